Background: an optimization exercise with open tools, aiming at small area. Do not read the settings as production practice.
RTL that was checked went through simulation tests only; none was proved equivalent to the original.
The runs stand in the order in which they began. Some may have run side by side, so a run need not build on the results above it, and the first need not be the original design.
The series may have gaps, and a smaller design here may also do less where the tests do not look.
For runs 10 to 12, 15, 17 to 19, 21 and 23, only the layout was checked, not whether the RTL still works.
In runs 5 to 23 the design's own scripts or RTL, not TritonCTS, make the clock network.
The clock port is modelled as an ideal driver, which makes a skipped or thinned clock tree look cheaper than it is; a real chip needs a root buffer or a tree.
Power and IR drop assume default switching activity.

$ cat flow/config.mk
export PLATFORM = sky130hd
export DESIGN_NAME = UAPBCORE
export DESIGN_NICKNAME = UAPBCORE
export VERILOG_FILES = /design/flow/design.v
export SDC_FILE = /design/flow/constraint.sdc
export NUM_CORES = 4
export LEC_CHECK = 0
export CAP_MARGIN = 20
export CORE_MARGIN = 2
export CORE_UTILIZATION = 40
export SLEW_MARGIN = 20
$ cat flow/constraint.sdc
create_clock -name core_clock -period 10.0 [get_ports {PCLK}]
set_input_delay 2.0000 -clock core_clock [delete_from_list [all_inputs] [get_ports {PCLK}]]
set_output_delay 2.0000 -clock core_clock [all_outputs]
set_load 0.01 [all_outputs]
$ cat flow/design.v
`timescale 1ns/1ps
module BGEN(
    input clk,
    input reset_n,
    input enable,
    input [8 - 1:0] FINAL_VALUE,
    output done
    );
    reg [8 - 1:0] Q_reg;
    wire [8 - 1:0] Q_next;
always @(posedge clk, negedge reset_n)
 begin
 if (~reset_n)
   Q_reg <= 'b0;
 else if(enable)
   Q_reg <= Q_next;
 else
   Q_reg <= Q_reg;
end
assign done = Q_reg == FINAL_VALUE;
assign Q_next = done ? 'b0 : Q_reg + 1'b1;
endmodule
`timescale 1ns / 1ps
module uart_rx(
input clk, reset_n,
input rx, s_tick,
output reg rx_done_tick,
output [8-1:0] rx_dout
);
localparam  idle = 0, start = 1,data = 2, stop = 3;
reg [1:0] state_reg, state_next;
reg [3:0] s_reg;
reg [3:0] s_next;                 
reg [8-1:0] n_reg;
reg [8-1:0] n_next;  
reg [8-1:0] b_reg, b_next;          
always @(posedge clk, negedge reset_n)
begin
 if(~reset_n)
 begin
  state_reg <= idle;
  s_reg <= 1'b0;
  n_reg <= 1'b0;
  b_reg <= 1'b0;
  end
else
 begin
  state_reg <= state_next;
  s_reg <= s_next;
  n_reg <= n_next;
  b_reg <= b_next;
  end
end
always @*
 begin
  state_next = state_reg;
  s_next = s_reg;
  n_next = n_reg;
  b_next = b_reg;
  rx_done_tick = 1'b0;
 case(state_reg)
  idle:
    if (~rx)
    begin
     s_next = 1'b0;
     state_next = start;
    end
 start:
  if (s_tick)
   if (s_reg == 7)
   begin
    s_next = 1'b0;
    n_next = 1'b0;
    state_next = data;
   end
   else
   s_next = s_reg + 1'b1;
 data:
  if (s_tick )
  if(s_reg == 15)
   begin
    s_next = 0;
    b_next = {rx, b_reg[8-1:1]};  
  if (n_reg == (8-1))
   state_next = stop;
  else
   n_next = n_reg + 1'b1;
  end
  else
   s_next = s_reg + 1'b1;
stop:
  if (s_tick)
	  if(s_reg == (16-1))
    begin
     rx_done_tick = 1'b1;
     state_next = idle;
    end
    else
     s_next = s_reg + 1'b1;
 default:
   state_next = idle;
 endcase
end
 assign rx_dout = b_reg;
endmodule
`timescale 1ns /1ps
module uart_tx(
  input clk, reset_n,
  input tx_start, s_tick,
  input [8-1:0] tx_din,
  output reg tx_done_tick,
  output tx_load,
  output tx
    );
localparam  idle = 0, start = 1,data = 2, stop = 3;
reg [1:0] state_reg, state_next;
reg [3:0] s_reg, s_next;                 
reg [8-1:0] n_reg, n_next;  
reg [8-1:0] b_reg, b_next;          
reg tx_reg, tx_next;                     
always @(posedge clk, negedge reset_n)
 begin
  if (~reset_n)
  begin
   state_reg <= idle;
   s_reg <= 0;
   n_reg <= 0;
   b_reg <= 0;
   tx_reg <= 1'b1;
  end
  else
  begin
   state_reg <= state_next;
   s_reg <= s_next;
   n_reg <= n_next;
   b_reg <= b_next;
   tx_reg <= tx_next;
 end
end
 always @*
  begin
  state_next = state_reg;
  s_next = s_reg;
  n_next = n_reg;
  b_next = b_reg;
  tx_next = tx_reg;
  tx_done_tick = 1'b0;
case (state_reg)
   idle:
	begin
      tx_next = 1'b1;
 if (tx_start)
    begin
    s_next = 0;
    b_next = tx_din;
    state_next = start;
     end
   end
  start:
    begin
     tx_next = 1'b0;
    if (s_tick)
     if (s_reg == 15)
       begin
       s_next = 0;
       n_next = 0;
       state_next = data;
       end
   else
  s_next = s_reg + 1'b1;
    end
  data: begin
    tx_next = b_reg[0];
     if (s_tick)
       if(s_reg == 15)
       begin
       s_next = 0;
       b_next = {1'b0, b_reg[8 - 1:1]};  
      if (n_reg == (8 - 1))
        state_next = stop;
       else
        n_next = n_reg + 1'b1;
        end
       else
       s_next = s_reg + 1'b1;
		 end
   stop: begin
      tx_next = 1;
     if (s_tick)
     if(s_reg == (16-1))
         begin
          tx_done_tick = 1'b1;
          state_next = idle;
         end
       else
       s_next = s_reg + 1'b1;
      end
    default:
           state_next = idle;
        endcase
    end
    assign tx_load = (state_reg == idle) && tx_start;
    assign tx = tx_reg;
endmodule
`timescale 1ns/1ps
module buffer_r( Clk, dataIn,RD, WR, dataOut, Rst,EMPTY);
input  Clk,RD,WR,Rst;
output  EMPTY;
input [8-1:0]dataIn;
output reg[8-1:0] dataOut;
reg full;
  assign EMPTY = !full;   
always @(posedge Clk, negedge Rst)
begin
 if(!Rst)begin
   full <= 1'b0;
   dataOut <= 'b0;
 end
 else if(WR)begin
   dataOut <= dataIn;      
   full <= 1'b1;
 end
 else if(RD)begin
   full <= 1'b0;           
 end
end
endmodule
`timescale 1ns/1ps
module buffer_t( tClk, tdataIn,tRD, tWR, tdataOut,tRst,tEMPTY,ttxrdy);
 input  tClk,tRD,tWR,tRst;
 output  tEMPTY,ttxrdy;
 input [8-1:0]tdataIn;
 output reg[8-1:0] tdataOut;
reg full;
 assign tEMPTY = !full;  
 assign ttxrdy = !full;  
always @(posedge tClk, negedge tRst)
begin
if(!tRst)begin
  full <= 1'b0;
  tdataOut <= 'b0;
end
else if(tWR && !full)begin
  tdataOut <= tdataIn;        
  full <= 1'b1;
end
else if(tRD)begin
  full <= 1'b0;               
end
end
endmodule
`timescale 1ns/1ps
module uart (
        input clk, reset_n,
	output [8-1:0] r_data,
        input rd_uart,
        output rx_empty,
        input rx,
	input [8-1: 0] w_data,
        input wr_uart,
        output tx_full,
        output t_x,
	input [8-1:0] TIMER_FINAL_VALUE,
		  output wire tick
    );
    BGEN baud_rate_generator (
        .clk(clk),
        .reset_n(reset_n),
        .enable(1'b1),
        .FINAL_VALUE(TIMER_FINAL_VALUE),
        .done(tick)
    );
    wire rx_done_tick;
    wire [8-1:0] rx_dout;
    uart_rx receiver(
        .clk(clk),
        .reset_n(reset_n),
        .rx(rx),
        .s_tick(tick),
        .rx_done_tick(rx_done_tick),
        .rx_dout(rx_dout)
    );
    buffer_r Rx (
        .Clk(clk),
        .Rst(reset_n),
        .dataIn(rx_dout),
        .WR(rx_done_tick),
        .RD(rd_uart),
        .dataOut(r_data),
        .EMPTY(rx_empty)
    );
    wire tx_empty, tx_done_tick, tx_load, tx_rdy;
	wire [8-1:0] txdin;
    uart_tx transmitter(
        .clk(clk),
        .reset_n(reset_n),
        .tx_start(~tx_empty),
        .s_tick(tick),
        .tx_din(txdin),
        .tx_done_tick(tx_done_tick),
        .tx_load(tx_load),
        .tx(t_x)
    );
    buffer_t tx (
        .tClk(clk),
        .tRst(reset_n),
        .tdataIn(w_data),
        .tWR(wr_uart),
        .tRD(tx_load),
        .tdataOut(txdin),
        .ttxrdy(tx_rdy),
        .tEMPTY(tx_empty)
    );
    assign tx_full = ~tx_rdy;
endmodule
`timescale 1ns / 1ps
module apbslave(
input  pclk,
input  presetn,
input  psel,
input  penable,
input  [1:0]P_ADDR,
input  pwrite,
input  [BITWIDTH-1:0]PW_DATA,
input rx,
input  [BITWIDTH-1:0]datain,
output reg[BITWIDTH-1:0]Pr_data,
output P_READY,
output [BITWIDTH-1:0]o_baud_val,
output [BITWIDTH-1:0]data_in,
output  wr_tx,
output  rd_rx,
output  TX_RDY,
output  RX_RDY,
output  RXOUT,
input tf_TXFULL,
input rbuff_RXEMPTY
);
parameter BITWIDTH=8;
reg [BITWIDTH-1:0] baud;
reg rxout;
wire wr = psel & penable & pwrite;
wire rd = psel & penable & ~pwrite;
always @(posedge pclk, negedge presetn)begin
 if(!presetn)begin
   baud <= 8'b00000011;
   rxout <= 1'b1;
 end else begin
   rxout <= rx;                        
   if(wr && P_ADDR == 2'd0)
     baud <= PW_DATA;
 end
end
always @*
 case(P_ADDR)
  2'd0: Pr_data = baud;
  2'd1: Pr_data = {6'b0, RX_RDY, TX_RDY};
  2'd2: Pr_data = 8'b0;
  default: Pr_data = datain;
 endcase
assign wr_tx = wr && P_ADDR == 2'd2;
assign rd_rx = rd && P_ADDR == 2'd3;
assign P_READY = 1'b1;
assign RXOUT = rxout; assign o_baud_val = baud; assign data_in = PW_DATA;
assign TX_RDY = ~tf_TXFULL; assign RX_RDY = ~rbuff_RXEMPTY;
endmodule
`timescale 1ns/1ps
module UAPBCORE(
input PCLK,
input PRESETN,
input PSEL,
input PENABLE,
input [1:0]PADDR,
input PWRITE,
input [8-1:0]PWDATA,
output [8-1:0]PRDATA,
output wire PREADY,
input RX,
output wire TX,
output wire TXRDY,
output wire RXRDY,
output wire[8-1:0]DATAOUT,
output wire s_tick
);
wire [8-1:0]data_intodatain;
wire [8-1:0]o_baud_valuetodatain;
wire rxtorx;
wire RR;  
wire TT;  
wire wr_tx, rd_rx;
uart uart(.clk(PCLK),.reset_n(PRESETN),.r_data(DATAOUT),.rd_uart(rd_rx),.wr_uart(wr_tx),.rx_empty(RR),.w_data(data_intodatain),.t_x(TX),.rx(rxtorx),.TIMER_FINAL_VALUE(o_baud_valuetodatain),.tx_full(TT),.tick(s_tick));
apbslave apbslave(.pclk(PCLK),.presetn(PRESETN),.psel(PSEL),.penable(PENABLE),.P_ADDR(PADDR),.pwrite(PWRITE),.PW_DATA(PWDATA),.rx(RX),.datain(DATAOUT),.Pr_data(PRDATA),.P_READY(PREADY),.o_baud_val(o_baud_valuetodatain),.data_in(data_intodatain),.wr_tx(wr_tx),.rd_rx(rd_rx),.RXOUT(rxtorx),.TX_RDY(TXRDY),.RX_RDY(RXRDY),.tf_TXFULL(TT),.rbuff_RXEMPTY(RR));
endmodule
$ cat flow/run.sh
#!/bin/bash
# synth_recipe.tcl (not shown) runs the flow's synth.tcl, then flattens the netlist and writes it again
# the make line also repeats each setting of config.mk as NAME=value (left out here)
make -C /OpenROAD-flow-scripts/flow DESIGN_CONFIG=/design/flow/config.mk WORK_HOME=/design/flow/orfs CLKGATE_MAP_FILE= SYNTH_SCRIPT=/design/flow/synth_recipe.tcl finish
==> results.py, run 1 <==
metrics = {
    "sta": {
        "tns_ns": 0,
        "fin_crit_sh": 0.5748,
        "slew_headroom": 0.4692,
        "fin_skew_ns": 0.01161,
        "drv_slew": 0,
        "setup-violations-final": 0,
        "worst_pin_slew_ns": 0.7862,
        "hold_viol": 0,
        "rsz0062_at_grt": "false",
        "fmax_mhz": 174.0,
        "finalCriticalPeriod_ns": 5.748,
    },
    "route": {
        "firstDrtPassIters": 5,
        "detail-route-antenna-nets": 0,
        "drc": 0,
        "num_vias": 2944,
        "wl_per_cell_um": 15.71,
        "finalWirelength_mm": 8.423,
        "drt_iter0_markers": 107,
        "vias_per_cell": 5.493,
    },
    "clock_tree": {
        "cts_setup_buffers": 0,
        "cts-buffers-inserted": 9,
        "cts_resized": 0,
        "htree_levels": 3,
        "insertion_delay_ns": 0.35,
        "cts.clk_slew.worst_paths_ns": 0.08,
        "cts.sinks": 80,
        "cts_hold_buf": 0,
        "cts_tree": "yes",
        "cts_buffer_depth": 2,
        "clock-root-buffer": "clkbuf_8",
    },
    "grt": {
        "track_usage": 0.1616,
        "overflow": 0,
        "antenna_found_initial": 0,
        "grt_max_degree": 81,
        "grt_pass1_wl_mm": 14.64,
        "grt_pass1_vias": 2965,
    },
    "worst_setup_path": {
        "crit_path_max_fanout": 8,
        "cp-start-kind": "input port",
        "critPathKind": "in -> out",
        "endpoint_kind": "output port",
        "critPathArrivalTime_ns": 3.75,
        "critical_path_required_ns": 8.00,
    },
    "logic_synthesis": {
        "synth_top_area_cell": "dfrtp_1",
        "synthCells": 360,
        "netlist_area_um2": 4121,
        "synthTopCellsByCount": "dfrtp_1, mux2_2, nand2_1, inv_1, o21ai_0",
        "synthTopCellsByArea": "dfrtp_1, mux2_2, ha_1",
        "synth_warnings": 6,
        "async_flop_share": 1.000,
        "synth_cell_types": 47,
        "avgSynthCellArea_um2": 11.45,
        "synth_nets": 391,
        "synth_edf_count": 0,
        "ys_ff_latch": 80,
        "synth_most_common_cell": "dfrtp_1",
        "synthFlopType": "dfrtp_1",
        "post-synth-top-area-fraction": 0.4614,
        "yosysSeqAreaShare": 0.4869,
    },
    "layout": {
        "nFillCells": 921,
        "n_antenna_cell": 0,
        "fin_nets": 427,
        "drive_gt1_frac": 0.2025,
        "syn_to_final_growth_pct": 17.18,
    },
    "floorplan": {
        "core_um2": 10180,
        "rows": 37,
        "dieArea_um2": 11130,
        "start_util": 0.4047,
        "fp.dieW_um": 105.5,
        "io-pin-count": 37,
        "die_y_um": 105.5,
    },
    "placement": {
        "gp_congestion": 0.7998,
        "dp_hpwl_mm": 5.893,
        "port_buffers": 35,
    },
    "power_and_ir_drop": {
        "p_per_area_nw_per_um2": 257.2,
        "p_total_w": 0.001242,
        "ir_drop_mv": 0.1198,
        "p_leak_nw": 2.131,
    },
    "min_path": {
        "hold_class": "reg -> reg",
    },
    "outcome": {
        "status": "finished clean",
    },
    "run": {
        "cap_violations": 0,
    },
}
## power by group
part / internal, W / total (W) / switching [W] / leakage [nW]
clock network: 0.000141 / 0.000267 / 0.000126 / 0.102
logic: 0.000225 / 0.000500 / 0.000276 / 0.997
registers: 0.000409 / 0.000475 / 0.0000658 / 1.03
total: 0.000775 / 0.00124 / 0.000468 / 2.13
## worst max-delay path, stage by stage
cell and delay [ns]:
clkdlybuf4s50_1 0.54, nor2_1 0.45, a22o_1 0.23, clkdlybuf4s50_1 0.53
## layout make-up
type	count	area, um2	area share
Clock buffer	9	123.9	0.02565
Clock inverter	6	92.59	0.01917
Inverter	19	71.32	0.01477
Multi-Input combinational cell	251	2013	0.4168
Sequential cell	80	2007	0.4155
Tap cell	136	170.2	0.03523
Timing Repair Buffer	35	351.6	0.07280
## worst paths after layout
check | start | to | slack, ns | cells past startpoint
worst max-delay path | PADDR[1] | PRDATA[1] | 4.25 | 4
worst min-delay path | uart.receiver.n_reg[7]$_DFFE_PN0P_ | uart.receiver.n_reg[7]$_DFFE_PN0P_ | 0.49 | 1
worst max register to register | uart.transmitter.state_reg[0]$_DFFE_PN0P_ | uart.transmitter.n_reg[3]$_DFFE_PN0P_ | 7.04 | 7
worst min register to register | uart.receiver.n_reg[7]$_DFFE_PN0P_ | uart.receiver.n_reg[7]$_DFFE_PN0P_ | 0.49 | 1
max in group asynchronous | PRESETN | uart.Rx.dataOut[2]$_DFFE_PN0P_ | 7.83 | 1
min in group asynchronous | PRESETN | uart.transmitter.n_reg[2]$_DFFE_PN0P_ | 1.66 | 1
## placed cells by master (no fill, tap or decap), types with 11 or more instances in the layout
cell type,instances
and3_1,12
a31oi_1,11
xor2_1,11
inv_1,17
dfrtp_1,76
nand2_1,18
nand3_1,14
clkdlybuf4s50_1,34
nor2_1,14
o21ai_0,16
mux2_2,50
a22o_1,11
ha_1,15
## logic make-up after synthesis
family / Yosys count / share of synthesized area
simple gates: 95 / 0.1354
flops: 80 / 0.4869
compound gates: 71 / 0.1251
mux: 54 / 0.1463
buf+inv: 29 / 0.02793
fa+ha+maj: 15 / 0.04554
xor+xnor: 15 / 0.03187
other cells: 1 / 0.0009099
## metrics by stage
| step | utilization | hold WS (ns) | cells | setup slack [ns] | cell area, um2 |
|---|---|---|---|---|---|
| final | 0.4742 | 0.4859 | 536 | 4.252 | 4830 |
| after global routing | 0.4742 | 0.5065 | 536 | 4.126 | 4830 |
| after CTS | 0.4733 | 0.4895 | 536 | 4.286 | 4821 |
| after detailed placement | 0.4521 | 0.4713 | 521 | 4.293 | 4604 |
| after global placement | 0.4512 | 0.4661 | 521 | 4.381 | 4596 |
| after floorplan | - | 0.4457 | 360 | 5.452 | 4121 |
## routing by layer
| metal | GRT usage | vias up | share of wire | wire length (um) |
|---|---|---|---|---|
| li1 | - | 1395 | - | - |
| met1 | 0.2206 | 1488 | 0.49 | 4089 |
| met2 | 0.2590 | 51 | 0.47 | 3991 |
| met3 | 0.03401 | 10 | 0.028 | 235 |
| met4 | 0.04887 | 0 | 0.013 | 107 |
| met5 | 0 | - | 0 | 0 |
==> run 2: changes to the inputs <==
==> flow/design.v (replaced) <==
`timescale 1ns/1ps
module UAPBCORE(
input PCLK,
input PRESETN,
input PSEL,
input PENABLE,
input [1:0] PADDR,
input PWRITE,
input [7:0] PWDATA,
output [7:0] PRDATA,
output PREADY,
input RX,
output TX,
output TXRDY,
output RXRDY,
output [7:0] DATAOUT,
output s_tick
);
wire wr = PSEL & PENABLE & PWRITE;
wire rd = PSEL & PENABLE & ~PWRITE;
reg [7:0] baud, q;
assign s_tick = (q == baud);
always @(posedge PCLK, negedge PRESETN)
  if (!PRESETN) begin
    baud <= 8'd3;
    q <= 8'd0;
  end else begin
    if (wr && PADDR == 2'd0)
      baud <= PWDATA;
    q <= s_tick ? 8'd0 : q + 8'd1;
  end
reg [7:0] thr;           
reg       tfull;
reg [7:0] tsr;           
reg [3:0] tp, ts;
reg       txr;
wire t_idle = ~tp[3] & tp[0] & ~tp[1];
wire t_load = t_idle & tfull;
wire t_en   = s_tick & ~t_idle;
always @(posedge PCLK)
  if (!tfull)
    thr <= PWDATA;
always @(posedge PCLK)
  if (t_idle)
    tsr <= thr;
always @(posedge PCLK)
  if (t_load)
    ts <= 4'd0;
  else if (t_en)
    ts <= ts + 4'd1;
always @(posedge PCLK, negedge PRESETN)
  if (!PRESETN) begin
    tfull <= 1'b0;
    tp <= 4'd1;
    txr <= 1'b1;
  end else begin
    if (wr && PADDR == 2'd2 && !tfull)
      tfull <= 1'b1;
    else if (t_load)
      tfull <= 1'b0;
    if (t_load)
      tp <= 4'd7;
    else if (t_en && ts == 4'd15)
      tp <= tp + 4'd1;
    txr <= tp[3] ? tsr[tp[2:0]] : ~tp[1];
  end
assign TX = txr;
assign TXRDY = ~tfull;
reg       rxs;
reg [3:0] rp, rs;
reg [7:0] rsr;
reg [7:0] rbuf;
reg       rfull;
wire r_idle  = ~rp[3] & rp[0] & ~rp[1];
wire r_start = r_idle & ~rxs;
wire r_en    = s_tick & ~r_idle;
wire r_last  = r_en && rs == 4'd15;
wire r_done  = r_last & ~rp[3] & ~rp[0];
always @(posedge PCLK)
  if (r_start)
    rs <= 4'd8;
  else if (r_en)
    rs <= rs + 4'd1;
always @(posedge PCLK)
  if (r_last & rp[3])
    rsr <= {rxs, rsr[7:1]};
always @(posedge PCLK, negedge PRESETN)
  if (!PRESETN) begin
    rxs <= 1'b1;
    rp <= 4'd1;
    rbuf <= 8'd0;
    rfull <= 1'b0;
  end else begin
    rxs <= RX;
    if (r_start)
      rp <= 4'd7;
    else if (r_last)
      rp <= rp + 4'd1;
    if (r_done) begin
      rbuf <= rsr;
      rfull <= 1'b1;
    end else if (rd && PADDR == 2'd3)
      rfull <= 1'b0;
  end
assign RXRDY = rfull;
assign DATAOUT = rbuf;
assign PREADY = 1'b1;
assign PRDATA = PADDR[1] ? (PADDR[0] ? rbuf : 8'd0)
                         : (PADDR[0] ? {6'd0, RXRDY, TXRDY} : baud);
endmodule
--- a/flow/config.mk
+++ b/flow/config.mk
@@ -6,4 +6,5 @@
 export NUM_CORES = 4
 export LEC_CHECK = 0
+export ABC_AREA = 1
 export CAP_MARGIN = 20
 export CORE_MARGIN = 2
==> run 2 against run 1 <==
Effect of this change: still clean on timing, DRC and antenna; sequential power decreased by 25%; worst hold slack got worse by 0.067 ns; cell count decreased by 15%; largest power group is now sequential cells.
==> results.py, run 2 <==
metrics = {
    "floorplan": {
        "die_y_um": 92.18,
        "io-pin-count": 37,
        "core_um2": 7647,
        "fp.dieW_um": 92.18,
        "dieArea_um2": 8497,
        "start_util": 0.4067,
        "rows": 32,
    },
    "clock_tree": {
        "cts.sinks": 68,
        "cts_resized": 0,
        "cts_buffer_depth": 2,
        "insertion_delay_ns": 0.33,
        "cts-buffers-inserted": 9,
        "htree_levels": 3,
        "cts_setup_buffers": 0,
        "cts.clk_slew.worst_paths_ns": 0.07,
        "cts_hold_buf": 0,
        "clock-root-buffer": "clkbuf_8",
        "cts_tree": "yes",
    },
    "logic_synthesis": {
        "synthTopCellsByCount": "nand2_1, dfrtp_1, inv_1, nand3_1, edfxtp_1",
        "avgSynthCellArea_um2": 9.969,
        "ys_ff_latch": 68,
        "synth_cell_types": 41,
        "synthFlopType": "dfrtp_1",
        "post-synth-top-area-fraction": 0.2414,
        "synth_top_area_cell": "dfrtp_1",
        "netlist_area_um2": 3110,
        "synth_most_common_cell": "nand2_1",
        "synth_edf_count": 24,
        "synthCells": 312,
        "synthTopCellsByArea": "dfrtp_1, edfxtp_1, nand2_1",
        "async_flop_share": 0.5294,
        "synth_warnings": 1,
        "yosysSeqAreaShare": 0.5752,
        "synth_nets": 333,
    },
    "worst_setup_path": {
        "cp_slowest_stage_delay_ns": 0.62,
        "endpoint_kind": "output port",
        "crit_chain": "clkdlybuf4s50_1, nor2_1, nand2_1, nand2_1, clkdlybuf4s50_1",
        "cp_num_buf_inv": 2,
        "critPathTopFamily": "buffers and inverters",
        "cp_slowest_cell": "clkdlybuf4s50_1",
        "critPathArrivalTime_ns": 3.81,
        "critical_path_required_ns": 8.00,
        "cp-start-kind": "input port",
        "critPathKind": "in -> out",
        "crit_path_max_fanout": 13,
    },
    "sta": {
        "fin_skew_ns": 0.008703,
        "finalCriticalPeriod_ns": 5.806,
        "setup_slack_ns": 4.194,
        "slew_headroom": 0.4601,
        "fmax_mhz": 172.2,
        "setup-violations-final": 0,
        "worst_pin_slew_ns": 0.8099,
        "hold_viol": 0,
        "fin_crit_sh": 0.5806,
        "tns_ns": 0,
        "drv_slew": 0,
        "rsz0062_at_grt": "false",
    },
    "min_path": {
        "hold_class": "reg -> reg",
    },
    "layout": {
        "layout_commonest_cell": "nand2_1",
        "syn_to_final_growth_pct": 18.66,
        "nFillCells": 707,
        "drive_gt1_frac": 0.1236,
        "fin_nets": 372,
        "n_antenna_cell": 0,
        "final_cell_mix": "nand2_1, clkdlybuf4s50_1, dfrtp_1, nand3_1, inv_1",
    },
    "placement": {
        "gp_congestion": 0.7668,
        "dp_hpwl_mm": 4.402,
        "pre_cts_ws_ns": 4.195,
        "port_buffers": 35,
    },
    "grt": {
        "antenna_found_initial": 0,
        "grt_pass1_vias": 2174,
        "grt_pass1_wl_mm": 10.37,
        "grt_max_degree": 37,
        "overflow": 0,
        "track_usage": 0.1574,
    },
    "route": {
        "wl_per_cell_um": 13.14,
        "detail-route-antenna-nets": 0,
        "vias_per_cell": 4.773,
        "drc": 0,
        "firstDrtPassIters": 4,
        "drt_iter0_markers": 95,
        "finalWirelength_mm": 6.020,
        "num_vias": 2186,
    },
    "power_and_ir_drop": {
        "ir_drop_mv": 0.1082,
        "pwr-share-comb": 0.199,
        "pwr-share-seq": 0.526,
        "p_leak_nw": 1.653,
        "p_total_w": 0.0006799,
        "p_clk_frac": 0.275,
        "p_per_area_nw_per_um2": 184.2,
        "intPower_w": 0.0004741,
        "power.share.switching": 0.3027,
        "power.switching_w": 0.0002058,
    },
    "run": {
        "cap_violations": 0,
    },
    "outcome": {
        "status": "finished clean",
    },
}
-- run 2: metrics by stage --
step | area [um2] | utilization | std cells | hold slack (ns)
floorplan | 3110 | - | 312 | 0.4003
CTS | 3691 | 0.4827 | 458 | 0.4207
global placement | 3530 | 0.4616 | 442 | 0.4007
finish | 3691 | 0.4827 | 458 | 0.4188
detailed placement | 3530 | 0.4616 | 442 | 0.4045
global route | 3691 | 0.4827 | 458 | 0.4338
-- run 2: final timing paths --
path                                      from  cells after the start                   to  slack (ns)
setup reg to reg           baud[0]$_DFFE_PN1P_                      8     rsr[6]$_DFFE_PP_        7.73
hold / removal                thr[4]$_DFFE_PN_                      0     tsr[4]$_DFFE_PN_        0.42
hold reg to reg               thr[4]$_DFFE_PN_                      0     tsr[4]$_DFFE_PN_        0.42
min in group asynchronous              PRESETN                      1  baud[3]$_DFFE_PN0P_        1.76
setup / recovery                      PADDR[0]                      5            PRDATA[6]        4.19
max in group asynchronous              PRESETN                      1       q[0]$_DFF_PN0_        7.73
-- run 2: cells by family (layout without fill, tap and decap cells) --
| kind of cell | count (synthesis) | count (layout) | share of synthesized area |
|---|---|---|---|
| DFF | 68 | 68 | 0.5752 |
| buffers and inverters | 38 | 82 | 0.05551 |
| other | 1 | 1 | 0.001206 |
| AOI/OAI and AO/OA | 30 | 30 | 0.05350 |
| muxes | 5 | 5 | 0.01810 |
| and+or+nand+nor | 150 | 150 | 0.2341 |
| adders and majority gates | 5 | 5 | 0.02011 |
| xor gates and xnor gates | 15 | 15 | 0.04224 |
-- run 2: area by class of cell --
| class | instances | area, um2 | area share |
|---|---|---|---|
| Clock buffer | 12 | 135.1 | 0.03661 |
| Timing Repair Buffer | 35 | 345.3 | 0.09356 |
| Inverter | 31 | 118.9 | 0.03220 |
| Sequential cell | 68 | 1789 | 0.4847 |
| Tap cell | 102 | 127.6 | 0.03458 |
| Clock inverter | 4 | 26.28 | 0.007119 |
| Multi-Input combinational cell | 206 | 1149 | 0.3112 |
-- run 2: power groups by stage --
stage               sequential (W)  clock, W  combinational (W)
floorplan                 0.000353         0           0.000106
global placement          0.000362         0           0.000134
detailed placement        0.000362         0           0.000137
CTS                       0.000358  0.000195           0.000138
global route              0.000363  0.000207           0.000160
finish                    0.000357  0.000187           0.000135
-- run 2: per-layer routing --
metal  track usage  vias to the layer above  share of wire
li1              -                     1113              -
met2        0.2604                       27           0.48
met5             0                        -              0
met3       0.04437                        7          0.032
met4       0.05597                        0          0.014
met1        0.1977                     1039           0.47
==> run 3: changes to the inputs <==
--- a/flow/config.mk
+++ b/flow/config.mk
@@ -6,5 +6,4 @@
 export NUM_CORES = 4
 export LEC_CHECK = 0
-export ABC_AREA = 1
 export CAP_MARGIN = 20
 export CORE_MARGIN = 2
==> run 3 against run 2 <==
Effect of this change: still clean; area after synthesis is 7.5% lower; worst hold slack hardly changed; total power is 25% higher; combinational power is 35% higher; cell area is 4.1% lower; register-to-register slack better by 0.10 ns; utilization is 3.2 points higher; sequential power is 17% higher; setup slack better by 0.015 ns.
==> results.py, run 3 <==
metrics = {
    "outcome": {
        "status": "finished clean",
    },
    "logic_synthesis": {
        "netlist_area_um2": 2878,
        "synth_edf_count": 24,
        "synth_warnings": 1,
        "synth_nets": 235,
        "yosysSeqAreaShare": 0.6217,
        "synthFlopType": "dfrtp_1",
        "synth_cell_types": 46,
        "synth_most_common_cell": "dfrtp_1",
        "synthTopCellsByCount": "dfrtp_1, edfxtp_1, mux2_2, nor2_1, xnor2_1",
        "post-synth-top-area-fraction": 0.2609,
        "synthTopCellsByArea": "dfrtp_1, edfxtp_1, mux2_2",
        "ys_ff_latch": 68,
        "synthCells": 214,
        "synth_top_area_cell": "dfrtp_1",
        "async_flop_share": 0.5294,
        "avgSynthCellArea_um2": 13.45,
    },
    "clock_tree": {
        "cts.sinks": 68,
        "cts_hold_buf": 0,
        "clock-root-buffer": "clkbuf_8",
        "htree_levels": 3,
        "cts_buffer_depth": 2,
        "cts_setup_buffers": 0,
        "cts.clk_slew.worst_paths_ns": 0.08,
        "cts-buffers-inserted": 9,
        "insertion_delay_ns": 0.34,
        "cts_tree": "yes",
        "cts_resized": 0,
    },
    "layout": {
        "syn_to_final_growth_pct": 22.96,
        "post-route-util": 0.5151,
        "drive_gt1_frac": 0.2077,
        "nFillCells": 604,
        "regArea_um2": 1789,
        "layout_commonest_cell": "clkdlybuf4s50_1",
        "fin_nets": 276,
        "fin_cells": 356,
        "multiInputGateArea_um2": 1035,
        "final_cell_mix": "clkdlybuf4s50_1, dfrtp_1, edfxtp_1, mux2_2, nor2_1",
        "n_antenna_cell": 0,
    },
    "power_and_ir_drop": {
        "p_total_w": 0.0008504,
        "ir_drop_mv": 0.1495,
        "p_per_area_nw_per_um2": 240.3,
        "p_leak_nw": 1.433,
    },
    "worst_setup_path": {
        "cp-start-kind": "input port",
        "critPathArrivalTime_ns": 3.79,
        "reg2reg_to": "rsr[2]$_DFFE_PP_",
        "cp_num_buf_inv": 2,
        "endpoint_kind": "output port",
        "r2r_start": "baud[0]$_DFFE_PN1P_",
        "critical_path_required_ns": 8.00,
        "critPathTopFamily": "buffers and inverters",
        "critPathKind": "in -> out",
        "worstSetupEndpoint": "PRDATA[1]",
        "cp.depth": 4,
        "cp_common_cell": "clkdlybuf4s50_1",
        "reg2reg_slack_ns": 7.83,
        "startpoint": "PADDR[1]",
        "cp_slowest_stage_delay_ns": 0.53,
        "cp_slowest_cell": "clkdlybuf4s50_1",
        "crit_chain": "clkdlybuf4s50_1, nor2_1, a22o_1, clkdlybuf4s50_1",
        "r2r_cells": 4,
        "crit_path_max_fanout": 8,
    },
    "placement": {
        "gp_congestion": 0.7677,
        "dp_hpwl_mm": 3.932,
        "pre_cts_ws_ns": 4.234,
        "dpl.cell_count": 340,
        "port_buffers": 35,
    },
    "route": {
        "drc": 0,
        "drt_iter0_markers": 49,
        "firstDrtPassIters": 4,
        "vias_per_cell": 4.997,
        "finalWirelength_mm": 5.532,
        "detail-route-antenna-nets": 0,
        "wl_per_cell_um": 15.54,
        "num_vias": 1779,
    },
    "sta": {
        "fin_crit_sh": 0.5792,
        "fin_skew_ns": 0.006181,
        "setup-violations-final": 0,
        "setup_slack_ns": 4.208,
        "fmax_mhz": 172.7,
        "worst_pin_slew_ns": 0.8186,
        "slew_headroom": 0.4543,
        "drv_slew": 0,
        "rsz0062_at_grt": "false",
        "hold_viol": 0,
        "tns_ns": 0,
        "finalCriticalPeriod_ns": 5.792,
    },
    "floorplan": {
        "dieArea_um2": 7889,
        "fp.dieW_um": 88.82,
        "die_y_um": 88.82,
        "io-pin-count": 37,
        "start_util": 0.4189,
        "core_um2": 6869,
        "rows": 30,
    },
    "grt": {
        "grt_max_degree": 37,
        "grt_pass1_vias": 1799,
        "overflow": 0,
        "track_usage": 0.1575,
        "grt_pass1_wl_mm": 8.997,
        "antenna_found_initial": 0,
    },
    "run": {
        "cap_violations": 0,
    },
    "min_path": {
        "hold_class": "reg -> reg",
    },
}
run 3: changes by cell type after synthesis, sizes merged, moves of 3 or more:
cell and delta:
o21ai -5, xnor2 +6, a22o +10, and2 +3, nor2 -6, nand4 -3
inv -24, nand2 -74, nand3 -21, mux2 +14, a21oi -10
run 3: stage by stage:
step	hold WS, ns	area [um2]
final	0.4184	3538
after global routing	0.4279	3538
after CTS	0.4203	3538
after detailed placement	0.4045	3316
after global placement	0.4002	3316
after floorplan	0.4003	2878
run 3: worst min-delay path by stage:
stage                     startpoint  depth (start not counted)          endpoint
detailed placement  thr[5]$_DFFE_PN_                          0  tsr[5]$_DFFE_PN_
global placement    thr[3]$_DFFE_PN_                          0  tsr[3]$_DFFE_PN_
CTS                 thr[5]$_DFFE_PN_                          0  tsr[5]$_DFFE_PN_
floorplan           thr[0]$_DFFE_PN_                          0  tsr[0]$_DFFE_PN_
finish              thr[5]$_DFFE_PN_                          0  tsr[5]$_DFFE_PN_
global route        thr[5]$_DFFE_PN_                          0  tsr[5]$_DFFE_PN_
run 3: cell families (layout without fill, tap and decap cells):
logic type | after synthesis | count (layout) | synth area share
XOR/XNOR | 19 | 19 | 0.05783
buffers and inverters | 12 | 58 | 0.01869
adder cells (fa/ha/maj) | 5 | 5 | 0.02174
AO/OA/AOI/OAI | 29 | 29 | 0.07435
multiplexers | 22 | 22 | 0.09348
AND/OR/NAND/NOR | 58 | 58 | 0.1109
other | 1 | 1 | 0.001303
flip-flops | 68 | 68 | 0.6217
run 3: final cells by class:
type                       count  share of cell area
sequential                    68              0.5057
multi-input combinational    134              0.2924
timing repair buffer          35             0.09760
clock buffer                   9             0.03501
tap                           96             0.03395
clock inverter                 7             0.02793
inverter                       7            0.007426
run 3: layer usage:
metal | global-route usage | vias up | routed length (um)
met5 | 0 | - | 0
met4 | 0.07851 | 0 | 76
met3 | 0.04291 | 10 | 225
met2 | 0.2327 | 40 | 2526
met1 | 0.2138 | 866 | 2703
li1 | - | 863 | -
run 3: where the power goes:
group          internal (W)  switching [W]
logic              0.000101      0.0000812
registers          0.000358      0.0000595
clock network      0.000142       0.000109
==> run 4: changes to the inputs <==
==> flow/flow/run.sh (new file) <==
#!/bin/bash
# Standard ORFS layout with smaller port buffers and a lighter clock tree.
set -euo pipefail
export BUFFER_PORTS_ARGS="-buffer_cell sky130_fd_sc_hd__buf_1"
export CTS_ARGS="-sink_clustering_enable -repair_clock_nets -dont_use_dummy_load -buf_list sky130_fd_sc_hd__clkbuf_8 -sink_clustering_size 40"
bash standard.sh > flow_standard.log 2>&1
==> flow/standard.sh (new file) <==
#!/bin/bash
# synth_recipe.tcl (not shown) runs the flow's synth.tcl, then flattens the netlist and writes it again
# the make line also repeats each setting of config.mk as NAME=value (left out here)
make -C /OpenROAD-flow-scripts/flow DESIGN_CONFIG=/design/flow/config.mk WORK_HOME=/design/flow/orfs CLKGATE_MAP_FILE= SYNTH_SCRIPT=/design/flow/synth_recipe.tcl "${@:-finish}"
removed: flow/run.sh
==> run 4 against run 3 <==
Effect of this change: area after synthesis stayed put; first-iteration DRC count up 43%; critical path type unchanged; global-route usage decreased by 0.32 points.
==> results.py, run 4 <==
metrics = {
    "outcome": {
        "status": "finished clean",
    },
    "route": {
        "finalWirelength_mm": 5.294,
        "num_vias": 1789,
        "detail-route-antenna-nets": 0,
        "drt_iter0_markers": 70,
        "wl_per_cell_um": 15.17,
        "drc": 0,
        "vias_per_cell": 5.126,
        "firstDrtPassIters": 4,
    },
    "worst_setup_path": {
        "reg2reg_to": "rsr[6]$_DFFE_PP_",
        "critPathArrivalTime_ns": 3.01,
        "crit_path_max_fanout": 8,
        "cp-start-kind": "input port",
        "critPathKind": "in -> out",
        "reg2reg_slack_ns": 7.83,
        "r2r_cells": 4,
        "endpoint_kind": "output port",
        "critical_path_required_ns": 8.00,
        "r2r_start": "baud[0]$_DFFE_PN1P_",
    },
    "sta": {
        "setup-violations-final": 0,
        "worst_pin_slew_ns": 0.9396,
        "finalCriticalPeriod_ns": 5.010,
        "drv_slew": 0,
        "fin_crit_sh": 0.5010,
        "rsz0062_at_grt": "false",
        "fmax_mhz": 199.6,
        "hold_viol": 0,
        "fin_skew_ns": 0.02338,
        "slew_headroom": 0.3736,
        "tns_ns": 0,
    },
    "logic_synthesis": {
        "async_flop_share": 0.5294,
        "synth_nets": 235,
        "post-synth-top-area-fraction": 0.2609,
        "yosys.area_share.adder": 0.02174,
        "synthTopCellsByArea": "dfrtp_1, edfxtp_1, mux2_2",
        "synth_xor_area_frac": 0.05783,
        "synthFlopType": "dfrtp_1",
        "synthTopCellsByCount": "dfrtp_1, edfxtp_1, mux2_2, nor2_1, xnor2_1",
        "synth_top_area_cell": "dfrtp_1",
        "synth_top_family_by_area": "simple AND/OR/NAND/NOR gates",
        "synth_most_common_cell": "dfrtp_1",
        "synth_edf_count": 24,
        "synthMuxAreaShare": 0.09348,
        "yosysSeqAreaShare": 0.6217,
        "avgSynthCellArea_um2": 13.45,
        "synthCells": 214,
        "synth_cell_types": 46,
        "synth_compound_area_frac": 0.07435,
        "synth-simple-area-share": 0.1109,
        "synth_warnings": 1,
        "netlist_area_um2": 2878,
        "ys_ff_latch": 68,
    },
    "layout": {
        "drive_gt1_frac": 0.1897,
        "post-route-util": 0.4698,
        "fin_nets": 276,
        "layout_commonest_cell": "buf_1",
        "syn_to_final_growth_pct": 12.13,
        "n_antenna_cell": 0,
        "final_cell_mix": "buf_1, dfrtp_1, edfxtp_1, mux2_2, nor2_1",
        "nFillCells": 615,
    },
    "clock_tree": {
        "htree_levels": 3,
        "cts_setup_buffers": 0,
        "cts_tree": "yes",
        "cts-buffers-inserted": 9,
        "cts.sinks": 68,
        "cts.clk_slew.worst_paths_ns": 0.08,
        "clock-root-buffer": "clkbuf_8",
        "cts_buffer_depth": 2,
        "insertion_delay_ns": 0.34,
        "cts_resized": 0,
        "cts_hold_buf": 0,
    },
    "grt": {
        "grt_pass1_vias": 1766,
        "track_usage": 0.1543,
        "grt_pass1_wl_mm": 8.873,
        "grt_max_degree": 37,
        "overflow": 0,
        "antenna_found_initial": 0,
    },
    "power_and_ir_drop": {
        "p_per_area_nw_per_um2": 230.1,
        "p_leak_nw": 1.301,
        "ir_drop_mv": 0.1134,
    },
    "placement": {
        "gp_congestion": 0.7568,
        "dp_hpwl_mm": 3.781,
        "port_buffers": 35,
    },
    "floorplan": {
        "fp.dieW_um": 88.82,
        "die_y_um": 88.82,
        "start_util": 0.4189,
        "dieArea_um2": 7889,
        "rows": 30,
        "io-pin-count": 37,
        "core_um2": 6869,
    },
    "min_path": {
        "hold_depth": 0,
        "hold_class": "reg -> reg",
        "min-delay-start": "thr[5]$_DFFE_PN_",
        "worst_hold_path.endpoint": "tsr[5]$_DFFE_PN_",
    },
    "run": {
        "cap_violations": 0,
    },
}
-- run 4: cell counts after synthesis --
No cell type changed its count.
-- run 4: layout make-up --
type	count	area, um2	share of cell area
clock buffers	9	123.9	0.03839
well taps	96	120.1	0.03722
repair buffers	35	132.6	0.04110
multi-input cells	134	1035	0.3207
inverters	7	26.28	0.008143
flip-flops and latches	68	1789	0.5545
-- run 4: worst max-delay path by stage --
| stage | from | end | slack [ns] | cells past startpoint |
|---|---|---|---|---|
| after floorplan | PADDR[1] | PRDATA[2] | 5.45 | 3 |
| after global placement | PADDR[1] | PRDATA[0] | 5.02 | 4 |
| final | PADDR[1] | PRDATA[0] | 4.99 | 4 |
| after CTS | PADDR[1] | PRDATA[1] | 5.01 | 4 |
| after detailed placement | PADDR[1] | PRDATA[1] | 5.01 | 4 |
| after global routing | PADDR[1] | PRDATA[0] | 4.91 | 4 |
-- run 4: metrics by stage --
step           std cells  hold WS [ns]  setup slack (ns)  cell area (um2)  total power [W]
3_3_place_gp         340        0.4028             5.024             3103        0.0005792
3_5_place_dp         340        0.4045             5.010             3103        0.0005849
4_1_cts              349        0.4052             5.010             3227        0.0007533
6_report             349        0.4049             4.990             3227        0.0007426
5_1_grt              349        0.4192             4.911             3227        0.0007924
2_1_floorplan        214        0.4003             5.452             2878        0.0005315
-- run 4: kinds of logic after synthesis --
kind of cell,Yosys count
other,1
XOR/XNOR,19
adder cells (fa/ha/maj),5
flip-flops,68
multiplexers,22
AND/OR/NAND/NOR,58
AO/OA/AOI/OAI,29
buffers and inverters,12
-- run 4: where the power goes --
part	internal (W)	switching, W	leakage, nW
clock network	0.0000800	0.0000845	0.0647
logic	0.0000792	0.0000810	0.498
registers	0.000359	0.0000590	0.738
-- run 4: per-layer routing --
metal	wire length (um)	vias up	global-route usage	part of all wire
met5	0	-	0	0
met4	85	0	0.07163	0.016
met3	308	7	0.04478	0.058
met2	2515	51	0.2395	0.48
met1	2384	871	0.1996	0.45
li1	-	860	-	-
-- run 4: worst max-delay path: stages --
cell    delay (ns)
buf_1         0.15
nor2_1        0.47
a22o_2        0.25
buf_1         0.14
==> run 5: changes to the inputs <==
==> flow/flow/run.sh (replaced) <==
#!/bin/bash
# The standard ORFS layout with buf_1 port buffers and a small clock tree of
# our own (flow/myclk.tcl, run after CTS): a grid of CLK_NX x CLK_NY clock
# buffers, each driving the flip-flops nearest to it.
set -euo pipefail
here=$(pwd)
export BUFFER_PORTS_ARGS="-buffer_cell sky130_fd_sc_hd__buf_1"
export CTS_ARGS="-sink_clustering_enable -repair_clock_nets -dont_use_dummy_load"
export POST_CTS_TCL=$here/flow/myclk.tcl
export CLK_NX=${CLK_NX:-2} CLK_NY=${CLK_NY:-2}
export CLK_BUF=${CLK_BUF:-sky130_fd_sc_hd__clkbuf_8}
export CLK_ROOT=${CLK_ROOT:-sky130_fd_sc_hd__clkbuf_4}
bash standard.sh > flow_standard.log 2>&1
==> flow/flow/myclk.tcl (new file) <==
# Replace the clock tree with CLK_NBUF buffers of type CLK_BUF, each driving
# a group of flip-flops split by x position; the clock port drives the buffers.
proc my_clock_tree {} {
  set bufm $::env(CLK_BUF)
  set block [ord::get_db_block]
  set db [ord::get_db]
  set clk [$block findNet PCLK]
  # collect every flip-flop clock pin reached from PCLK through buffers
  set sinks {}
  set bufs {}
  set todo [list $clk]
  while {[llength $todo]} {
    set n [lindex $todo 0]; set todo [lrange $todo 1 end]
    foreach it [$n getITerms] {
      if {![$it isInputSignal] && [$it getIoType] ne "INPUT"} continue
      set inst [$it getInst]
      set m [$inst getMaster]
      if {[$m isSequential]} { lappend sinks $it; continue }
      lappend bufs $inst
      foreach o [$inst getITerms] {
        if {[$o getIoType] eq "OUTPUT" && [$o getNet] ne "NULL"} { lappend todo [$o getNet] }
      }
    }
  }
  foreach inst $bufs {
    set nets {}
    foreach o [$inst getITerms] { if {[$o getIoType] eq "OUTPUT" && [$o getNet] ne "NULL"} {lappend nets [$o getNet]} }
    odb::dbInst_destroy $inst
    foreach n $nets { if {$n ne $clk} { odb::dbNet_destroy $n } }
  }
  # cut the sinks into a CLK_NX x CLK_NY grid of groups of equal size:
  # columns by x, then each column into rows by y
  set nx $::env(CLK_NX)
  set ny $::env(CLK_NY)
  set l {}
  foreach it $sinks {
    set b [[$it getInst] getBBox]
    lappend l [list [$b xMin] [$b yMin] $it]
  }
  set l [lsort -integer -index 0 $l]
  set n [llength $l]
  set groups {}
  for {set c 0} {$c < $nx} {incr c} {
    set col [lrange $l [expr {$c * $n / $nx}] [expr {($c + 1) * $n / $nx - 1}]]
    set col [lsort -integer -index 1 $col]
    set m [llength $col]
    for {set r 0} {$r < $ny} {incr r} {
      lappend groups [lrange $col [expr {$r * $m / $ny}] [expr {($r + 1) * $m / $ny - 1}]]
    }
  }
  set master [$db findMaster $bufm]
  set src $clk
  if {[llength $groups] > 4} {
    set rm [$db findMaster $::env(CLK_ROOT)]
    set root [odb::dbInst_create $block $rm "clkbuf_my_root"]
    set src [odb::dbNet_create $block "clknet_root"]
    $src setSigType CLOCK
    [$root findITerm A] connect $clk
    [$root findITerm X] connect $src
    set rx 0; set ry 0
    foreach e $l { incr rx [lindex $e 0]; incr ry [lindex $e 1] }
    $root setLocation [expr {$rx / $n}] [expr {$ry / $n}]
    $root setPlacementStatus PLACED
  }
  set g 0
  foreach grp $groups {
    set net [odb::dbNet_create $block "clknet_$g"]
    $net setSigType CLOCK
    set inst [odb::dbInst_create $block $master "clkbuf_my_$g"]
    set sx 0; set sy 0
    foreach e $grp {
      set it [lindex $e 2]
      $it disconnect
      $it connect $net
      incr sx [lindex $e 0]; incr sy [lindex $e 1]
    }
    set k [llength $grp]
    $inst setLocation [expr {$sx / $k}] [expr {$sy / $k}]
    $inst setPlacementStatus PLACED
    [$inst findITerm A] connect $src
    [$inst findITerm X] connect $net
    incr g
  }
  set nbuf [llength $groups]
  puts "my_clock_tree: $n sinks, removed [llength $bufs] buffers, $nbuf x $bufm"
}
my_clock_tree
detailed_placement
check_placement -verbose
--- a/flow/config.mk
+++ b/flow/config.mk
@@ -8,4 +8,4 @@
 export CAP_MARGIN = 20
 export CORE_MARGIN = 2
-export CORE_UTILIZATION = 40
+export CORE_UTILIZATION = 70
 export SLEW_MARGIN = 20
==> run 5 against run 4 <==
Effect of this change: still clean; setup slack got worse by 0.011 ns; maximum frequency fell by 0.21%; utilization rose by 31 points; sequential power barely moved; total power fell by 7.2%; first-iteration DRC count rose by 120%; sequential share of layout area rose by 2.3 points; cell count fell by 15%; critical endpoint is now PRDATA[4]; largest power group unchanged; highest routed layer unchanged.
==> results.py, run 5 <==
metrics = {
    "worst_setup_path": {
        "cp-start-kind": "input port",
        "crit_chain": "buf_1, nor2_1, a22o_1, buf_1",
        "cp_slowest_cell": "nor2_1",
        "cp.depth": 4,
        "cp_num_buf_inv": 2,
        "startpoint": "PADDR[1]",
        "critPathKind": "in -> out",
        "reg2reg_slack_ns": 7.76,
        "cp_slowest_stage_delay_ns": 0.47,
        "critPathTopFamily": "simple AND/OR/NAND/NOR gates",
        "critPathArrivalTime_ns": 3.02,
        "r2r_start": "baud[1]$_DFFE_PN1P_",
        "r2r_cells": 4,
        "cp_common_cell": "buf_1",
        "crit_path_max_fanout": 8,
        "worstSetupEndpoint": "PRDATA[4]",
        "endpoint_kind": "output port",
        "critical_path_required_ns": 8.00,
        "reg2reg_to": "rsr[1]$_DFFE_PP_",
    },
    "layout": {
        "drive_gt1_frac": 0.1734,
        "final_cell_mix": "buf_1, dfrtp_1, edfxtp_1, mux2_2, nor2_1",
        "regArea_um2": 1789,
        "nFillCells": 254,
        "n_antenna_cell": 0,
        "multiInputGateArea_um2": 1035,
        "syn_to_final_growth_pct": 7.739,
        "layout_commonest_cell": "buf_1",
        "fin_area_um2": 3100,
        "fin_nets": 271,
        "fin_cells": 298,
    },
    "power_and_ir_drop": {
        "p_clk_frac": 0.147,
        "p_leak_nw": 1.265,
        "power.switching_w": 0.0002143,
        "pwr-share-comb": 0.247,
        "intPower_w": 0.0004750,
        "pwr-share-seq": 0.606,
        "p_per_area_nw_per_um2": 222.3,
        "ir_drop_mv": 0.1542,
        "power.share.switching": 0.3109,
    },
    "grt": {
        "track_usage": 0.2694,
        "grt_max_degree": 37,
        "antenna_found_initial": 0,
        "overflow": 0,
        "grt_pass1_vias": 1814,
        "grt_pass1_wl_mm": 8.783,
    },
    "logic_synthesis": {
        "synthTopCellsByArea": "dfrtp_1, edfxtp_1, mux2_2",
        "synth_nets": 235,
        "avgSynthCellArea_um2": 13.45,
        "synthFlopType": "dfrtp_1",
        "post-synth-top-area-fraction": 0.2609,
        "synth_cell_types": 46,
        "synthCells": 214,
        "netlist_area_um2": 2878,
        "synth_top_area_cell": "dfrtp_1",
        "ys_ff_latch": 68,
        "async_flop_share": 0.5294,
        "synth_most_common_cell": "dfrtp_1",
        "synth_edf_count": 24,
        "synth_warnings": 1,
        "yosysSeqAreaShare": 0.6217,
        "synthTopCellsByCount": "dfrtp_1, edfxtp_1, mux2_2, nor2_1, xnor2_1",
    },
    "run": {
        "cap_violations": 0,
    },
    "floorplan": {
        "start_util": 0.7246,
        "fp.dieW_um": 68.12,
        "die_y_um": 68.12,
        "io-pin-count": 37,
        "dieArea_um2": 4640,
        "core_um2": 3971,
        "rows": 23,
    },
    "sta": {
        "finalCriticalPeriod_ns": 5.021,
        "tns_ns": 0,
        "rsz0062_at_grt": "false",
        "hold_viol": 0,
        "fmax_mhz": 199.2,
        "setup_slack_ns": 4.979,
        "worst_pin_slew_ns": 0.8704,
        "slew_headroom": 0.4197,
        "whs_ns": 0.4289,
        "fin_skew_ns": 0.008402,
        "drv_slew": 0,
        "fin_crit_sh": 0.5021,
        "setup-violations-final": 0,
    },
    "outcome": {
        "status": "finished clean",
    },
    "route": {
        "firstDrtPassIters": 4,
        "finalWirelength_mm": 5.597,
        "drt_iter0_markers": 153,
        "wl_per_cell_um": 18.78,
        "detail-route-antenna-nets": 0,
        "num_vias": 1777,
        "drc": 0,
        "vias_per_cell": 5.963,
    },
    "placement": {
        "gp_congestion": 0.8250,
        "place_area_um2": 3045,
        "dp_hpwl_mm": 4.095,
        "pre_cts_ws_ns": 5.006,
        "port_buffers": 35,
        "dpl.cell_count": 294,
    },
    "clock_tree": {
        "cts.sinks": 68,
        "cts.clk_slew.worst_paths_ns": 0.09,
        "insertion_delay_ns": 0.16,
    },
    "min_path": {
        "hold_class": "reg -> reg",
    },
}
run 5: cell counts after synthesis:
No cell type changed its count.
run 5: cell type report:
type / count / share of cell area
Buffer: 4 / 0.01776
Sequential cell: 68 / 0.5771
Timing Repair Buffer: 35 / 0.04278
Inverter: 7 / 0.008475
Multi-Input combinational cell: 134 / 0.3337
Tap cell: 50 / 0.02018
run 5: routing by layer:
layer	vias up	global-route usage	wire, um
met5	-	0	0
met4	0	0.07500	74
met3	8	0.05592	231
met2	48	0.4818	3077
met1	881	0.3311	2214
li1	840	-	-
run 5: metrics by stage:
stage               utilization  total power (W)
global route             0.7807        0.0007294
global placement         0.7669        0.0005693
detailed placement       0.7669        0.0005897
finish                   0.7807        0.0006893
floorplan                     -        0.0005315
run 5: worst min-delay path by stage:
| stage | startpoint | endpoint | depth (start not counted) |
|---|---|---|---|
| floorplan | thr[0]$_DFFE_PN_ | tsr[0]$_DFFE_PN_ | 0 |
| global placement | thr[5]$_DFFE_PN_ | tsr[5]$_DFFE_PN_ | 0 |
| detailed placement | thr[0]$_DFFE_PN_ | tsr[0]$_DFFE_PN_ | 0 |
| global route | thr[0]$_DFFE_PN_ | tsr[0]$_DFFE_PN_ | 0 |
| finish | thr[6]$_DFFE_PN_ | tsr[6]$_DFFE_PN_ | 0 |
run 5: power groups by stage:
stage | logic (W) | registers (W) | clock network, W
5_1_grt | 0.000192 | 0.000426 | 0.000111
2_1_floorplan | 0.000123 | 0.000409 | 0
6_report | 0.000170 | 0.000418 | 0.000101
3_5_place_dp | 0.000167 | 0.000422 | 0
3_3_place_gp | 0.000153 | 0.000416 | 0
run 5: kinds of logic (layout without fill, tap and decap cells):
| family | after synthesis | after routing | synth area share |
|---|---|---|---|
| simple gates | 58 | 58 | 0.1109 |
| flops | 68 | 68 | 0.6217 |
| compound gates | 29 | 29 | 0.07435 |
| fa+ha+maj | 5 | 5 | 0.02174 |
| mux | 22 | 22 | 0.09348 |
| other cells | 1 | 1 | 0.001303 |
| buf+inv | 12 | 46 | 0.01869 |
| xor+xnor | 19 | 19 | 0.05783 |
==> run 6: changes to the inputs <==
--- a/flow/design.v
+++ b/flow/design.v
@@ -33,5 +33,8 @@
 reg       tfull;
 reg [7:0] tsr;           
-reg [3:0] tp, ts;
+reg [3:0] ts;
+reg [2:0] tpr;         
+reg       tp2;
+wire [3:0] tp = {tpr[2], tp2, tpr[1:0]};
 reg       txr;
 wire t_idle = ~tp[3] & tp[0] & ~tp[1];
@@ -46,4 +49,9 @@
 always @(posedge PCLK)
   if (t_load)
+    tp2 <= 1'b1;
+  else if (t_en && ts == 4'd15)
+    tp2 <= tp[2] ^ (tp[1] & tp[0]);
+always @(posedge PCLK)
+  if (t_load)
     ts <= 4'd0;
   else if (t_en)
@@ -52,5 +60,5 @@
   if (!PRESETN) begin
     tfull <= 1'b0;
-    tp <= 4'd1;
+    tpr <= 3'b001;
     txr <= 1'b1;
   end else begin
@@ -60,7 +68,7 @@
       tfull <= 1'b0;
     if (t_load)
-      tp <= 4'd7;
+      tpr <= 3'b011;
     else if (t_en && ts == 4'd15)
-      tp <= tp + 4'd1;
+      tpr <= {tp[3] ^ (&tp[2:0]), tp[1] ^ tp[0], ~tp[0]};
     txr <= tp[3] ? tsr[tp[2:0]] : ~tp[1];
   end
@@ -68,5 +76,8 @@
 assign TXRDY = ~tfull;
 reg       rxs;
-reg [3:0] rp, rs;
+reg [3:0] rs;
+reg [2:0] rpr;         
+reg       rp2;
+wire [3:0] rp = {rpr[2], rp2, rpr[1:0]};
 reg [7:0] rsr;
 reg [7:0] rbuf;
@@ -83,4 +94,9 @@
     rs <= rs + 4'd1;
 always @(posedge PCLK)
+  if (r_start)
+    rp2 <= 1'b1;
+  else if (r_last)
+    rp2 <= rp[2] ^ (rp[1] & rp[0]);
+always @(posedge PCLK)
   if (r_last & rp[3])
     rsr <= {rxs, rsr[7:1]};
@@ -88,5 +104,5 @@
   if (!PRESETN) begin
     rxs <= 1'b1;
-    rp <= 4'd1;
+    rpr <= 3'b001;
     rbuf <= 8'd0;
     rfull <= 1'b0;
@@ -94,7 +110,7 @@
     rxs <= RX;
     if (r_start)
-      rp <= 4'd7;
+      rpr <= 3'b011;
     else if (r_last)
-      rp <= rp + 4'd1;
+      rpr <= {rp[3] ^ (&rp[2:0]), rp[1] ^ rp[0], ~rp[0]};
     if (r_done) begin
       rbuf <= rsr;
--- a/flow/flow/run.sh
+++ b/flow/flow/run.sh
@@ -8,4 +8,5 @@
 export CTS_ARGS="-sink_clustering_enable -repair_clock_nets -dont_use_dummy_load"
 export POST_CTS_TCL=$here/flow/myclk.tcl
+export POST_SYNTH_TCL=$here/flow/downsize.tcl
 export CLK_NX=${CLK_NX:-2} CLK_NY=${CLK_NY:-2}
 export CLK_BUF=${CLK_BUF:-sky130_fd_sc_hd__clkbuf_8}
==> flow/flow/downsize.tcl (new file) <==
# Give every cell the smallest-area variant of its own function (same cell
# name up to the drive-strength suffix); later repair steps size up again
# where timing, slew or capacitance need it.
proc downsize_all {} {
  set db [ord::get_db]
  set block [ord::get_db_block]
  array set best {}
  foreach lib [$db getLibs] {
    foreach m [$lib getMasters] {
      if {![regexp {^(sky130_fd_sc_hd__.+)_(\d+)$} [$m getName] -> base drv]} continue
      set a [expr {[$m getWidth] * [$m getHeight]}]
      if {![info exists best($base)]} {
        set best($base) [list $a $drv $m]
        continue
      }
      lassign $best($base) ba bd
      if {$a < $ba || ($a == $ba && $drv < $bd)} {
        set best($base) [list $a $drv $m]
      }
    }
  }
  set n 0
  foreach inst [$block getInsts] {
    set m [$inst getMaster]
    if {![regexp {^(sky130_fd_sc_hd__.+)_(\d+)$} [$m getName] -> base drv]} continue
    if {![info exists best($base)]} continue
    set b [lindex $best($base) 2]
    if {$b ne $m} {
      $inst swapMaster $b
      incr n
    }
  }
  puts "downsize_all: $n cells changed"
}
downsize_all
==> run 6 against run 5 <==
Effect of this change: clock power hardly changed; worst hold slack got worse by 0.0026 ns; setup slack lost 0.00076 ns; largest cell class unchanged.
==> results.py, run 6 <==
metrics = {
    "grt": {
        "antenna_found_initial": 0,
        "grt_pass1_wl_mm": 8.362,
        "grt_pass1_vias": 1745,
        "grt_max_degree": 35,
        "overflow": 0,
        "track_usage": 0.2563,
    },
    "power_and_ir_drop": {
        "p_total_w": 0.0006148,
        "p_clk_frac": 0.165,
        "pwr-share-seq": 0.636,
        "p_leak_nw": 1.246,
        "power.share.switching": 0.2888,
        "p_per_area_nw_per_um2": 199.9,
        "intPower_w": 0.0004373,
        "power.switching_w": 0.0001775,
        "ir_drop_mv": 0.1669,
        "pwr-share-comb": 0.198,
    },
    "layout": {
        "post-route-util": 0.7801,
        "layout_commonest_cell": "buf_1",
        "fin_nets": 272,
        "n_antenna_cell": 0,
        "drive_gt1_frac": 0.03239,
        "final_cell_mix": "buf_1, dfrtp_1, edfxtp_1, mux2_1, nor2_1",
        "syn_to_final_growth_pct": 8.139,
    },
    "logic_synthesis": {
        "synthTopCellsByArea": "edfxtp_1, dfrtp_1, mux2_2",
        "synth_cell_types": 40,
        "synth_edf_count": 24,
        "netlist_area_um2": 2844,
        "yosysSeqAreaShare": 0.6210,
        "synth_top_area_cell": "edfxtp_1",
        "avgSynthCellArea_um2": 13.29,
        "yosysChipArea_um2": 2865,
        "synthMuxAreaShare": 0.09782,
        "synthFlopType": "dfrtp_1",
        "synthCells": 214,
        "synth_most_common_cell": "dfrtp_1",
        "synth_compound_area_frac": 0.07336,
        "synthTopCellsByCount": "dfrtp_1, edfxtp_1, mux2_2, nor2_1, xor2_1",
        "synth_xor_area_frac": 0.05502,
        "synth_top_family_by_area": "simple AND/OR/NAND/NOR gates",
        "yosys.area_share.adder": 0.03057,
        "async_flop_share": 0.5000,
        "synth_nets": 237,
        "post-synth-top-area-fraction": 0.2515,
        "synth-simple-area-share": 0.1017,
        "ys_ff_latch": 68,
        "synth_warnings": 1,
    },
    "placement": {
        "pre_cts_ws_ns": 5.002,
        "dp_hpwl_mm": 4.007,
        "gp_congestion": 0.8035,
        "port_buffers": 35,
    },
    "outcome": {
        "status": "finished clean",
    },
    "sta": {
        "setup_slack_ns": 4.978,
        "rsz0062_at_grt": "false",
        "fin_crit_sh": 0.5022,
        "slew_headroom": 0.4211,
        "finalCriticalPeriod_ns": 5.022,
        "setup-violations-final": 0,
        "drv_slew": 0,
        "fmax_mhz": 199.1,
        "tns_ns": 0,
        "worst_pin_slew_ns": 0.8684,
        "hold_viol": 0,
        "fin_skew_ns": 0.004970,
    },
    "floorplan": {
        "rows": 23,
        "die_y_um": 67.74,
        "core_um2": 3943,
        "io-pin-count": 37,
        "dieArea_um2": 4589,
        "fp.dieW_um": 67.74,
        "start_util": 0.7214,
    },
    "worst_setup_path": {
        "cp_common_cell": "buf_1",
        "cp_slowest_stage_delay_ns": 0.49,
        "reg2reg_slack_ns": 7.43,
        "cp_slowest_cell": "nor2_1",
        "r2r_start": "baud[1]$_DFFE_PN1P_",
        "r2r_cells": 5,
        "cp_num_buf_inv": 2,
        "critPathTopFamily": "simple AND/OR/NAND/NOR gates",
        "crit_path_max_fanout": 8,
        "worstSetupEndpoint": "PRDATA[0]",
        "crit_chain": "buf_1, nor2_1, a22o_1, buf_1",
        "critPathArrivalTime_ns": 3.02,
        "endpoint_kind": "output port",
        "cp.depth": 4,
        "reg2reg_to": "rsr[3]$_DFFE_PP_",
        "startpoint": "PADDR[0]",
        "critPathKind": "in -> out",
        "critical_path_required_ns": 8.00,
        "cp-start-kind": "input port",
    },
    "route": {
        "vias_per_cell": 5.912,
        "drt_iter0_markers": 120,
        "wl_per_cell_um": 17.72,
        "drc": 0,
        "detail-route-antenna-nets": 0,
        "num_vias": 1756,
        "finalWirelength_mm": 5.262,
        "firstDrtPassIters": 4,
    },
    "min_path": {
        "hold_class": "reg -> reg",
        "hold_depth": 0,
    },
    "clock_tree": {
        "cts.sinks": 68,
        "insertion_delay_ns": 0.16,
        "cts.clk_slew.worst_paths_ns": 0.10,
    },
    "run": {
        "cap_violations": 0,
    },
}
run 6: cell types whose count changed after synthesis, sizes merged, moves of 3 or more:
cell / change
xnor2: -8
nand4: -3
nand3: +5
xor2: +7
nor4: +3
run 6: metal layers:
metal | routed length [um] | share of wire | GRT usage
met1 | 2258 | 0.43 | 0.3364
met2 | 2727 | 0.52 | 0.4240
met3 | 193 | 0.037 | 0.06000
met4 | 82 | 0.016 | 0.08163
met5 | 0 | 0 | 0
run 6: per-stage QoR:
stage	instance area (um2)	hold WS, ns	cells
after global placement	3020	0.4025	293
final	3075	0.4262	297
after global routing	3075	0.4329	297
after floorplan	2844	0.4003	214
after detailed placement	3020	0.4054	293
run 6: worst min-delay path by stage:
stage | from | to | slack (ns)
floorplan | thr[0]$_DFFE_PN_ | tsr[0]$_DFFE_PN_ | 0.40
global placement | thr[6]$_DFFE_PN_ | tsr[6]$_DFFE_PN_ | 0.40
detailed placement | thr[4]$_DFFE_PN_ | tsr[4]$_DFFE_PN_ | 0.41
global route | thr[5]$_DFFE_PN_ | tsr[5]$_DFFE_PN_ | 0.43
finish | thr[6]$_DFFE_PN_ | tsr[6]$_DFFE_PN_ | 0.43
run 6: layout make-up:
class	instances	area, um2
well taps	50	62.56
flip-flops and latches	68	1779
repair buffers	36	140.1
plain buffers	4	55.05
fillers	236	867.1
multi-input cells	133	1016
inverters	6	22.52
run 6: cell families after synthesis:
kind of cell / after synthesis
DFF: 68
and+or+nand+nor: 56
AOI/OAI and AO/OA: 28
muxes: 23
xor gates and xnor gates: 18
buffers and inverters: 13
adders and majority gates: 7
other: 1
run 6: power groups by stage:
stage	Sequential (W)	Combinational (W)	Clock [W]
after floorplan	0.000382	0.0000933	0
after global placement	0.000392	0.000113	0
after detailed placement	0.000396	0.000122	0
after global routing	0.000397	0.000141	0.000114
final	0.000391	0.000122	0.000102
==> run 7: changes to the inputs <==
==> flow/flow/run.sh (replaced) <==
#!/bin/bash
# The standard ORFS layout with:
#  - the standard synthesis, then its combinational logic re-mapped for area
#    (flow/resynth.sh; flip-flops untouched);
#  - every cell first at its smallest drive (flow/downsize.tcl, after synthesis);
#  - buf_1 port buffers;
#  - a small clock tree of our own (flow/myclk.tcl, run after CTS): a grid of
#    CLK_NX x CLK_NY clock buffers, each driving the flip-flops nearest to it.
set -euo pipefail
here=$(pwd)
export BUFFER_PORTS_ARGS="-buffer_cell sky130_fd_sc_hd__buf_1"
export CTS_ARGS="-sink_clustering_enable -repair_clock_nets -dont_use_dummy_load"
export POST_CTS_TCL=$here/flow/myclk.tcl
export POST_SYNTH_TCL=$here/flow/downsize.tcl
export CLK_NX=${CLK_NX:-2} CLK_NY=${CLK_NY:-2}
export CLK_BUF=${CLK_BUF:-sky130_fd_sc_hd__clkbuf_8}
export CLK_ROOT=${CLK_ROOT:-sky130_fd_sc_hd__clkbuf_4}
results=$here/orfs/results/$FLOW_PLATFORM/UAPBCORE/base
bash standard.sh synth > flow_synth.log 2>&1
bash flow/resynth.sh $results/1_2_yosys.v
bash standard.sh > flow_standard.log 2>&1
==> flow/flow/resynth.sh (new file) <==
#!/bin/bash
# Re-map the combinational logic of the standard synthesis netlist for area.
# The flip-flops are kept as they are (same instances, names and cells): the
# liberty models of every sequential cell are black boxes, the combinational
# cells are flattened into gates and mapped again by ABC with amap.
set -euo pipefail
net=$1
lib=$FLOW_HOME/platforms/sky130hd/lib/sky130_fd_sc_hd__tt_025C_1v80.lib
here=$(pwd)
dontuse=""
for c in $(grep -A40 "DONT_USE_CELLS" $FLOW_HOME/platforms/sky130hd/config.mk | grep -o "sky130_fd_sc_hd__[a-z0-9_]*"); do
  dontuse="$dontuse -dont_use $c"
done
cp "$net" "$here/resynth_in.v"
cat > "$here/resynth.abc" <<'ABC'
strash
dch -f
amap -m
ABC
cat > "$here/resynth.ys" <<YS
read_liberty -ignore_miss_func $lib
blackbox sky130_fd_sc_hd__df* sky130_fd_sc_hd__edf* sky130_fd_sc_hd__sdf* sky130_fd_sc_hd__dl* sky130_fd_sc_hd__sedf*
read_verilog $here/resynth_in.v
hierarchy -check -top $FLOW_TOP
flatten
opt_clean -purge
stat -liberty $lib
abc -liberty $lib $dontuse -script $here/resynth.abc
opt_clean -purge
hilomap -singleton -hicell sky130_fd_sc_hd__conb_1 HI -locell sky130_fd_sc_hd__conb_1 LO
splitnets
opt_clean -purge
insbuf -buf sky130_fd_sc_hd__buf_4 A X
stat -liberty $lib
select $FLOW_TOP
write_verilog -selected -noattr -nohex -nodec $net
YS
yosys=${YOSYS_EXE:-$(command -v yosys || echo $FLOW_HOME/../tools/install/yosys/bin/yosys)}
ok=1
"$yosys" -s "$here/resynth.ys" > "$here/resynth.log" 2>&1 || ok=0
# the new netlist must read back cleanly and match the standard one,
# register for register; otherwise keep the standard netlist
if [[ $ok == 1 ]]; then
  "$yosys" -p "read_liberty -lib $lib; read_verilog $net; hierarchy -check -top $FLOW_TOP; check -assert" \
    > "$here/resynth_check.log" 2>&1 || ok=0
fi
if [[ $ok == 1 ]]; then
  "$yosys" -p "read_liberty -ignore_miss_func $lib; read_verilog $here/resynth_in.v; rename $FLOW_TOP gold; read_verilog $net; rename $FLOW_TOP gate; flatten; rename -hide w:_*; async2sync; equiv_make gold gate equiv; hierarchy -top equiv; equiv_simple; equiv_induct; equiv_status -assert" \
    > "$here/resynth_equiv.log" 2>&1 || ok=0
fi
if [[ $ok == 1 ]]; then
  grep "Chip area" "$here/resynth.log"
else
  echo "resynth failed; keeping the standard netlist"
  cp "$here/resynth_in.v" "$net"
fi
==> run 7 against run 6 <==
Effect of this change: setup slack lost 0.019 ns; clock skew grew 0.0015 ns; clock power about the same; combinational power shrank 41%; sequential cell count unchanged; utilization rose by 1.6 points; total power is 18% lower; via count up 13%; cell count is 14% higher; synthesized cell count is 21% higher; critical path type unchanged; largest power group unchanged.
==> results.py, run 7 <==
metrics = {
    "worst_setup_path": {
        "critPathArrivalTime_ns": 3.04,
        "reg2reg_slack_ns": 6.43,
        "endpoint_kind": "output port",
        "reg2reg_to": "rbuf[1]$_DFFE_PN0P_",
        "r2r_start": "baud[1]$_DFFE_PN1P_",
        "cp-start-kind": "input port",
        "critPathKind": "in -> out",
        "crit_path_max_fanout": 7,
        "critical_path_required_ns": 8.00,
        "r2r_cells": 12,
    },
    "clock_tree": {
        "cts.clk_slew.worst_paths_ns": 0.09,
        "cts.sinks": 68,
        "insertion_delay_ns": 0.16,
    },
    "min_path": {
        "worst_hold_path.endpoint": "tsr[7]$_DFFE_PN_",
        "hold_depth": 0,
        "min-delay-start": "thr[7]$_DFFE_PN_",
        "hold_class": "reg -> reg",
    },
    "placement": {
        "port_buffers": 35,
        "gp_congestion": 0.8693,
        "dp_hpwl_mm": 3.866,
    },
    "sta": {
        "hold_viol": 0,
        "slew_headroom": 0.4353,
        "fin_crit_sh": 0.5041,
        "finalCriticalPeriod_ns": 5.041,
        "whs_ns": 0.4270,
        "fmax_mhz": 198.4,
        "tns_ns": 0,
        "fin_skew_ns": 0.006482,
        "drv_slew": 0,
        "rsz0062_at_grt": "false",
        "worst_pin_slew_ns": 0.8471,
        "setup-violations-final": 0,
    },
    "floorplan": {
        "start_util": 0.7354,
        "rows": 22,
        "dieArea_um2": 4389,
        "core_um2": 3689,
        "die_y_um": 66.25,
        "io-pin-count": 37,
        "fp.dieW_um": 66.25,
    },
    "route": {
        "drt_iter0_markers": 218,
        "drc": 0,
        "wl_per_cell_um": 15.40,
        "detail-route-antenna-nets": 0,
        "vias_per_cell": 5.858,
        "num_vias": 1980,
        "firstDrtPassIters": 4,
        "finalWirelength_mm": 5.205,
    },
    "logic_synthesis": {
        "avgSynthCellArea_um2": 10.51,
        "synth_warnings": 1,
        "netlist_area_um2": 2713,
        "synthCells": 258,
        "synth_nets": 274,
    },
    "grt": {
        "grt_pass1_wl_mm": 8.542,
        "overflow": 0,
        "antenna_found_initial": 0,
        "grt_max_degree": 35,
        "track_usage": 0.2655,
        "grt_pass1_vias": 1884,
    },
    "power_and_ir_drop": {
        "ir_drop_mv": 0.1265,
        "p_leak_nw": 1.060,
        "p_per_area_nw_per_um2": 171.9,
    },
    "layout": {
        "n_antenna_cell": 0,
        "final_cell_mix": "nor2_1, clkinv_1, buf_1, dfrtp_1, edfxtp_1",
        "drive_gt1_frac": 0.02069,
        "syn_to_final_growth_pct": 8.303,
        "layout_commonest_cell": "nor2_1",
        "fin_nets": 308,
    },
    "run": {
        "cap_violations": 0,
    },
    "outcome": {
        "status": "finished clean",
    },
}
==> run 7: changes by cell type in the layout (fill, tap and decap cells not counted), moves of 6 or more <==
cell,change
clkinv_1,+36
nor2_1,+22
mux2_1,-19
a21oi_1,+18
o22ai_1,+13
xor2_1,-13
a22o_1,-11
nand3_1,-8
o21ai_0,+8
ha_1,-7
nand2_1,+7
nor3_1,+6
==> run 7: per-stage QoR <==
step	power [W]	worst slack [ns]	util	cell area, um2	std cells
floorplan	0.0003857	5.409	-	2713	258
global placement	0.0004047	5.104	0.7815	2883	334
finish	0.0005051	4.959	0.7965	2938	338
detailed placement	0.0004092	4.982	0.7815	2883	334
global route	0.0005324	4.850	0.7965	2938	338
==> run 7: power by group <==
| part | leakage [nW] | switching [W] | internal [W] | total (W) |
|---|---|---|---|---|
| clock network | 0.0288 | 0.0000645 | 0.0000371 | 0.000102 |
| registers | 0.703 | 0.0000188 | 0.000313 | 0.000332 |
| logic | 0.328 | 0.0000434 | 0.0000280 | 0.0000714 |
| total | 1.06 | 0.000127 | 0.000378 | 0.000505 |
==> run 7: worst max-delay path by stage <==
| stage | start | to | slack (ns) | depth (start not counted) |
|---|---|---|---|---|
| finish | PADDR[1] | PRDATA[3] | 4.96 | 5 |
| global route | PADDR[1] | PRDATA[1] | 4.85 | 5 |
| detailed placement | PADDR[1] | PRDATA[3] | 4.98 | 5 |
| global placement | PADDR[1] | PRDATA[1] | 5.10 | 5 |
| floorplan | PADDR[1] | PRDATA[1] | 5.41 | 3 |
==> run 7: layout make-up <==
class                   count  area [um2]
inverters                  37       138.9
well taps                  48       60.06
repair buffers             36       140.1
multi-input cells         145       764.5
flip-flops and latches     68        1779
plain buffers               4       55.05
fillers                   226       750.7
==> run 7: worst max-delay path, stage by stage <==
cell and delay, ns:
buf_1 0.14, nor2_1 0.22, clkinv_1 0.26, o22ai_1 0.25
buf_1 0.18
==> run 7: layer usage <==
metal | vias to the layer above | wire [um] | track usage | part of all wire
met5 | - | 0 | 0 | 0
met1 | 926 | 2152 | 0.3425 | 0.41
met3 | 6 | 360 | 0.05622 | 0.069
met4 | 0 | 74 | 0.07908 | 0.014
li1 | 973 | - | - | -
met2 | 75 | 2617 | 0.4538 | 0.50
==> run 8: changes to the inputs <==
--- a/flow/flow/run.sh
+++ b/flow/flow/run.sh
@@ -18,4 +18,4 @@
 results=$here/orfs/results/$FLOW_PLATFORM/UAPBCORE/base
 bash standard.sh synth > flow_synth.log 2>&1
-bash flow/resynth.sh $results/1_2_yosys.v
+bash flow/resynth.sh $results/1_2_yosys.v > resynth.log 2>&1
 bash standard.sh > flow_standard.log 2>&1
==> flow/flow/resynth.sh (replaced) <==
#!/bin/bash
# Re-map the combinational logic of the standard synthesis netlist for area.
# The flip-flops are kept as they are (same instances, names and cells): the
# liberty models of every sequential cell are black boxes, the combinational
# cells are flattened into gates and mapped again by ABC with a few area
# scripts. The smallest result that reads back cleanly and is proven
# equivalent to the standard netlist (register for register) replaces it;
# if none is, the standard netlist stays.
set -euo pipefail
net=$1
lib=$FLOW_HOME/platforms/sky130hd/lib/sky130_fd_sc_hd__tt_025C_1v80.lib
here=$(pwd)
rs=$here/resynth
mkdir -p "$rs"
yosys=${YOSYS_EXE:-$(command -v yosys || echo $FLOW_HOME/../tools/install/yosys/bin/yosys)}
dontuse=""
for c in $(grep -A40 "DONT_USE_CELLS" $FLOW_HOME/platforms/sky130hd/config.mk | grep -o "sky130_fd_sc_hd__[a-z0-9_]*"); do
  dontuse="$dontuse -dont_use $c"
done
cp "$net" "$rs/std.v"

scripts=(
  "strash; dch -f; amap -m"
  "strash; dch -f; amap"
  "strash; dch -f; amap -m; strash; dch -f; amap -m"
  "strash; dc2; dch -f; amap -m"
  "strash; ifraig; scorr; dc2; dch -f; amap"
  "strash; balance; rewrite; refactor; balance; rewrite; rewrite -z; balance; refactor -z; rewrite -z; balance; dch -f; amap"
  "strash; dch -f; map -a"
)
i=0
for s in "${scripts[@]}"; do
  echo "$s" | tr ';' '\n' > "$rs/s$i.abc"
  cat > "$rs/s$i.ys" <<YS
read_liberty -ignore_miss_func $lib
blackbox sky130_fd_sc_hd__df* sky130_fd_sc_hd__edf* sky130_fd_sc_hd__sdf* sky130_fd_sc_hd__dl* sky130_fd_sc_hd__sedf*
read_verilog $rs/std.v
hierarchy -check -top $FLOW_TOP
flatten
rename -hide w:*.*
opt_clean -purge
abc -liberty $lib $dontuse -script $rs/s$i.abc
opt_clean -purge
hilomap -singleton -hicell sky130_fd_sc_hd__conb_1 HI -locell sky130_fd_sc_hd__conb_1 LO
splitnets
opt_clean -purge
insbuf -buf sky130_fd_sc_hd__buf_4 A X
select $FLOW_TOP
tee -o $rs/s$i.area stat -liberty $lib
write_verilog -selected -noattr -nohex -nodec $rs/n$i.v
YS
  ( "$yosys" -s "$rs/s$i.ys" > "$rs/s$i.log" 2>&1 || rm -f "$rs/n$i.v" ) &
  i=$((i + 1))
done
wait
cands=""
for j in $(seq 0 $((i - 1))); do
  [[ -f $rs/n$j.v ]] || continue
  a=$(grep "Chip area" "$rs/s$j.area" | awk '{print $NF}')
  echo "script $j: area $a"
  cands="$cands$a $j"$'\n'
done
chosen=""
for j in $(echo -n "$cands" | sort -n | awk '{print $2}'); do
  c=$rs/n$j.v
  "$yosys" -p "read_liberty -lib $lib; read_verilog $c; hierarchy -check -top $FLOW_TOP; check -assert" \
    > "$rs/check$j.log" 2>&1 || continue
  "$yosys" -p "read_liberty -ignore_miss_func $lib; read_verilog $rs/std.v; rename $FLOW_TOP gold; read_verilog $c; rename $FLOW_TOP gate; flatten; rename -hide w:_*; async2sync; equiv_make gold gate equiv; hierarchy -top equiv; equiv_simple; equiv_induct; equiv_status -assert" \
    > "$rs/equiv$j.log" 2>&1 || continue
  chosen=$j
  break
done
if [[ -n $chosen ]]; then
  echo "using script $chosen"
  cp "$rs/n$chosen.v" "$net"
else
  echo "no re-mapped netlist passed; keeping the standard netlist"
fi
--- a/flow/config.mk
+++ b/flow/config.mk
@@ -6,6 +6,6 @@
 export NUM_CORES = 4
 export LEC_CHECK = 0
-export CAP_MARGIN = 20
+export CAP_MARGIN = 0
 export CORE_MARGIN = 2
-export CORE_UTILIZATION = 70
-export SLEW_MARGIN = 20
+export CORE_UTILIZATION = 40
+export SLEW_MARGIN = 0
==> run 8 against run 7 <==
Effect of this change: first-iteration DRC count shrank 67%; utilization shrank 33 points; clock skew grew 0.0039 ns; highest routed layer unchanged; synthesized cell count shrank 2.7%; cell count grew 9.2%; still clean on timing, DRC and antenna.
==> results.py, run 8 <==
metrics = {
    "grt": {
        "overflow": 0,
        "track_usage": 0.1473,
        "grt_pass1_vias": 1787,
        "grt_pass1_wl_mm": 8.500,
        "grt_max_degree": 35,
        "antenna_found_initial": 0,
    },
    "logic_synthesis": {
        "synth_nets": 267,
        "netlist_area_um2": 2666,
        "avgSynthCellArea_um2": 10.62,
        "synthCells": 251,
        "synth_warnings": 1,
    },
    "floorplan": {
        "start_util": 0.4175,
        "core_um2": 6386,
        "io-pin-count": 37,
        "rows": 29,
        "dieArea_um2": 7335,
        "fp.dieW_um": 85.65,
        "die_y_um": 85.65,
    },
    "sta": {
        "slew_headroom": 0.4075,
        "setup-violations-final": 0,
        "tns_ns": 0,
        "fin_crit_sh": 0.4998,
        "whs_ns": 0.4260,
        "hold_viol": 0,
        "finalCriticalPeriod_ns": 4.998,
        "fmax_mhz": 200.1,
        "drv_slew": 0,
        "fin_skew_ns": 0.01036,
        "worst_pin_slew_ns": 0.8887,
        "rsz0062_at_grt": "false",
    },
    "power_and_ir_drop": {
        "pwr-share-seq": 0.665,
        "p_clk_frac": 0.212,
        "pwr-share-comb": 0.123,
        "p_leak_nw": 1.101,
        "power.share.switching": 0.2451,
        "power.switching_w": 0.0001209,
        "p_per_area_nw_per_um2": 166.0,
        "intPower_w": 0.0003723,
        "ir_drop_mv": 0.09775,
        "p_total_w": 0.0004932,
    },
    "clock_tree": {
        "cts.clk_slew.worst_paths_ns": 0.10,
        "cts.sinks": 68,
        "insertion_delay_ns": 0.16,
    },
    "placement": {
        "gp_congestion": 0.8089,
        "place_area_um2": 2917,
        "dp_hpwl_mm": 3.764,
        "dpl.cell_count": 365,
        "port_buffers": 35,
    },
    "worst_setup_path": {
        "critPathKind": "in -> out",
        "cp.depth": 5,
        "reg2reg_to": "tpr[2]$_DFFE_PN0P_",
        "cp-start-kind": "input port",
        "critPathArrivalTime_ns": 3.00,
        "r2r_cells": 13,
        "endpoint_kind": "output port",
        "reg2reg_slack_ns": 6.86,
        "worstSetupEndpoint": "PRDATA[1]",
        "startpoint": "PADDR[1]",
        "crit_chain": "buf_1, nor2_1, clkinv_1, o22ai_1, buf_1",
        "cp_slowest_stage_delay_ns": 0.25,
        "cp_common_cell": "buf_1",
        "cp_slowest_cell": "clkinv_1",
        "critical_path_required_ns": 8.00,
        "crit_path_max_fanout": 7,
        "r2r_start": "baud[0]$_DFFE_PN1P_",
        "critPathTopFamily": "buffers and inverters",
        "cp_num_buf_inv": 3,
    },
    "route": {
        "firstDrtPassIters": 4,
        "drt_iter0_markers": 72,
        "drc": 0,
        "vias_per_cell": 5.019,
        "routed.top_layer": "met4",
        "detail-route-antenna-nets": 0,
        "wl_per_cell_um": 13.52,
        "wl_met1_mm": 2.340,
        "num_vias": 1852,
        "finalWirelength_mm": 4.988,
        "route.met2.wl_mm": 2.429,
        "wl_met3_um": 148,
    },
    "layout": {
        "fin_cells": 369,
        "fin_nets": 310,
        "layout_commonest_cell": "nor2_1",
        "syn_to_final_growth_pct": 11.45,
        "drive_gt1_frac": 0.02740,
        "final_cell_mix": "nor2_1, clkinv_1, buf_1, dfrtp_1, edfxtp_1",
        "nFillCells": 624,
        "n_antenna_cell": 0,
        "fin_area_um2": 2972,
    },
    "min_path": {
        "hold_class": "reg -> reg",
    },
    "outcome": {
        "status": "finished clean",
    },
    "run": {
        "cap_violations": 0,
    },
}
[run 8: worst min-delay path by stage]
stage / start / end / cells after the start
5_1_grt: thr[5]$_DFFE_PN_ / tsr[5]$_DFFE_PN_ / 0
2_1_floorplan: thr[0]$_DFFE_PN_ / tsr[0]$_DFFE_PN_ / 0
3_3_place_gp: thr[2]$_DFFE_PN_ / tsr[2]$_DFFE_PN_ / 0
6_report: thr[5]$_DFFE_PN_ / tsr[5]$_DFFE_PN_ / 0
3_5_place_dp: thr[0]$_DFFE_PN_ / tsr[0]$_DFFE_PN_ / 0
[run 8: worst reg2reg max path, cell delays in order (launching register included)]
cell,delay (ns)
dfstp_1,0.61
o22ai_1,0.12
a2111oi_0,0.35
nand2_1,0.12
a2111oi_2,0.22
buf_4,0.24
clkinv_1,0.13
nor2_1,0.22
and3_1,0.24
and2_0,0.20
nand2_1,0.13
nor3_1,0.31
nor2_1,0.07
a21oi_1,0.12
[run 8: power by group through the flow]
stage                logic, W  clock network (W)  registers [W]
finish              0.0000607           0.000104       0.000328
floorplan           0.0000417                  0       0.000330
global placement    0.0000602                  0       0.000333
global route        0.0000712           0.000117       0.000332
detailed placement  0.0000619                  0       0.000334
[run 8: cell type report]
type	count	area (um2)	share of cell area
flip-flops and latches	68	1779	0.5987
inverters	41	153.9	0.05179
repair buffers	37	147.6	0.04968
plain buffers	4	55.05	0.01853
multi-input cells	142	739.5	0.2488
well taps	77	96.34	0.03242
[run 8: per-stage QoR]
stage | setup WS, ns | utilization
6_report | 5.002 | 0.4653
5_1_grt | 4.841 | 0.4653
3_5_place_dp | 5.027 | 0.4567
3_3_place_gp | 5.063 | 0.4567
2_1_floorplan | 5.305 | -
[run 8: per-layer routing]
| metal | vias to the layer above | global-route usage |
|---|---|---|
| li1 | 960 | - |
| met2 | 19 | 0.2514 |
| met4 | 0 | 0.04762 |
| met3 | 6 | 0.02695 |
| met5 | - | 0 |
| met1 | 867 | 0.1906 |
==> run 9: changes to the inputs <==
--- a/flow/config.mk
+++ b/flow/config.mk
@@ -8,4 +8,5 @@
 export CAP_MARGIN = 0
 export CORE_MARGIN = 2
-export CORE_UTILIZATION = 40
+export CORE_UTILIZATION = 70
+export GPL_TIMING_DRIVEN = 0
 export SLEW_MARGIN = 0
==> run 9 against run 8 <==
Effect of this change: still clean; critical path depth up 1; sequential share of layout area up 0.79 points; clock skew up 0.0022 ns; die area down 41%; utilization up 34 points; worst hold slack worse by 0.012 ns; synthesized cell count unchanged; register-to-register slack worse by 0.60 ns; sequential cell count unchanged; critical path type unchanged; critical endpoint is now PRDATA[2]; largest cell class unchanged.
==> results.py, run 9 <==
metrics = {
    "sta": {
        "rsz0062_at_grt": "false",
        "fin_skew_ns": 0.01256,
        "setup-violations-final": 0,
        "hold_viol": 0,
        "tns_ns": 0,
        "slew_headroom": 0.3983,
        "setup_slack_ns": 4.889,
        "finalCriticalPeriod_ns": 5.111,
        "drv_slew": 0,
        "fmax_mhz": 195.6,
        "worst_pin_slew_ns": 0.8976,
        "whs_ns": 0.4137,
        "fin_crit_sh": 0.5111,
    },
    "layout": {
        "drive_gt1_frac": 0.02749,
        "layout_commonest_cell": "nor2_1",
        "multiInputGateArea_um2": 744.5,
        "n_antenna_cell": 0,
        "nFillCells": 231,
        "regArea_um2": 1779,
        "final_cell_mix": "nor2_1, clkinv_1, buf_1, dfrtp_1, edfxtp_1",
        "post-route-util": 0.8011,
        "fin_nets": 309,
        "syn_to_final_growth_pct": 9.995,
    },
    "floorplan": {
        "io-pin-count": 37,
        "core_um2": 3661,
        "start_util": 0.7283,
        "rows": 22,
        "die_y_um": 65.72,
        "dieArea_um2": 4318,
        "fp.dieW_um": 65.72,
    },
    "power_and_ir_drop": {
        "intPower_w": 0.0003723,
        "power.switching_w": 0.0001215,
        "p_clk_frac": 0.202,
        "p_leak_nw": 1.097,
        "p_per_area_nw_per_um2": 168.4,
        "p_total_w": 0.0004938,
        "pwr-share-seq": 0.668,
        "power.share.switching": 0.2461,
        "pwr-share-comb": 0.130,
        "ir_drop_mv": 0.1480,
    },
    "route": {
        "wl_per_cell_um": 16.24,
        "drt_iter0_markers": 178,
        "firstDrtPassIters": 5,
        "vias_per_cell": 5.894,
        "num_vias": 1998,
        "finalWirelength_mm": 5.504,
        "detail-route-antenna-nets": 0,
        "drc": 0,
    },
    "logic_synthesis": {
        "synthCells": 251,
        "netlist_area_um2": 2666,
        "synth_warnings": 1,
        "avgSynthCellArea_um2": 10.62,
        "synth_nets": 267,
    },
    "grt": {
        "grt_max_degree": 35,
        "grt_pass1_vias": 1894,
        "overflow": 0,
        "track_usage": 0.2758,
        "antenna_found_initial": 0,
        "grt_pass1_wl_mm": 8.721,
    },
    "placement": {
        "gp_congestion": 0.8187,
        "dp_hpwl_mm": 4.075,
        "port_buffers": 35,
        "pre_cts_ws_ns": 4.949,
    },
    "outcome": {
        "status": "finished clean",
    },
    "min_path": {
        "hold_depth": 0,
        "min-delay-start": "thr[0]$_DFFE_PN_",
        "hold_class": "reg -> reg",
        "worst_hold_path.endpoint": "tsr[0]$_DFFE_PN_",
    },
    "worst_setup_path": {
        "critical_path_required_ns": 8.00,
        "startpoint": "PADDR[1]",
        "critPathArrivalTime_ns": 3.11,
        "cp_slowest_stage_delay_ns": 0.25,
        "critPathTopFamily": "buffers and inverters",
        "cp_slowest_cell": "clkinv_1",
        "critPathKind": "in -> out",
        "r2r_start": "baud[1]$_DFFE_PN1P_",
        "cp-start-kind": "input port",
        "crit_path_max_fanout": 7,
        "reg2reg_slack_ns": 6.26,
        "reg2reg_to": "rbuf[0]$_DFFE_PN0P_",
        "cp_num_buf_inv": 4,
        "r2r_cells": 10,
        "endpoint_kind": "output port",
        "crit_chain": "buf_1, clkinv_1, nor2_1, clkinv_1, o22ai_1, buf_1",
    },
    "clock_tree": {
        "cts.clk_slew.worst_paths_ns": 0.10,
        "insertion_delay_ns": 0.16,
        "cts.sinks": 68,
    },
    "run": {
        "cap_violations": 0,
    },
}
-- run 9: final cells by class --
| cell class | instances | area share |
|---|---|---|
| flip-flops and latches | 68 | 0.6067 |
| multi-input cells | 142 | 0.2538 |
| inverters | 41 | 0.05247 |
| repair buffers | 36 | 0.04778 |
| well taps | 48 | 0.02048 |
| plain buffers | 4 | 0.01877 |
-- run 9: routing by layer --
layer / wire, um / vias to the layer above / GRT usage
met1: 2187 / 960 / 0.3354
met4: 78 / 0 / 0.09375
met5: 0 / - / 0
met2: 2976 / 71 / 0.4836
met3: 261 / 10 / 0.06336
li1: - / 957 / -
-- run 9: worst max-delay path by stage --
stage	end	slack, ns	cells after the start
final	PRDATA[2]	4.89	6
after global routing	PRDATA[5]	4.82	6
after detailed placement	PRDATA[5]	4.95	6
after global placement	rbuf[1]$_DFFE_PN0P_	3.98	9
after floorplan	s_tick	5.31	4
-- run 9: power by group through the flow --
stage | clock network [W] | registers [W] | logic (W)
2_1_floorplan | 0 | 0.000330 | 0.0000417
5_1_grt | 0.000110 | 0.000333 | 0.0000717
3_3_place_gp | 0 | 0.000333 | 0.0000571
3_5_place_dp | 0 | 0.000335 | 0.0000635
6_report | 0.0000997 | 0.000330 | 0.0000641
-- run 9: through the flow --
| step | std cells | cell area (um2) |
|---|---|---|
| detailed placement | 335 | 2873 |
| finish | 339 | 2933 |
| floorplan | 251 | 2666 |
| global placement | 334 | 2858 |
| global route | 339 | 2933 |
-- run 9: worst reg2reg max path, cell delays in order, from the launching register on --
cell	delay, ns
dfstp_1	0.55
o22ai_1	0.10
a2111oi_0	0.39
nand2_1	0.12
a2111oi_2	0.54
buf_4	0.27
clkinv_1	0.10
or2_0	0.28
nor3_2	0.74
clkinv_1	0.28
a22o_1	0.27
==> run 10: changes to the inputs <==
--- a/flow/design.v
+++ b/flow/design.v
@@ -63,8 +63,8 @@
     txr <= 1'b1;
   end else begin
-    if (wr && PADDR == 2'd2 && !tfull)
+    if (t_load)
+      tfull <= 1'b0;
+    else if (wr && PADDR == 2'd2)
       tfull <= 1'b1;
-    else if (t_load)
-      tfull <= 1'b0;
     if (t_load)
       tpr <= 3'b011;
==> run 10 against run 9 <==
Effect of this change: register-to-register slack worse by 0.17 ns; largest power group unchanged; utilization is 0.24 points lower; worst hold slack better by 0.012 ns; largest cell class unchanged; global-route usage is 0.43 points lower; critical endpoint is now PRDATA[5]; sequential share of layout area is 0.18 points higher.
==> results.py, run 10 <==
metrics = {
    "layout": {
        "fin_cells": 338,
        "layout_commonest_cell": "nor2_1",
        "n_antenna_cell": 0,
        "final_cell_mix": "nor2_1, clkinv_1, buf_1, dfrtp_1, edfxtp_1",
        "syn_to_final_growth_pct": 9.925,
        "drive_gt1_frac": 0.02759,
        "fin_nets": 308,
    },
    "worst_setup_path": {
        "crit_chain": "buf_1, clkinv_1, nor2_1, clkinv_1, o22ai_1, buf_1",
        "critPathArrivalTime_ns": 3.03,
        "reg2reg_to": "rbuf[1]$_DFFE_PN0P_",
        "r2r_cells": 10,
        "critPathTopFamily": "buffers and inverters",
        "cp_slowest_stage_delay_ns": 0.21,
        "cp_slowest_cell": "clkinv_1",
        "cp-start-kind": "input port",
        "reg2reg_slack_ns": 6.09,
        "r2r_start": "baud[0]$_DFFE_PN1P_",
        "critPathKind": "in -> out",
        "endpoint_kind": "output port",
        "crit_path_max_fanout": 7,
        "cp_num_buf_inv": 4,
        "critical_path_required_ns": 8.00,
    },
    "power_and_ir_drop": {
        "power.share.switching": 0.2470,
        "p_per_area_nw_per_um2": 169.1,
        "power.switching_w": 0.0001221,
        "p_clk_frac": 0.204,
        "ir_drop_mv": 0.1659,
        "pwr-share-seq": 0.667,
        "p_leak_nw": 1.092,
        "pwr-share-comb": 0.129,
        "intPower_w": 0.0003723,
    },
    "route": {
        "firstDrtPassIters": 4,
        "num_vias": 2015,
        "finalWirelength_mm": 5.348,
        "drc": 0,
        "detail-route-antenna-nets": 0,
        "vias_per_cell": 5.962,
        "drt_iter0_markers": 135,
        "wl_per_cell_um": 15.82,
    },
    "clock_tree": {
        "insertion_delay_ns": 0.16,
        "cts.clk_slew.worst_paths_ns": 0.10,
        "cts.sinks": 68,
    },
    "grt": {
        "track_usage": 0.2715,
        "grt_max_degree": 35,
        "antenna_found_initial": 0,
        "grt_pass1_vias": 1883,
        "grt_pass1_wl_mm": 8.597,
        "overflow": 0,
    },
    "sta": {
        "slew_headroom": 0.4022,
        "fin_skew_ns": 0.004284,
        "finalCriticalPeriod_ns": 5.025,
        "hold_viol": 0,
        "setup-violations-final": 0,
        "whs_ns": 0.4255,
        "rsz0062_at_grt": "false",
        "fmax_mhz": 199.0,
        "fin_crit_sh": 0.5025,
        "drv_slew": 0,
        "worst_pin_slew_ns": 0.8918,
        "setup_slack_ns": 4.975,
        "tns_ns": 0,
    },
    "floorplan": {
        "die_y_um": 65.65,
        "fp.dieW_um": 65.65,
        "io-pin-count": 37,
        "start_util": 0.7266,
        "core_um2": 3661,
        "dieArea_um2": 4309,
        "rows": 22,
    },
    "min_path": {
        "hold_depth": 0,
        "hold_class": "reg -> reg",
        "min-delay-start": "thr[3]$_DFFE_PN_",
        "worst_hold_path.endpoint": "tsr[3]$_DFFE_PN_",
    },
    "placement": {
        "gp_congestion": 0.7834,
        "port_buffers": 35,
        "dpl.cell_count": 334,
        "pre_cts_ws_ns": 5.026,
        "dp_hpwl_mm": 3.894,
    },
    "logic_synthesis": {
        "synthCells": 250,
        "avgSynthCellArea_um2": 10.64,
        "synth_nets": 266,
        "netlist_area_um2": 2660,
        "synth_warnings": 1,
    },
    "run": {
        "cap_violations": 0,
    },
    "outcome": {
        "status": "finished clean",
    },
}
run 10: how the worst max path moves through the flow:
stage,startpoint,to,slack [ns],cells past startpoint
after global placement,baud[0]$_DFFE_PN1P_,rbuf[0]$_DFFE_PN0P_,4.03,9
after detailed placement,PADDR[1],PRDATA[4],5.03,6
final,PADDR[1],PRDATA[5],4.97,6
after global routing,PADDR[0],PRDATA[5],4.89,6
after floorplan,baud[1]$_DFFE_PN1P_,s_tick,5.31,4
run 10: metrics by stage:
step / total power [W] / cell area [um2] / util
2_1_floorplan: 0.0003715 / 2660 / -
3_3_place_gp: 0.0003896 / 2851 / 0.7789
3_5_place_dp: 0.0003960 / 2864 / 0.7823
5_1_grt: 0.0005169 / 2924 / 0.7987
6_report: 0.0004944 / 2924 / 0.7987
run 10: final cells by class:
type	instances	area [um2]
Timing Repair Buffer	36	137.6
Tap cell	48	60.06
Fill cell	231	737.0
Sequential cell	68	1779
Buffer	4	55.05
Inverter	41	153.9
Multi-Input combinational cell	141	738.2
run 10: power by group through the flow:
| stage | logic (W) | registers, W | clock network [W] |
|---|---|---|---|
| 2_1_floorplan | 0.0000417 | 0.000330 | 0 |
| 3_3_place_gp | 0.0000572 | 0.000332 | 0 |
| 3_5_place_dp | 0.0000616 | 0.000334 | 0 |
| 5_1_grt | 0.0000720 | 0.000333 | 0.000112 |
| 6_report | 0.0000639 | 0.000330 | 0.000101 |
run 10: layer usage:
layer | wire [um] | GRT usage | up-vias
met4 | 183 | 0.1198 | 0
met2 | 2745 | 0.4482 | 65
met1 | 2170 | 0.3483 | 975
li1 | - | - | 956
met3 | 248 | 0.05651 | 19
met5 | 0 | 0 | -
==> run 11: changes to the inputs <==
--- a/flow/design.v
+++ b/flow/design.v
@@ -55,5 +55,5 @@
   if (t_load)
     ts <= 4'd0;
-  else if (t_en)
+  else if (s_tick)
     ts <= ts + 4'd1;
 always @(posedge PCLK, negedge PRESETN)
@@ -91,5 +91,5 @@
   if (r_start)
     rs <= 4'd8;
-  else if (r_en)
+  else if (s_tick)
     rs <= rs + 4'd1;
 always @(posedge PCLK)
@@ -99,5 +99,5 @@
     rp2 <= rp[2] ^ (rp[1] & rp[0]);
 always @(posedge PCLK)
-  if (r_last & rp[3])
+  if (s_tick && rs == 4'd15)
     rsr <= {rxs, rsr[7:1]};
 always @(posedge PCLK, negedge PRESETN)
==> run 11 against run 10 <==
Effect of this change: still clean; clock power barely moved; sequential share of layout area is 1.2 points higher; area after synthesis decreased by 1.6%; setup slack got worse by 0.054 ns; critical path type unchanged.
==> results.py, run 11 <==
metrics = {
    "worst_setup_path": {
        "critical_path_required_ns": 8.00,
        "cp_slowest_cell": "clkinv_1",
        "crit_path_max_fanout": 7,
        "cp-start-kind": "input port",
        "critPathKind": "in -> out",
        "crit_chain": "buf_1, clkinv_1, nor2_1, clkinv_1, o22ai_1, buf_1",
        "critPathArrivalTime_ns": 3.08,
        "endpoint_kind": "output port",
        "cp_slowest_stage_delay_ns": 0.23,
    },
    "grt": {
        "grt_pass1_wl_mm": 7.866,
        "antenna_found_initial": 0,
        "grt_pass1_vias": 1791,
        "overflow": 0,
        "grt-busiest-layer": "met2",
        "met3_usage": 0.05993,
        "grt_max_degree": 35,
        "gr-usage-met1": 0.3190,
        "use_met2": 0.4265,
        "track_usage": 0.2527,
    },
    "sta": {
        "worst_pin_slew_ns": 1.260,
        "hold_viol": 0,
        "fin_crit_sh": 0.5080,
        "fmax_mhz": 196.9,
        "tns_ns": 0,
        "fin_skew_ns": 0.005034,
        "slew_headroom": 0.1532,
        "setup-violations-final": 0,
        "rsz0062_at_grt": "false",
        "finalCriticalPeriod_ns": 5.080,
        "whs_ns": 0.4288,
        "drv_slew": 0,
    },
    "route": {
        "finalWirelength_mm": 5.010,
        "num_vias": 1918,
        "wl_per_cell_um": 15.42,
        "detail-route-antenna-nets": 0,
        "vias_per_cell": 5.902,
        "firstDrtPassIters": 4,
        "drc": 0,
        "drt_iter0_markers": 154,
    },
    "power_and_ir_drop": {
        "power.share.switching": 0.2388,
        "power.switching_w": 0.0001165,
        "p_per_area_nw_per_um2": 170.0,
        "p_clk_frac": 0.208,
        "p_leak_nw": 1.041,
        "ir_drop_mv": 0.1344,
        "pwr-share-seq": 0.667,
        "intPower_w": 0.0003712,
        "pwr-share-comb": 0.125,
    },
    "placement": {
        "port_buffers": 35,
        "gp_congestion": 0.7815,
        "place_area_um2": 2809,
        "dp_hpwl_mm": 3.620,
    },
    "floorplan": {
        "die_y_um": 65.14,
        "start_util": 0.7200,
        "dieArea_um2": 4243,
        "core_um2": 3633,
        "rows": 22,
        "fp.dieW_um": 65.14,
        "io-pin-count": 37,
    },
    "layout": {
        "final_cell_mix": "clkinv_1, buf_1, nor2_1, dfrtp_1, edfxtp_1",
        "syn_to_final_growth_pct": 9.660,
        "layout_commonest_cell": "clkinv_1",
        "fin_area_um2": 2869,
        "drive_gt1_frac": 0.02166,
        "fin_nets": 295,
        "n_antenna_cell": 0,
    },
    "outcome": {
        "status": "finished clean",
    },
    "logic_synthesis": {
        "synthCells": 238,
        "avgSynthCellArea_um2": 10.99,
        "netlist_area_um2": 2616,
        "synth_nets": 254,
        "synth_warnings": 1,
    },
    "clock_tree": {
        "cts.sinks": 68,
        "insertion_delay_ns": 0.16,
        "cts.clk_slew.worst_paths_ns": 0.10,
    },
    "min_path": {
        "hold_class": "reg -> reg",
    },
    "run": {
        "cap_violations": 0,
    },
}
==> run 11: worst paths after layout <==
kind / startpoint / to / slack [ns] / cells after the start
worst max-delay path: PADDR[1] / PRDATA[5] / 4.92 / 6
worst min-delay path: thr[3]$_DFFE_PN_ / tsr[3]$_DFFE_PN_ / 0.43 / 0
worst max register to register: baud[0]$_DFFE_PN1P_ / rbuf[0]$_DFFE_PN0P_ / 6.80 / 11
worst min register to register: thr[3]$_DFFE_PN_ / tsr[3]$_DFFE_PN_ / 0.43 / 0
max in group asynchronous: PRESETN / rbuf[6]$_DFFE_PN0P_ / 7.62 / 1
min in group asynchronous: PRESETN / rbuf[1]$_DFFE_PN0P_ / 1.90 / 1
==> run 11: critical path, delay by kind of cell <==
family          cells  cell delay [ns]
buf+inv             4             0.70
simple gates        1             0.17
compound gates      1             0.22
==> run 11: stage by stage <==
stage	std cells	total power, W	setup WS (ns)	utilization
finish	325	0.0004877	4.920	0.7896
global route	325	0.0005081	4.881	0.7896
detailed placement	321	0.0003921	4.993	0.7731
global placement	321	0.0003878	5.009	0.7727
floorplan	238	0.0003696	5.412	-
==> run 11: final cells by class <==
type                       count  area (um2)
buffer                         4       55.05
inverter                      36       135.1
tap                           48       60.06
multi-input combinational    134       706.9
timing repair buffer          35       132.6
sequential                    68        1779
fill                         238       764.5
==> run 11: power by group through the flow <==
stage	combinational (W)	clock, W	sequential (W)
detailed placement	0.0000614	0	0.000331
finish	0.0000609	0.000101	0.000325
floorplan	0.0000419	0	0.000328
global route	0.0000688	0.000111	0.000328
global placement	0.0000583	0	0.000330
==> run 11: layer usage <==
layer	wire, um	vias up
li1	-	923
met1	2130	926
met2	2534	60
met3	244	9
met4	101	0
met5	0	-
==> run 12: changes to the inputs <==
--- a/flow/design.v
+++ b/flow/design.v
@@ -53,5 +53,5 @@
     tp2 <= tp[2] ^ (tp[1] & tp[0]);
 always @(posedge PCLK)
-  if (t_load)
+  if (t_idle)
     ts <= 4'd0;
   else if (s_tick)
@@ -89,5 +89,5 @@
 wire r_done  = r_last & ~rp[3] & ~rp[0];
 always @(posedge PCLK)
-  if (r_start)
+  if (r_idle)
     rs <= 4'd8;
   else if (s_tick)
==> run 12 against run 11 <==
Effect of this change: clock power hardly changed; first-iteration DRC count decreased by 4.5%; setup slack better by 0.19 ns.
==> results.py, run 12 <==
metrics = {
    "outcome": {
        "status": "finished clean",
    },
    "logic_synthesis": {
        "avgSynthCellArea_um2": 11.02,
        "synthCells": 239,
        "netlist_area_um2": 2634,
        "synth_nets": 255,
        "synth_warnings": 1,
    },
    "route": {
        "num_vias": 1877,
        "detail-route-antenna-nets": 0,
        "drt_iter0_markers": 147,
        "finalWirelength_mm": 5.172,
        "vias_per_cell": 5.758,
        "drc": 0,
        "firstDrtPassIters": 4,
        "wl_per_cell_um": 15.87,
    },
    "min_path": {
        "min-delay-start": "thr[7]$_DFFE_PN_",
        "hold_class": "reg -> reg",
    },
    "worst_setup_path": {
        "cp_slowest_stage_delay_ns": 0.27,
        "cp_num_buf_inv": 3,
        "cp.depth": 5,
        "r2r_cells": 10,
        "critPathArrivalTime_ns": 2.89,
        "cp_slowest_cell": "nand2_1",
        "critPathTopFamily": "buffers and inverters",
        "cp_common_cell": "buf_1",
        "critical_path_required_ns": 8.00,
        "worstSetupEndpoint": "PRDATA[0]",
        "cp-start-kind": "input port",
        "critPathKind": "in -> out",
        "reg2reg_to": "rbuf[0]$_DFFE_PN0P_",
        "r2r_start": "baud[0]$_DFFE_PN1P_",
        "reg2reg_slack_ns": 6.05,
        "endpoint_kind": "output port",
        "crit_chain": "buf_1, clkinv_1, nand2_1, o22ai_1, buf_1",
        "crit_path_max_fanout": 9,
        "startpoint": "PADDR[1]",
    },
    "clock_tree": {
        "cts.clk_slew.worst_paths_ns": 0.10,
        "insertion_delay_ns": 0.16,
        "cts.sinks": 68,
    },
    "floorplan": {
        "fp.dieW_um": 65.34,
        "io-pin-count": 37,
        "die_y_um": 65.34,
        "start_util": 0.7249,
        "dieArea_um2": 4269,
        "rows": 22,
        "core_um2": 3633,
    },
    "placement": {
        "place_area_um2": 2826,
        "dp_hpwl_mm": 3.790,
        "port_buffers": 35,
        "dpl.cell_count": 322,
        "gp_congestion": 0.8274,
    },
    "sta": {
        "hold_viol": 0,
        "fin_crit_sh": 0.4887,
        "tns_ns": 0,
        "rsz0062_at_grt": "false",
        "fin_skew_ns": 0.006065,
        "worst_pin_slew_ns": 0.9840,
        "whs_ns": 0.4358,
        "finalCriticalPeriod_ns": 4.887,
        "slew_headroom": 0.3416,
        "drv_slew": 0,
        "setup-violations-final": 0,
        "fmax_mhz": 204.6,
    },
    "layout": {
        "drive_gt1_frac": 0.01799,
        "fin_nets": 296,
        "layout_commonest_cell": "nor2_1",
        "fin_area_um2": 2882,
        "final_cell_mix": "nor2_1, clkinv_1, buf_1, dfrtp_1, edfxtp_1",
        "syn_to_final_growth_pct": 9.406,
        "n_antenna_cell": 0,
        "fin_cells": 326,
    },
    "grt": {
        "grt_pass1_wl_mm": 8.811,
        "antenna_found_initial": 0,
        "track_usage": 0.2759,
        "grt_max_degree": 35,
        "overflow": 0,
        "grt_pass1_vias": 1864,
    },
    "power_and_ir_drop": {
        "p_total_w": 0.0005029,
        "ir_drop_mv": 0.1636,
        "p_leak_nw": 1.082,
        "p_per_area_nw_per_um2": 174.5,
    },
    "run": {
        "cap_violations": 0,
    },
}
run 12: worst min-delay path by stage:
stage,end,slack [ns],depth (start not counted)
after detailed placement,tsr[7]$_DFFE_PN_,0.41,0
after global placement,tsr[0]$_DFFE_PN_,0.40,0
after floorplan,tsr[0]$_DFFE_PN_,0.40,0
after global routing,tsr[5]$_DFFE_PN_,0.44,0
final,tsr[7]$_DFFE_PN_,0.44,0
run 12: power by group:
group	internal [W]	total (W)	switching, W
clock	0.0000372	0.000103	0.0000656
sequential	0.000316	0.000334	0.0000175
combinational	0.0000243	0.0000665	0.0000422
run 12: area by class of cell:
| class | instances | area, um2 |
|---|---|---|
| flip-flops and latches | 68 | 1779 |
| fillers | 247 | 752.0 |
| multi-input cells | 134 | 715.7 |
| inverters | 37 | 138.9 |
| repair buffers | 35 | 132.6 |
| well taps | 48 | 60.06 |
| plain buffers | 4 | 55.05 |
run 12: through the flow:
step / util / setup WS, ns
detailed placement: 0.7779 / 5.176
floorplan: - / 5.535
finish: 0.7930 / 5.113
global route: 0.7930 / 5.015
global placement: 0.7775 / 5.183
run 12: metal layers:
metal  GRT usage  routed length, um  up-vias
li1            -                  -      916
met1      0.3954               2281      897
met2      0.4426               2496       54
met3     0.03596                276       10
met4     0.09635                116        0
met5           0                  0        -
==> run 13: changes to the inputs <==
--- a/flow/design.v
+++ b/flow/design.v
@@ -53,5 +53,5 @@
     tp2 <= tp[2] ^ (tp[1] & tp[0]);
 always @(posedge PCLK)
-  if (t_idle)
+  if (t_load)
     ts <= 4'd0;
   else if (s_tick)
@@ -89,5 +89,5 @@
 wire r_done  = r_last & ~rp[3] & ~rp[0];
 always @(posedge PCLK)
-  if (r_idle)
+  if (r_start)
     rs <= 4'd8;
   else if (s_tick)
@@ -99,5 +99,5 @@
     rp2 <= rp[2] ^ (rp[1] & rp[0]);
 always @(posedge PCLK)
-  if (s_tick && rs == 4'd15)
+  if (r_last & rp[3])
     rsr <= {rxs, rsr[7:1]};
 always @(posedge PCLK, negedge PRESETN)
==> run 13 against run 12 <==
Effect of this change: still clean; maximum frequency down 2.8%; clock skew decreased by 0.0015 ns; sequential power is essentially flat; sequential share of layout area increased by 0.40 points; cell count decreased by 0.61%; utilization decreased by 0.52 points; first-iteration DRC count down 33%; sequential cell count is the same; clock power fell by 4%.
==> results.py, run 13 <==
metrics = {
    "logic_synthesis": {
        "avgSynthCellArea_um2": 11.03,
        "netlist_area_um2": 2615,
        "synthCells": 237,
        "synth_warnings": 1,
        "synth_nets": 253,
    },
    "layout": {
        "fin_nets": 294,
        "drive_gt1_frac": 0.01812,
        "n_antenna_cell": 0,
        "syn_to_final_growth_pct": 9.474,
        "layout_commonest_cell": "nor2_1",
        "fin_area_um2": 2863,
        "final_cell_mix": "nor2_1, buf_1, clkinv_1, dfrtp_1, edfxtp_1",
        "nFillCells": 250,
    },
    "grt": {
        "overflow": 0,
        "antenna_found_initial": 0,
        "track_usage": 0.2597,
        "grt_max_degree": 35,
        "grt_pass1_vias": 1785,
        "grt_pass1_wl_mm": 8.211,
    },
    "route": {
        "num_vias": 1868,
        "wl_per_cell_um": 15.43,
        "firstDrtPassIters": 4,
        "detail-route-antenna-nets": 0,
        "vias_per_cell": 5.765,
        "drc": 0,
        "finalWirelength_mm": 5.000,
        "drt_iter0_markers": 99,
    },
    "floorplan": {
        "rows": 22,
        "io-pin-count": 37,
        "start_util": 0.7197,
        "core_um2": 3633,
        "die_y_um": 65.12,
        "dieArea_um2": 4241,
        "fp.dieW_um": 65.12,
    },
    "placement": {
        "dp_hpwl_mm": 3.807,
        "gp_congestion": 0.8624,
        "port_buffers": 35,
        "place_area_um2": 2808,
    },
    "sta": {
        "rsz0062_at_grt": "false",
        "worst_pin_slew_ns": 0.9141,
        "finalCriticalPeriod_ns": 5.030,
        "slew_headroom": 0.3859,
        "tns_ns": 0,
        "whs_ns": 0.4271,
        "fin_skew_ns": 0.004599,
        "setup-violations-final": 0,
        "drv_slew": 0,
        "hold_viol": 0,
        "fmax_mhz": 198.8,
        "fin_crit_sh": 0.5030,
    },
    "power_and_ir_drop": {
        "power.switching_w": 0.0001175,
        "p_per_area_nw_per_um2": 172.0,
        "intPower_w": 0.0003748,
        "p_clk_frac": 0.201,
        "p_leak_nw": 1.060,
        "pwr-share-seq": 0.672,
        "power.share.switching": 0.2386,
        "ir_drop_mv": 0.1244,
        "pwr-share-comb": 0.128,
    },
    "outcome": {
        "status": "finished clean",
    },
    "worst_setup_path": {
        "cp_slowest_cell": "nor2_1",
        "crit_chain": "buf_1, clkinv_1, nor2_1, nand2_1, o21ai_0, buf_1",
        "critPathKind": "in -> out",
        "cp_slowest_stage_delay_ns": 0.32,
        "critical_path_required_ns": 8.00,
        "critPathArrivalTime_ns": 3.03,
        "cp_common_cell": "buf_1",
        "endpoint_kind": "output port",
        "crit_path_max_fanout": 6,
        "cp-start-kind": "input port",
        "reg2reg_slack_ns": 6.40,
    },
    "clock_tree": {
        "cts.sinks": 68,
        "insertion_delay_ns": 0.16,
        "cts.clk_slew.worst_paths_ns": 0.09,
    },
    "min_path": {
        "hold_class": "reg -> reg",
    },
    "run": {
        "cap_violations": 0,
    },
}
## run 13: power by group through the flow
stage                     Clock [W]  Sequential (W)  Combinational (W)
after global placement            0        0.000335          0.0000603
after detailed placement          0        0.000336          0.0000632
after floorplan                   0        0.000331          0.0000438
final                     0.0000987        0.000331          0.0000630
after global routing       0.000109        0.000334          0.0000716
## run 13: metrics by stage
stage / utilization / total power [W] / setup slack (ns) / cells
3_3_place_gp: 0.7724 / 0.0003949 / 4.996 / 320
6_report: 0.7879 / 0.0004923 / 4.970 / 324
2_1_floorplan: - / 0.0003753 / 5.433 / 237
5_1_grt: 0.7879 / 0.0005146 / 4.795 / 324
3_5_place_dp: 0.7727 / 0.0003994 / 4.985 / 320
## run 13: critical path: cells and delay by family
family,cells,cell delay [ns]
buffers and inverters,3,0.50
AND/OR/NAND/NOR,2,0.41
AO/OA/AOI/OAI,1,0.11
## run 13: final cells by class
type	count	area [um2]	area share
inverters	30	112.6	0.03934
multi-input cells	139	723.2	0.2526
well taps	48	60.06	0.02098
flip-flops and latches	68	1779	0.6215
repair buffers	35	132.6	0.04633
plain buffers	4	55.05	0.01923
## run 13: per-layer routing
layer	global-route usage	vias to the layer above	share of wire
met2	0.4781	34	0.55
met3	0.03596	5	0.032
met5	0	-	0
li1	-	921	-
met1	0.3263	908	0.41
met4	0.06771	0	0.0054
## run 13: final timing paths
kind,to,startpoint,cells past startpoint
setup / recovery,PRDATA[5],PADDR[1],6
hold / removal,tsr[5]$_DFFE_PN_,thr[5]$_DFFE_PN_,0
setup reg to reg,rbuf[2]$_DFFE_PN0P_,baud[1]$_DFFE_PN1P_,10
hold reg to reg,tsr[5]$_DFFE_PN_,thr[5]$_DFFE_PN_,0
max in group asynchronous,rbuf[7]$_DFFE_PN0P_,PRESETN,1
min in group asynchronous,baud[4]$_DFFE_PN0P_,PRESETN,1
==> run 14: changes to the inputs <==
--- a/flow/flow/run.sh
+++ b/flow/flow/run.sh
@@ -13,6 +13,6 @@
 export POST_CTS_TCL=$here/flow/myclk.tcl
 export POST_SYNTH_TCL=$here/flow/downsize.tcl
-export CLK_NX=${CLK_NX:-2} CLK_NY=${CLK_NY:-2}
-export CLK_BUF=${CLK_BUF:-sky130_fd_sc_hd__clkbuf_8}
+export CLK_NX=${CLK_NX:-1} CLK_NY=${CLK_NY:-2}
+export CLK_BUF=${CLK_BUF:-sky130_fd_sc_hd__clkbuf_16}
 export CLK_ROOT=${CLK_ROOT:-sky130_fd_sc_hd__clkbuf_4}
 results=$here/orfs/results/$FLOW_PLATFORM/UAPBCORE/base
==> run 14 against run 13 <==
Effect of this change: synthesized cell count unchanged; clock power about the same; register-to-register slack about the same; sequential share of layout area increased by 0.11 points; sequential power hardly changed; setup slack improved by 0.012 ns; global-route usage shrank 0.23 points; die area did not move; maximum frequency grew 0.23%; routed wire length about the same; critical path type unchanged; largest cell class unchanged; largest power group unchanged.
==> results.py, run 14 <==
metrics = {
    "logic_synthesis": {
        "synth_nets": 253,
        "synth_warnings": 1,
        "synthCells": 237,
        "netlist_area_um2": 2615,
        "avgSynthCellArea_um2": 11.03,
    },
    "worst_setup_path": {
        "critical_path_required_ns": 8.00,
        "crit_path_max_fanout": 6,
        "cp-start-kind": "input port",
        "startpoint": "PADDR[1]",
        "critPathArrivalTime_ns": 3.02,
        "r2r_start": "baud[1]$_DFFE_PN1P_",
        "endpoint_kind": "output port",
        "critPathKind": "in -> out",
    },
    "layout": {
        "layout_commonest_cell": "nor2_1",
        "n_antenna_cell": 0,
        "final_cell_mix": "nor2_1, buf_1, clkinv_1, dfrtp_1, edfxtp_1",
        "post-route-util": 0.7865,
        "fin_nets": 292,
        "syn_to_final_growth_pct": 9.282,
        "fin_cells": 322,
        "drive_gt1_frac": 0.01095,
        "nFillCells": 248,
    },
    "power_and_ir_drop": {
        "power.share.switching": 0.2426,
        "intPower_w": 0.0003753,
        "p_total_w": 0.0004954,
        "p_per_area_nw_per_um2": 173.4,
        "p_clk_frac": 0.205,
        "ir_drop_mv": 0.1108,
        "pwr-share-seq": 0.668,
        "pwr-share-comb": 0.127,
        "p_leak_nw": 1.056,
        "power.switching_w": 0.0001202,
    },
    "sta": {
        "fin_crit_sh": 0.5019,
        "hold_viol": 0,
        "drv_slew": 0,
        "setup-violations-final": 0,
        "fmax_mhz": 199.3,
        "setup_slack_ns": 4.981,
        "slew_headroom": 0.3834,
        "fin_skew_ns": 0.008532,
        "finalCriticalPeriod_ns": 5.019,
        "rsz0062_at_grt": "false",
        "worst_pin_slew_ns": 0.9178,
        "tns_ns": 0,
    },
    "route": {
        "routed.top_layer": "met4",
        "wl_met3_um": 173,
        "drc": 0,
        "firstDrtPassIters": 4,
        "drt_iter0_markers": 112,
        "route.met2.wl_mm": 2.680,
        "wl_met1_mm": 2.101,
        "wl_per_cell_um": 15.52,
        "vias_per_cell": 5.770,
        "num_vias": 1858,
        "finalWirelength_mm": 4.999,
        "detail-route-antenna-nets": 0,
    },
    "placement": {
        "dp_hpwl_mm": 3.807,
        "port_buffers": 35,
        "dpl.cell_count": 320,
        "gp_congestion": 0.8624,
        "pre_cts_ws_ns": 4.985,
    },
    "grt": {
        "overflow": 0,
        "grt_pass1_wl_mm": 8.245,
        "grt_pass1_vias": 1788,
        "grt_max_degree": 35,
        "antenna_found_initial": 0,
        "track_usage": 0.2574,
    },
    "floorplan": {
        "core_um2": 3633,
        "start_util": 0.7197,
        "io-pin-count": 37,
        "fp.dieW_um": 65.12,
        "die_y_um": 65.12,
        "dieArea_um2": 4241,
        "rows": 22,
    },
    "min_path": {
        "min-delay-start": "thr[5]$_DFFE_PN_",
        "hold_class": "reg -> reg",
    },
    "outcome": {
        "status": "finished clean",
    },
    "clock_tree": {
        "insertion_delay_ns": 0.18,
        "cts.sinks": 68,
        "cts.clk_slew.worst_paths_ns": 0.12,
    },
    "run": {
        "cap_violations": 0,
    },
}
==> run 14: layout make-up <==
type	instances	area, um2	share of cell area
Tap cell	48	60.06	0.02102
Inverter	30	112.6	0.03940
Sequential cell	68	1779	0.6226
Buffer	2	50.05	0.01751
Timing Repair Buffer	35	132.6	0.04641
Multi-Input combinational cell	139	723.2	0.2531
==> run 14: metal layers <==
metal  up-vias  GRT usage
li1        913          -
met3         5    0.02568
met1       902     0.3337
met4         0    0.05208
met2        38     0.4781
met5         -          0
==> run 14: metrics by stage <==
stage | hold WS, ns | instance area [um2]
finish | 0.4437 | 2858
global route | 0.4401 | 2858
detailed placement | 0.4054 | 2808
global placement | 0.4005 | 2806
floorplan | 0.4003 | 2615
==> run 14: power by group through the flow <==
stage          registers [W]  clock network (W)  logic [W]
3_3_place_gp        0.000335                  0  0.0000603
3_5_place_dp        0.000336                  0  0.0000632
2_1_floorplan       0.000331                  0  0.0000438
5_1_grt             0.000334           0.000111  0.0000716
6_report            0.000331           0.000102  0.0000630
==> run 14: worst paths after layout <==
check                           slack, ns  depth (start not counted)                   to
worst max-delay path                 4.98                          6            PRDATA[5]
worst min-delay path                 0.44                          0     tsr[5]$_DFFE_PN_
worst max register to register       6.40                         10  rbuf[2]$_DFFE_PN0P_
worst min register to register       0.44                          0     tsr[5]$_DFFE_PN_
max in group asynchronous            7.63                          1       q[1]$_DFF_PN0_
min in group asynchronous            1.88                          1  baud[4]$_DFFE_PN0P_
==> run 14: critical path, cell delays in order <==
cell and delay (ns):
buf_1 0.15, clkinv_1 0.17, nor2_1 0.31, nand2_1 0.09, o21ai_0 0.11, buf_1 0.18
==> run 15: changes to the inputs <==
--- a/flow/design.v
+++ b/flow/design.v
@@ -31,5 +31,5 @@
   end
 reg [7:0] thr;           
-reg       tfull;
+reg       tempty;        
 reg [7:0] tsr;           
 reg [3:0] ts;
@@ -39,8 +39,8 @@
 reg       txr;
 wire t_idle = ~tp[3] & tp[0] & ~tp[1];
-wire t_load = t_idle & tfull;
+wire t_load = t_idle & ~tempty;
 wire t_en   = s_tick & ~t_idle;
 always @(posedge PCLK)
-  if (!tfull)
+  if (tempty)
     thr <= PWDATA;
 always @(posedge PCLK)
@@ -59,12 +59,12 @@
 always @(posedge PCLK, negedge PRESETN)
   if (!PRESETN) begin
-    tfull <= 1'b0;
+    tempty <= 1'b1;
     tpr <= 3'b001;
     txr <= 1'b1;
   end else begin
     if (t_load)
-      tfull <= 1'b0;
+      tempty <= 1'b1;
     else if (wr && PADDR == 2'd2)
-      tfull <= 1'b1;
+      tempty <= 1'b0;
     if (t_load)
       tpr <= 3'b011;
@@ -74,5 +74,5 @@
   end
 assign TX = txr;
-assign TXRDY = ~tfull;
+assign TXRDY = tempty;
 reg       rxs;
 reg [3:0] rs;
--- a/flow/flow/run.sh
+++ b/flow/flow/run.sh
@@ -13,6 +13,6 @@
 export POST_CTS_TCL=$here/flow/myclk.tcl
 export POST_SYNTH_TCL=$here/flow/downsize.tcl
-export CLK_NX=${CLK_NX:-1} CLK_NY=${CLK_NY:-2}
-export CLK_BUF=${CLK_BUF:-sky130_fd_sc_hd__clkbuf_16}
+export CLK_NX=${CLK_NX:-2} CLK_NY=${CLK_NY:-2}
+export CLK_BUF=${CLK_BUF:-sky130_fd_sc_hd__clkbuf_8}
 export CLK_ROOT=${CLK_ROOT:-sky130_fd_sc_hd__clkbuf_4}
 results=$here/orfs/results/$FLOW_PLATFORM/UAPBCORE/base
==> run 15 against run 14 <==
Effect of this change: critical path depth fell by 1; die area is 0.77% higher; setup slack improved by 0.18 ns; global-route usage rose by 0.088 points; clock power is essentially flat; area after synthesis rose by 0.81%; first-iteration DRC count increased by 60%; synthesized cell count rose by 2.5%.
==> results.py, run 15 <==
metrics = {
    "outcome": {
        "status": "finished clean",
    },
    "grt": {
        "gr-usage-met1": 0.3256,
        "track_usage": 0.2583,
        "antenna_found_initial": 0,
        "use_met2": 0.4503,
        "overflow": 0,
        "grt_max_degree": 35,
        "grt_pass1_wl_mm": 8.238,
        "grt-busiest-layer": "met2",
        "met3_usage": 0.03938,
        "grt_pass1_vias": 1847,
    },
    "logic_synthesis": {
        "synthCells": 243,
        "netlist_area_um2": 2636,
        "synth_nets": 259,
        "synth_warnings": 1,
        "avgSynthCellArea_um2": 10.85,
    },
    "layout": {
        "n_antenna_cell": 0,
        "nFillCells": 241,
        "layout_commonest_cell": "nor2_1",
        "multiInputGateArea_um2": 723.2,
        "fin_nets": 301,
        "drive_gt1_frac": 0.02473,
        "syn_to_final_growth_pct": 9.919,
        "regArea_um2": 1780,
        "final_cell_mix": "nor2_1, clkinv_1, buf_1, dfrtp_1, edfxtp_1",
    },
    "floorplan": {
        "die_y_um": 65.37,
        "core_um2": 3633,
        "dieArea_um2": 4273,
        "fp.dieW_um": 65.37,
        "start_util": 0.7256,
        "rows": 22,
        "io-pin-count": 37,
    },
    "sta": {
        "worst_pin_slew_ns": 1.228,
        "rsz0062_at_grt": "false",
        "whs_ns": 0.4246,
        "setup-violations-final": 0,
        "hold_viol": 0,
        "fin_skew_ns": 0.004441,
        "setup_slack_ns": 5.157,
        "drv_slew": 0,
        "tns_ns": 0,
        "fmax_mhz": 206.5,
        "fin_crit_sh": 0.4843,
        "slew_headroom": 0.1749,
        "finalCriticalPeriod_ns": 4.843,
    },
    "worst_setup_path": {
        "critPathKind": "in -> out",
        "critPathArrivalTime_ns": 2.84,
        "crit_path_max_fanout": 7,
        "endpoint_kind": "output port",
        "cp-start-kind": "input port",
        "critical_path_required_ns": 8.00,
    },
    "power_and_ir_drop": {
        "pwr-share-seq": 0.676,
        "p_total_w": 0.0004938,
        "intPower_w": 0.0003747,
        "ir_drop_mv": 0.1273,
        "pwr-share-comb": 0.121,
        "power.share.switching": 0.2412,
        "p_per_area_nw_per_um2": 170.4,
        "p_leak_nw": 1.063,
        "p_clk_frac": 0.204,
        "power.switching_w": 0.0001191,
    },
    "placement": {
        "gp_congestion": 0.8558,
        "pre_cts_ws_ns": 5.174,
        "dp_hpwl_mm": 3.683,
        "port_buffers": 35,
    },
    "route": {
        "num_vias": 1916,
        "wl_per_cell_um": 14.90,
        "drt_iter0_markers": 179,
        "finalWirelength_mm": 4.932,
        "vias_per_cell": 5.789,
        "detail-route-antenna-nets": 0,
        "firstDrtPassIters": 4,
        "drc": 0,
    },
    "clock_tree": {
        "cts.clk_slew.worst_paths_ns": 0.09,
        "cts.sinks": 68,
        "insertion_delay_ns": 0.16,
    },
    "min_path": {
        "hold_class": "reg -> reg",
    },
    "run": {
        "cap_violations": 0,
    },
}
[run 15: final timing paths]
kind | startpoint | to | slack, ns | cells after the start
min | thr[7]$_DFFE_PP_ | tsr[7]$_DFFE_PN_ | 0.42 | 0
max | PADDR[0] | PRDATA[5] | 5.16 | 5
max in group asynchronous | PRESETN | rpr[1]$_DFFE_PN0P_ | 7.61 | 1
min reg2reg | thr[7]$_DFFE_PP_ | tsr[7]$_DFFE_PN_ | 0.42 | 0
max reg2reg | baud[2]$_DFFE_PN0P_ | tp2$_SDFFE_PP1P_ | 6.56 | 13
min in group asynchronous | PRESETN | baud[2]$_DFFE_PN0P_ | 1.91 | 1
[run 15: critical path: stages]
cell and delay, ns:
buf_1 0.18, clkinv_1 0.14, nand2_1 0.24, o22ai_1 0.14, buf_1 0.15
[run 15: final cells by class]
class | instances | area share
plain buffers | 4 | 0.01900
well taps | 48 | 0.02073
inverters | 37 | 0.04793
flip-flops and latches | 68 | 0.6144
repair buffers | 36 | 0.04836
multi-input cells | 138 | 0.2496
[run 15: metal layers]
layer / part of all wire / vias to the layer above
li1: - / 938
met5: 0 / -
met3: 0.036 / 10
met1: 0.43 / 918
met2: 0.52 / 50
met4: 0.021 / 0
[run 15: power groups by stage]
stage / registers [W] / logic (W) / clock network [W]
final: 0.000334 / 0.0000595 / 0.000101
after floorplan: 0.000334 / 0.0000405 / 0
after detailed placement: 0.000339 / 0.0000600 / 0
after global placement: 0.000338 / 0.0000568 / 0
after global routing: 0.000337 / 0.0000679 / 0.000113
[run 15: metrics by stage]
| step | area, um2 | instances | utilization |
|---|---|---|---|
| 2_1_floorplan | 2636 | 243 | - |
| 3_3_place_gp | 2828 | 326 | 0.7782 |
| 3_5_place_dp | 2843 | 327 | 0.7824 |
| 5_1_grt | 2898 | 331 | 0.7975 |
| 6_report | 2898 | 331 | 0.7975 |
==> run 16: changes to the inputs <==
--- a/flow/design.v
+++ b/flow/design.v
@@ -31,5 +31,5 @@
   end
 reg [7:0] thr;           
-reg       tempty;        
+reg       tfull;
 reg [7:0] tsr;           
 reg [3:0] ts;
@@ -39,8 +39,8 @@
 reg       txr;
 wire t_idle = ~tp[3] & tp[0] & ~tp[1];
-wire t_load = t_idle & ~tempty;
+wire t_load = t_idle & tfull;
 wire t_en   = s_tick & ~t_idle;
 always @(posedge PCLK)
-  if (tempty)
+  if (!tfull)
     thr <= PWDATA;
 always @(posedge PCLK)
@@ -59,12 +59,12 @@
 always @(posedge PCLK, negedge PRESETN)
   if (!PRESETN) begin
-    tempty <= 1'b1;
+    tfull <= 1'b0;
     tpr <= 3'b001;
     txr <= 1'b1;
   end else begin
     if (t_load)
-      tempty <= 1'b1;
+      tfull <= 1'b0;
     else if (wr && PADDR == 2'd2)
-      tempty <= 1'b0;
+      tfull <= 1'b1;
     if (t_load)
       tpr <= 3'b011;
@@ -74,5 +74,5 @@
   end
 assign TX = txr;
-assign TXRDY = tempty;
+assign TXRDY = ~tfull;
 reg       rxs;
 reg [3:0] rs;
--- a/flow/flow/resynth.sh
+++ b/flow/flow/resynth.sh
@@ -23,6 +23,20 @@
   "strash; dch -f; amap -m"
   "strash; dch -f; amap"
+  "strash; dc2; dch -f; amap -m"
+  "strash; dc2; dch -f; amap"
+  "strash; dc2; dc2; dch -f; amap -m"
+  "strash; resub; dch -f; amap -m"
+  "strash; rewrite; dch -f; amap -m"
+  "strash; refactor; dch -f; amap -m"
+  "strash; balance; dch -f; amap -m"
+  "strash; dch; amap -m"
+  "strash; dch -r; amap -m"
+  "strash; ifraig; dch -f; amap -m"
   "strash; dch -f; amap -m; strash; dch -f; amap -m"
-  "strash; dc2; dch -f; amap -m"
+  "strash; drw; drf; dch -f; amap -m"
+  "strash; dc2; dch; amap"
+  "strash; rewrite -z; refactor -z; dch -f; amap -m"
+  "strash; dc2; resub -K 8; dch -f; amap -m"
+  "strash; &get -n; &dc2; &put; dch -f; amap -m"
   "strash; ifraig; scorr; dc2; dch -f; amap"
   "strash; balance; rewrite; refactor; balance; rewrite; rewrite -z; balance; refactor -z; rewrite -z; balance; dch -f; amap"
==> run 16 against run 15 <==
Effect of this change: area after synthesis shrank 0.81%; cell count shrank 2.1%; setup slack lost 0.19 ns; synthesized cell count shrank 2.5%; critical path depth grew 1; utilization shrank 0.96 points; total power shrank 0.30%; clock power is essentially flat; combinational power grew 5.9%; routed wire length grew 1.4%; largest power group unchanged.
==> results.py, run 16 <==
metrics = {
    "layout": {
        "n_antenna_cell": 0,
        "drive_gt1_frac": 0.01812,
        "fin_nets": 294,
        "layout_commonest_cell": "nor2_1",
        "final_cell_mix": "nor2_1, buf_1, clkinv_1, dfrtp_1, edfxtp_1",
        "syn_to_final_growth_pct": 9.474,
    },
    "grt": {
        "grt_pass1_wl_mm": 8.211,
        "use_met2": 0.4781,
        "antenna_found_initial": 0,
        "grt_max_degree": 35,
        "gr-usage-met1": 0.3263,
        "overflow": 0,
        "track_usage": 0.2597,
        "met3_usage": 0.03596,
        "grt_pass1_vias": 1785,
        "grt-busiest-layer": "met2",
    },
    "logic_synthesis": {
        "synth_warnings": 1,
        "avgSynthCellArea_um2": 11.03,
        "synthCells": 237,
        "synth_nets": 253,
        "netlist_area_um2": 2615,
    },
    "route": {
        "drc": 0,
        "num_vias": 1868,
        "wl_per_cell_um": 15.43,
        "drt_iter0_markers": 99,
        "vias_per_cell": 5.765,
        "detail-route-antenna-nets": 0,
        "finalWirelength_mm": 5.000,
        "firstDrtPassIters": 4,
    },
    "sta": {
        "hold_viol": 0,
        "slew_headroom": 0.3859,
        "fin_skew_ns": 0.004599,
        "fin_crit_sh": 0.5030,
        "whs_ns": 0.4271,
        "rsz0062_at_grt": "false",
        "finalCriticalPeriod_ns": 5.030,
        "fmax_mhz": 198.8,
        "tns_ns": 0,
        "drv_slew": 0,
        "setup-violations-final": 0,
        "worst_pin_slew_ns": 0.9141,
    },
    "worst_setup_path": {
        "endpoint_kind": "output port",
        "critPathKind": "in -> out",
        "crit_path_max_fanout": 6,
        "critPathArrivalTime_ns": 3.03,
        "crit_chain": "buf_1, clkinv_1, nor2_1, nand2_1, o21ai_0, buf_1",
        "cp-start-kind": "input port",
        "cp_slowest_cell": "nor2_1",
        "reg2reg_slack_ns": 6.40,
        "critical_path_required_ns": 8.00,
        "cp_common_cell": "buf_1",
        "cp_slowest_stage_delay_ns": 0.32,
    },
    "floorplan": {
        "core_um2": 3633,
        "io-pin-count": 37,
        "die_y_um": 65.12,
        "rows": 22,
        "fp.dieW_um": 65.12,
        "dieArea_um2": 4241,
        "start_util": 0.7197,
    },
    "power_and_ir_drop": {
        "power.switching_w": 0.0001175,
        "ir_drop_mv": 0.1244,
        "pwr-share-seq": 0.672,
        "p_per_area_nw_per_um2": 172.0,
        "p_leak_nw": 1.060,
        "p_clk_frac": 0.201,
        "pwr-share-comb": 0.128,
        "power.share.switching": 0.2386,
        "intPower_w": 0.0003748,
    },
    "clock_tree": {
        "insertion_delay_ns": 0.16,
        "cts.clk_slew.worst_paths_ns": 0.09,
        "cts.sinks": 68,
    },
    "outcome": {
        "status": "finished clean",
    },
    "placement": {
        "gp_congestion": 0.8624,
        "dp_hpwl_mm": 3.807,
        "port_buffers": 35,
    },
    "min_path": {
        "hold_class": "reg -> reg",
    },
    "run": {
        "cap_violations": 0,
    },
}
## run 16: layout make-up
type                            instances  area [um2]
Timing Repair Buffer                   35       132.6
Buffer                                  4       55.05
Inverter                               30       112.6
Fill cell                             250       770.7
Tap cell                               48       60.06
Multi-Input combinational cell        139       723.2
Sequential cell                        68        1779
## run 16: worst paths after layout
kind,startpoint,end,cells past startpoint
max,PADDR[1],PRDATA[5],6
min,thr[5]$_DFFE_PN_,tsr[5]$_DFFE_PN_,0
max reg2reg,baud[1]$_DFFE_PN1P_,rbuf[2]$_DFFE_PN0P_,10
min reg2reg,thr[5]$_DFFE_PN_,tsr[5]$_DFFE_PN_,0
max in group asynchronous,PRESETN,rbuf[7]$_DFFE_PN0P_,1
min in group asynchronous,PRESETN,baud[4]$_DFFE_PN0P_,1
## run 16: routing by layer
metal | share of wire | up-vias
met3 | 0.032 | 5
met2 | 0.55 | 34
met4 | 0.0054 | 0
met5 | 0 | -
li1 | - | 921
met1 | 0.41 | 908
## run 16: power by group through the flow
stage	clock network [W]	registers [W]	logic, W
floorplan	0	0.000331	0.0000438
global placement	0	0.000335	0.0000603
detailed placement	0	0.000336	0.0000632
global route	0.000109	0.000334	0.0000716
finish	0.0000987	0.000331	0.0000630
## run 16: stage by stage
stage | instances | power, W | utilization | cell area (um2) | worst slack, ns
6_report | 324 | 0.0004923 | 0.7879 | 2863 | 4.970
5_1_grt | 324 | 0.0005146 | 0.7879 | 2863 | 4.795
3_5_place_dp | 320 | 0.0003994 | 0.7727 | 2808 | 4.985
3_3_place_gp | 320 | 0.0003949 | 0.7724 | 2806 | 4.996
2_1_floorplan | 237 | 0.0003753 | - | 2615 | 5.433
## run 16: worst max-delay path, delay by kind of cell
family	cells	cell delay [ns]
AO/OA/AOI/OAI	1	0.11
buffers and inverters	3	0.50
AND/OR/NAND/NOR	2	0.41
==> run 17: changes to the inputs <==
--- a/flow/design.v
+++ b/flow/design.v
@@ -45,5 +45,5 @@
     thr <= PWDATA;
 always @(posedge PCLK)
-  if (t_idle)
+  if (t_load)
     tsr <= thr;
 always @(posedge PCLK)
@@ -99,5 +99,5 @@
     rp2 <= rp[2] ^ (rp[1] & rp[0]);
 always @(posedge PCLK)
-  if (r_last & rp[3])
+  if (s_tick && rs == 4'd15)
     rsr <= {rxs, rsr[7:1]};
 always @(posedge PCLK, negedge PRESETN)
==> run 17 against run 16 <==
Effect of this change: still clean; total power is 0.63% lower; cell count is 0.62% higher; critical path depth is 1 lower; critical endpoint is now PRDATA[7]; largest power group unchanged; highest routed layer unchanged; first-iteration DRC count is 27% higher; area after synthesis is 0.29% lower.
==> results.py, run 17 <==
metrics = {
    "worst_setup_path": {
        "critical_path_required_ns": 8.00,
        "endpoint_kind": "output port",
        "critPathArrivalTime_ns": 2.85,
        "crit_path_max_fanout": 8,
        "r2r_cells": 10,
        "critPathKind": "in -> out",
        "cp-start-kind": "input port",
    },
    "sta": {
        "fin_skew_ns": 0.006553,
        "rsz0062_at_grt": "false",
        "fmax_mhz": 206.3,
        "tns_ns": 0,
        "worst_pin_slew_ns": 0.7928,
        "setup-violations-final": 0,
        "finalCriticalPeriod_ns": 4.848,
        "drv_slew": 0,
        "fin_crit_sh": 0.4848,
        "hold_viol": 0,
        "slew_headroom": 0.4686,
    },
    "clock_tree": {
        "cts.sinks": 68,
        "cts.clk_slew.worst_paths_ns": 0.09,
        "insertion_delay_ns": 0.16,
    },
    "placement": {
        "gp_congestion": 0.9313,
        "port_buffers": 35,
        "dp_hpwl_mm": 3.689,
    },
    "layout": {
        "syn_to_final_growth_pct": 10.22,
        "nFillCells": 232,
        "drive_gt1_frac": 0.02878,
        "regArea_um2": 1779,
        "n_antenna_cell": 0,
        "multiInputGateArea_um2": 711.9,
        "final_cell_mix": "clkinv_1, buf_1, nor2_1, dfrtp_1, edfxtp_1",
        "fin_nets": 296,
    },
    "power_and_ir_drop": {
        "power.switching_w": 0.0001180,
        "p_clk_frac": 0.208,
        "pwr-share-comb": 0.126,
        "ir_drop_mv": 0.1397,
        "p_total_w": 0.0004892,
        "intPower_w": 0.0003712,
        "p_per_area_nw_per_um2": 170.2,
        "pwr-share-seq": 0.666,
        "power.share.switching": 0.2412,
        "p_leak_nw": 1.059,
    },
    "floorplan": {
        "rows": 22,
        "start_util": 0.7176,
        "core_um2": 3633,
        "fp.dieW_um": 65.03,
        "io-pin-count": 37,
        "dieArea_um2": 4229,
        "die_y_um": 65.03,
    },
    "route": {
        "wl_per_cell_um": 15.20,
        "firstDrtPassIters": 4,
        "vias_per_cell": 5.709,
        "detail-route-antenna-nets": 0,
        "drt_iter0_markers": 126,
        "finalWirelength_mm": 4.956,
        "drc": 0,
        "num_vias": 1861,
    },
    "grt": {
        "track_usage": 0.2554,
        "overflow": 0,
        "grt_pass1_wl_mm": 8.093,
        "grt_pass1_vias": 1798,
        "antenna_found_initial": 0,
        "grt_max_degree": 35,
    },
    "logic_synthesis": {
        "netlist_area_um2": 2608,
        "synthCells": 238,
        "avgSynthCellArea_um2": 10.96,
        "synth_warnings": 1,
        "synth_nets": 254,
    },
    "min_path": {
        "hold_depth": 0,
        "hold_class": "reg -> reg",
    },
    "run": {
        "cap_violations": 0,
    },
    "outcome": {
        "status": "finished clean",
    },
}
==> run 17: critical path: stages <==
cell and delay (ns):
buf_1 0.21, clkinv_1 0.13, nand2_1 0.24, o22ai_1 0.13
buf_1 0.14
==> run 17: layout make-up <==
cell class / instances / area share
Inverter: 34 / 0.04441
Multi-Input combinational cell: 136 / 0.2477
Sequential cell: 68 / 0.6191
Tap cell: 48 / 0.02090
Buffer: 4 / 0.01916
Timing Repair Buffer: 36 / 0.04876
==> run 17: worst paths after layout <==
check                                    startpoint                  end  slack [ns]
worst max-delay path                       PADDR[1]            PRDATA[7]        5.15
worst min-delay path               thr[7]$_DFFE_PN_     tsr[7]$_DFFE_PP_        0.43
worst max register to register  baud[1]$_DFFE_PN1P_  rbuf[0]$_DFFE_PN0P_        6.23
worst min register to register     thr[7]$_DFFE_PN_     tsr[7]$_DFFE_PP_        0.43
max in group asynchronous                   PRESETN  rbuf[3]$_DFFE_PN0P_        7.62
min in group asynchronous                   PRESETN   tpr[2]$_DFFE_PN0P_        1.90
==> run 17: power groups by stage <==
stage                     sequential [W]  combinational, W  clock, W
after detailed placement        0.000331         0.0000619         0
after global routing            0.000328         0.0000685  0.000112
after global placement          0.000330         0.0000576         0
final                           0.000326         0.0000617  0.000102
after floorplan                 0.000328         0.0000413         0
==> run 17: metal layers <==
layer  vias to the layer above  part of all wire  track usage
met2                        26              0.53       0.4639
met5                         -                 0            0
li1                        922                 -            -
met1                       905              0.42       0.3153
met4                         0             0.017      0.08333
met3                         8             0.031      0.03646
==> run 17: per-stage QoR <==
| step | setup WS (ns) | utilization | hold WS (ns) | cells | instance area, um2 |
|---|---|---|---|---|---|
| after floorplan | 5.547 | - | 0.4003 | 238 | 2608 |
| after global placement | 5.038 | 0.7703 | 0.4003 | 321 | 2799 |
| after detailed placement | 5.159 | 0.7744 | 0.4065 | 322 | 2814 |
| after global routing | 5.037 | 0.7910 | 0.4430 | 326 | 2874 |
| final | 5.152 | 0.7910 | 0.4307 | 326 | 2874 |
==> run 18: changes to the inputs <==
--- a/flow/design.v
+++ b/flow/design.v
@@ -31,5 +31,5 @@
   end
 reg [7:0] thr;           
-reg       tfull;
+reg       tempty;        
 reg [7:0] tsr;           
 reg [3:0] ts;
@@ -39,8 +39,8 @@
 reg       txr;
 wire t_idle = ~tp[3] & tp[0] & ~tp[1];
-wire t_load = t_idle & tfull;
+wire t_load = t_idle & ~tempty;
 wire t_en   = s_tick & ~t_idle;
 always @(posedge PCLK)
-  if (!tfull)
+  if (tempty)
     thr <= PWDATA;
 always @(posedge PCLK)
@@ -59,12 +59,12 @@
 always @(posedge PCLK, negedge PRESETN)
   if (!PRESETN) begin
-    tfull <= 1'b0;
+    tempty <= 1'b1;
     tpr <= 3'b001;
     txr <= 1'b1;
   end else begin
     if (t_load)
-      tfull <= 1'b0;
+      tempty <= 1'b1;
     else if (wr && PADDR == 2'd2)
-      tfull <= 1'b1;
+      tempty <= 1'b0;
     if (t_load)
       tpr <= 3'b011;
@@ -74,5 +74,5 @@
   end
 assign TX = txr;
-assign TXRDY = ~tfull;
+assign TXRDY = tempty;
 reg       rxs;
 reg [3:0] rs;
@@ -99,5 +99,5 @@
     rp2 <= rp[2] ^ (rp[1] & rp[0]);
 always @(posedge PCLK)
-  if (s_tick && rs == 4'd15)
+  if (r_last & rp[3])
     rsr <= {rxs, rsr[7:1]};
 always @(posedge PCLK, negedge PRESETN)
==> run 18 against run 17 <==
Effect of this change: global-route usage is 0.78 points higher; highest routed layer unchanged; critical path type unchanged; combinational power is 24% higher; cell area is 0.44% lower; first-iteration DRC count is 42% higher; sequential cell count stayed put; largest cell class unchanged; still clean on timing, DRC and antenna; clock power hardly changed.
==> results.py, run 18 <==
metrics = {
    "outcome": {
        "status": "finished clean",
    },
    "clock_tree": {
        "cts.sinks": 68,
        "insertion_delay_ns": 0.16,
        "cts.clk_slew.worst_paths_ns": 0.10,
    },
    "placement": {
        "dp_hpwl_mm": 3.870,
        "place_area_um2": 2806,
        "gp_congestion": 0.8996,
        "port_buffers": 35,
        "pre_cts_ws_ns": 4.882,
    },
    "floorplan": {
        "core_um2": 3633,
        "io-pin-count": 37,
        "rows": 22,
        "fp.dieW_um": 65.11,
        "dieArea_um2": 4239,
        "die_y_um": 65.11,
        "start_util": 0.7194,
    },
    "worst_setup_path": {
        "cp_slowest_stage_delay_ns": 0.41,
        "critPathTopFamily": "simple AND/OR/NAND/NOR gates",
        "cp_num_buf_inv": 3,
        "crit_path_max_fanout": 8,
        "cp_common_cell": "buf_1",
        "crit_chain": "buf_1, clkinv_1, nor2_1, nand2_1, o21ai_0, buf_1",
        "cp.depth": 6,
        "critical_path_required_ns": 8.00,
        "cp_slowest_cell": "nor2_1",
        "critPathKind": "in -> out",
        "r2r_cells": 8,
        "cp-start-kind": "input port",
        "endpoint_kind": "output port",
        "critPathArrivalTime_ns": 3.17,
    },
    "power_and_ir_drop": {
        "power.share.switching": 0.2561,
        "p_total_w": 0.0005230,
        "p_per_area_nw_per_um2": 182.8,
        "power.switching_w": 0.0001340,
        "p_clk_frac": 0.191,
        "intPower_w": 0.0003891,
        "p_leak_nw": 1.062,
        "ir_drop_mv": 0.1482,
        "pwr-share-comb": 0.146,
        "pwr-share-seq": 0.663,
    },
    "layout": {
        "drive_gt1_frac": 0.01901,
        "fin_nets": 281,
        "n_antenna_cell": 0,
        "nFillCells": 238,
        "layout_commonest_cell": "buf_1",
        "final_cell_mix": "buf_1, clkinv_1, nor2_1, dfrtp_1, edfxtp_1",
        "syn_to_final_growth_pct": 9.478,
        "fin_area_um2": 2861,
    },
    "sta": {
        "fin_crit_sh": 0.5167,
        "tns_ns": 0,
        "finalCriticalPeriod_ns": 5.167,
        "setup-violations-final": 0,
        "hold_viol": 0,
        "worst_pin_slew_ns": 0.9035,
        "slew_headroom": 0.3930,
        "fin_skew_ns": 0.008396,
        "fmax_mhz": 193.6,
        "setup_slack_ns": 4.833,
        "drv_slew": 0,
        "rsz0062_at_grt": "false",
    },
    "min_path": {
        "hold_class": "reg -> reg",
        "hold_depth": 0,
    },
    "logic_synthesis": {
        "synthCells": 224,
        "netlist_area_um2": 2614,
        "synth_nets": 240,
        "avgSynthCellArea_um2": 11.67,
        "synth_warnings": 1,
    },
    "route": {
        "vias_per_cell": 6.006,
        "detail-route-antenna-nets": 0,
        "num_vias": 1868,
        "finalWirelength_mm": 5.091,
        "firstDrtPassIters": 4,
        "drc": 0,
        "wl_per_cell_um": 16.37,
        "drt_iter0_markers": 179,
    },
    "grt": {
        "track_usage": 0.2632,
        "grt_pass1_wl_mm": 8.300,
        "antenna_found_initial": 0,
        "grt_max_degree": 35,
        "overflow": 0,
        "grt_pass1_vias": 1843,
    },
    "run": {
        "cap_violations": 0,
    },
}
==> run 18: power by group through the flow <==
stage	Clock, W	Combinational, W	Sequential, W
detailed placement	0	0.0000759	0.000351
finish	0.0000999	0.0000765	0.000347
floorplan	0	0.0000547	0.000344
global route	0.000108	0.0000857	0.000350
global placement	0	0.0000714	0.000349
==> run 18: area by class of cell <==
class	count	area, um2	share of cell area
flip-flops and latches	68	1780	0.6222
multi-input cells	128	728.2	0.2545
well taps	48	60.06	0.02099
plain buffers	4	55.05	0.01924
repair buffers	35	132.6	0.04635
inverters	28	105.1	0.03673
==> run 18: worst paths after layout <==
kind                                          start                  end  slack, ns
worst min register to register     thr[6]$_DFFE_PP_     tsr[6]$_DFFE_PP_       0.43
worst max register to register  baud[0]$_DFFE_PN1P_  rbuf[4]$_DFFE_PN0P_       6.39
worst min-delay path               thr[6]$_DFFE_PP_     tsr[6]$_DFFE_PP_       0.43
min in group asynchronous                   PRESETN   tpr[2]$_DFFE_PN0P_       1.89
max in group asynchronous                   PRESETN  rbuf[2]$_DFFE_PN0P_       7.63
worst max-delay path                       PADDR[1]            PRDATA[2]       4.83
==> run 18: metal layers <==
layer | wire, um | global-route usage
met1 | 1977 | 0.3152
met2 | 2781 | 0.4742
met3 | 248 | 0.06336
met4 | 83 | 0.08073
met5 | 0 | 0
==> run 18: metrics by stage <==
| step | util | hold slack [ns] | std cells |
|---|---|---|---|
| after floorplan | - | 0.4003 | 224 |
| after global placement | 0.7720 | 0.4006 | 307 |
| after detailed placement | 0.7724 | 0.4056 | 307 |
| after global routing | 0.7875 | 0.4410 | 311 |
| final | 0.7875 | 0.4300 | 311 |
==> run 19: changes to the inputs <==
--- a/flow/design.v
+++ b/flow/design.v
@@ -31,5 +31,5 @@
   end
 reg [7:0] thr;           
-reg       tempty;        
+reg       tfull;
 reg [7:0] tsr;           
 reg [3:0] ts;
@@ -38,9 +38,9 @@
 wire [3:0] tp = {tpr[2], tp2, tpr[1:0]};
 reg       txr;
-wire t_idle = ~tp[3] & tp[0] & ~tp[1];
-wire t_load = t_idle & ~tempty;
+wire t_idle = tp[3] & tp[0] & ~tp[1];
+wire t_load = t_idle & tfull;
 wire t_en   = s_tick & ~t_idle;
 always @(posedge PCLK)
-  if (tempty)
+  if (!tfull)
     thr <= PWDATA;
 always @(posedge PCLK)
@@ -59,20 +59,20 @@
 always @(posedge PCLK, negedge PRESETN)
   if (!PRESETN) begin
-    tempty <= 1'b1;
-    tpr <= 3'b001;
+    tfull <= 1'b0;
+    tpr <= 3'b101;
     txr <= 1'b1;
   end else begin
     if (t_load)
-      tempty <= 1'b1;
+      tfull <= 1'b0;
     else if (wr && PADDR == 2'd2)
-      tempty <= 1'b0;
+      tfull <= 1'b1;
     if (t_load)
-      tpr <= 3'b011;
+      tpr <= 3'b111;
     else if (t_en && ts == 4'd15)
       tpr <= {tp[3] ^ (&tp[2:0]), tp[1] ^ tp[0], ~tp[0]};
-    txr <= tp[3] ? tsr[tp[2:0]] : ~tp[1];
+    txr <= ~tp[3] ? tsr[tp[2:0]] : ~tp[1];
   end
 assign TX = txr;
-assign TXRDY = tempty;
+assign TXRDY = ~tfull;
 reg       rxs;
 reg [3:0] rs;
@@ -83,9 +83,9 @@
 reg [7:0] rbuf;
 reg       rfull;
-wire r_idle  = ~rp[3] & rp[0] & ~rp[1];
+wire r_idle  = rp[3] & rp[0] & ~rp[1];
 wire r_start = r_idle & ~rxs;
 wire r_en    = s_tick & ~r_idle;
 wire r_last  = r_en && rs == 4'd15;
-wire r_done  = r_last & ~rp[3] & ~rp[0];
+wire r_done  = r_last & rp[3] & ~rp[0];
 always @(posedge PCLK)
   if (r_start)
@@ -99,10 +99,10 @@
     rp2 <= rp[2] ^ (rp[1] & rp[0]);
 always @(posedge PCLK)
-  if (r_last & rp[3])
+  if (r_last & ~rp[3])
     rsr <= {rxs, rsr[7:1]};
 always @(posedge PCLK, negedge PRESETN)
   if (!PRESETN) begin
     rxs <= 1'b1;
-    rpr <= 3'b001;
+    rpr <= 3'b101;
     rbuf <= 8'd0;
     rfull <= 1'b0;
@@ -110,5 +110,5 @@
     rxs <= RX;
     if (r_start)
-      rpr <= 3'b011;
+      rpr <= 3'b111;
     else if (r_last)
       rpr <= {rp[3] ^ (&rp[2:0]), rp[1] ^ rp[0], ~rp[0]};
==> run 19 against run 18 <==
Effect of this change: sequential power shrank 3%; combinational power shrank 19%; synthesized cell count grew 4.5%; worst hold slack lost 0.0045 ns; clock power decreased by 0.8%; sequential share of layout area down 0.17 points; clock skew is 0.0011 ns lower; total power is 5.0% lower; register-to-register slack better by 0.04 ns; first-iteration DRC count down 30%.
==> results.py, run 19 <==
metrics = {
    "min_path": {
        "hold_class": "reg -> reg",
        "hold_depth": 0,
    },
    "grt": {
        "antenna_found_initial": 0,
        "overflow": 0,
        "grt_pass1_vias": 1682,
        "grt_pass1_wl_mm": 7.962,
        "grt_max_degree": 35,
        "track_usage": 0.2518,
    },
    "floorplan": {
        "rows": 22,
        "start_util": 0.7221,
        "fp.dieW_um": 65.22,
        "io-pin-count": 37,
        "die_y_um": 65.22,
        "dieArea_um2": 4254,
        "core_um2": 3633,
    },
    "sta": {
        "rsz0062_at_grt": "false",
        "whs_ns": 0.4254,
        "hold_viol": 0,
        "slew_headroom": 0.3150,
        "setup-violations-final": 0,
        "setup_slack_ns": 4.870,
        "finalCriticalPeriod_ns": 5.130,
        "drv_slew": 0,
        "fin_skew_ns": 0.007253,
        "tns_ns": 0,
        "worst_pin_slew_ns": 1.020,
        "fmax_mhz": 194.9,
        "fin_crit_sh": 0.5130,
    },
    "power_and_ir_drop": {
        "p_leak_nw": 1.070,
        "intPower_w": 0.0003786,
        "p_per_area_nw_per_um2": 173.1,
        "p_clk_frac": 0.199,
        "pwr-share-comb": 0.125,
        "ir_drop_mv": 0.1281,
        "power.switching_w": 0.0001185,
        "pwr-share-seq": 0.675,
        "power.share.switching": 0.2384,
    },
    "worst_setup_path": {
        "crit_path_max_fanout": 9,
        "worstSetupEndpoint": "PRDATA[0]",
        "r2r_cells": 9,
        "crit_chain": "buf_1, clkinv_1, nor2_1, a222oi_1, clkinv_1, buf_1",
        "cp-start-kind": "input port",
        "r2r_start": "baud[1]$_DFFE_PN1P_",
        "critPathArrivalTime_ns": 3.13,
        "critical_path_required_ns": 8.00,
        "reg2reg_to": "rbuf[0]$_DFFE_PN0P_",
        "endpoint_kind": "output port",
        "cp_slowest_stage_delay_ns": 0.46,
        "cp_slowest_cell": "nor2_1",
        "critPathKind": "in -> out",
        "reg2reg_slack_ns": 6.43,
        "startpoint": "PADDR[1]",
    },
    "placement": {
        "dp_hpwl_mm": 3.452,
        "port_buffers": 35,
        "gp_congestion": 0.8475,
        "dpl.cell_count": 317,
        "pre_cts_ws_ns": 4.868,
    },
    "route": {
        "detail-route-antenna-nets": 0,
        "wl_met3_um": 223,
        "drt_iter0_markers": 126,
        "routed.top_layer": "met4",
        "finalWirelength_mm": 4.695,
        "wl_met1_mm": 2.050,
        "firstDrtPassIters": 4,
        "drc": 0,
        "vias_per_cell": 5.670,
        "num_vias": 1820,
        "route.met2.wl_mm": 2.328,
        "wl_per_cell_um": 14.63,
    },
    "logic_synthesis": {
        "synth_warnings": 1,
        "avgSynthCellArea_um2": 11.21,
        "synth_nets": 250,
        "synthCells": 234,
        "netlist_area_um2": 2624,
    },
    "layout": {
        "post-route-util": 0.7903,
        "fin_nets": 291,
        "syn_to_final_growth_pct": 9.442,
        "fin_cells": 321,
        "nFillCells": 236,
        "n_antenna_cell": 0,
        "final_cell_mix": "nor2_1, clkinv_1, buf_1, dfrtp_1, edfxtp_1",
        "drive_gt1_frac": 0.01832,
        "layout_commonest_cell": "nor2_1",
    },
    "clock_tree": {
        "cts.sinks": 68,
        "insertion_delay_ns": 0.16,
        "cts.clk_slew.worst_paths_ns": 0.09,
    },
    "outcome": {
        "status": "finished clean",
    },
    "run": {
        "cap_violations": 0,
    },
}
-- run 19: changes by cell type in the layout (fill, tap and decap cells not counted), moves of 3 or more --
cell      previous run  this run
nor2_1              28        38
clkinv_1            28        37
a21oi_1             10        15
a22o_1               9        14
nor3_1              12         7
nand2_1             15        12
o22ai_1              6         9
-- run 19: final cells by class --
cell class              count  area, um2  area share
plain buffers               4      55.05     0.01917
inverters                  37      138.9     0.04837
multi-input cells         129      703.2      0.2449
flip-flops and latches     68       1782      0.6205
well taps                  48      60.06     0.02092
repair buffers             35      132.6     0.04619
-- run 19: worst min path at each step --
stage                          start          endpoint  slack (ns)
global placement    thr[4]$_DFFE_PN_  tsr[4]$_DFFE_PP_        0.40
global route        thr[5]$_DFFE_PN_  tsr[5]$_DFFE_PP_        0.43
floorplan           thr[0]$_DFFE_PN_  tsr[0]$_DFFE_PP_        0.40
detailed placement  thr[7]$_DFFE_PN_  tsr[7]$_DFFE_PP_        0.41
finish              thr[5]$_DFFE_PN_  tsr[5]$_DFFE_PP_        0.43
-- run 19: through the flow --
step,power (W),area [um2]
2_1_floorplan,0.0003810,2624
3_3_place_gp,0.0004003,2815
3_5_place_dp,0.0004037,2816
5_1_grt,0.0005232,2872
6_report,0.0004971,2872
-- run 19: layer usage --
layer	track usage	up-vias
li1	-	909
met1	0.3550	855
met2	0.4005	48
met3	0.05651	8
met4	0.07292	0
met5	0	-
-- run 19: critical path: cells and delay by family --
kind	cells	cell delay (ns)
simple gates	1	0.46
buf+inv	4	0.45
compound gates	1	0.22
-- run 19: power by group through the flow --
stage	clock, W	combinational (W)	sequential, W
floorplan	0	0.0000456	0.000335
global placement	0	0.0000603	0.000340
detailed placement	0	0.0000629	0.000341
global route	0.000112	0.0000717	0.000339
finish	0.0000991	0.0000623	0.000336
==> run 20: changes to the inputs <==
--- a/flow/design.v
+++ b/flow/design.v
@@ -38,5 +38,5 @@
 wire [3:0] tp = {tpr[2], tp2, tpr[1:0]};
 reg       txr;
-wire t_idle = tp[3] & tp[0] & ~tp[1];
+wire t_idle = ~tp[3] & tp[0] & ~tp[1];
 wire t_load = t_idle & tfull;
 wire t_en   = s_tick & ~t_idle;
@@ -60,5 +60,5 @@
   if (!PRESETN) begin
     tfull <= 1'b0;
-    tpr <= 3'b101;
+    tpr <= 3'b001;
     txr <= 1'b1;
   end else begin
@@ -68,8 +68,8 @@
       tfull <= 1'b1;
     if (t_load)
-      tpr <= 3'b111;
+      tpr <= 3'b011;
     else if (t_en && ts == 4'd15)
       tpr <= {tp[3] ^ (&tp[2:0]), tp[1] ^ tp[0], ~tp[0]};
-    txr <= ~tp[3] ? tsr[tp[2:0]] : ~tp[1];
+    txr <= tp[3] ? tsr[tp[2:0]] : ~tp[1];
   end
 assign TX = txr;
@@ -83,9 +83,9 @@
 reg [7:0] rbuf;
 reg       rfull;
-wire r_idle  = rp[3] & rp[0] & ~rp[1];
+wire r_idle  = ~rp[3] & rp[0] & ~rp[1];
 wire r_start = r_idle & ~rxs;
 wire r_en    = s_tick & ~r_idle;
 wire r_last  = r_en && rs == 4'd15;
-wire r_done  = r_last & rp[3] & ~rp[0];
+wire r_done  = r_last & ~rp[3] & ~rp[0];
 always @(posedge PCLK)
   if (r_start)
@@ -99,10 +99,10 @@
     rp2 <= rp[2] ^ (rp[1] & rp[0]);
 always @(posedge PCLK)
-  if (r_last & ~rp[3])
+  if (r_last & rp[3])
     rsr <= {rxs, rsr[7:1]};
 always @(posedge PCLK, negedge PRESETN)
   if (!PRESETN) begin
     rxs <= 1'b1;
-    rpr <= 3'b101;
+    rpr <= 3'b001;
     rbuf <= 8'd0;
     rfull <= 1'b0;
@@ -110,5 +110,5 @@
     rxs <= RX;
     if (r_start)
-      rpr <= 3'b111;
+      rpr <= 3'b011;
     else if (r_last)
       rpr <= {rp[3] ^ (&rp[2:0]), rp[1] ^ rp[0], ~rp[0]};
==> run 20 against run 19 <==
Effect of this change: still clean; cell count unchanged; sequential share of layout area up 0.32 points; setup slack gained 0.079 ns; utilization up 0.083 points; first-iteration DRC count fell by 24%; register-to-register slack worse by 0.26 ns.
==> results.py, run 20 <==
metrics = {
    "outcome": {
        "status": "finished clean",
    },
    "clock_tree": {
        "insertion_delay_ns": 0.15,
        "cts.sinks": 68,
        "cts.clk_slew.worst_paths_ns": 0.09,
    },
    "min_path": {
        "hold_class": "reg -> reg",
        "hold_depth": 0,
        "min-delay-start": "thr[2]$_DFFE_PN_",
        "worst_hold_path.endpoint": "tsr[2]$_DFFE_PP_",
    },
    "logic_synthesis": {
        "synth_nets": 250,
        "avgSynthCellArea_um2": 11.13,
        "synthCells": 234,
        "synth_warnings": 1,
        "netlist_area_um2": 2605,
    },
    "sta": {
        "finalCriticalPeriod_ns": 5.051,
        "fmax_mhz": 198.0,
        "fin_skew_ns": 0.004535,
        "drv_slew": 0,
        "tns_ns": 0,
        "slew_headroom": 0.3614,
        "setup-violations-final": 0,
        "worst_pin_slew_ns": 0.9505,
        "hold_viol": 0,
        "setup_slack_ns": 4.949,
        "fin_crit_sh": 0.5051,
        "rsz0062_at_grt": "false",
    },
    "grt": {
        "overflow": 0,
        "track_usage": 0.2544,
        "grt_pass1_vias": 1742,
        "grt_max_degree": 35,
        "grt_pass1_wl_mm": 7.893,
        "antenna_found_initial": 0,
    },
    "layout": {
        "n_antenna_cell": 0,
        "final_cell_mix": "nor2_1, buf_1, clkinv_1, dfrtp_1, edfxtp_1",
        "fin_area_um2": 2853,
        "syn_to_final_growth_pct": 9.510,
        "fin_nets": 291,
        "fin_cells": 321,
        "drive_gt1_frac": 0.01832,
    },
    "placement": {
        "gp_congestion": 0.8154,
        "port_buffers": 35,
        "pre_cts_ws_ns": 4.974,
        "place_area_um2": 2798,
        "dp_hpwl_mm": 3.614,
        "dpl.cell_count": 317,
    },
    "run": {
        "cap_violations": 0,
    },
    "worst_setup_path": {
        "cp_slowest_cell": "nor2_1",
        "r2r_cells": 12,
        "critPathTopFamily": "buffers and inverters",
        "cp_common_cell": "buf_1",
        "cp-start-kind": "input port",
        "cp_slowest_stage_delay_ns": 0.33,
        "critPathArrivalTime_ns": 3.05,
        "r2r_start": "baud[1]$_DFFE_PN1P_",
        "reg2reg_to": "rbuf[7]$_DFFE_PN0P_",
        "crit_path_max_fanout": 6,
        "critPathKind": "in -> out",
        "reg2reg_slack_ns": 6.17,
        "crit_chain": "buf_1, clkinv_1, nor2_1, nand2_1, o21ai_0, buf_1",
        "endpoint_kind": "output port",
        "cp_num_buf_inv": 3,
        "critical_path_required_ns": 8.00,
    },
    "floorplan": {
        "die_y_um": 65.01,
        "dieArea_um2": 4226,
        "fp.dieW_um": 65.01,
        "io-pin-count": 37,
        "core_um2": 3606,
        "start_util": 0.7224,
        "rows": 22,
    },
    "route": {
        "firstDrtPassIters": 4,
        "drc": 0,
        "vias_per_cell": 5.713,
        "finalWirelength_mm": 4.804,
        "drt_iter0_markers": 96,
        "num_vias": 1834,
        "detail-route-antenna-nets": 0,
        "wl_per_cell_um": 14.97,
    },
    "power_and_ir_drop": {
        "p_leak_nw": 1.051,
        "p_per_area_nw_per_um2": 172.5,
        "ir_drop_mv": 0.1272,
    },
}
## run 20: worst max-delay path by stage
stage | cells after the start | to | startpoint
detailed placement | 6 | PRDATA[4] | PADDR[1]
global route | 6 | PRDATA[2] | PADDR[1]
global placement | 6 | PRDATA[7] | PADDR[1]
finish | 6 | PRDATA[4] | PADDR[1]
floorplan | 4 | PRDATA[2] | PADDR[1]
## run 20: through the flow
stage | power [W] | hold slack, ns | utilization
floorplan | 0.0003762 | 0.4003 | -
global placement | 0.0003953 | 0.4022 | 0.7755
detailed placement | 0.0003996 | 0.4066 | 0.7759
global route | 0.0005157 | 0.4461 | 0.7911
finish | 0.0004920 | 0.4283 | 0.7911
## run 20: power breakdown
| group | switching (W) | leakage, nW | internal, W | total [W] |
|---|---|---|---|---|
| Sequential | 0.0000156 | 0.709 | 0.000315 | 0.000331 |
| Combinational | 0.0000405 | 0.313 | 0.0000227 | 0.0000633 |
| Clock | 0.0000609 | 0.0288 | 0.0000370 | 0.0000979 |
## run 20: worst register-to-register path, cell delays in order (launching register included)
cell	delay, ns
dfstp_1	0.51
clkinv_1	0.14
a221oi_1	0.31
o221ai_1	0.18
a211oi_1	0.22
nand2_1	0.15
nor2_1	0.19
nand2_1	0.12
nor2_1	0.17
nand2_1	0.15
nor3_1	0.75
clkinv_1	0.49
a22o_1	0.36
## run 20: final cells by class
cell class	count	area, um2
Sequential cell	68	1779
Inverter	28	105.1
Multi-Input combinational cell	138	720.7
Tap cell	48	60.06
Buffer	4	55.05
Fill cell	235	753.2
Timing Repair Buffer	35	132.6
## run 20: layer usage
layer | vias to the layer above | part of all wire | track usage
li1 | 921 | - | -
met1 | 878 | 0.42 | 0.3136
met2 | 30 | 0.53 | 0.4562
met3 | 5 | 0.032 | 0.04514
met4 | 0 | 0.014 | 0.07979
met5 | - | 0 | 0
==> run 21: changes to the inputs <==
--- a/flow/design.v
+++ b/flow/design.v
@@ -34,7 +34,5 @@
 reg [7:0] tsr;           
 reg [3:0] ts;
-reg [2:0] tpr;         
-reg       tp2;
-wire [3:0] tp = {tpr[2], tp2, tpr[1:0]};
+reg [3:0] tp;
 reg       txr;
 wire t_idle = ~tp[3] & tp[0] & ~tp[1];
@@ -49,9 +47,4 @@
 always @(posedge PCLK)
   if (t_load)
-    tp2 <= 1'b1;
-  else if (t_en && ts == 4'd15)
-    tp2 <= tp[2] ^ (tp[1] & tp[0]);
-always @(posedge PCLK)
-  if (t_load)
     ts <= 4'd0;
   else if (s_tick)
@@ -60,5 +53,5 @@
   if (!PRESETN) begin
     tfull <= 1'b0;
-    tpr <= 3'b001;
+    tp <= 4'd1;
     txr <= 1'b1;
   end else begin
@@ -68,7 +61,7 @@
       tfull <= 1'b1;
     if (t_load)
-      tpr <= 3'b011;
+      tp <= 4'd7;
     else if (t_en && ts == 4'd15)
-      tpr <= {tp[3] ^ (&tp[2:0]), tp[1] ^ tp[0], ~tp[0]};
+      tp <= tp + 4'd1;
     txr <= tp[3] ? tsr[tp[2:0]] : ~tp[1];
   end
@@ -77,7 +70,5 @@
 reg       rxs;
 reg [3:0] rs;
-reg [2:0] rpr;         
-reg       rp2;
-wire [3:0] rp = {rpr[2], rp2, rpr[1:0]};
+reg [3:0] rp;
 reg [7:0] rsr;
 reg [7:0] rbuf;
@@ -94,9 +85,4 @@
     rs <= rs + 4'd1;
 always @(posedge PCLK)
-  if (r_start)
-    rp2 <= 1'b1;
-  else if (r_last)
-    rp2 <= rp[2] ^ (rp[1] & rp[0]);
-always @(posedge PCLK)
   if (r_last & rp[3])
     rsr <= {rxs, rsr[7:1]};
@@ -104,5 +90,5 @@
   if (!PRESETN) begin
     rxs <= 1'b1;
-    rpr <= 3'b001;
+    rp <= 4'd1;
     rbuf <= 8'd0;
     rfull <= 1'b0;
@@ -110,7 +96,7 @@
     rxs <= RX;
     if (r_start)
-      rpr <= 3'b011;
+      rp <= 4'd7;
     else if (r_last)
-      rpr <= {rp[3] ^ (&rp[2:0]), rp[1] ^ rp[0], ~rp[0]};
+      rp <= rp + 4'd1;
     if (r_done) begin
       rbuf <= rsr;
==> run 21 against run 20 <==
Effect of this change: register-to-register slack better by 0.41 ns; largest power group unchanged; routed wire length down 2.0%; clock skew down 0.0017 ns; cell count up 0.93%; setup slack worse by 0.062 ns; critical endpoint is now PRDATA[5]; worst hold slack better by 0.0052 ns; first-iteration DRC count up 40%; sequential cell count unchanged; sequential share of layout area down 0.14 points; still clean.
==> results.py, run 21 <==
metrics = {
    "outcome": {
        "status": "finished clean",
    },
    "min_path": {
        "min-delay-start": "thr[5]$_DFFE_PN_",
        "worst_hold_path.endpoint": "tsr[5]$_DFFE_PP_",
        "hold_depth": 0,
        "hold_class": "reg -> reg",
    },
    "sta": {
        "setup-violations-final": 0,
        "hold_viol": 0,
        "fin_skew_ns": 0.002834,
        "fin_crit_sh": 0.5113,
        "tns_ns": 0,
        "rsz0062_at_grt": "false",
        "finalCriticalPeriod_ns": 5.113,
        "fmax_mhz": 195.6,
        "slew_headroom": 0.4565,
        "drv_slew": 0,
        "setup_slack_ns": 4.887,
        "worst_pin_slew_ns": 0.8152,
    },
    "route": {
        "num_vias": 1843,
        "finalWirelength_mm": 4.709,
        "firstDrtPassIters": 4,
        "drc": 0,
        "drt_iter0_markers": 134,
        "vias_per_cell": 5.688,
        "detail-route-antenna-nets": 0,
        "wl_per_cell_um": 14.53,
    },
    "grt": {
        "grt_pass1_vias": 1699,
        "met3_usage": 0.04795,
        "grt-busiest-layer": "met2",
        "antenna_found_initial": 0,
        "grt_pass1_wl_mm": 7.783,
        "grt_max_degree": 37,
        "track_usage": 0.2428,
        "gr-usage-met1": 0.3235,
        "use_met2": 0.4107,
        "overflow": 0,
    },
    "clock_tree": {
        "cts.clk_slew.worst_paths_ns": 0.09,
        "cts.sinks": 68,
        "insertion_delay_ns": 0.15,
    },
    "worst_setup_path": {
        "critPathArrivalTime_ns": 3.11,
        "cp_slowest_cell": "nor2_1",
        "critPathKind": "in -> out",
        "critPathTopFamily": "buffers and inverters",
        "endpoint_kind": "output port",
        "crit_path_max_fanout": 6,
        "critical_path_required_ns": 8.00,
        "reg2reg_slack_ns": 6.58,
        "cp-start-kind": "input port",
        "r2r_start": "baud[1]$_DFFE_PN1P_",
        "cp_slowest_stage_delay_ns": 0.24,
        "reg2reg_to": "rbuf[6]$_DFFE_PN0P_",
        "startpoint": "PADDR[0]",
        "r2r_cells": 10,
        "cp_num_buf_inv": 4,
        "crit_chain": "buf_1, clkinv_1, nor2_1, clkinv_1, o22ai_1, buf_1",
    },
    "power_and_ir_drop": {
        "power.switching_w": 0.0001147,
        "p_per_area_nw_per_um2": 169.8,
        "ir_drop_mv": 0.1318,
        "intPower_w": 0.0003734,
        "power.share.switching": 0.2349,
        "p_clk_frac": 0.199,
        "pwr-share-seq": 0.677,
        "pwr-share-comb": 0.124,
        "p_leak_nw": 1.074,
    },
    "logic_synthesis": {
        "synthCells": 237,
        "avgSynthCellArea_um2": 11.09,
        "synth_nets": 253,
        "synth_warnings": 1,
        "netlist_area_um2": 2628,
    },
    "layout": {
        "syn_to_final_growth_pct": 9.429,
        "n_antenna_cell": 0,
        "fin_area_um2": 2875,
        "drive_gt1_frac": 0.01812,
        "post-route-util": 0.7913,
        "layout_commonest_cell": "nor2_1",
        "fin_cells": 324,
        "final_cell_mix": "nor2_1, clkinv_1, buf_1, dfrtp_1, edfxtp_1",
        "fin_nets": 294,
    },
    "placement": {
        "dpl.cell_count": 320,
        "gp_congestion": 0.8986,
        "port_buffers": 35,
        "place_area_um2": 2820,
        "pre_cts_ws_ns": 4.926,
        "dp_hpwl_mm": 3.504,
    },
    "floorplan": {
        "die_y_um": 65.27,
        "start_util": 0.7231,
        "io-pin-count": 37,
        "rows": 22,
        "fp.dieW_um": 65.27,
        "core_um2": 3633,
        "dieArea_um2": 4260,
    },
    "run": {
        "cap_violations": 0,
    },
}
run 21: cell type report:
| class | count | area (um2) |
|---|---|---|
| inverter | 35 | 131.4 |
| buffer | 4 | 55.05 |
| multi-input combinational | 134 | 706.9 |
| timing repair buffer | 35 | 132.6 |
| tap | 48 | 60.06 |
| sequential | 68 | 1789 |
| fill | 232 | 758.2 |
run 21: worst max-delay path by stage:
stage	end	slack [ns]	depth (start not counted)
2_1_floorplan	PRDATA[2]	5.31	4
3_3_place_gp	PRDATA[6]	4.95	6
3_5_place_dp	PRDATA[5]	4.93	6
5_1_grt	PRDATA[5]	4.72	6
6_report	PRDATA[5]	4.89	6
run 21: worst register-to-register path: cells and delay by family, from the launching register on:
family,cells,cell delay [ns]
AO/OA/AOI/OAI,3,0.87
buffers and inverters,2,0.60
AND/OR/NAND/NOR,5,1.31
flip-flops,1,0.54
run 21: layer usage:
metal	vias up	share of wire
li1	920	-
met1	887	0.42
met2	31	0.52
met3	5	0.040
met4	0	0.012
met5	-	0
run 21: power groups by stage:
stage               Clock [W]  Combinational (W)  Sequential (W)
detailed placement          0          0.0000606        0.000336
finish              0.0000971          0.0000605        0.000331
global route         0.000109          0.0000694        0.000334
global placement            0          0.0000581        0.000335
floorplan                   0          0.0000417        0.000332
run 21: through the flow:
step	hold slack, ns	power, W
after floorplan	0.4003	0.0003734
after global placement	0.4009	0.0003932
after detailed placement	0.4074	0.0003969
after global routing	0.4364	0.0005118
final	0.4335	0.0004881
==> run 22: changes to the inputs <==
--- a/flow/design.v
+++ b/flow/design.v
@@ -34,5 +34,7 @@
 reg [7:0] tsr;           
 reg [3:0] ts;
-reg [3:0] tp;
+reg [2:0] tpr;         
+reg       tp2;
+wire [3:0] tp = {tpr[2], tp2, tpr[1:0]};
 reg       txr;
 wire t_idle = ~tp[3] & tp[0] & ~tp[1];
@@ -47,4 +49,9 @@
 always @(posedge PCLK)
   if (t_load)
+    tp2 <= 1'b1;
+  else if (t_en && ts == 4'd15)
+    tp2 <= tp[2] ^ (tp[1] & tp[0]);
+always @(posedge PCLK)
+  if (t_load)
     ts <= 4'd0;
   else if (s_tick)
@@ -53,5 +60,5 @@
   if (!PRESETN) begin
     tfull <= 1'b0;
-    tp <= 4'd1;
+    tpr <= 3'b001;
     txr <= 1'b1;
   end else begin
@@ -61,7 +68,7 @@
       tfull <= 1'b1;
     if (t_load)
-      tp <= 4'd7;
+      tpr <= 3'b011;
     else if (t_en && ts == 4'd15)
-      tp <= tp + 4'd1;
+      tpr <= {tp[3] ^ (&tp[2:0]), tp[1] ^ tp[0], ~tp[0]};
     txr <= tp[3] ? tsr[tp[2:0]] : ~tp[1];
   end
@@ -70,5 +77,7 @@
 reg       rxs;
 reg [3:0] rs;
-reg [3:0] rp;
+reg [2:0] rpr;         
+reg       rp2;
+wire [3:0] rp = {rpr[2], rp2, rpr[1:0]};
 reg [7:0] rsr;
 reg [7:0] rbuf;
@@ -85,4 +94,9 @@
     rs <= rs + 4'd1;
 always @(posedge PCLK)
+  if (r_start)
+    rp2 <= 1'b1;
+  else if (r_last)
+    rp2 <= rp[2] ^ (rp[1] & rp[0]);
+always @(posedge PCLK)
   if (r_last & rp[3])
     rsr <= {rxs, rsr[7:1]};
@@ -90,5 +104,5 @@
   if (!PRESETN) begin
     rxs <= 1'b1;
-    rp <= 4'd1;
+    rpr <= 3'b001;
     rbuf <= 8'd0;
     rfull <= 1'b0;
@@ -96,7 +110,7 @@
     rxs <= RX;
     if (r_start)
-      rp <= 4'd7;
+      rpr <= 3'b011;
     else if (r_last)
-      rp <= rp + 4'd1;
+      rpr <= {rp[3] ^ (&rp[2:0]), rp[1] ^ rp[0], ~rp[0]};
     if (r_done) begin
       rbuf <= rsr;
--- a/flow/flow/run.sh
+++ b/flow/flow/run.sh
@@ -13,6 +13,6 @@
 export POST_CTS_TCL=$here/flow/myclk.tcl
 export POST_SYNTH_TCL=$here/flow/downsize.tcl
-export CLK_NX=${CLK_NX:-2} CLK_NY=${CLK_NY:-2}
-export CLK_BUF=${CLK_BUF:-sky130_fd_sc_hd__clkbuf_8}
+export CLK_NX=${CLK_NX:-1} CLK_NY=${CLK_NY:-2}
+export CLK_BUF=${CLK_BUF:-sky130_fd_sc_hd__clkbuf_16}
 export CLK_ROOT=${CLK_ROOT:-sky130_fd_sc_hd__clkbuf_4}
 results=$here/orfs/results/$FLOW_PLATFORM/UAPBCORE/base
==> run 22 against run 21 <==
Effect of this change: worst hold slack barely moved; sequential power barely moved; clock skew rose by 0.0012 ns; first-iteration DRC count fell by 25%; clock power rose by 4%; setup slack improved by 0.061 ns; critical path depth did not move; utilization fell by 0.16 points; die area fell by 0.80%; global-route usage fell by 0.086 points.
==> results.py, run 22 <==
metrics = {
    "min_path": {
        "min-delay-start": "thr[5]$_DFFE_PN_",
        "hold_depth": 0,
        "worst_hold_path.endpoint": "tsr[5]$_DFFE_PP_",
        "hold_class": "reg -> reg",
    },
    "power_and_ir_drop": {
        "p_clk_frac": 0.204,
        "power.share.switching": 0.2404,
        "intPower_w": 0.0003753,
        "p_leak_nw": 1.047,
        "pwr-share-comb": 0.128,
        "power.switching_w": 0.0001188,
        "ir_drop_mv": 0.1048,
        "pwr-share-seq": 0.668,
        "p_per_area_nw_per_um2": 173.5,
    },
    "sta": {
        "slew_headroom": 0.3911,
        "finalCriticalPeriod_ns": 5.052,
        "worst_pin_slew_ns": 0.9063,
        "fmax_mhz": 197.9,
        "setup_slack_ns": 4.948,
        "fin_crit_sh": 0.5052,
        "setup-violations-final": 0,
        "hold_viol": 0,
        "drv_slew": 0,
        "fin_skew_ns": 0.004018,
        "rsz0062_at_grt": "false",
        "tns_ns": 0,
    },
    "grt": {
        "antenna_found_initial": 0,
        "grt_pass1_vias": 1733,
        "grt_max_degree": 35,
        "track_usage": 0.2419,
        "overflow": 0,
        "grt_pass1_wl_mm": 7.693,
    },
    "layout": {
        "final_cell_mix": "nor2_1, buf_1, clkinv_1, dfrtp_1, edfxtp_1",
        "drive_gt1_frac": 0.01107,
        "syn_to_final_growth_pct": 9.318,
        "fin_nets": 289,
        "fin_cells": 319,
        "n_antenna_cell": 0,
    },
    "clock_tree": {
        "cts.sinks": 68,
        "cts.clk_slew.worst_paths_ns": 0.11,
        "insertion_delay_ns": 0.17,
    },
    "floorplan": {
        "core_um2": 3606,
        "dieArea_um2": 4226,
        "fp.dieW_um": 65.01,
        "start_util": 0.7224,
        "io-pin-count": 37,
        "die_y_um": 65.01,
        "rows": 22,
    },
    "worst_setup_path": {
        "crit_path_max_fanout": 6,
        "critPathKind": "in -> out",
        "cp-start-kind": "input port",
        "r2r_cells": 12,
        "reg2reg_slack_ns": 6.22,
        "critical_path_required_ns": 8.00,
        "reg2reg_to": "rbuf[7]$_DFFE_PN0P_",
        "critPathArrivalTime_ns": 3.05,
        "r2r_start": "baud[1]$_DFFE_PN1P_",
        "endpoint_kind": "output port",
    },
    "route": {
        "vias_per_cell": 5.683,
        "drc": 0,
        "num_vias": 1813,
        "wl_per_cell_um": 14.81,
        "firstDrtPassIters": 4,
        "drt_iter0_markers": 100,
        "detail-route-antenna-nets": 0,
        "finalWirelength_mm": 4.724,
    },
    "placement": {
        "dpl.cell_count": 317,
        "dp_hpwl_mm": 3.614,
        "gp_congestion": 0.8154,
        "port_buffers": 35,
        "pre_cts_ws_ns": 4.974,
    },
    "run": {
        "cap_violations": 0,
    },
    "outcome": {
        "status": "finished clean",
    },
    "logic_synthesis": {
        "synth_warnings": 1,
        "synthCells": 234,
        "synth_nets": 250,
        "avgSynthCellArea_um2": 11.13,
        "netlist_area_um2": 2605,
    },
}
-- run 22: routing by layer --
metal | track usage | part of all wire | up-vias
li1 | - | - | 918
met1 | 0.3094 | 0.44 | 861
met2 | 0.4459 | 0.52 | 31
met3 | 0.02431 | 0.031 | 3
met4 | 0.05585 | 0.0074 | 0
met5 | 0 | 0 | -
-- run 22: worst max-delay path, cell delays in order --
cell      delay (ns)
buf_1           0.16
clkinv_1        0.18
nor2_1          0.33
nand2_1         0.09
o21ai_0         0.10
buf_1           0.18
-- run 22: final cells by class --
class	instances	area, um2
Fill cell	239	758.2
Buffer	2	50.05
Timing Repair Buffer	35	132.6
Tap cell	48	60.06
Inverter	28	105.1
Sequential cell	68	1779
Multi-Input combinational cell	138	720.7
-- run 22: power groups by stage --
stage                     clock [W]  sequential, W  combinational (W)
final                      0.000101       0.000330          0.0000631
after global routing       0.000111       0.000333          0.0000712
after detailed placement          0       0.000336          0.0000639
after global placement            0       0.000335          0.0000605
after floorplan                   0       0.000333          0.0000436
-- run 22: how the worst max path moves through the flow --
| stage | start | endpoint | slack, ns | cells after the start |
|---|---|---|---|---|
| final | PADDR[1] | PRDATA[4] | 4.95 | 6 |
| after detailed placement | PADDR[1] | PRDATA[4] | 4.97 | 6 |
| after global placement | PADDR[1] | PRDATA[7] | 4.99 | 6 |
| after floorplan | PADDR[1] | PRDATA[2] | 5.42 | 4 |
| after global routing | PADDR[1] | PRDATA[2] | 4.78 | 6 |
-- run 22: through the flow --
stage	total power, W	hold slack, ns	instance area [um2]	util
detailed placement	0.0003996	0.4066	2798	0.7759
floorplan	0.0003762	0.4003	2605	-
finish	0.0004940	0.4338	2848	0.7897
global placement	0.0003953	0.4022	2796	0.7755
global route	0.0005151	0.4494	2848	0.7897
==> run 23: changes to the inputs <==
--- a/flow/design.v
+++ b/flow/design.v
@@ -19,14 +19,14 @@
 wire wr = PSEL & PENABLE & PWRITE;
 wire rd = PSEL & PENABLE & ~PWRITE;
-reg [7:0] baud, q;
-assign s_tick = (q == baud);
+reg [7:0] baud, qn;       
+assign s_tick = (qn == ~baud);
 always @(posedge PCLK, negedge PRESETN)
   if (!PRESETN) begin
     baud <= 8'd3;
-    q <= 8'd0;
+    qn <= 8'hff;
   end else begin
     if (wr && PADDR == 2'd0)
       baud <= PWDATA;
-    q <= s_tick ? 8'd0 : q + 8'd1;
+    qn <= s_tick ? 8'hff : qn - 8'd1;
   end
 reg [7:0] thr;           
==> run 23 against run 22 <==
Effect of this change: register-to-register slack got worse by 0.32 ns; total power rose by 2.7%; die area rose by 0.76%; sequential share of layout area fell by 0.41 points; still clean on timing, DRC and antenna; via count rose by 3.0%; critical path depth did not move; clock skew rose by 0.0066 ns.
==> results.py, run 23 <==
metrics = {
    "sta": {
        "fin_crit_sh": 0.5192,
        "setup-violations-final": 0,
        "tns_ns": 0,
        "fin_skew_ns": 0.01057,
        "drv_slew": 0,
        "hold_viol": 0,
        "slew_headroom": 0.3698,
        "finalCriticalPeriod_ns": 5.192,
        "fmax_mhz": 192.6,
        "worst_pin_slew_ns": 0.9381,
        "rsz0062_at_grt": "false",
    },
    "layout": {
        "layout_commonest_cell": "buf_1",
        "nFillCells": 235,
        "fin_cells": 318,
        "drive_gt1_frac": 0.01852,
        "post-route-util": 0.7934,
        "n_antenna_cell": 0,
        "final_cell_mix": "buf_1, nor2_1, clkinv_1, edfxtp_1, dfrtp_1",
        "multiInputGateArea_um2": 742.0,
        "syn_to_final_growth_pct": 9.766,
        "fin_nets": 288,
        "regArea_um2": 1789,
    },
    "logic_synthesis": {
        "synth_warnings": 1,
        "netlist_area_um2": 2626,
        "synthCells": 232,
        "avgSynthCellArea_um2": 11.32,
        "synth_nets": 248,
    },
    "floorplan": {
        "start_util": 0.7228,
        "fp.dieW_um": 65.25,
        "io-pin-count": 37,
        "dieArea_um2": 4258,
        "rows": 22,
        "die_y_um": 65.25,
        "core_um2": 3633,
    },
    "grt": {
        "grt_pass1_vias": 1821,
        "grt_max_degree": 35,
        "overflow": 0,
        "grt_pass1_wl_mm": 8.286,
        "track_usage": 0.2530,
        "antenna_found_initial": 0,
    },
    "route": {
        "finalWirelength_mm": 4.869,
        "num_vias": 1867,
        "wl_per_cell_um": 15.31,
        "firstDrtPassIters": 4,
        "drt_iter0_markers": 124,
        "vias_per_cell": 5.871,
        "drc": 0,
        "detail-route-antenna-nets": 0,
    },
    "run": {
        "cap_violations": 0,
    },
    "worst_setup_path": {
        "endpoint_kind": "output port",
        "startpoint": "PADDR[1]",
        "r2r_start": "qn[6]$_DFF_PN1_",
        "cp_slowest_cell": "nor2_1",
        "cp-start-kind": "input port",
        "critPathKind": "in -> out",
        "cp_common_cell": "buf_1",
        "critical_path_required_ns": 8.00,
        "critPathArrivalTime_ns": 3.19,
        "cp_slowest_stage_delay_ns": 0.38,
        "crit_path_max_fanout": 9,
        "crit_chain": "buf_1, clkinv_1, nor2_1, nand2_1, o21ai_0, buf_1",
    },
    "min_path": {
        "min-delay-start": "thr[4]$_DFFE_PN_",
        "hold_class": "reg -> reg",
    },
    "power_and_ir_drop": {
        "p_leak_nw": 1.069,
        "power.switching_w": 0.0001230,
        "p_per_area_nw_per_um2": 176.0,
        "ir_drop_mv": 0.1017,
        "pwr-share-seq": 0.679,
        "p_clk_frac": 0.196,
        "intPower_w": 0.0003843,
        "power.share.switching": 0.2425,
        "pwr-share-comb": 0.125,
    },
    "placement": {
        "port_buffers": 35,
        "dpl.cell_count": 316,
        "dp_hpwl_mm": 3.590,
        "gp_congestion": 0.8437,
    },
    "clock_tree": {
        "cts.sinks": 68,
        "cts.clk_slew.worst_paths_ns": 0.12,
        "insertion_delay_ns": 0.18,
    },
    "outcome": {
        "status": "finished clean",
    },
}
run 23: power by group through the flow:
stage / sequential (W) / combinational [W] / clock, W
final: 0.000344 / 0.0000636 / 0.0000992
after global routing: 0.000348 / 0.0000724 / 0.000113
after detailed placement: 0.000349 / 0.0000632 / 0
after global placement: 0.000348 / 0.0000581 / 0
after floorplan: 0.000343 / 0.0000437 / 0
run 23: final timing paths:
check	end	cells after the start	slack, ns
worst max-delay path	PRDATA[4]	6	4.81
worst min-delay path	tsr[4]$_DFFE_PP_	0	0.43
worst max register to register	rbuf[5]$_DFFE_PN0P_	10	5.90
worst min register to register	tsr[4]$_DFFE_PP_	0	0.43
max in group asynchronous	rbuf[5]$_DFFE_PN0P_	1	7.65
min in group asynchronous	tpr[2]$_DFFE_PN0P_	1	1.88
run 23: worst max-delay path, delay by kind of cell:
family                 cells  cell delay, ns
AOI/OAI and AO/OA          1            0.13
buffers and inverters      3            0.59
and+or+nand+nor            2            0.47
run 23: layout make-up:
class,instances,area share
Sequential cell,68,0.6207
Multi-Input combinational cell,137,0.2574
Inverter,27,0.03516
Timing Repair Buffer,36,0.04861
Tap cell,48,0.02083
Buffer,2,0.01736
run 23: stage by stage:
step	hold WS, ns	instance area (um2)	power (W)	worst slack [ns]
2_1_floorplan	0.4003	2626	0.0003866	5.355
3_3_place_gp	0.4006	2818	0.0004063	4.923
3_5_place_dp	0.4063	2833	0.0004127	4.885
5_1_grt	0.4345	2883	0.0005333	4.708
6_report	0.4266	2883	0.0005073	4.808
run 23: layer usage:
metal | vias to the layer above | part of all wire | global-route usage
met1 | 919 | 0.43 | 0.3260
met5 | - | 0 | 0
met4 | 0 | 0.014 | 0.06250
met3 | 7 | 0.032 | 0.03253
li1 | 909 | - | -
met2 | 32 | 0.52 | 0.4579

## afterwards: timing with drivers on the ports
How much do the figures lean on ideal ports? The routed layouts below were timed once more, with nothing changed but the port constraints. Step 1, drivers: a clkbuf_16 drives PCLK and a buf_2 each remaining input, both assumed. Step 2 also shifts input and output timing later by t, the mid clock arrival at the registers, as if the neighbouring blocks saw the same clock. a / b / c = no drivers / after step 1 / after step 2; a / b = the first two.
run | t (ns) | setup WS [ns] | worst register clock-pin slew, ns | worst slew at a driven data input, ns
run 1 | 0.379 | 4.252 / 4.230 / 4.230 | 0.09 / 0.09 | 0.04
run 2 | 0.355 | 4.194 / 4.171 / 4.171 | 0.07 / 0.07 | 0.04
run 3 | 0.366 | 4.208 / 4.185 / 4.185 | 0.08 / 0.08 | 0.04
run 4 | 0.356 | 4.990 / 4.969 / 4.969 | 0.08 / 0.08 | 0.04
run 5 | 0.211 | 4.979 / 4.955 / 4.955 | 0.10 / 0.10 | 0.04
run 6 | 0.206 | 4.978 / 4.956 / 4.956 | 0.10 / 0.10 | 0.03
run 7 | 0.210 | 4.959 / 4.939 / 4.939 | 0.10 / 0.10 | 0.04
run 8 | 0.213 | 5.002 / 4.972 / 4.972 | 0.11 / 0.11 | 0.04
run 9 | 0.205 | 4.889 / 4.862 / 4.862 | 0.10 / 0.10 | 0.04
run 10 | 0.208 | 4.975 / 4.951 / 4.951 | 0.10 / 0.10 | 0.03
run 11 | 0.208 | 4.920 / 4.898 / 4.898 | 0.10 / 0.10 | 0.03
run 12 | 0.209 | 5.113 / 5.082 / 5.082 | 0.10 / 0.10 | 0.04
run 13 | 0.201 | 4.970 / 4.943 / 4.943 | 0.10 / 0.10 | 0.04
run 14 | 0.217 | 4.981 / 4.955 / 4.955 | 0.12 / 0.12 | 0.04
run 15 | 0.207 | 5.157 / 5.135 / 5.135 | 0.10 / 0.10 | 0.03
run 16 | 0.201 | 4.970 / 4.943 / 4.943 | 0.10 / 0.10 | 0.04
run 17 | 0.210 | 5.152 / 5.130 / 5.130 | 0.10 / 0.10 | 0.05
run 18 | 0.207 | 4.833 / 4.812 / 4.812 | 0.10 / 0.10 | 0.03
run 19 | 0.208 | 4.870 / 4.849 / 4.849 | 0.10 / 0.10 | 0.03
run 20 | 0.206 | 4.949 / 4.927 / 4.927 | 0.10 / 0.10 | 0.04
run 21 | 0.203 | 4.887 / 4.864 / 4.864 | 0.09 / 0.09 | 0.04
run 22 | 0.214 | 4.948 / 4.926 / 4.926 | 0.11 / 0.11 | 0.04
run 23 | 0.213 | 4.808 / 4.783 / 4.783 | 0.12 / 0.12 | 0.03
After both steps every run listed still meets setup and hold. The setup slack of run 12, which loses most, moves by -0.031 ns with the drivers and by -0.031 ns with both steps.
